This is an optimization exercise on Yosys and OpenROAD, whose aim is small area, a short achievable clock period and few clock cycles, not a production implementation. Only simulation tests tie the RTL to the original design; equivalence was not proved. Order is by start time. A run may have started before the one above it ended, and the first run may already hold edits. Some runs may be left out. An edit can pass the tests and still lose a function that they never use.

**design/flow/design.v**
```verilog
`timescale 1ns / 1ps
module mult_param (
    input  [191:0] LANE,
    input  [107:0] ENC,
    output [8*324-1:0] PP
    );
    genvar s, t, i;
    for (s = 0; s < 8; s = s + 1) begin : g_slot
        for (t = 0; t < 9; t = t + 1) begin : g_tap
            wire [7:0] a = LANE[8*(6*(s/4 + t/3) + s%4 + t%3) +: 8];
            wire [8:0] x  = {a[7], a};
            wire [8:0] x2 = {a, 1'b0};
            for (i = 0; i < 4; i = i + 1) begin : g_row
                wire [8:0] p = (({9{ENC[12*t + i]}} & x) | ({9{ENC[12*t + 4 + i]}} & x2)) ^ {9{ENC[12*t + 8 + i]}};
                assign PP[324*s + 36*t + 9*i +: 9] = {~p[8], p[7:0]};
            end
        end
    end
endmodule
`timescale 1ns / 1ps
module subkernel_f (
    input  [323:0] pp,
    input  [21:0] nb,
    output [39:0] cout
    );
    wire f1;
    wire f2;
    wire f3;
    wire f4;
    wire f5;
    wire f6;
    wire f7;
    wire f8;
    wire f9;
    wire f10;
    wire f11;
    wire f12;
    wire f13;
    wire f14;
    wire f15;
    wire f16;
    wire f17;
    wire f18;
    wire f19;
    wire f20;
    wire f21;
    wire f22;
    wire f23;
    wire f24;
    wire f25;
    wire f26;
    wire f27;
    wire f28;
    wire f29;
    wire f30;
    wire f31;
    wire f32;
    wire f33;
    wire f34;
    wire f35;
    wire f36;
    wire f37;
    wire f38;
    wire f39;
    wire f40;
    wire f41;
    wire f42;
    wire f43;
    wire f44;
    wire f45;
    wire f46;
    wire f47;
    wire f48;
    wire f49;
    wire f50;
    wire f51;
    wire f52;
    wire f53;
    wire f54;
    wire f55;
    wire f56;
    wire f57;
    wire f58;
    wire f59;
    wire f60;
    wire f61;
    wire f62;
    wire f63;
    wire f64;
    wire f65;
    wire f66;
    wire f67;
    wire f68;
    wire f69;
    wire f70;
    wire f71;
    wire f72;
    wire f73;
    wire f74;
    wire f75;
    wire f76;
    wire f77;
    wire f78;
    wire f79;
    wire f80;
    wire f81;
    wire f82;
    wire f83;
    wire f84;
    wire f85;
    wire f86;
    wire f87;
    wire f88;
    wire f89;
    wire f90;
    wire f91;
    wire f92;
    wire f93;
    wire f94;
    wire f95;
    wire f96;
    wire f97;
    wire f98;
    wire f99;
    wire f100;
    wire f101;
    wire f102;
    wire f103;
    wire f104;
    wire f105;
    wire f106;
    wire f107;
    wire f108;
    wire f109;
    wire f110;
    wire f111;
    wire f112;
    wire f113;
    wire f114;
    wire f115;
    wire f116;
    wire f117;
    wire f118;
    wire f119;
    wire f120;
    wire f121;
    wire f122;
    wire f123;
    wire f124;
    wire f125;
    wire f126;
    wire f127;
    wire f128;
    wire f129;
    wire f130;
    wire f131;
    wire f132;
    wire f133;
    wire f134;
    wire f135;
    wire f136;
    wire f137;
    wire f138;
    wire f139;
    wire f140;
    wire f141;
    wire f142;
    wire f143;
    wire f144;
    wire f145;
    wire f146;
    wire f147;
    wire f148;
    wire f149;
    wire f150;
    wire f151;
    wire f152;
    wire f153;
    wire f154;
    wire f155;
    wire f156;
    wire f157;
    wire f158;
    wire f159;
    wire f160;
    wire f161;
    wire f162;
    wire f163;
    wire f164;
    wire f165;
    wire f166;
    wire f167;
    wire f168;
    wire f169;
    wire f170;
    wire f171;
    wire f172;
    wire f173;
    wire f174;
    wire f175;
    wire f176;
    wire f177;
    wire f178;
    wire f179;
    wire f180;
    wire f181;
    wire f182;
    wire f183;
    wire f184;
    wire f185;
    wire f186;
    wire f187;
    wire f188;
    wire f189;
    wire f190;
    wire f191;
    wire f192;
    wire f193;
    wire f194;
    wire f195;
    wire f196;
    wire f197;
    wire f198;
    wire f199;
    wire f200;
    wire f201;
    wire f202;
    wire f203;
    wire f204;
    wire f205;
    wire f206;
    wire f207;
    wire f208;
    wire f209;
    wire f210;
    wire f211;
    wire f212;
    wire f213;
    wire f214;
    wire f215;
    wire f216;
    wire f217;
    wire f218;
    wire f219;
    wire f220;
    wire f221;
    wire f222;
    wire f223;
    wire f224;
    wire f225;
    wire f226;
    wire f227;
    wire f228;
    wire f229;
    wire f230;
    wire f231;
    wire f232;
    wire f233;
    wire f234;
    wire f235;
    wire f236;
    wire f237;
    wire f238;
    wire f239;
    wire f240;
    wire f241;
    wire f242;
    wire f243;
    wire f244;
    wire f245;
    wire f246;
    wire f247;
    wire f248;
    wire f249;
    wire f250;
    wire f251;
    wire f252;
    wire f253;
    wire f254;
    wire f255;
    wire f256;
    wire f257;
    wire f258;
    wire f259;
    wire f260;
    wire f261;
    wire f262;
    wire f263;
    wire f264;
    wire f265;
    wire f266;
    wire f267;
    wire f268;
    wire f269;
    wire f270;
    wire f271;
    wire f272;
    wire f273;
    wire f274;
    wire f275;
    wire f276;
    wire f277;
    wire f278;
    wire f279;
    wire f280;
    wire f281;
    wire f282;
    wire f283;
    wire f284;
    wire f285;
    wire f286;
    wire f287;
    wire f288;
    wire f289;
    wire f290;
    wire f291;
    wire f292;
    wire f293;
    wire f294;
    wire f295;
    wire f296;
    wire f297;
    wire f298;
    wire f299;
    wire f300;
    wire f301;
    wire f302;
    wire f303;
    wire f304;
    wire f305;
    wire f306;
    wire f307;
    wire f308;
    wire f309;
    wire f310;
    wire f311;
    wire f312;
    wire f313;
    wire f314;
    wire f315;
    wire f316;
    wire f317;
    wire f318;
    wire f319;
    wire f320;
    wire f321;
    wire f322;
    wire f323;
    wire f324;
    wire f325;
    wire f326;
    wire f327;
    wire f328;
    wire f329;
    wire f330;
    wire f331;
    wire f332;
    wire f333;
    wire f334;
    wire f335;
    wire f336;
    wire f337;
    wire f338;
    wire f339;
    wire f340;
    wire f341;
    wire f342;
    wire f343;
    wire f344;
    wire f345;
    wire f346;
    wire f347;
    wire f348;
    wire f349;
    wire f350;
    wire f351;
    wire f352;
    wire f353;
    wire f354;
    wire f355;
    wire f356;
    wire f357;
    wire f358;
    wire f359;
    wire f360;
    wire f361;
    wire f362;
    wire f363;
    wire f364;
    wire f365;
    wire f366;
    wire f367;
    wire f368;
    wire f369;
    wire f370;
    wire f371;
    wire f372;
    wire f373;
    wire f374;
    wire f375;
    wire f376;
    wire f377;
    wire f378;
    wire f379;
    wire f380;
    wire f381;
    wire f382;
    wire f383;
    wire f384;
    wire f385;
    wire f386;
    wire f387;
    wire f388;
    wire f389;
    wire f390;
    wire f391;
    wire f392;
    wire f393;
    wire f394;
    wire f395;
    wire f396;
    wire f397;
    wire f398;
    wire f399;
    wire f400;
    wire f401;
    wire f402;
    wire f403;
    wire f404;
    wire f405;
    wire f406;
    wire f407;
    wire f408;
    wire f409;
    wire f410;
    wire f411;
    wire f412;
    wire f413;
    wire f414;
    wire f415;
    wire f416;
    wire f417;
    wire f418;
    wire f419;
    wire f420;
    wire f421;
    wire f422;
    wire f423;
    wire f424;
    wire f425;
    wire f426;
    wire f427;
    wire f428;
    wire f429;
    wire f430;
    wire f431;
    wire f432;
    wire f433;
    wire f434;
    wire f435;
    wire f436;
    wire f437;
    wire f438;
    wire f439;
    wire f440;
    wire f441;
    wire f442;
    wire f443;
    wire f444;
    wire f445;
    wire f446;
    wire f447;
    wire f448;
    wire f449;
    wire f450;
    wire f451;
    wire f452;
    wire f453;
    wire f454;
    wire f455;
    wire f456;
    wire f457;
    wire f458;
    wire f459;
    wire f460;
    wire f461;
    wire f462;
    wire f463;
    wire f464;
    wire f465;
    wire f466;
    wire f467;
    wire f468;
    wire f469;
    wire f470;
    wire f471;
    wire f472;
    wire f473;
    wire f474;
    wire f475;
    wire f476;
    wire f477;
    wire f478;
    wire f479;
    wire f480;
    wire f481;
    wire f482;
    wire f483;
    wire f484;
    wire f485;
    wire f486;
    wire f487;
    wire f488;
    wire f489;
    wire f490;
    wire f491;
    wire f492;
    wire f493;
    wire f494;
    wire f495;
    wire f496;
    wire f497;
    wire f498;
    wire f499;
    wire f500;
    wire f501;
    wire f502;
    wire f503;
    wire f504;
    wire f505;
    wire f506;
    wire f507;
    wire f508;
    wire f509;
    wire f510;
    wire f511;
    wire f512;
    wire f513;
    wire f514;
    wire f515;
    wire f516;
    wire f517;
    wire f518;
    wire f519;
    wire f520;
    wire f521;
    wire f522;
    wire f523;
    wire f524;
    wire f525;
    wire f526;
    wire f527;
    wire f528;
    wire f529;
    wire f530;
    wire f531;
    wire f532;
    wire f533;
    wire f534;
    wire f535;
    wire f536;
    wire f537;
    wire f538;
    wire f539;
    wire f540;
    wire f541;
    wire f542;
    wire f543;
    wire f544;
    wire f545;
    wire f546;
    wire f547;
    wire f548;
    wire f549;
    wire f550;
    wire f551;
    wire f552;
    wire f553;
    wire f554;
    wire f555;
    wire f556;
    wire f557;
    wire f558;
    wire f559;
    wire f560;
    wire f561;
    wire f562;
    wire f563;
    wire f564;
    wire f565;
    wire f566;
    wire f567;
    wire f568;
    fa uf1 (.a(pp[0]), .b(pp[36]), .c(pp[72]), .s(f1), .co(f2));
    fa uf3 (.a(pp[108]), .b(pp[144]), .c(pp[180]), .s(f3), .co(f4));
    fa uf5 (.a(pp[216]), .b(pp[252]), .c(pp[288]), .s(f5), .co(f6));
    fa uf7 (.a(f1), .b(f3), .c(f5), .s(f7), .co(f8));
    fa uf9 (.a(pp[1]), .b(pp[37]), .c(pp[73]), .s(f9), .co(f10));
    fa uf11 (.a(pp[109]), .b(pp[145]), .c(pp[181]), .s(f11), .co(f12));
    fa uf13 (.a(pp[217]), .b(pp[253]), .c(pp[289]), .s(f13), .co(f14));
    fa uf15 (.a(f2), .b(f4), .c(f6), .s(f15), .co(f16));
    fa uf17 (.a(f9), .b(f11), .c(f13), .s(f17), .co(f18));
    fa uf19 (.a(f8), .b(f15), .c(f17), .s(f19), .co(f20));
    fa uf21 (.a(pp[2]), .b(pp[9]), .c(pp[38]), .s(f21), .co(f22));
    fa uf23 (.a(pp[45]), .b(pp[74]), .c(pp[81]), .s(f23), .co(f24));
    fa uf25 (.a(pp[110]), .b(pp[117]), .c(pp[146]), .s(f25), .co(f26));
    fa uf27 (.a(pp[153]), .b(pp[182]), .c(pp[189]), .s(f27), .co(f28));
    fa uf29 (.a(pp[218]), .b(pp[225]), .c(pp[254]), .s(f29), .co(f30));
    fa uf31 (.a(pp[261]), .b(pp[290]), .c(pp[297]), .s(f31), .co(f32));
    fa uf33 (.a(f10), .b(f12), .c(f14), .s(f33), .co(f34));
    fa uf35 (.a(f21), .b(f23), .c(f25), .s(f35), .co(f36));
    fa uf37 (.a(f27), .b(f29), .c(f31), .s(f37), .co(f38));
    fa uf39 (.a(f16), .b(f18), .c(f33), .s(f39), .co(f40));
    fa uf41 (.a(f35), .b(f37), .c(f20), .s(f41), .co(f42));
    fa uf43 (.a(pp[3]), .b(pp[10]), .c(pp[39]), .s(f43), .co(f44));
    fa uf45 (.a(pp[46]), .b(pp[75]), .c(pp[82]), .s(f45), .co(f46));
    fa uf47 (.a(pp[111]), .b(pp[118]), .c(pp[147]), .s(f47), .co(f48));
    fa uf49 (.a(pp[154]), .b(pp[183]), .c(pp[190]), .s(f49), .co(f50));
    fa uf51 (.a(pp[219]), .b(pp[226]), .c(pp[255]), .s(f51), .co(f52));
    fa uf53 (.a(pp[262]), .b(pp[291]), .c(pp[298]), .s(f53), .co(f54));
    fa uf55 (.a(f22), .b(f24), .c(f26), .s(f55), .co(f56));
    fa uf57 (.a(f28), .b(f30), .c(f32), .s(f57), .co(f58));
    fa uf59 (.a(f43), .b(f45), .c(f47), .s(f59), .co(f60));
    fa uf61 (.a(f49), .b(f51), .c(f53), .s(f61), .co(f62));
    fa uf63 (.a(f34), .b(f36), .c(f38), .s(f63), .co(f64));
    fa uf65 (.a(f55), .b(f57), .c(f59), .s(f65), .co(f66));
    fa uf67 (.a(f61), .b(f40), .c(f63), .s(f67), .co(f68));
    fa uf69 (.a(f65), .b(f42), .c(f67), .s(f69), .co(f70));
    fa uf71 (.a(pp[4]), .b(pp[11]), .c(pp[18]), .s(f71), .co(f72));
    fa uf73 (.a(pp[40]), .b(pp[47]), .c(pp[54]), .s(f73), .co(f74));
    fa uf75 (.a(pp[76]), .b(pp[83]), .c(pp[90]), .s(f75), .co(f76));
    fa uf77 (.a(pp[112]), .b(pp[119]), .c(pp[126]), .s(f77), .co(f78));
    fa uf79 (.a(pp[148]), .b(pp[155]), .c(pp[162]), .s(f79), .co(f80));
    fa uf81 (.a(pp[184]), .b(pp[191]), .c(pp[198]), .s(f81), .co(f82));
    fa uf83 (.a(pp[220]), .b(pp[227]), .c(pp[234]), .s(f83), .co(f84));
    fa uf85 (.a(pp[256]), .b(pp[263]), .c(pp[270]), .s(f85), .co(f86));
    fa uf87 (.a(pp[292]), .b(pp[299]), .c(pp[306]), .s(f87), .co(f88));
    fa uf89 (.a(f44), .b(f46), .c(f48), .s(f89), .co(f90));
    fa uf91 (.a(f50), .b(f52), .c(f54), .s(f91), .co(f92));
    fa uf93 (.a(f71), .b(f73), .c(f75), .s(f93), .co(f94));
    fa uf95 (.a(f77), .b(f79), .c(f81), .s(f95), .co(f96));
    fa uf97 (.a(f83), .b(f85), .c(f87), .s(f97), .co(f98));
    fa uf99 (.a(f56), .b(f58), .c(f60), .s(f99), .co(f100));
    fa uf101 (.a(f62), .b(f89), .c(f91), .s(f101), .co(f102));
    fa uf103 (.a(f93), .b(f95), .c(f97), .s(f103), .co(f104));
    fa uf105 (.a(f64), .b(f66), .c(f99), .s(f105), .co(f106));
    fa uf107 (.a(f101), .b(f103), .c(f68), .s(f107), .co(f108));
    fa uf109 (.a(f105), .b(f70), .c(f107), .s(f109), .co(f110));
    fa uf111 (.a(pp[5]), .b(pp[12]), .c(pp[19]), .s(f111), .co(f112));
    fa uf113 (.a(pp[41]), .b(pp[48]), .c(pp[55]), .s(f113), .co(f114));
    fa uf115 (.a(pp[77]), .b(pp[84]), .c(pp[91]), .s(f115), .co(f116));
    fa uf117 (.a(pp[113]), .b(pp[120]), .c(pp[127]), .s(f117), .co(f118));
    fa uf119 (.a(pp[149]), .b(pp[156]), .c(pp[163]), .s(f119), .co(f120));
    fa uf121 (.a(pp[185]), .b(pp[192]), .c(pp[199]), .s(f121), .co(f122));
    fa uf123 (.a(pp[221]), .b(pp[228]), .c(pp[235]), .s(f123), .co(f124));
    fa uf125 (.a(pp[257]), .b(pp[264]), .c(pp[271]), .s(f125), .co(f126));
    fa uf127 (.a(pp[293]), .b(pp[300]), .c(pp[307]), .s(f127), .co(f128));
    fa uf129 (.a(f72), .b(f74), .c(f76), .s(f129), .co(f130));
    fa uf131 (.a(f78), .b(f80), .c(f82), .s(f131), .co(f132));
    fa uf133 (.a(f84), .b(f86), .c(f88), .s(f133), .co(f134));
    fa uf135 (.a(f111), .b(f113), .c(f115), .s(f135), .co(f136));
    fa uf137 (.a(f117), .b(f119), .c(f121), .s(f137), .co(f138));
    fa uf139 (.a(f123), .b(f125), .c(f127), .s(f139), .co(f140));
    fa uf141 (.a(f90), .b(f92), .c(f94), .s(f141), .co(f142));
    fa uf143 (.a(f96), .b(f98), .c(f129), .s(f143), .co(f144));
    fa uf145 (.a(f131), .b(f133), .c(f135), .s(f145), .co(f146));
    fa uf147 (.a(f137), .b(f139), .c(f100), .s(f147), .co(f148));
    fa uf149 (.a(f102), .b(f104), .c(f141), .s(f149), .co(f150));
    fa uf151 (.a(f143), .b(f145), .c(f147), .s(f151), .co(f152));
    fa uf153 (.a(f106), .b(f149), .c(f151), .s(f153), .co(f154));
    fa uf155 (.a(pp[6]), .b(pp[13]), .c(pp[20]), .s(f155), .co(f156));
    fa uf157 (.a(pp[27]), .b(pp[42]), .c(pp[49]), .s(f157), .co(f158));
    fa uf159 (.a(pp[56]), .b(pp[63]), .c(pp[78]), .s(f159), .co(f160));
    fa uf161 (.a(pp[85]), .b(pp[92]), .c(pp[99]), .s(f161), .co(f162));
    fa uf163 (.a(pp[114]), .b(pp[121]), .c(pp[128]), .s(f163), .co(f164));
    fa uf165 (.a(pp[135]), .b(pp[150]), .c(pp[157]), .s(f165), .co(f166));
    fa uf167 (.a(pp[164]), .b(pp[171]), .c(pp[186]), .s(f167), .co(f168));
    fa uf169 (.a(pp[193]), .b(pp[200]), .c(pp[207]), .s(f169), .co(f170));
    fa uf171 (.a(pp[222]), .b(pp[229]), .c(pp[236]), .s(f171), .co(f172));
    fa uf173 (.a(pp[243]), .b(pp[258]), .c(pp[265]), .s(f173), .co(f174));
    fa uf175 (.a(pp[272]), .b(pp[279]), .c(pp[294]), .s(f175), .co(f176));
    fa uf177 (.a(pp[301]), .b(pp[308]), .c(pp[315]), .s(f177), .co(f178));
    fa uf179 (.a(f112), .b(f114), .c(f116), .s(f179), .co(f180));
    fa uf181 (.a(f118), .b(f120), .c(f122), .s(f181), .co(f182));
    fa uf183 (.a(f124), .b(f126), .c(f128), .s(f183), .co(f184));
    fa uf185 (.a(f155), .b(f157), .c(f159), .s(f185), .co(f186));
    fa uf187 (.a(f161), .b(f163), .c(f165), .s(f187), .co(f188));
    fa uf189 (.a(f167), .b(f169), .c(f171), .s(f189), .co(f190));
    fa uf191 (.a(f173), .b(f175), .c(f177), .s(f191), .co(f192));
    fa uf193 (.a(f130), .b(f132), .c(f134), .s(f193), .co(f194));
    fa uf195 (.a(f136), .b(f138), .c(f140), .s(f195), .co(f196));
    fa uf197 (.a(f179), .b(f181), .c(f183), .s(f197), .co(f198));
    fa uf199 (.a(f185), .b(f187), .c(f189), .s(f199), .co(f200));
    fa uf201 (.a(f191), .b(f142), .c(f144), .s(f201), .co(f202));
    fa uf203 (.a(f146), .b(f193), .c(f195), .s(f203), .co(f204));
    fa uf205 (.a(f197), .b(f199), .c(f148), .s(f205), .co(f206));
    fa uf207 (.a(f150), .b(f201), .c(f203), .s(f207), .co(f208));
    fa uf209 (.a(f152), .b(f205), .c(f207), .s(f209), .co(f210));
    fa uf211 (.a(pp[7]), .b(pp[14]), .c(pp[21]), .s(f211), .co(f212));
    fa uf213 (.a(pp[28]), .b(pp[43]), .c(pp[50]), .s(f213), .co(f214));
    fa uf215 (.a(pp[57]), .b(pp[64]), .c(pp[79]), .s(f215), .co(f216));
    fa uf217 (.a(pp[86]), .b(pp[93]), .c(pp[100]), .s(f217), .co(f218));
    fa uf219 (.a(pp[115]), .b(pp[122]), .c(pp[129]), .s(f219), .co(f220));
    fa uf221 (.a(pp[136]), .b(pp[151]), .c(pp[158]), .s(f221), .co(f222));
    fa uf223 (.a(pp[165]), .b(pp[172]), .c(pp[187]), .s(f223), .co(f224));
    fa uf225 (.a(pp[194]), .b(pp[201]), .c(pp[208]), .s(f225), .co(f226));
    fa uf227 (.a(pp[223]), .b(pp[230]), .c(pp[237]), .s(f227), .co(f228));
    fa uf229 (.a(pp[244]), .b(pp[259]), .c(pp[266]), .s(f229), .co(f230));
    fa uf231 (.a(pp[273]), .b(pp[280]), .c(pp[295]), .s(f231), .co(f232));
    fa uf233 (.a(pp[302]), .b(pp[309]), .c(pp[316]), .s(f233), .co(f234));
    fa uf235 (.a(f156), .b(f158), .c(f160), .s(f235), .co(f236));
    fa uf237 (.a(f162), .b(f164), .c(f166), .s(f237), .co(f238));
    fa uf239 (.a(f168), .b(f170), .c(f172), .s(f239), .co(f240));
    fa uf241 (.a(f174), .b(f176), .c(f178), .s(f241), .co(f242));
    fa uf243 (.a(f211), .b(f213), .c(f215), .s(f243), .co(f244));
    fa uf245 (.a(f217), .b(f219), .c(f221), .s(f245), .co(f246));
    fa uf247 (.a(f223), .b(f225), .c(f227), .s(f247), .co(f248));
    fa uf249 (.a(f229), .b(f231), .c(f233), .s(f249), .co(f250));
    fa uf251 (.a(f180), .b(f182), .c(f184), .s(f251), .co(f252));
    fa uf253 (.a(f186), .b(f188), .c(f190), .s(f253), .co(f254));
    fa uf255 (.a(f192), .b(f235), .c(f237), .s(f255), .co(f256));
    fa uf257 (.a(f239), .b(f241), .c(f243), .s(f257), .co(f258));
    fa uf259 (.a(f245), .b(f247), .c(f249), .s(f259), .co(f260));
    fa uf261 (.a(f194), .b(f196), .c(f198), .s(f261), .co(f262));
    fa uf263 (.a(f200), .b(f251), .c(f253), .s(f263), .co(f264));
    fa uf265 (.a(f255), .b(f257), .c(f259), .s(f265), .co(f266));
    fa uf267 (.a(f202), .b(f204), .c(f261), .s(f267), .co(f268));
    fa uf269 (.a(f263), .b(f265), .c(f206), .s(f269), .co(f270));
    fa uf271 (.a(f208), .b(f267), .c(f269), .s(f271), .co(f272));
    fa uf273 (.a(pp[8]), .b(pp[15]), .c(pp[22]), .s(f273), .co(f274));
    fa uf275 (.a(pp[29]), .b(pp[44]), .c(pp[51]), .s(f275), .co(f276));
    fa uf277 (.a(pp[58]), .b(pp[65]), .c(pp[80]), .s(f277), .co(f278));
    fa uf279 (.a(pp[87]), .b(pp[94]), .c(pp[101]), .s(f279), .co(f280));
    fa uf281 (.a(pp[116]), .b(pp[123]), .c(pp[130]), .s(f281), .co(f282));
    fa uf283 (.a(pp[137]), .b(pp[152]), .c(pp[159]), .s(f283), .co(f284));
    fa uf285 (.a(pp[166]), .b(pp[173]), .c(pp[188]), .s(f285), .co(f286));
    fa uf287 (.a(pp[195]), .b(pp[202]), .c(pp[209]), .s(f287), .co(f288));
    fa uf289 (.a(pp[224]), .b(pp[231]), .c(pp[238]), .s(f289), .co(f290));
    fa uf291 (.a(pp[245]), .b(pp[260]), .c(pp[267]), .s(f291), .co(f292));
    fa uf293 (.a(pp[274]), .b(pp[281]), .c(pp[296]), .s(f293), .co(f294));
    fa uf295 (.a(pp[303]), .b(pp[310]), .c(pp[317]), .s(f295), .co(f296));
    fa uf297 (.a(f212), .b(f214), .c(f216), .s(f297), .co(f298));
    fa uf299 (.a(f218), .b(f220), .c(f222), .s(f299), .co(f300));
    fa uf301 (.a(f224), .b(f226), .c(f228), .s(f301), .co(f302));
    fa uf303 (.a(f230), .b(f232), .c(f234), .s(f303), .co(f304));
    fa uf305 (.a(f273), .b(f275), .c(f277), .s(f305), .co(f306));
    fa uf307 (.a(f279), .b(f281), .c(f283), .s(f307), .co(f308));
    fa uf309 (.a(f285), .b(f287), .c(f289), .s(f309), .co(f310));
    fa uf311 (.a(f291), .b(f293), .c(f295), .s(f311), .co(f312));
    fa uf313 (.a(f236), .b(f238), .c(f240), .s(f313), .co(f314));
    fa uf315 (.a(f242), .b(f244), .c(f246), .s(f315), .co(f316));
    fa uf317 (.a(f248), .b(f250), .c(f297), .s(f317), .co(f318));
    fa uf319 (.a(f299), .b(f301), .c(f303), .s(f319), .co(f320));
    fa uf321 (.a(f305), .b(f307), .c(f309), .s(f321), .co(f322));
    fa uf323 (.a(f311), .b(f252), .c(f254), .s(f323), .co(f324));
    fa uf325 (.a(f256), .b(f258), .c(f260), .s(f325), .co(f326));
    fa uf327 (.a(f313), .b(f315), .c(f317), .s(f327), .co(f328));
    fa uf329 (.a(f319), .b(f321), .c(f262), .s(f329), .co(f330));
    fa uf331 (.a(f264), .b(f266), .c(f323), .s(f331), .co(f332));
    fa uf333 (.a(f325), .b(f327), .c(f329), .s(f333), .co(f334));
    fa uf335 (.a(f268), .b(f331), .c(f270), .s(f335), .co(f336));
    fa uf337 (.a(pp[16]), .b(pp[23]), .c(pp[30]), .s(f337), .co(f338));
    fa uf339 (.a(pp[52]), .b(pp[59]), .c(pp[66]), .s(f339), .co(f340));
    fa uf341 (.a(pp[88]), .b(pp[95]), .c(pp[102]), .s(f341), .co(f342));
    fa uf343 (.a(pp[124]), .b(pp[131]), .c(pp[138]), .s(f343), .co(f344));
    fa uf345 (.a(pp[160]), .b(pp[167]), .c(pp[174]), .s(f345), .co(f346));
    fa uf347 (.a(pp[196]), .b(pp[203]), .c(pp[210]), .s(f347), .co(f348));
    fa uf349 (.a(pp[232]), .b(pp[239]), .c(pp[246]), .s(f349), .co(f350));
    fa uf351 (.a(pp[268]), .b(pp[275]), .c(pp[282]), .s(f351), .co(f352));
    fa uf353 (.a(pp[304]), .b(pp[311]), .c(pp[318]), .s(f353), .co(f354));
    fa uf355 (.a(f274), .b(f276), .c(f278), .s(f355), .co(f356));
    fa uf357 (.a(f280), .b(f282), .c(f284), .s(f357), .co(f358));
    fa uf359 (.a(f286), .b(f288), .c(f290), .s(f359), .co(f360));
    fa uf361 (.a(f292), .b(f294), .c(f296), .s(f361), .co(f362));
    fa uf363 (.a(f337), .b(f339), .c(f341), .s(f363), .co(f364));
    fa uf365 (.a(f343), .b(f345), .c(f347), .s(f365), .co(f366));
    fa uf367 (.a(f349), .b(f351), .c(f353), .s(f367), .co(f368));
    fa uf369 (.a(f298), .b(f300), .c(f302), .s(f369), .co(f370));
    fa uf371 (.a(f304), .b(f306), .c(f308), .s(f371), .co(f372));
    fa uf373 (.a(f310), .b(f312), .c(f355), .s(f373), .co(f374));
    fa uf375 (.a(f357), .b(f359), .c(f361), .s(f375), .co(f376));
    fa uf377 (.a(f363), .b(f365), .c(f367), .s(f377), .co(f378));
    fa uf379 (.a(f314), .b(f316), .c(f318), .s(f379), .co(f380));
    fa uf381 (.a(f320), .b(f322), .c(f369), .s(f381), .co(f382));
    fa uf383 (.a(f371), .b(f373), .c(f375), .s(f383), .co(f384));
    fa uf385 (.a(f377), .b(f324), .c(f326), .s(f385), .co(f386));
    fa uf387 (.a(f328), .b(f379), .c(f381), .s(f387), .co(f388));
    fa uf389 (.a(f383), .b(f330), .c(f332), .s(f389), .co(f390));
    fa uf391 (.a(f385), .b(f387), .c(f334), .s(f391), .co(f392));
    fa uf393 (.a(pp[17]), .b(pp[24]), .c(pp[31]), .s(f393), .co(f394));
    fa uf395 (.a(pp[53]), .b(pp[60]), .c(pp[67]), .s(f395), .co(f396));
    fa uf397 (.a(pp[89]), .b(pp[96]), .c(pp[103]), .s(f397), .co(f398));
    fa uf399 (.a(pp[125]), .b(pp[132]), .c(pp[139]), .s(f399), .co(f400));
    fa uf401 (.a(pp[161]), .b(pp[168]), .c(pp[175]), .s(f401), .co(f402));
    fa uf403 (.a(pp[197]), .b(pp[204]), .c(pp[211]), .s(f403), .co(f404));
    fa uf405 (.a(pp[233]), .b(pp[240]), .c(pp[247]), .s(f405), .co(f406));
    fa uf407 (.a(pp[269]), .b(pp[276]), .c(pp[283]), .s(f407), .co(f408));
    fa uf409 (.a(pp[305]), .b(pp[312]), .c(pp[319]), .s(f409), .co(f410));
    fa uf411 (.a(f338), .b(f340), .c(f342), .s(f411), .co(f412));
    fa uf413 (.a(f344), .b(f346), .c(f348), .s(f413), .co(f414));
    fa uf415 (.a(f350), .b(f352), .c(f354), .s(f415), .co(f416));
    fa uf417 (.a(f393), .b(f395), .c(f397), .s(f417), .co(f418));
    fa uf419 (.a(f399), .b(f401), .c(f403), .s(f419), .co(f420));
    fa uf421 (.a(f405), .b(f407), .c(f409), .s(f421), .co(f422));
    fa uf423 (.a(f356), .b(f358), .c(f360), .s(f423), .co(f424));
    fa uf425 (.a(f362), .b(f364), .c(f366), .s(f425), .co(f426));
    fa uf427 (.a(f368), .b(f411), .c(f413), .s(f427), .co(f428));
    fa uf429 (.a(f415), .b(f417), .c(f419), .s(f429), .co(f430));
    fa uf431 (.a(f421), .b(f370), .c(f372), .s(f431), .co(f432));
    fa uf433 (.a(f374), .b(f376), .c(f378), .s(f433), .co(f434));
    fa uf435 (.a(f423), .b(f425), .c(f427), .s(f435), .co(f436));
    fa uf437 (.a(f429), .b(f380), .c(f382), .s(f437), .co(f438));
    fa uf439 (.a(f384), .b(f431), .c(f433), .s(f439), .co(f440));
    fa uf441 (.a(f435), .b(f386), .c(f388), .s(f441), .co(f442));
    fa uf443 (.a(pp[25]), .b(pp[32]), .c(pp[61]), .s(f443), .co(f444));
    fa uf445 (.a(pp[68]), .b(pp[97]), .c(pp[104]), .s(f445), .co(f446));
    fa uf447 (.a(pp[133]), .b(pp[140]), .c(pp[169]), .s(f447), .co(f448));
    fa uf449 (.a(pp[176]), .b(pp[205]), .c(pp[212]), .s(f449), .co(f450));
    fa uf451 (.a(pp[241]), .b(pp[248]), .c(pp[277]), .s(f451), .co(f452));
    fa uf453 (.a(pp[284]), .b(pp[313]), .c(pp[320]), .s(f453), .co(f454));
    fa uf455 (.a(f394), .b(f396), .c(f398), .s(f455), .co(f456));
    fa uf457 (.a(f400), .b(f402), .c(f404), .s(f457), .co(f458));
    fa uf459 (.a(f406), .b(f408), .c(f410), .s(f459), .co(f460));
    fa uf461 (.a(f443), .b(f445), .c(f447), .s(f461), .co(f462));
    fa uf463 (.a(f449), .b(f451), .c(f453), .s(f463), .co(f464));
    fa uf465 (.a(f412), .b(f414), .c(f416), .s(f465), .co(f466));
    fa uf467 (.a(f418), .b(f420), .c(f422), .s(f467), .co(f468));
    fa uf469 (.a(f455), .b(f457), .c(f459), .s(f469), .co(f470));
    fa uf471 (.a(f461), .b(f463), .c(f424), .s(f471), .co(f472));
    fa uf473 (.a(f426), .b(f428), .c(f430), .s(f473), .co(f474));
    fa uf475 (.a(f465), .b(f467), .c(f469), .s(f475), .co(f476));
    fa uf477 (.a(f471), .b(f432), .c(f434), .s(f477), .co(f478));
    fa uf479 (.a(f436), .b(f473), .c(f475), .s(f479), .co(f480));
    fa uf481 (.a(f438), .b(f440), .c(f477), .s(f481), .co(f482));
    fa uf483 (.a(pp[26]), .b(pp[33]), .c(pp[62]), .s(f483), .co(f484));
    fa uf485 (.a(pp[69]), .b(pp[98]), .c(pp[105]), .s(f485), .co(f486));
    fa uf487 (.a(pp[134]), .b(pp[141]), .c(pp[170]), .s(f487), .co(f488));
    fa uf489 (.a(pp[177]), .b(pp[206]), .c(pp[213]), .s(f489), .co(f490));
    fa uf491 (.a(pp[242]), .b(pp[249]), .c(pp[278]), .s(f491), .co(f492));
    fa uf493 (.a(pp[285]), .b(pp[314]), .c(pp[321]), .s(f493), .co(f494));
    fa uf495 (.a(f444), .b(f446), .c(f448), .s(f495), .co(f496));
    fa uf497 (.a(f450), .b(f452), .c(f454), .s(f497), .co(f498));
    fa uf499 (.a(f483), .b(f485), .c(f487), .s(f499), .co(f500));
    fa uf501 (.a(f489), .b(f491), .c(f493), .s(f501), .co(f502));
    fa uf503 (.a(f456), .b(f458), .c(f460), .s(f503), .co(f504));
    fa uf505 (.a(f462), .b(f464), .c(f495), .s(f505), .co(f506));
    fa uf507 (.a(f497), .b(f499), .c(f501), .s(f507), .co(f508));
    fa uf509 (.a(f466), .b(f468), .c(f470), .s(f509), .co(f510));
    fa uf511 (.a(f503), .b(f505), .c(f507), .s(f511), .co(f512));
    fa uf513 (.a(f472), .b(f474), .c(f476), .s(f513), .co(f514));
    fa uf515 (.a(f509), .b(f511), .c(f478), .s(f515), .co(f516));
    fa uf517 (.a(pp[34]), .b(pp[70]), .c(pp[106]), .s(f517), .co(f518));
    fa uf519 (.a(pp[142]), .b(pp[178]), .c(pp[214]), .s(f519), .co(f520));
    fa uf521 (.a(pp[250]), .b(pp[286]), .c(pp[322]), .s(f521), .co(f522));
    fa uf523 (.a(f484), .b(f486), .c(f488), .s(f523), .co(f524));
    fa uf525 (.a(f490), .b(f492), .c(f494), .s(f525), .co(f526));
    fa uf527 (.a(f517), .b(f519), .c(f521), .s(f527), .co(f528));
    fa uf529 (.a(f496), .b(f498), .c(f500), .s(f529), .co(f530));
    fa uf531 (.a(f502), .b(f523), .c(f525), .s(f531), .co(f532));
    fa uf533 (.a(f527), .b(f504), .c(f506), .s(f533), .co(f534));
    fa uf535 (.a(f508), .b(f529), .c(f531), .s(f535), .co(f536));
    fa uf537 (.a(f510), .b(f512), .c(f533), .s(f537), .co(f538));
    fa uf539 (.a(f535), .b(f514), .c(f537), .s(f539), .co(f540));
    fa uf541 (.a(pp[35]), .b(pp[71]), .c(pp[107]), .s(f541), .co(f542));
    fa uf543 (.a(pp[143]), .b(pp[179]), .c(pp[215]), .s(f543), .co(f544));
    fa uf545 (.a(pp[251]), .b(pp[287]), .c(pp[323]), .s(f545), .co(f546));
    fa uf547 (.a(f518), .b(f520), .c(f522), .s(f547), .co(f548));
    fa uf549 (.a(f541), .b(f543), .c(f545), .s(f549), .co(f550));
    fa uf551 (.a(f524), .b(f526), .c(f528), .s(f551), .co(f552));
    fa uf553 (.a(f547), .b(f549), .c(f530), .s(f553), .co(f554));
    fa uf555 (.a(f532), .b(f551), .c(f553), .s(f555), .co(f556));
    fa uf557 (.a(f534), .b(f536), .c(f555), .s(f557), .co(f558));
    fa uf559 (.a(f542), .b(f544), .c(f546), .s(f559), .co(f560));
    fa uf561 (.a(f548), .b(f550), .c(f559), .s(f561), .co(f562));
    fa uf563 (.a(f552), .b(f561), .c(f554), .s(f563), .co(f564));
    fa uf565 (.a(f556), .b(f563), .c(f558), .s(f565), .co(f566));
    fa uf567 (.a(f560), .b(f562), .c(f564), .s(f567), .co(f568));
    assign cout[0] = f7;    
    assign cout[1] = f19;    
    assign cout[2] = f39;    
    assign cout[3] = f41;    
    assign cout[4] = f69;    
    assign cout[5] = f109;    
    assign cout[6] = f108;    
    assign cout[7] = f153;    
    assign cout[8] = f110;    
    assign cout[9] = f154;    
    assign cout[10] = f209;    
    assign cout[11] = f210;    
    assign cout[12] = f271;    
    assign cout[13] = f333;    
    assign cout[14] = f272;    
    assign cout[15] = f335;    
    assign cout[16] = f389;    
    assign cout[17] = f336;    
    assign cout[18] = f391;    
    assign cout[19] = f437;    
    assign cout[20] = f439;    
    assign cout[21] = f390;    
    assign cout[22] = f441;    
    assign cout[23] = f392;    
    assign cout[24] = f479;    
    assign cout[25] = f442;    
    assign cout[26] = f481;    
    assign cout[27] = f480;    
    assign cout[28] = f513;    
    assign cout[29] = f515;    
    assign cout[30] = f482;    
    assign cout[31] = f516;    
    assign cout[32] = f539;    
    assign cout[33] = f538;    
    assign cout[34] = f557;    
    assign cout[35] = f540;    
    assign cout[36] = f565;    
    assign cout[37] = f566;    
    assign cout[38] = f567;    
    assign cout[39] = f568;    
endmodule
module subkernel_b (
    input  [39:0] cin,
    input  [21:0] nb,
    output [21:0] result
    );
    wire b1;
    wire b2;
    wire b3;
    wire b4;
    wire b5;
    wire b6;
    wire b7;
    wire b8;
    wire b9;
    wire b10;
    wire b11;
    wire b12;
    wire b13;
    wire b14;
    wire b15;
    wire b16;
    wire b17;
    wire b18;
    wire b19;
    wire b20;
    wire b21;
    wire b22;
    wire b23;
    wire b24;
    wire b25;
    wire b26;
    wire b27;
    wire b28;
    wire b29;
    wire b30;
    wire b31;
    wire b32;
    wire b33;
    wire b34;
    wire b35;
    wire b36;
    wire b37;
    wire b38;
    wire b39;
    wire b40;
    wire b41;
    wire b42;
    wire b43;
    wire b44;
    wire b45;
    wire b46;
    wire b47;
    wire b48;
    wire b49;
    wire b50;
    wire b51;
    wire b52;
    wire b53;
    wire b54;
    wire b55;
    wire b56;
    wire b57;
    wire b58;
    assign b1 = cin[2] ^ cin[3];
    assign b2 = cin[2] & cin[3];
    assign b3 = cin[4] ^ nb[3];
    assign b4 = cin[4] & nb[3];
    assign b5 = cin[5] ^ nb[4];
    assign b6 = cin[5] & nb[4];
    fa ub7 (.a(cin[6]), .b(cin[7]), .c(cin[8]), .s(b7), .co(b8));
    assign b9 = nb[5] ^ b6;
    assign b10 = nb[5] & b6;
    fa ub11 (.a(cin[9]), .b(cin[10]), .c(nb[6]), .s(b11), .co(b12));
    assign b13 = b8 ^ b11;
    assign b14 = b8 & b11;
    fa ub15 (.a(cin[11]), .b(cin[12]), .c(nb[7]), .s(b15), .co(b16));
    assign b17 = b12 ^ b15;
    assign b18 = b12 & b15;
    fa ub19 (.a(cin[13]), .b(cin[14]), .c(cin[15]), .s(b19), .co(b20));
    fa ub21 (.a(nb[8]), .b(b16), .c(b19), .s(b21), .co(b22));
    fa ub23 (.a(cin[16]), .b(cin[17]), .c(cin[18]), .s(b23), .co(b24));
    fa ub25 (.a(nb[9]), .b(b20), .c(b23), .s(b25), .co(b26));
    fa ub27 (.a(cin[19]), .b(cin[20]), .c(cin[21]), .s(b27), .co(b28));
    fa ub29 (.a(cin[22]), .b(cin[23]), .c(nb[10]), .s(b29), .co(b30));
    fa ub31 (.a(b24), .b(b27), .c(b29), .s(b31), .co(b32));
    fa ub33 (.a(cin[24]), .b(cin[25]), .c(cin[26]), .s(b33), .co(b34));
    fa ub35 (.a(nb[11]), .b(b28), .c(b30), .s(b35), .co(b36));
    assign b37 = b33 ^ b32;
    assign b38 = b33 & b32;
    fa ub39 (.a(cin[27]), .b(cin[28]), .c(cin[29]), .s(b39), .co(b40));
    fa ub41 (.a(cin[30]), .b(nb[12]), .c(b34), .s(b41), .co(b42));
    fa ub43 (.a(b39), .b(b41), .c(b36), .s(b43), .co(b44));
    fa ub45 (.a(cin[31]), .b(cin[32]), .c(nb[13]), .s(b45), .co(b46));
    fa ub47 (.a(b40), .b(b45), .c(b42), .s(b47), .co(b48));
    fa ub49 (.a(cin[33]), .b(cin[34]), .c(cin[35]), .s(b49), .co(b50));
    fa ub51 (.a(nb[14]), .b(b46), .c(b49), .s(b51), .co(b52));
    fa ub53 (.a(cin[36]), .b(nb[15]), .c(b50), .s(b53), .co(b54));
    fa ub55 (.a(cin[37]), .b(cin[38]), .c(nb[16]), .s(b55), .co(b56));
    assign b57 = cin[39] ^ nb[17];
    assign b58 = cin[39] & nb[17];
    wire [21:0] ra = {nb[21], nb[20], nb[19], nb[18], b56, b54, b52, b48, b44, b38, b35, b26, b22, b18, b14, b10, b7, b4, b2, nb[2], cin[1], cin[0]};
    wire [21:0] rb = {1'b0, 1'b0, 1'b0, b58, b57, b55, b53, b51, b47, b43, b37, b31, b25, b21, b17, b13, b9, b5, b3, b1, nb[1], nb[0]};
    assign result = ra + rb;
endmodule
module fa (input a, b, c, output s, co);
    wire x = a ^ b;
    assign s = x ^ c;
    assign co = (a & b) | (x & c);
endmodule
`timescale 1ns / 1ps
module kernel#(parameter BIT_SIZE = 8,
               parameter INPUT_WIDTH=6,
               parameter INPUT_HEIGHT=6,
               parameter CHANNEL_SIZE=1,
               parameter SUBKERNEL_OUT_BIT = 20,
               parameter KERNEL_WIDTH = 3,
               parameter KERNEL_HEIGHT = 3,
               parameter STRIDE = 1,
               parameter OUTPUT_WIDTH = (INPUT_WIDTH - KERNEL_WIDTH) / STRIDE + 1,
               parameter OUTPUT_HEIGHT = (INPUT_HEIGHT - KERNEL_HEIGHT) / STRIDE + 1,
               parameter CHANNEL_EXTENSION_BIT = 2
               )(
    input [INPUT_WIDTH*INPUT_HEIGHT*CHANNEL_SIZE*BIT_SIZE-1:0] input_buffer,
    input [KERNEL_WIDTH*KERNEL_HEIGHT*CHANNEL_SIZE*BIT_SIZE-1:0] kernel_buffer,
    input signed [BIT_SIZE-1:0] bias,
    input clock,reset,enable,
    output  [(SUBKERNEL_OUT_BIT + CHANNEL_EXTENSION_BIT)*OUTPUT_WIDTH*OUTPUT_HEIGHT - 1 :0] conv_result,
    output reg done
    );
    localparam RW = 22;
    localparam NC = 40;
    localparam PPW = 324;
    wire [191:0] lane = reset ? input_buffer[0 +: 192] : input_buffer[96 +: 192];
    wire [107:0] enc;
    wire [21:0] nb;
    wire [8:0] negs [0:3];
    genvar t, i, r, c;
    for (t = 0; t < 9; t = t + 1) begin : g_w
        wire [7:0] w = kernel_buffer[8*t +: 8];
        wire [8:0] wx = {w, 1'b0};
        for (i = 0; i < 4; i = i + 1) begin : g_d
            wire b2 = wx[2*i+2], b1 = wx[2*i+1], b0 = wx[2*i];
            assign enc[12*t + i]     = b1 ^ b0;
            assign enc[12*t + 4 + i] = (b2 & ~b1 & ~b0) | (~b2 & b1 & b0);
            assign enc[12*t + 8 + i] = b2;
            assign negs[i][t] = b2;
        end
    end
    wire nbs1;
    wire nbs2;
    wire nbs3;
    wire nbs4;
    wire nbs5;
    wire nbs6;
    wire nbs7;
    wire nbs8;
    wire nbs9;
    wire nbs10;
    wire nbs11;
    wire nbs12;
    wire nbs13;
    wire nbs14;
    wire nbs15;
    wire nbs16;
    wire nbs17;
    wire nbs18;
    wire nbs19;
    wire nbs20;
    wire nbs21;
    wire nbs22;
    wire nbs23;
    wire nbs24;
    wire nbs25;
    wire nbs26;
    wire nbs27;
    wire nbs28;
    wire nbs29;
    wire nbs30;
    wire nbs31;
    wire nbs32;
    wire nbs33;
    wire nbs34;
    wire nbs35;
    wire nbs36;
    wire nbs37;
    wire nbs38;
    wire nbs39;
    wire nbs40;
    wire nbs41;
    wire nbs42;
    wire nbs43;
    wire nbs44;
    wire nbs45;
    wire nbs46;
    wire nbs47;
    wire nbs48;
    wire nbs49;
    wire nbs50;
    wire nbs51;
    wire nbs52;
    wire nbs53;
    wire nbs54;
    wire nbs55;
    wire nbs56;
    wire nbs57;
    wire nbs58;
    wire nbs59;
    wire nbs60;
    wire nbs61;
    wire nbs62;
    wire nbs63;
    wire nbs64;
    wire nbs65;
    wire nbs66;
    wire nbs67;
    wire nbs68;
    wire nbs69;
    wire nbs70;
    wire nbs71;
    wire nbs72;
    wire nbs73;
    wire nbs74;
    wire nbs75;
    wire nbs76;
    wire nbs77;
    wire nbs78;
    wire nbs79;
    wire nbs80;
    wire nbs81;
    wire nbs82;
    wire nbs83;
    wire nbs84;
    assign nbs3 = bias[0] ^ negs[0][0];
    assign nbs1 = nbs3 ^ negs[0][1];
    assign nbs2 = (bias[0] & negs[0][0]) | (nbs3 & negs[0][1]);
    assign nbs6 = negs[0][2] ^ negs[0][3];
    assign nbs4 = nbs6 ^ negs[0][4];
    assign nbs5 = (negs[0][2] & negs[0][3]) | (nbs6 & negs[0][4]);
    assign nbs9 = negs[0][5] ^ negs[0][6];
    assign nbs7 = nbs9 ^ negs[0][7];
    assign nbs8 = (negs[0][5] & negs[0][6]) | (nbs9 & negs[0][7]);
    assign nbs12 = negs[0][8] ^ nbs1;
    assign nbs10 = nbs12 ^ nbs4;
    assign nbs11 = (negs[0][8] & nbs1) | (nbs12 & nbs4);
    assign nbs15 = bias[1] ^ nbs2;
    assign nbs13 = nbs15 ^ nbs5;
    assign nbs14 = (bias[1] & nbs2) | (nbs15 & nbs5);
    assign nbs16 = nbs8 ^ nbs11;
    assign nbs17 = nbs8 & nbs11;
    assign nbs20 = bias[2] ^ negs[1][0];
    assign nbs18 = nbs20 ^ negs[1][1];
    assign nbs19 = (bias[2] & negs[1][0]) | (nbs20 & negs[1][1]);
    assign nbs23 = negs[1][2] ^ negs[1][3];
    assign nbs21 = nbs23 ^ negs[1][4];
    assign nbs22 = (negs[1][2] & negs[1][3]) | (nbs23 & negs[1][4]);
    assign nbs26 = negs[1][5] ^ negs[1][6];
    assign nbs24 = nbs26 ^ negs[1][7];
    assign nbs25 = (negs[1][5] & negs[1][6]) | (nbs26 & negs[1][7]);
    assign nbs29 = negs[1][8] ^ nbs18;
    assign nbs27 = nbs29 ^ nbs21;
    assign nbs28 = (negs[1][8] & nbs18) | (nbs29 & nbs21);
    assign nbs32 = nbs24 ^ nbs14;
    assign nbs30 = nbs32 ^ nbs27;
    assign nbs31 = (nbs24 & nbs14) | (nbs32 & nbs27);
    assign nbs35 = bias[3] ^ nbs19;
    assign nbs33 = nbs35 ^ nbs22;
    assign nbs34 = (bias[3] & nbs19) | (nbs35 & nbs22);
    assign nbs38 = nbs25 ^ nbs28;
    assign nbs36 = nbs38 ^ nbs33;
    assign nbs37 = (nbs25 & nbs28) | (nbs38 & nbs33);
    assign nbs41 = bias[4] ^ negs[2][0];
    assign nbs39 = nbs41 ^ negs[2][1];
    assign nbs40 = (bias[4] & negs[2][0]) | (nbs41 & negs[2][1]);
    assign nbs44 = negs[2][2] ^ negs[2][3];
    assign nbs42 = nbs44 ^ negs[2][4];
    assign nbs43 = (negs[2][2] & negs[2][3]) | (nbs44 & negs[2][4]);
    assign nbs47 = negs[2][5] ^ negs[2][6];
    assign nbs45 = nbs47 ^ negs[2][7];
    assign nbs46 = (negs[2][5] & negs[2][6]) | (nbs47 & negs[2][7]);
    assign nbs50 = negs[2][8] ^ nbs39;
    assign nbs48 = nbs50 ^ nbs42;
    assign nbs49 = (negs[2][8] & nbs39) | (nbs50 & nbs42);
    assign nbs53 = nbs45 ^ nbs34;
    assign nbs51 = nbs53 ^ nbs48;
    assign nbs52 = (nbs45 & nbs34) | (nbs53 & nbs48);
    assign nbs56 = bias[5] ^ nbs40;
    assign nbs54 = nbs56 ^ nbs43;
    assign nbs55 = (bias[5] & nbs40) | (nbs56 & nbs43);
    assign nbs59 = nbs46 ^ nbs49;
    assign nbs57 = nbs59 ^ nbs54;
    assign nbs58 = (nbs46 & nbs49) | (nbs59 & nbs54);
    assign nbs62 = bias[6] ^ negs[3][0];
    assign nbs60 = nbs62 ^ negs[3][1];
    assign nbs61 = (bias[6] & negs[3][0]) | (nbs62 & negs[3][1]);
    assign nbs65 = negs[3][2] ^ negs[3][3];
    assign nbs63 = nbs65 ^ negs[3][4];
    assign nbs64 = (negs[3][2] & negs[3][3]) | (nbs65 & negs[3][4]);
    assign nbs68 = negs[3][5] ^ negs[3][6];
    assign nbs66 = nbs68 ^ negs[3][7];
    assign nbs67 = (negs[3][5] & negs[3][6]) | (nbs68 & negs[3][7]);
    assign nbs71 = negs[3][8] ^ nbs60;
    assign nbs69 = nbs71 ^ nbs63;
    assign nbs70 = (negs[3][8] & nbs60) | (nbs71 & nbs63);
    assign nbs74 = nbs66 ^ nbs55;
    assign nbs72 = nbs74 ^ nbs69;
    assign nbs73 = (nbs66 & nbs55) | (nbs74 & nbs69);
    assign nbs77 = ~bias[7] ^ 1'b1;
    assign nbs75 = nbs77 ^ nbs61;
    assign nbs76 = (~bias[7] & 1'b1) | (nbs77 & nbs61);
    assign nbs80 = nbs64 ^ nbs67;
    assign nbs78 = nbs80 ^ nbs75;
    assign nbs79 = (nbs64 & nbs67) | (nbs80 & nbs75);
    assign nbs81 = nbs70 ^ nbs78;
    assign nbs82 = nbs70 & nbs78;
    assign nbs83 = nbs76 ^ nbs79;
    assign nbs84 = nbs76 & nbs79;
    assign nb = {1'b1, 1'b1, 1'b1, 1'b1, 1'b0, 1'b1, 1'b0, 1'b0, 1'b0, 1'b0, 1'b0, 1'b0, 1'b1, nbs82, nbs73, nbs58, nbs52, nbs37, nbs31, nbs17, nbs13, nbs7} + {1'b0, 1'b0, 1'b0, 1'b0, 1'b0, 1'b0, 1'b0, 1'b0, 1'b0, 1'b0, 1'b0, 1'b0, nbs84, nbs83, nbs81, nbs72, nbs57, nbs51, nbs36, nbs30, nbs16, nbs10};
    wire [8*PPW-1:0] pp;
    mult_param mp (.LANE(lane), .ENC(enc), .PP(pp));
    reg [8*NC-1:0] st;
    reg [21:0] nb_q;
    reg [8*RW-1:0] lo;
    wire [8*RW-1:0] fin;
    reg ph;
    for (r = 0; r < 2; r = r + 1) begin : g_r
        for (c = 0; c < 4; c = c + 1) begin : g_c
            wire [NC-1:0] f_out;
            subkernel_f skf (.pp(pp[PPW*(4*r+c) +: PPW]), .nb(nb), .cout(f_out));
            always @(posedge clock) st[NC*(4*r+c) +: NC] <= f_out;
            subkernel_b skb (.cin(st[NC*(4*r+c) +: NC]), .nb(nb_q), .result(fin[RW*(4*r+c) +: RW]));
        end
    end
    always @(posedge clock) begin
        nb_q <= nb;
        ph <= reset;
        if (ph) lo <= fin;
        done <= ~reset;
    end
    assign conv_result = {fin, lo};
endmodule
```
**design/flow/run.sh**
```bash
#!/bin/bash
# synth_recipe.tcl (not shown) runs the flow's synth.tcl, then flattens the netlist and writes it again
# the make line also repeats each setting of config.mk as NAME=value (left out here)
make -C /OpenROAD-flow-scripts/flow DESIGN_CONFIG=/design/flow/config.mk WORK_HOME=/design/flow/orfs CLKGATE_MAP_FILE= SYNTH_SCRIPT=/design/flow/synth_recipe.tcl finish
```
**design/flow/config.mk**
```make
export PLATFORM = sky130hd
export DESIGN_NAME = kernel
export DESIGN_NICKNAME = kernel
export VERILOG_FILES = /design/flow/design.v
export SDC_FILE = /design/flow/constraint.sdc
export NUM_CORES = 4
export LEC_CHECK = 0
export ABC_AREA = 0
export CAP_MARGIN = 40
export CORE_MARGIN = 2
export CORE_UTILIZATION = 50
export PLACE_DENSITY = 0.62
export SETUP_SLACK_MARGIN = 1.5
export SLEW_MARGIN = 40
export SYNTH_HIERARCHICAL = 1
export SYNTH_MINIMUM_KEEP_SIZE = 0
```
**design/flow/constraint.sdc**
```tcl
create_clock -name core_clock -period 7.0 [get_ports {clock}]
set_input_delay 1.4000 -clock core_clock [delete_from_list [all_inputs] [get_ports {clock}]]
set_output_delay 1.4000 -clock core_clock [all_outputs]
set_load 0.01 [all_outputs]
```
==> reports/results.txt, run 1 <==
# IOs -> 724
Yosys top cell area share -> 0.384
run status -> stopped before the end
Post-synth top flop -> dfxtp_1
syn_area_per_cell -> 11.4 sq um
Initial Utilization -> 0.503
Die H -> 512 um
Cells after Synth -> 11400
# clock sinks -> 509
CTS Buf Count -> 71
Area after DPL -> 140000 sq um
gr usage total -> 0.524
H-tree depth -> 3
row count -> 186
CTS Hold Bufs -> 0
Remaining Overflow, GRT -> 2
dpl hpwl -> 455 mm
warnings from Yosys -> 7
clock buffer depth -> 3
First Error -> [ERROR GRT-0232] Routing congestion too high. Check the congestion heatmap in the GUI.
failing step -> global routing (5_1_grt)
ys async rst share -> 0
dominant cell type by area after synthesis -> fa_1
Unique masters post-synth -> 51
top cells by area, synth -> fa_1, xnor2_1, a22oi_1, dfxtp_1, a22oi_2
sequential fraction of the synthesis area -> 0.0926
Seq cells post-synth -> 509
PortBufs -> 722
number of flops mapped to enable cells by yosys -> 176
Mapped Area -> 129000 sq um
GP Congestion -> 1.08
Clock Root Buffer -> clkbuf_16
Die Wd -> 512 um
Placed Cells incl. Taps -> 14700
pin count of the biggest net entering global routing -> 85
## per-stage QoR
step	hold slack [ps]	util	setup slack, ps
floorplan	583	-	1250
global placement	557	0.547	268
detailed placement	564	0.547	281
CTS	571	0.582	1350
## timing repair
| item | CTS |
|---|---|
| setup endpoints to repair | 299 |
| setup buffers | 305 |
| resized for setup | 831 |
| gates cloned | 53 |
| pin swaps | 289 |
## worst max-delay path by stage
stage | startpoint | end | slack, ps | cells past startpoint
4_1_cts | nb_q[10] | conv_result[347] | 1350 | 13
3_5_place_dp | kernel_buffer[26] | st[132] | 280 | 14
3_3_place_gp | reset | st[12] | 270 | 12
2_1_floorplan | reset | st[236] | 1250 | 15
## kinds of logic after synthesis
family	Yosys count	share of synthesized area
AO/OA/AOI/OAI	2826	0.175
XOR/XNOR	2769	0.188
adder cells (fa/ha/maj)	2704	0.406
buffers and inverters	1716	0.0987
AND/OR/NAND/NOR	637	0.0215
flip-flops	509	0.0926
multiplexers	201	0.0175
other	2	0.0000582
## layer usage
layer / GRT usage / GRT overflow
met1: 0.605 / 0
met2: 0.652 / 2
met3: 0.369 / 0
met4: 0.388 / 0
met5: 0.107 / 0
## modules after synthesis (local to each module, per instance)
module       cells inside  cell area [sq um]  flops+latches
fa                      1               20.0              0
kernel                956              16100            509
mult_param           6480              52900              0
subkernel_b           146               1090              0
subkernel_f            40                300              0
## cell usage after synthesis (192+ instances only)
library cell and number:
nand2_1 404, o21ai_0 192, mux2_2 192, ha_1 229, buf_4 701, a22oi_2 520
dfxtp_1 333, o21ai_1 238, xnor2_1 2389, a22oi_1 1496, buf_6 399, fa_1 2475
xor2_1 380, buf_2 498
Testbench counts, summed over its fixed seeds: cycles 192.
==> run 2: changes to the inputs <==
--- a/design/flow/design.v
+++ b/design/flow/design.v
@@ -21,7 +21,7 @@
 module subkernel_f (
     input  [323:0] pp,
     input  [21:0] nb,
-    output [39:0] cout
+    output [36:0] cout
     );
     wire f1;
     wire f2;
@@ -591,6 +591,12 @@
     wire f566;
     wire f567;
     wire f568;
+    wire f569;
+    wire f570;
+    wire f571;
+    wire f572;
+    wire f573;
+    wire f574;
     fa uf1 (.a(pp[0]), .b(pp[36]), .c(pp[72]), .s(f1), .co(f2));
     fa uf3 (.a(pp[108]), .b(pp[144]), .c(pp[180]), .s(f3), .co(f4));
     fa uf5 (.a(pp[216]), .b(pp[252]), .c(pp[288]), .s(f5), .co(f6));
@@ -668,256 +674,256 @@
     fa uf149 (.a(f102), .b(f104), .c(f141), .s(f149), .co(f150));
     fa uf151 (.a(f143), .b(f145), .c(f147), .s(f151), .co(f152));
     fa uf153 (.a(f106), .b(f149), .c(f151), .s(f153), .co(f154));
-    fa uf155 (.a(pp[6]), .b(pp[13]), .c(pp[20]), .s(f155), .co(f156));
-    fa uf157 (.a(pp[27]), .b(pp[42]), .c(pp[49]), .s(f157), .co(f158));
-    fa uf159 (.a(pp[56]), .b(pp[63]), .c(pp[78]), .s(f159), .co(f160));
-    fa uf161 (.a(pp[85]), .b(pp[92]), .c(pp[99]), .s(f161), .co(f162));
-    fa uf163 (.a(pp[114]), .b(pp[121]), .c(pp[128]), .s(f163), .co(f164));
-    fa uf165 (.a(pp[135]), .b(pp[150]), .c(pp[157]), .s(f165), .co(f166));
-    fa uf167 (.a(pp[164]), .b(pp[171]), .c(pp[186]), .s(f167), .co(f168));
-    fa uf169 (.a(pp[193]), .b(pp[200]), .c(pp[207]), .s(f169), .co(f170));
-    fa uf171 (.a(pp[222]), .b(pp[229]), .c(pp[236]), .s(f171), .co(f172));
-    fa uf173 (.a(pp[243]), .b(pp[258]), .c(pp[265]), .s(f173), .co(f174));
-    fa uf175 (.a(pp[272]), .b(pp[279]), .c(pp[294]), .s(f175), .co(f176));
-    fa uf177 (.a(pp[301]), .b(pp[308]), .c(pp[315]), .s(f177), .co(f178));
-    fa uf179 (.a(f112), .b(f114), .c(f116), .s(f179), .co(f180));
-    fa uf181 (.a(f118), .b(f120), .c(f122), .s(f181), .co(f182));
-    fa uf183 (.a(f124), .b(f126), .c(f128), .s(f183), .co(f184));
-    fa uf185 (.a(f155), .b(f157), .c(f159), .s(f185), .co(f186));
-    fa uf187 (.a(f161), .b(f163), .c(f165), .s(f187), .co(f188));
-    fa uf189 (.a(f167), .b(f169), .c(f171), .s(f189), .co(f190));
-    fa uf191 (.a(f173), .b(f175), .c(f177), .s(f191), .co(f192));
-    fa uf193 (.a(f130), .b(f132), .c(f134), .s(f193), .co(f194));
-    fa uf195 (.a(f136), .b(f138), .c(f140), .s(f195), .co(f196));
-    fa uf197 (.a(f179), .b(f181), .c(f183), .s(f197), .co(f198));
-    fa uf199 (.a(f185), .b(f187), .c(f189), .s(f199), .co(f200));
-    fa uf201 (.a(f191), .b(f142), .c(f144), .s(f201), .co(f202));
-    fa uf203 (.a(f146), .b(f193), .c(f195), .s(f203), .co(f204));
-    fa uf205 (.a(f197), .b(f199), .c(f148), .s(f205), .co(f206));
-    fa uf207 (.a(f150), .b(f201), .c(f203), .s(f207), .co(f208));
-    fa uf209 (.a(f152), .b(f205), .c(f207), .s(f209), .co(f210));
-    fa uf211 (.a(pp[7]), .b(pp[14]), .c(pp[21]), .s(f211), .co(f212));
-    fa uf213 (.a(pp[28]), .b(pp[43]), .c(pp[50]), .s(f213), .co(f214));
-    fa uf215 (.a(pp[57]), .b(pp[64]), .c(pp[79]), .s(f215), .co(f216));
-    fa uf217 (.a(pp[86]), .b(pp[93]), .c(pp[100]), .s(f217), .co(f218));
-    fa uf219 (.a(pp[115]), .b(pp[122]), .c(pp[129]), .s(f219), .co(f220));
-    fa uf221 (.a(pp[136]), .b(pp[151]), .c(pp[158]), .s(f221), .co(f222));
-    fa uf223 (.a(pp[165]), .b(pp[172]), .c(pp[187]), .s(f223), .co(f224));
-    fa uf225 (.a(pp[194]), .b(pp[201]), .c(pp[208]), .s(f225), .co(f226));
-    fa uf227 (.a(pp[223]), .b(pp[230]), .c(pp[237]), .s(f227), .co(f228));
-    fa uf229 (.a(pp[244]), .b(pp[259]), .c(pp[266]), .s(f229), .co(f230));
-    fa uf231 (.a(pp[273]), .b(pp[280]), .c(pp[295]), .s(f231), .co(f232));
-    fa uf233 (.a(pp[302]), .b(pp[309]), .c(pp[316]), .s(f233), .co(f234));
-    fa uf235 (.a(f156), .b(f158), .c(f160), .s(f235), .co(f236));
-    fa uf237 (.a(f162), .b(f164), .c(f166), .s(f237), .co(f238));
-    fa uf239 (.a(f168), .b(f170), .c(f172), .s(f239), .co(f240));
-    fa uf241 (.a(f174), .b(f176), .c(f178), .s(f241), .co(f242));
-    fa uf243 (.a(f211), .b(f213), .c(f215), .s(f243), .co(f244));
-    fa uf245 (.a(f217), .b(f219), .c(f221), .s(f245), .co(f246));
-    fa uf247 (.a(f223), .b(f225), .c(f227), .s(f247), .co(f248));
-    fa uf249 (.a(f229), .b(f231), .c(f233), .s(f249), .co(f250));
-    fa uf251 (.a(f180), .b(f182), .c(f184), .s(f251), .co(f252));
-    fa uf253 (.a(f186), .b(f188), .c(f190), .s(f253), .co(f254));
-    fa uf255 (.a(f192), .b(f235), .c(f237), .s(f255), .co(f256));
-    fa uf257 (.a(f239), .b(f241), .c(f243), .s(f257), .co(f258));
-    fa uf259 (.a(f245), .b(f247), .c(f249), .s(f259), .co(f260));
-    fa uf261 (.a(f194), .b(f196), .c(f198), .s(f261), .co(f262));
-    fa uf263 (.a(f200), .b(f251), .c(f253), .s(f263), .co(f264));
-    fa uf265 (.a(f255), .b(f257), .c(f259), .s(f265), .co(f266));
-    fa uf267 (.a(f202), .b(f204), .c(f261), .s(f267), .co(f268));
-    fa uf269 (.a(f263), .b(f265), .c(f206), .s(f269), .co(f270));
-    fa uf271 (.a(f208), .b(f267), .c(f269), .s(f271), .co(f272));
-    fa uf273 (.a(pp[8]), .b(pp[15]), .c(pp[22]), .s(f273), .co(f274));
-    fa uf275 (.a(pp[29]), .b(pp[44]), .c(pp[51]), .s(f275), .co(f276));
-    fa uf277 (.a(pp[58]), .b(pp[65]), .c(pp[80]), .s(f277), .co(f278));
-    fa uf279 (.a(pp[87]), .b(pp[94]), .c(pp[101]), .s(f279), .co(f280));
-    fa uf281 (.a(pp[116]), .b(pp[123]), .c(pp[130]), .s(f281), .co(f282));
-    fa uf283 (.a(pp[137]), .b(pp[152]), .c(pp[159]), .s(f283), .co(f284));
-    fa uf285 (.a(pp[166]), .b(pp[173]), .c(pp[188]), .s(f285), .co(f286));
-    fa uf287 (.a(pp[195]), .b(pp[202]), .c(pp[209]), .s(f287), .co(f288));
-    fa uf289 (.a(pp[224]), .b(pp[231]), .c(pp[238]), .s(f289), .co(f290));
-    fa uf291 (.a(pp[245]), .b(pp[260]), .c(pp[267]), .s(f291), .co(f292));
-    fa uf293 (.a(pp[274]), .b(pp[281]), .c(pp[296]), .s(f293), .co(f294));
-    fa uf295 (.a(pp[303]), .b(pp[310]), .c(pp[317]), .s(f295), .co(f296));
-    fa uf297 (.a(f212), .b(f214), .c(f216), .s(f297), .co(f298));
-    fa uf299 (.a(f218), .b(f220), .c(f222), .s(f299), .co(f300));
-    fa uf301 (.a(f224), .b(f226), .c(f228), .s(f301), .co(f302));
-    fa uf303 (.a(f230), .b(f232), .c(f234), .s(f303), .co(f304));
-    fa uf305 (.a(f273), .b(f275), .c(f277), .s(f305), .co(f306));
-    fa uf307 (.a(f279), .b(f281), .c(f283), .s(f307), .co(f308));
-    fa uf309 (.a(f285), .b(f287), .c(f289), .s(f309), .co(f310));
-    fa uf311 (.a(f291), .b(f293), .c(f295), .s(f311), .co(f312));
-    fa uf313 (.a(f236), .b(f238), .c(f240), .s(f313), .co(f314));
-    fa uf315 (.a(f242), .b(f244), .c(f246), .s(f315), .co(f316));
-    fa uf317 (.a(f248), .b(f250), .c(f297), .s(f317), .co(f318));
-    fa uf319 (.a(f299), .b(f301), .c(f303), .s(f319), .co(f320));
-    fa uf321 (.a(f305), .b(f307), .c(f309), .s(f321), .co(f322));
-    fa uf323 (.a(f311), .b(f252), .c(f254), .s(f323), .co(f324));
-    fa uf325 (.a(f256), .b(f258), .c(f260), .s(f325), .co(f326));
-    fa uf327 (.a(f313), .b(f315), .c(f317), .s(f327), .co(f328));
-    fa uf329 (.a(f319), .b(f321), .c(f262), .s(f329), .co(f330));
-    fa uf331 (.a(f264), .b(f266), .c(f323), .s(f331), .co(f332));
-    fa uf333 (.a(f325), .b(f327), .c(f329), .s(f333), .co(f334));
-    fa uf335 (.a(f268), .b(f331), .c(f270), .s(f335), .co(f336));
-    fa uf337 (.a(pp[16]), .b(pp[23]), .c(pp[30]), .s(f337), .co(f338));
-    fa uf339 (.a(pp[52]), .b(pp[59]), .c(pp[66]), .s(f339), .co(f340));
-    fa uf341 (.a(pp[88]), .b(pp[95]), .c(pp[102]), .s(f341), .co(f342));
-    fa uf343 (.a(pp[124]), .b(pp[131]), .c(pp[138]), .s(f343), .co(f344));
-    fa uf345 (.a(pp[160]), .b(pp[167]), .c(pp[174]), .s(f345), .co(f346));
-    fa uf347 (.a(pp[196]), .b(pp[203]), .c(pp[210]), .s(f347), .co(f348));
-    fa uf349 (.a(pp[232]), .b(pp[239]), .c(pp[246]), .s(f349), .co(f350));
-    fa uf351 (.a(pp[268]), .b(pp[275]), .c(pp[282]), .s(f351), .co(f352));
-    fa uf353 (.a(pp[304]), .b(pp[311]), .c(pp[318]), .s(f353), .co(f354));
-    fa uf355 (.a(f274), .b(f276), .c(f278), .s(f355), .co(f356));
-    fa uf357 (.a(f280), .b(f282), .c(f284), .s(f357), .co(f358));
-    fa uf359 (.a(f286), .b(f288), .c(f290), .s(f359), .co(f360));
-    fa uf361 (.a(f292), .b(f294), .c(f296), .s(f361), .co(f362));
-    fa uf363 (.a(f337), .b(f339), .c(f341), .s(f363), .co(f364));
-    fa uf365 (.a(f343), .b(f345), .c(f347), .s(f365), .co(f366));
-    fa uf367 (.a(f349), .b(f351), .c(f353), .s(f367), .co(f368));
-    fa uf369 (.a(f298), .b(f300), .c(f302), .s(f369), .co(f370));
-    fa uf371 (.a(f304), .b(f306), .c(f308), .s(f371), .co(f372));
-    fa uf373 (.a(f310), .b(f312), .c(f355), .s(f373), .co(f374));
-    fa uf375 (.a(f357), .b(f359), .c(f361), .s(f375), .co(f376));
-    fa uf377 (.a(f363), .b(f365), .c(f367), .s(f377), .co(f378));
-    fa uf379 (.a(f314), .b(f316), .c(f318), .s(f379), .co(f380));
-    fa uf381 (.a(f320), .b(f322), .c(f369), .s(f381), .co(f382));
-    fa uf383 (.a(f371), .b(f373), .c(f375), .s(f383), .co(f384));
-    fa uf385 (.a(f377), .b(f324), .c(f326), .s(f385), .co(f386));
-    fa uf387 (.a(f328), .b(f379), .c(f381), .s(f387), .co(f388));
-    fa uf389 (.a(f383), .b(f330), .c(f332), .s(f389), .co(f390));
-    fa uf391 (.a(f385), .b(f387), .c(f334), .s(f391), .co(f392));
-    fa uf393 (.a(pp[17]), .b(pp[24]), .c(pp[31]), .s(f393), .co(f394));
-    fa uf395 (.a(pp[53]), .b(pp[60]), .c(pp[67]), .s(f395), .co(f396));
-    fa uf397 (.a(pp[89]), .b(pp[96]), .c(pp[103]), .s(f397), .co(f398));
-    fa uf399 (.a(pp[125]), .b(pp[132]), .c(pp[139]), .s(f399), .co(f400));
-    fa uf401 (.a(pp[161]), .b(pp[168]), .c(pp[175]), .s(f401), .co(f402));
-    fa uf403 (.a(pp[197]), .b(pp[204]), .c(pp[211]), .s(f403), .co(f404));
-    fa uf405 (.a(pp[233]), .b(pp[240]), .c(pp[247]), .s(f405), .co(f406));
-    fa uf407 (.a(pp[269]), .b(pp[276]), .c(pp[283]), .s(f407), .co(f408));
-    fa uf409 (.a(pp[305]), .b(pp[312]), .c(pp[319]), .s(f409), .co(f410));
-    fa uf411 (.a(f338), .b(f340), .c(f342), .s(f411), .co(f412));
-    fa uf413 (.a(f344), .b(f346), .c(f348), .s(f413), .co(f414));
-    fa uf415 (.a(f350), .b(f352), .c(f354), .s(f415), .co(f416));
-    fa uf417 (.a(f393), .b(f395), .c(f397), .s(f417), .co(f418));
-    fa uf419 (.a(f399), .b(f401), .c(f403), .s(f419), .co(f420));
-    fa uf421 (.a(f405), .b(f407), .c(f409), .s(f421), .co(f422));
-    fa uf423 (.a(f356), .b(f358), .c(f360), .s(f423), .co(f424));
-    fa uf425 (.a(f362), .b(f364), .c(f366), .s(f425), .co(f426));
-    fa uf427 (.a(f368), .b(f411), .c(f413), .s(f427), .co(f428));
-    fa uf429 (.a(f415), .b(f417), .c(f419), .s(f429), .co(f430));
-    fa uf431 (.a(f421), .b(f370), .c(f372), .s(f431), .co(f432));
-    fa uf433 (.a(f374), .b(f376), .c(f378), .s(f433), .co(f434));
-    fa uf435 (.a(f423), .b(f425), .c(f427), .s(f435), .co(f436));
-    fa uf437 (.a(f429), .b(f380), .c(f382), .s(f437), .co(f438));
-    fa uf439 (.a(f384), .b(f431), .c(f433), .s(f439), .co(f440));
-    fa uf441 (.a(f435), .b(f386), .c(f388), .s(f441), .co(f442));
-    fa uf443 (.a(pp[25]), .b(pp[32]), .c(pp[61]), .s(f443), .co(f444));
-    fa uf445 (.a(pp[68]), .b(pp[97]), .c(pp[104]), .s(f445), .co(f446));
-    fa uf447 (.a(pp[133]), .b(pp[140]), .c(pp[169]), .s(f447), .co(f448));
-    fa uf449 (.a(pp[176]), .b(pp[205]), .c(pp[212]), .s(f449), .co(f450));
-    fa uf451 (.a(pp[241]), .b(pp[248]), .c(pp[277]), .s(f451), .co(f452));
-    fa uf453 (.a(pp[284]), .b(pp[313]), .c(pp[320]), .s(f453), .co(f454));
-    fa uf455 (.a(f394), .b(f396), .c(f398), .s(f455), .co(f456));
-    fa uf457 (.a(f400), .b(f402), .c(f404), .s(f457), .co(f458));
-    fa uf459 (.a(f406), .b(f408), .c(f410), .s(f459), .co(f460));
-    fa uf461 (.a(f443), .b(f445), .c(f447), .s(f461), .co(f462));
-    fa uf463 (.a(f449), .b(f451), .c(f453), .s(f463), .co(f464));
-    fa uf465 (.a(f412), .b(f414), .c(f416), .s(f465), .co(f466));
-    fa uf467 (.a(f418), .b(f420), .c(f422), .s(f467), .co(f468));
-    fa uf469 (.a(f455), .b(f457), .c(f459), .s(f469), .co(f470));
-    fa uf471 (.a(f461), .b(f463), .c(f424), .s(f471), .co(f472));
-    fa uf473 (.a(f426), .b(f428), .c(f430), .s(f473), .co(f474));
-    fa uf475 (.a(f465), .b(f467), .c(f469), .s(f475), .co(f476));
-    fa uf477 (.a(f471), .b(f432), .c(f434), .s(f477), .co(f478));
-    fa uf479 (.a(f436), .b(f473), .c(f475), .s(f479), .co(f480));
-    fa uf481 (.a(f438), .b(f440), .c(f477), .s(f481), .co(f482));
-    fa uf483 (.a(pp[26]), .b(pp[33]), .c(pp[62]), .s(f483), .co(f484));
-    fa uf485 (.a(pp[69]), .b(pp[98]), .c(pp[105]), .s(f485), .co(f486));
-    fa uf487 (.a(pp[134]), .b(pp[141]), .c(pp[170]), .s(f487), .co(f488));
-    fa uf489 (.a(pp[177]), .b(pp[206]), .c(pp[213]), .s(f489), .co(f490));
-    fa uf491 (.a(pp[242]), .b(pp[249]), .c(pp[278]), .s(f491), .co(f492));
-    fa uf493 (.a(pp[285]), .b(pp[314]), .c(pp[321]), .s(f493), .co(f494));
-    fa uf495 (.a(f444), .b(f446), .c(f448), .s(f495), .co(f496));
-    fa uf497 (.a(f450), .b(f452), .c(f454), .s(f497), .co(f498));
-    fa uf499 (.a(f483), .b(f485), .c(f487), .s(f499), .co(f500));
-    fa uf501 (.a(f489), .b(f491), .c(f493), .s(f501), .co(f502));
-    fa uf503 (.a(f456), .b(f458), .c(f460), .s(f503), .co(f504));
-    fa uf505 (.a(f462), .b(f464), .c(f495), .s(f505), .co(f506));
-    fa uf507 (.a(f497), .b(f499), .c(f501), .s(f507), .co(f508));
-    fa uf509 (.a(f466), .b(f468), .c(f470), .s(f509), .co(f510));
-    fa uf511 (.a(f503), .b(f505), .c(f507), .s(f511), .co(f512));
-    fa uf513 (.a(f472), .b(f474), .c(f476), .s(f513), .co(f514));
-    fa uf515 (.a(f509), .b(f511), .c(f478), .s(f515), .co(f516));
-    fa uf517 (.a(pp[34]), .b(pp[70]), .c(pp[106]), .s(f517), .co(f518));
-    fa uf519 (.a(pp[142]), .b(pp[178]), .c(pp[214]), .s(f519), .co(f520));
-    fa uf521 (.a(pp[250]), .b(pp[286]), .c(pp[322]), .s(f521), .co(f522));
-    fa uf523 (.a(f484), .b(f486), .c(f488), .s(f523), .co(f524));
-    fa uf525 (.a(f490), .b(f492), .c(f494), .s(f525), .co(f526));
-    fa uf527 (.a(f517), .b(f519), .c(f521), .s(f527), .co(f528));
-    fa uf529 (.a(f496), .b(f498), .c(f500), .s(f529), .co(f530));
-    fa uf531 (.a(f502), .b(f523), .c(f525), .s(f531), .co(f532));
-    fa uf533 (.a(f527), .b(f504), .c(f506), .s(f533), .co(f534));
-    fa uf535 (.a(f508), .b(f529), .c(f531), .s(f535), .co(f536));
-    fa uf537 (.a(f510), .b(f512), .c(f533), .s(f537), .co(f538));
-    fa uf539 (.a(f535), .b(f514), .c(f537), .s(f539), .co(f540));
-    fa uf541 (.a(pp[35]), .b(pp[71]), .c(pp[107]), .s(f541), .co(f542));
-    fa uf543 (.a(pp[143]), .b(pp[179]), .c(pp[215]), .s(f543), .co(f544));
-    fa uf545 (.a(pp[251]), .b(pp[287]), .c(pp[323]), .s(f545), .co(f546));
-    fa uf547 (.a(f518), .b(f520), .c(f522), .s(f547), .co(f548));
-    fa uf549 (.a(f541), .b(f543), .c(f545), .s(f549), .co(f550));
-    fa uf551 (.a(f524), .b(f526), .c(f528), .s(f551), .co(f552));
-    fa uf553 (.a(f547), .b(f549), .c(f530), .s(f553), .co(f554));
-    fa uf555 (.a(f532), .b(f551), .c(f553), .s(f555), .co(f556));
-    fa uf557 (.a(f534), .b(f536), .c(f555), .s(f557), .co(f558));
-    fa uf559 (.a(f542), .b(f544), .c(f546), .s(f559), .co(f560));
-    fa uf561 (.a(f548), .b(f550), .c(f559), .s(f561), .co(f562));
-    fa uf563 (.a(f552), .b(f561), .c(f554), .s(f563), .co(f564));
-    fa uf565 (.a(f556), .b(f563), .c(f558), .s(f565), .co(f566));
-    fa uf567 (.a(f560), .b(f562), .c(f564), .s(f567), .co(f568));
+    fa uf155 (.a(f108), .b(f153), .c(f110), .s(f155), .co(f156));
+    fa uf157 (.a(pp[6]), .b(pp[13]), .c(pp[20]), .s(f157), .co(f158));
+    fa uf159 (.a(pp[27]), .b(pp[42]), .c(pp[49]), .s(f159), .co(f160));
+    fa uf161 (.a(pp[56]), .b(pp[63]), .c(pp[78]), .s(f161), .co(f162));
+    fa uf163 (.a(pp[85]), .b(pp[92]), .c(pp[99]), .s(f163), .co(f164));
+    fa uf165 (.a(pp[114]), .b(pp[121]), .c(pp[128]), .s(f165), .co(f166));
+    fa uf167 (.a(pp[135]), .b(pp[150]), .c(pp[157]), .s(f167), .co(f168));
+    fa uf169 (.a(pp[164]), .b(pp[171]), .c(pp[186]), .s(f169), .co(f170));
+    fa uf171 (.a(pp[193]), .b(pp[200]), .c(pp[207]), .s(f171), .co(f172));
+    fa uf173 (.a(pp[222]), .b(pp[229]), .c(pp[236]), .s(f173), .co(f174));
+    fa uf175 (.a(pp[243]), .b(pp[258]), .c(pp[265]), .s(f175), .co(f176));
+    fa uf177 (.a(pp[272]), .b(pp[279]), .c(pp[294]), .s(f177), .co(f178));
+    fa uf179 (.a(pp[301]), .b(pp[308]), .c(pp[315]), .s(f179), .co(f180));
+    fa uf181 (.a(f112), .b(f114), .c(f116), .s(f181), .co(f182));
+    fa uf183 (.a(f118), .b(f120), .c(f122), .s(f183), .co(f184));
+    fa uf185 (.a(f124), .b(f126), .c(f128), .s(f185), .co(f186));
+    fa uf187 (.a(f157), .b(f159), .c(f161), .s(f187), .co(f188));
+    fa uf189 (.a(f163), .b(f165), .c(f167), .s(f189), .co(f190));
+    fa uf191 (.a(f169), .b(f171), .c(f173), .s(f191), .co(f192));
+    fa uf193 (.a(f175), .b(f177), .c(f179), .s(f193), .co(f194));
+    fa uf195 (.a(f130), .b(f132), .c(f134), .s(f195), .co(f196));
+    fa uf197 (.a(f136), .b(f138), .c(f140), .s(f197), .co(f198));
+    fa uf199 (.a(f181), .b(f183), .c(f185), .s(f199), .co(f200));
+    fa uf201 (.a(f187), .b(f189), .c(f191), .s(f201), .co(f202));
+    fa uf203 (.a(f193), .b(f142), .c(f144), .s(f203), .co(f204));
+    fa uf205 (.a(f146), .b(f195), .c(f197), .s(f205), .co(f206));
+    fa uf207 (.a(f199), .b(f201), .c(f148), .s(f207), .co(f208));
+    fa uf209 (.a(f150), .b(f203), .c(f205), .s(f209), .co(f210));
+    fa uf211 (.a(f152), .b(f207), .c(f209), .s(f211), .co(f212));
+    fa uf213 (.a(pp[7]), .b(pp[14]), .c(pp[21]), .s(f213), .co(f214));
+    fa uf215 (.a(pp[28]), .b(pp[43]), .c(pp[50]), .s(f215), .co(f216));
+    fa uf217 (.a(pp[57]), .b(pp[64]), .c(pp[79]), .s(f217), .co(f218));
+    fa uf219 (.a(pp[86]), .b(pp[93]), .c(pp[100]), .s(f219), .co(f220));
+    fa uf221 (.a(pp[115]), .b(pp[122]), .c(pp[129]), .s(f221), .co(f222));
+    fa uf223 (.a(pp[136]), .b(pp[151]), .c(pp[158]), .s(f223), .co(f224));
+    fa uf225 (.a(pp[165]), .b(pp[172]), .c(pp[187]), .s(f225), .co(f226));
+    fa uf227 (.a(pp[194]), .b(pp[201]), .c(pp[208]), .s(f227), .co(f228));
+    fa uf229 (.a(pp[223]), .b(pp[230]), .c(pp[237]), .s(f229), .co(f230));
+    fa uf231 (.a(pp[244]), .b(pp[259]), .c(pp[266]), .s(f231), .co(f232));
+    fa uf233 (.a(pp[273]), .b(pp[280]), .c(pp[295]), .s(f233), .co(f234));
+    fa uf235 (.a(pp[302]), .b(pp[309]), .c(pp[316]), .s(f235), .co(f236));
+    fa uf237 (.a(f158), .b(f160), .c(f162), .s(f237), .co(f238));
+    fa uf239 (.a(f164), .b(f166), .c(f168), .s(f239), .co(f240));
+    fa uf241 (.a(f170), .b(f172), .c(f174), .s(f241), .co(f242));
+    fa uf243 (.a(f176), .b(f178), .c(f180), .s(f243), .co(f244));
+    fa uf245 (.a(f213), .b(f215), .c(f217), .s(f245), .co(f246));
+    fa uf247 (.a(f219), .b(f221), .c(f223), .s(f247), .co(f248));
+    fa uf249 (.a(f225), .b(f227), .c(f229), .s(f249), .co(f250));
+    fa uf251 (.a(f231), .b(f233), .c(f235), .s(f251), .co(f252));
+    fa uf253 (.a(f182), .b(f184), .c(f186), .s(f253), .co(f254));
+    fa uf255 (.a(f188), .b(f190), .c(f192), .s(f255), .co(f256));
+    fa uf257 (.a(f194), .b(f237), .c(f239), .s(f257), .co(f258));
+    fa uf259 (.a(f241), .b(f243), .c(f245), .s(f259), .co(f260));
+    fa uf261 (.a(f247), .b(f249), .c(f251), .s(f261), .co(f262));
+    fa uf263 (.a(f196), .b(f198), .c(f200), .s(f263), .co(f264));
+    fa uf265 (.a(f202), .b(f253), .c(f255), .s(f265), .co(f266));
+    fa uf267 (.a(f257), .b(f259), .c(f261), .s(f267), .co(f268));
+    fa uf269 (.a(f204), .b(f206), .c(f263), .s(f269), .co(f270));
+    fa uf271 (.a(f265), .b(f267), .c(f208), .s(f271), .co(f272));
+    fa uf273 (.a(f210), .b(f269), .c(f271), .s(f273), .co(f274));
+    fa uf275 (.a(pp[8]), .b(pp[15]), .c(pp[22]), .s(f275), .co(f276));
+    fa uf277 (.a(pp[29]), .b(pp[44]), .c(pp[51]), .s(f277), .co(f278));
+    fa uf279 (.a(pp[58]), .b(pp[65]), .c(pp[80]), .s(f279), .co(f280));
+    fa uf281 (.a(pp[87]), .b(pp[94]), .c(pp[101]), .s(f281), .co(f282));
+    fa uf283 (.a(pp[116]), .b(pp[123]), .c(pp[130]), .s(f283), .co(f284));
+    fa uf285 (.a(pp[137]), .b(pp[152]), .c(pp[159]), .s(f285), .co(f286));
+    fa uf287 (.a(pp[166]), .b(pp[173]), .c(pp[188]), .s(f287), .co(f288));
+    fa uf289 (.a(pp[195]), .b(pp[202]), .c(pp[209]), .s(f289), .co(f290));
+    fa uf291 (.a(pp[224]), .b(pp[231]), .c(pp[238]), .s(f291), .co(f292));
+    fa uf293 (.a(pp[245]), .b(pp[260]), .c(pp[267]), .s(f293), .co(f294));
+    fa uf295 (.a(pp[274]), .b(pp[281]), .c(pp[296]), .s(f295), .co(f296));
+    fa uf297 (.a(pp[303]), .b(pp[310]), .c(pp[317]), .s(f297), .co(f298));
+    fa uf299 (.a(f214), .b(f216), .c(f218), .s(f299), .co(f300));
+    fa uf301 (.a(f220), .b(f222), .c(f224), .s(f301), .co(f302));
+    fa uf303 (.a(f226), .b(f228), .c(f230), .s(f303), .co(f304));
+    fa uf305 (.a(f232), .b(f234), .c(f236), .s(f305), .co(f306));
+    fa uf307 (.a(f275), .b(f277), .c(f279), .s(f307), .co(f308));
+    fa uf309 (.a(f281), .b(f283), .c(f285), .s(f309), .co(f310));
+    fa uf311 (.a(f287), .b(f289), .c(f291), .s(f311), .co(f312));
+    fa uf313 (.a(f293), .b(f295), .c(f297), .s(f313), .co(f314));
+    fa uf315 (.a(f238), .b(f240), .c(f242), .s(f315), .co(f316));
+    fa uf317 (.a(f244), .b(f246), .c(f248), .s(f317), .co(f318));
+    fa uf319 (.a(f250), .b(f252), .c(f299), .s(f319), .co(f320));
+    fa uf321 (.a(f301), .b(f303), .c(f305), .s(f321), .co(f322));
+    fa uf323 (.a(f307), .b(f309), .c(f311), .s(f323), .co(f324));
+    fa uf325 (.a(f313), .b(f254), .c(f256), .s(f325), .co(f326));
+    fa uf327 (.a(f258), .b(f260), .c(f262), .s(f327), .co(f328));
+    fa uf329 (.a(f315), .b(f317), .c(f319), .s(f329), .co(f330));
+    fa uf331 (.a(f321), .b(f323), .c(f264), .s(f331), .co(f332));
+    fa uf333 (.a(f266), .b(f268), .c(f325), .s(f333), .co(f334));
+    fa uf335 (.a(f327), .b(f329), .c(f331), .s(f335), .co(f336));
+    fa uf337 (.a(f270), .b(f333), .c(f272), .s(f337), .co(f338));
+    fa uf339 (.a(pp[16]), .b(pp[23]), .c(pp[30]), .s(f339), .co(f340));
+    fa uf341 (.a(pp[52]), .b(pp[59]), .c(pp[66]), .s(f341), .co(f342));
+    fa uf343 (.a(pp[88]), .b(pp[95]), .c(pp[102]), .s(f343), .co(f344));
+    fa uf345 (.a(pp[124]), .b(pp[131]), .c(pp[138]), .s(f345), .co(f346));
+    fa uf347 (.a(pp[160]), .b(pp[167]), .c(pp[174]), .s(f347), .co(f348));
+    fa uf349 (.a(pp[196]), .b(pp[203]), .c(pp[210]), .s(f349), .co(f350));
+    fa uf351 (.a(pp[232]), .b(pp[239]), .c(pp[246]), .s(f351), .co(f352));
+    fa uf353 (.a(pp[268]), .b(pp[275]), .c(pp[282]), .s(f353), .co(f354));
+    fa uf355 (.a(pp[304]), .b(pp[311]), .c(pp[318]), .s(f355), .co(f356));
+    fa uf357 (.a(f276), .b(f278), .c(f280), .s(f357), .co(f358));
+    fa uf359 (.a(f282), .b(f284), .c(f286), .s(f359), .co(f360));
+    fa uf361 (.a(f288), .b(f290), .c(f292), .s(f361), .co(f362));
+    fa uf363 (.a(f294), .b(f296), .c(f298), .s(f363), .co(f364));
+    fa uf365 (.a(f339), .b(f341), .c(f343), .s(f365), .co(f366));
+    fa uf367 (.a(f345), .b(f347), .c(f349), .s(f367), .co(f368));
+    fa uf369 (.a(f351), .b(f353), .c(f355), .s(f369), .co(f370));
+    fa uf371 (.a(f300), .b(f302), .c(f304), .s(f371), .co(f372));
+    fa uf373 (.a(f306), .b(f308), .c(f310), .s(f373), .co(f374));
+    fa uf375 (.a(f312), .b(f314), .c(f357), .s(f375), .co(f376));
+    fa uf377 (.a(f359), .b(f361), .c(f363), .s(f377), .co(f378));
+    fa uf379 (.a(f365), .b(f367), .c(f369), .s(f379), .co(f380));
+    fa uf381 (.a(f316), .b(f318), .c(f320), .s(f381), .co(f382));
+    fa uf383 (.a(f322), .b(f324), .c(f371), .s(f383), .co(f384));
+    fa uf385 (.a(f373), .b(f375), .c(f377), .s(f385), .co(f386));
+    fa uf387 (.a(f379), .b(f326), .c(f328), .s(f387), .co(f388));
+    fa uf389 (.a(f330), .b(f381), .c(f383), .s(f389), .co(f390));
+    fa uf391 (.a(f385), .b(f332), .c(f334), .s(f391), .co(f392));
+    fa uf393 (.a(f387), .b(f389), .c(f336), .s(f393), .co(f394));
+    fa uf395 (.a(pp[17]), .b(pp[24]), .c(pp[31]), .s(f395), .co(f396));
+    fa uf397 (.a(pp[53]), .b(pp[60]), .c(pp[67]), .s(f397), .co(f398));
+    fa uf399 (.a(pp[89]), .b(pp[96]), .c(pp[103]), .s(f399), .co(f400));
+    fa uf401 (.a(pp[125]), .b(pp[132]), .c(pp[139]), .s(f401), .co(f402));
+    fa uf403 (.a(pp[161]), .b(pp[168]), .c(pp[175]), .s(f403), .co(f404));
+    fa uf405 (.a(pp[197]), .b(pp[204]), .c(pp[211]), .s(f405), .co(f406));
+    fa uf407 (.a(pp[233]), .b(pp[240]), .c(pp[247]), .s(f407), .co(f408));
+    fa uf409 (.a(pp[269]), .b(pp[276]), .c(pp[283]), .s(f409), .co(f410));
+    fa uf411 (.a(pp[305]), .b(pp[312]), .c(pp[319]), .s(f411), .co(f412));
+    fa uf413 (.a(f340), .b(f342), .c(f344), .s(f413), .co(f414));
+    fa uf415 (.a(f346), .b(f348), .c(f350), .s(f415), .co(f416));
+    fa uf417 (.a(f352), .b(f354), .c(f356), .s(f417), .co(f418));
+    fa uf419 (.a(f395), .b(f397), .c(f399), .s(f419), .co(f420));
+    fa uf421 (.a(f401), .b(f403), .c(f405), .s(f421), .co(f422));
+    fa uf423 (.a(f407), .b(f409), .c(f411), .s(f423), .co(f424));
+    fa uf425 (.a(f358), .b(f360), .c(f362), .s(f425), .co(f426));
+    fa uf427 (.a(f364), .b(f366), .c(f368), .s(f427), .co(f428));
+    fa uf429 (.a(f370), .b(f413), .c(f415), .s(f429), .co(f430));
+    fa uf431 (.a(f417), .b(f419), .c(f421), .s(f431), .co(f432));
+    fa uf433 (.a(f423), .b(f372), .c(f374), .s(f433), .co(f434));
+    fa uf435 (.a(f376), .b(f378), .c(f380), .s(f435), .co(f436));
+    fa uf437 (.a(f425), .b(f427), .c(f429), .s(f437), .co(f438));
+    fa uf439 (.a(f431), .b(f382), .c(f384), .s(f439), .co(f440));
+    fa uf441 (.a(f386), .b(f433), .c(f435), .s(f441), .co(f442));
+    fa uf443 (.a(f437), .b(f388), .c(f390), .s(f443), .co(f444));
+    fa uf445 (.a(f439), .b(f441), .c(f392), .s(f445), .co(f446));
+    fa uf447 (.a(pp[25]), .b(pp[32]), .c(pp[61]), .s(f447), .co(f448));
+    fa uf449 (.a(pp[68]), .b(pp[97]), .c(pp[104]), .s(f449), .co(f450));
+    fa uf451 (.a(pp[133]), .b(pp[140]), .c(pp[169]), .s(f451), .co(f452));
+    fa uf453 (.a(pp[176]), .b(pp[205]), .c(pp[212]), .s(f453), .co(f454));
+    fa uf455 (.a(pp[241]), .b(pp[248]), .c(pp[277]), .s(f455), .co(f456));
+    fa uf457 (.a(pp[284]), .b(pp[313]), .c(pp[320]), .s(f457), .co(f458));
+    fa uf459 (.a(f396), .b(f398), .c(f400), .s(f459), .co(f460));
+    fa uf461 (.a(f402), .b(f404), .c(f406), .s(f461), .co(f462));
+    fa uf463 (.a(f408), .b(f410), .c(f412), .s(f463), .co(f464));
+    fa uf465 (.a(f447), .b(f449), .c(f451), .s(f465), .co(f466));
+    fa uf467 (.a(f453), .b(f455), .c(f457), .s(f467), .co(f468));
+    fa uf469 (.a(f414), .b(f416), .c(f418), .s(f469), .co(f470));
+    fa uf471 (.a(f420), .b(f422), .c(f424), .s(f471), .co(f472));
+    fa uf473 (.a(f459), .b(f461), .c(f463), .s(f473), .co(f474));
+    fa uf475 (.a(f465), .b(f467), .c(f426), .s(f475), .co(f476));
+    fa uf477 (.a(f428), .b(f430), .c(f432), .s(f477), .co(f478));
+    fa uf479 (.a(f469), .b(f471), .c(f473), .s(f479), .co(f480));
+    fa uf481 (.a(f475), .b(f434), .c(f436), .s(f481), .co(f482));
+    fa uf483 (.a(f438), .b(f477), .c(f479), .s(f483), .co(f484));
+    fa uf485 (.a(f440), .b(f442), .c(f481), .s(f485), .co(f486));
+    fa uf487 (.a(pp[26]), .b(pp[33]), .c(pp[62]), .s(f487), .co(f488));
+    fa uf489 (.a(pp[69]), .b(pp[98]), .c(pp[105]), .s(f489), .co(f490));
+    fa uf491 (.a(pp[134]), .b(pp[141]), .c(pp[170]), .s(f491), .co(f492));
+    fa uf493 (.a(pp[177]), .b(pp[206]), .c(pp[213]), .s(f493), .co(f494));
+    fa uf495 (.a(pp[242]), .b(pp[249]), .c(pp[278]), .s(f495), .co(f496));
+    fa uf497 (.a(pp[285]), .b(pp[314]), .c(pp[321]), .s(f497), .co(f498));
+    fa uf499 (.a(f448), .b(f450), .c(f452), .s(f499), .co(f500));
+    fa uf501 (.a(f454), .b(f456), .c(f458), .s(f501), .co(f502));
+    fa uf503 (.a(f487), .b(f489), .c(f491), .s(f503), .co(f504));
+    fa uf505 (.a(f493), .b(f495), .c(f497), .s(f505), .co(f506));
+    fa uf507 (.a(f460), .b(f462), .c(f464), .s(f507), .co(f508));
+    fa uf509 (.a(f466), .b(f468), .c(f499), .s(f509), .co(f510));
+    fa uf511 (.a(f501), .b(f503), .c(f505), .s(f511), .co(f512));
+    fa uf513 (.a(f470), .b(f472), .c(f474), .s(f513), .co(f514));
+    fa uf515 (.a(f507), .b(f509), .c(f511), .s(f515), .co(f516));
+    fa uf517 (.a(f476), .b(f478), .c(f480), .s(f517), .co(f518));
+    fa uf519 (.a(f513), .b(f515), .c(f482), .s(f519), .co(f520));
+    fa uf521 (.a(f484), .b(f517), .c(f519), .s(f521), .co(f522));
+    fa uf523 (.a(pp[34]), .b(pp[70]), .c(pp[106]), .s(f523), .co(f524));
+    fa uf525 (.a(pp[142]), .b(pp[178]), .c(pp[214]), .s(f525), .co(f526));
+    fa uf527 (.a(pp[250]), .b(pp[286]), .c(pp[322]), .s(f527), .co(f528));
+    fa uf529 (.a(f488), .b(f490), .c(f492), .s(f529), .co(f530));
+    fa uf531 (.a(f494), .b(f496), .c(f498), .s(f531), .co(f532));
+    fa uf533 (.a(f523), .b(f525), .c(f527), .s(f533), .co(f534));
+    fa uf535 (.a(f500), .b(f502), .c(f504), .s(f535), .co(f536));
+    fa uf537 (.a(f506), .b(f529), .c(f531), .s(f537), .co(f538));
+    fa uf539 (.a(f533), .b(f508), .c(f510), .s(f539), .co(f540));
+    fa uf541 (.a(f512), .b(f535), .c(f537), .s(f541), .co(f542));
+    fa uf543 (.a(f514), .b(f516), .c(f539), .s(f543), .co(f544));
+    fa uf545 (.a(f541), .b(f518), .c(f543), .s(f545), .co(f546));
+    fa uf547 (.a(pp[35]), .b(pp[71]), .c(pp[107]), .s(f547), .co(f548));
+    fa uf549 (.a(pp[143]), .b(pp[179]), .c(pp[215]), .s(f549), .co(f550));
+    fa uf551 (.a(pp[251]), .b(pp[287]), .c(pp[323]), .s(f551), .co(f552));
+    fa uf553 (.a(f524), .b(f526), .c(f528), .s(f553), .co(f554));
+    fa uf555 (.a(f547), .b(f549), .c(f551), .s(f555), .co(f556));
+    fa uf557 (.a(f530), .b(f532), .c(f534), .s(f557), .co(f558));
+    fa uf559 (.a(f553), .b(f555), .c(f536), .s(f559), .co(f560));
+    fa uf561 (.a(f538), .b(f557), .c(f559), .s(f561), .co(f562));
+    fa uf563 (.a(f540), .b(f542), .c(f561), .s(f563), .co(f564));
+    fa uf565 (.a(f548), .b(f550), .c(f552), .s(f565), .co(f566));
+    fa uf567 (.a(f554), .b(f556), .c(f565), .s(f567), .co(f568));
+    fa uf569 (.a(f558), .b(f567), .c(f560), .s(f569), .co(f570));
+    fa uf571 (.a(f562), .b(f569), .c(f564), .s(f571), .co(f572));
+    fa uf573 (.a(f566), .b(f568), .c(f570), .s(f573), .co(f574));
     assign cout[0] = f7;    
     assign cout[1] = f19;    
     assign cout[2] = f39;    
     assign cout[3] = f41;    
     assign cout[4] = f69;    
     assign cout[5] = f109;    
-    assign cout[6] = f108;    
-    assign cout[7] = f153;    
-    assign cout[8] = f110;    
-    assign cout[9] = f154;    
-    assign cout[10] = f209;    
-    assign cout[11] = f210;    
-    assign cout[12] = f271;    
-    assign cout[13] = f333;    
-    assign cout[14] = f272;    
-    assign cout[15] = f335;    
-    assign cout[16] = f389;    
-    assign cout[17] = f336;    
-    assign cout[18] = f391;    
-    assign cout[19] = f437;    
-    assign cout[20] = f439;    
-    assign cout[21] = f390;    
-    assign cout[22] = f441;    
-    assign cout[23] = f392;    
-    assign cout[24] = f479;    
-    assign cout[25] = f442;    
-    assign cout[26] = f481;    
-    assign cout[27] = f480;    
-    assign cout[28] = f513;    
-    assign cout[29] = f515;    
-    assign cout[30] = f482;    
-    assign cout[31] = f516;    
-    assign cout[32] = f539;    
-    assign cout[33] = f538;    
-    assign cout[34] = f557;    
-    assign cout[35] = f540;    
-    assign cout[36] = f565;    
-    assign cout[37] = f566;    
-    assign cout[38] = f567;    
-    assign cout[39] = f568;    
+    assign cout[6] = f155;    
+    assign cout[7] = f154;    
+    assign cout[8] = f211;    
+    assign cout[9] = f156;    
+    assign cout[10] = f212;    
+    assign cout[11] = f273;    
+    assign cout[12] = f335;    
+    assign cout[13] = f274;    
+    assign cout[14] = f337;    
+    assign cout[15] = f391;    
+    assign cout[16] = f338;    
+    assign cout[17] = f393;    
+    assign cout[18] = f443;    
+    assign cout[19] = f394;    
+    assign cout[20] = f445;    
+    assign cout[21] = f483;    
+    assign cout[22] = f444;    
+    assign cout[23] = f485;    
+    assign cout[24] = f446;    
+    assign cout[25] = f486;    
+    assign cout[26] = f521;    
+    assign cout[27] = f520;    
+    assign cout[28] = f545;    
+    assign cout[29] = f522;    
+    assign cout[30] = f544;    
+    assign cout[31] = f563;    
+    assign cout[32] = f546;    
+    assign cout[33] = f571;    
+    assign cout[34] = f572;    
+    assign cout[35] = f573;    
+    assign cout[36] = f574;    
 endmodule
 module subkernel_b (
-    input  [39:0] cin,
+    input  [36:0] cin,
     input  [21:0] nb,
     output [21:0] result
     );
@@ -973,51 +979,42 @@
     wire b50;
     wire b51;
     wire b52;
-    wire b53;
-    wire b54;
-    wire b55;
-    wire b56;
-    wire b57;
-    wire b58;
     assign b1 = cin[2] ^ cin[3];
     assign b2 = cin[2] & cin[3];
-    assign b3 = cin[4] ^ nb[3];
-    assign b4 = cin[4] & nb[3];
+    assign b3 = cin[4] ^ b2;
+    assign b4 = cin[4] & b2;
     assign b5 = cin[5] ^ nb[4];
     assign b6 = cin[5] & nb[4];
-    fa ub7 (.a(cin[6]), .b(cin[7]), .c(cin[8]), .s(b7), .co(b8));
-    assign b9 = nb[5] ^ b6;
-    assign b10 = nb[5] & b6;
-    fa ub11 (.a(cin[9]), .b(cin[10]), .c(nb[6]), .s(b11), .co(b12));
-    assign b13 = b8 ^ b11;
-    assign b14 = b8 & b11;
-    fa ub15 (.a(cin[11]), .b(cin[12]), .c(nb[7]), .s(b15), .co(b16));
-    assign b17 = b12 ^ b15;
-    assign b18 = b12 & b15;
-    fa ub19 (.a(cin[13]), .b(cin[14]), .c(cin[15]), .s(b19), .co(b20));
-    fa ub21 (.a(nb[8]), .b(b16), .c(b19), .s(b21), .co(b22));
-    fa ub23 (.a(cin[16]), .b(cin[17]), .c(cin[18]), .s(b23), .co(b24));
-    fa ub25 (.a(nb[9]), .b(b20), .c(b23), .s(b25), .co(b26));
-    fa ub27 (.a(cin[19]), .b(cin[20]), .c(cin[21]), .s(b27), .co(b28));
-    fa ub29 (.a(cin[22]), .b(cin[23]), .c(nb[10]), .s(b29), .co(b30));
-    fa ub31 (.a(b24), .b(b27), .c(b29), .s(b31), .co(b32));
-    fa ub33 (.a(cin[24]), .b(cin[25]), .c(cin[26]), .s(b33), .co(b34));
-    fa ub35 (.a(nb[11]), .b(b28), .c(b30), .s(b35), .co(b36));
-    assign b37 = b33 ^ b32;
-    assign b38 = b33 & b32;
+    assign b7 = cin[6] ^ nb[5];
+    assign b8 = cin[6] & nb[5];
+    fa ub9 (.a(cin[7]), .b(cin[8]), .c(cin[9]), .s(b9), .co(b10));
+    assign b11 = nb[6] ^ b9;
+    assign b12 = nb[6] & b9;
+    fa ub13 (.a(cin[10]), .b(cin[11]), .c(nb[7]), .s(b13), .co(b14));
+    assign b15 = b10 ^ b12;
+    assign b16 = b10 & b12;
+    fa ub17 (.a(cin[12]), .b(cin[13]), .c(cin[14]), .s(b17), .co(b18));
+    fa ub19 (.a(nb[8]), .b(b17), .c(b14), .s(b19), .co(b20));
+    fa ub21 (.a(cin[15]), .b(cin[16]), .c(cin[17]), .s(b21), .co(b22));
+    fa ub23 (.a(nb[9]), .b(b18), .c(b21), .s(b23), .co(b24));
+    fa ub25 (.a(cin[18]), .b(cin[19]), .c(cin[20]), .s(b25), .co(b26));
+    fa ub27 (.a(nb[10]), .b(b22), .c(b25), .s(b27), .co(b28));
+    fa ub29 (.a(cin[21]), .b(cin[22]), .c(cin[23]), .s(b29), .co(b30));
+    fa ub31 (.a(cin[24]), .b(nb[11]), .c(b26), .s(b31), .co(b32));
+    assign b33 = b29 ^ b28;
+    assign b34 = b29 & b28;
+    fa ub35 (.a(cin[25]), .b(cin[26]), .c(nb[12]), .s(b35), .co(b36));
+    fa ub37 (.a(b30), .b(b35), .c(b32), .s(b37), .co(b38));
     fa ub39 (.a(cin[27]), .b(cin[28]), .c(cin[29]), .s(b39), .co(b40));
-    fa ub41 (.a(cin[30]), .b(nb[12]), .c(b34), .s(b41), .co(b42));
-    fa ub43 (.a(b39), .b(b41), .c(b36), .s(b43), .co(b44));
-    fa ub45 (.a(cin[31]), .b(cin[32]), .c(nb[13]), .s(b45), .co(b46));
-    fa ub47 (.a(b40), .b(b45), .c(b42), .s(b47), .co(b48));
-    fa ub49 (.a(cin[33]), .b(cin[34]), .c(cin[35]), .s(b49), .co(b50));
-    fa ub51 (.a(nb[14]), .b(b46), .c(b49), .s(b51), .co(b52));
-    fa ub53 (.a(cin[36]), .b(nb[15]), .c(b50), .s(b53), .co(b54));
-    fa ub55 (.a(cin[37]), .b(cin[38]), .c(nb[16]), .s(b55), .co(b56));
-    assign b57 = cin[39] ^ nb[17];
-    assign b58 = cin[39] & nb[17];
-    wire [21:0] ra = {nb[21], nb[20], nb[19], nb[18], b56, b54, b52, b48, b44, b38, b35, b26, b22, b18, b14, b10, b7, b4, b2, nb[2], cin[1], cin[0]};
-    wire [21:0] rb = {1'b0, 1'b0, 1'b0, b58, b57, b55, b53, b51, b47, b43, b37, b31, b25, b21, b17, b13, b9, b5, b3, b1, nb[1], nb[0]};
+    fa ub41 (.a(nb[13]), .b(b39), .c(b36), .s(b41), .co(b42));
+    fa ub43 (.a(cin[30]), .b(cin[31]), .c(cin[32]), .s(b43), .co(b44));
+    fa ub45 (.a(nb[14]), .b(b40), .c(b43), .s(b45), .co(b46));
+    fa ub47 (.a(cin[33]), .b(nb[15]), .c(b44), .s(b47), .co(b48));
+    fa ub49 (.a(cin[34]), .b(cin[35]), .c(nb[16]), .s(b49), .co(b50));
+    assign b51 = cin[36] ^ nb[17];
+    assign b52 = cin[36] & nb[17];
+    wire [21:0] ra = {nb[21], nb[20], nb[19], nb[18], b50, b48, b46, b42, b38, b34, b31, b24, b20, b16, b13, b8, b6, b4, nb[3], nb[2], cin[1], cin[0]};
+    wire [21:0] rb = {1'b0, 1'b0, 1'b0, b52, b51, b49, b47, b45, b41, b37, b33, b27, b23, b19, b15, b11, b7, b5, b3, b1, nb[1], nb[0]};
     assign result = ra + rb;
 endmodule
 module fa (input a, b, c, output s, co);
@@ -1046,7 +1043,7 @@
     output reg done
     );
     localparam RW = 22;
-    localparam NC = 40;
+    localparam NC = 37;
     localparam PPW = 324;
     wire [191:0] lane = reset ? input_buffer[0 +: 192] : input_buffer[96 +: 192];
     wire [107:0] enc;
==> design/flow/flow/run.sh (new file) <==
#!/bin/bash
# The standard layout (standard.sh, unchanged synthesis and steps),
# with plain buffers (buf_2) as the port buffers instead of the default
# delay-cell buffers.  All tool output goes to the ORFS logs and to
# standard_sh.log in this folder.
set -euo pipefail
export BUFFER_PORTS_ARGS="-buffer_cell sky130_fd_sc_hd__buf_2"
bash standard.sh > standard_sh.log 2>&1
==> design/flow/standard.sh (new file) <==
#!/bin/bash
# synth_recipe.tcl (not shown) runs the flow's synth.tcl, then flattens the netlist and writes it again
# the make line also repeats each setting of config.mk as NAME=value (left out here)
make -C /OpenROAD-flow-scripts/flow DESIGN_CONFIG=/design/flow/config.mk WORK_HOME=/design/flow/orfs CLKGATE_MAP_FILE= SYNTH_SCRIPT=/design/flow/synth_recipe.tcl "${@:-finish}"
--- a/design/flow/config.mk
+++ b/design/flow/config.mk
@@ -8,9 +8,9 @@
 export ABC_AREA = 0
 export CAP_MARGIN = 40
 export CORE_MARGIN = 2
-export CORE_UTILIZATION = 50
-export PLACE_DENSITY = 0.62
-export SETUP_SLACK_MARGIN = 1.5
+export CORE_UTILIZATION = 40
+export PLACE_DENSITY = 0.55
+export SETUP_SLACK_MARGIN = 1.2
 export SLEW_MARGIN = 40
 export SYNTH_HIERARCHICAL = 1
 export SYNTH_MINIMUM_KEEP_SIZE = 0
removed: design/flow/run.sh
==> reports/results.txt, run 2 <==
final WL -> 644 mm
HP Class -> reg -> reg
startpoint types -> input pin
ANT nets after route -> 0
most common cell after layout, fill and taps aside -> xnor2_1
DRC Markers -> 0
slew margin rel. -> 0.332
First DRT Iteration DRCs -> 14500
CTS clock-pin slew for the worst setup and hold paths -> 60 ps
Die H -> 570 um
Die Wd -> 570 um
Post-synth top cells -> fa_1, xnor2_1, a22oi_1
max reg flops -> 296
Critical Path AT -> 6530 ps
area of the multi-input gates -> 107000 sq um
antenna violations before repair -> 59
Critical Path End Type -> register
pin count of the biggest net entering global routing -> 89
CTS Buf Count -> 61
RSZ-0062 raised after global routing -> true
Register Area -> 11500 sq um
Top Registers -> st: 296 flops, lo: 176 flops, nb_q: 11 flops
Mapped Area -> 128000 sq um
Clock Root Buffer -> clkbuf_16
Seq cells post-synth -> 485
CP max FO -> 48
max_cap viols -> 0
dpl hpwl -> 445 mm
PortBufs -> 722
final worst path period share -> 0.840
number of flops mapped to enable cells by yosys -> 176
syn_area_per_cell -> 11.4 sq um
total iterations of the first detailed-routing run -> 9
max-slew violations -> 0
run status -> timing/DRC/antenna clean
Initial Utilization -> 0.403
most numerous cell in the Yosys netlist -> fa_1
Worst-Margin Slew -> 1000 ps
FILL cells -> 29700
# setup viols final -> 0
Worst Skew -> 25.2 ps
first-pass GRT wire length -> 871 mm
clock buffer depth -> 3
Post-synth top flop -> dfxtp_1
post-layout min period -> 5880 ps
top cells by area, synth -> fa_1, xnor2_1, a22oi_1, a22oi_2, dfxtp_1
worst hold slack -> 562 ps
Unique masters post-synth -> 52
vias in the first global route -> 108000
CTS tree -> yes
Largest Register -> st
die area -> 325000 sq um
DR vias/cell -> 6.71
worst path required time -> 7650 ps
core area -> 319000 sq um
H-tree depth -> 2
Max Clock Freq -> 170 MHz
fraction of layout cells with a size suffix above 1 -> 0.232
# clock sinks -> 485
commonest cells after routing, fill and taps aside -> xnor2_1, fa_1, a22oi_1, buf_2, a22oi_2
row count -> 207
GP Congestion -> 1.01
gr usage total -> 0.385
Yosys top cell area share -> 0.386
via count -> 103000
synthesis-to-layout area growth -> 7.47%
clock latency (worst-skew pair) -> 790 ps
# nets final -> 14200
CP Class -> in -> reg
ys async rst share -> 0
Cells after Synth -> 11300
per-cell routed wire length -> 41.8 um
warnings from Yosys -> 7
# IOs -> 724
CTS Hold Bufs -> 0
Remaining Overflow, GRT -> 0
Fin. Hold Viols -> 0
dominant cell type by area after synthesis -> fa_1
sequential fraction of the synthesis area -> 0.0894
==> run 2: cell types whose count changed after synthesis, moves of 32 or more <==
cell     delta
nand3_1    +40
a21oi_1    +32
o21ai_1    +32
o21ai_0    -80
==> run 2: kinds of logic (layout without fill, tap and decap cells) <==
kind of cell,after synthesis,after routing,synth area share
other,2,162,0.0000585
XOR/XNOR,2769,2769,0.189
AO/OA/AOI/OAI,2754,2754,0.173
flip-flops,485,485,0.0894
buffers and inverters,1692,1474,0.0978
AND/OR/NAND/NOR,701,701,0.0252
multiplexers,193,199,0.0169
adder cells (fa/ha/maj),2704,2704,0.408
==> run 2: worst paths after layout <==
kind	slack [ps]	startpoint	cells after the start	to
min reg2reg	560	st[37]	1	lo[22]
min	560	st[37]	1	lo[22]
max reg2reg	3390	nb_q[5]	8	lo[36]
max	1120	reset	14	st[128]
==> run 2: modules after synthesis, one instance, submodules excluded <==
module	times used	cell area [sq um]	flip-flops and latches
mult_param	1	52900	0
kernel	1	15600	485
fa	2440	20.0	0
subkernel_b	8	1090	0
subkernel_f	8	278	0
==> run 2: metrics by stage <==
step | instances | area (sq um) | util | setup TNS [ps] | worst slack, ps
global placement | 15200 | 134000 | 0.421 | -4.65 | -3.13
global route | 15400 | 138000 | 0.433 | 0 | 1120
floorplan | 11400 | 130000 | - | 0 | 1070
finish | 15400 | 138000 | 0.433 | 0 | 1120
detailed placement | 15200 | 134000 | 0.422 | 0 | 34.1
CTS | 15400 | 137000 | 0.429 | 0 | 1160
==> run 2: metal layers <==
metal	track usage	vias to the layer above	routed length, um
met5	0.0156	-	1760
met4	0.244	50	51600
met3	0.169	2471	99800
met2	0.535	9673	257000
met1	0.484	53600	234000
li1	-	37700	-
==> run 2: what timing repair did <==
action                                  in CTS  in global routing
setup buffers                                9                 22
resized for setup                           41                101
pin swaps                                    2                 16
endpoints found under the setup margin     105                 81
cloned                                       3                 11
==> run 2: critical path: stages <==
cell	delay, ps
buf_16	200
buf_16	190
buf_4	140
mux2_2	360
buf_12	190
a22oi_2	370
xnor2_1	130
fa_2	420
fa_1	620
fa_1	460
fa_1	420
fa_1	480
fa_1	400
fa_1	430
==> run 2: layout make-up <==
class	instances	share of cell area
Clock buffer	90	0.0136
Inverter	63	0.00171
Timing Repair Buffer	1296	0.0824
Antenna cell	34	0.000617
Clock inverter	25	0.00112
Sequential cell	485	0.0835
Tap cell	4180	0.0379
Multi-Input combinational cell	9255	0.779
Testbench counts for the RTL of run 2, summed over its fixed seeds: cycles 192.
Power of run 2 is left out: the tool's default activity adds up to more than one toggle a clock period on the data nets, which glitch-free logic cannot reach.
==> run 3: changes to the inputs <==
--- a/design/flow/config.mk
+++ b/design/flow/config.mk
@@ -8,9 +8,9 @@
 export ABC_AREA = 0
 export CAP_MARGIN = 40
 export CORE_MARGIN = 2
-export CORE_UTILIZATION = 40
-export PLACE_DENSITY = 0.55
-export SETUP_SLACK_MARGIN = 1.2
+export CORE_UTILIZATION = 35
+export PLACE_DENSITY = 0.5
+export SETUP_SLACK_MARGIN = 1.0
 export SLEW_MARGIN = 40
 export SYNTH_HIERARCHICAL = 1
 export SYNTH_MINIMUM_KEEP_SIZE = 0
==> reports/results.txt, run 3 <==
Fin. Hold Viols -> 0
PortBufs -> 722
die area -> 372000 sq um
Worst-Margin Slew -> 1060 ps
FILL cells -> 35500
Cells after Synth -> 11300
Placed Cells incl. Taps -> 15900
Post-synth top cells -> fa_1, xnor2_1, a22oi_1
synthesis-to-layout area growth -> 8.09%
CTS Hold Bufs -> 0
Critical Path AT -> 6720 ps
max reg flops -> 296
cell mode on critical path -> fa_1
slowest CP cell -> mux2_2
dpl hpwl -> 467 mm
Yosys top cell area share -> 0.386
CP delay by family, top -> adder cells
antenna violations before repair -> 69
DRC Markers -> 0
gr usage total -> 0.351
sequential fraction of the synthesis area -> 0.0894
H-tree depth -> 3
vias in the first global route -> 108000
ys async rst share -> 0
# nets final -> 14300
syn_area_per_cell -> 11.4 sq um
clock latency (worst-skew pair) -> 820 ps
CTS tree -> yes
first-pass GRT wire length -> 902 mm
Post-synth top flop -> dfxtp_1
fraction of layout cells with a size suffix above 1 -> 0.206
most numerous cell in the Yosys netlist -> fa_1
commonest cells after routing, fill and taps aside -> fa_1, xnor2_1, a22oi_1, buf_2, a22oi_2
Unique masters post-synth -> 52
most common cell after layout, fill and taps aside -> fa_1
pin count of the biggest net entering global routing -> 89
Max Clock Freq -> 166 MHz
RSZ-0062 raised after global routing -> true
Clock Root Buffer -> clkbuf_16
Remaining Overflow, GRT -> 0
Seq cells post-synth -> 485
Critical Path End Type -> register
row count -> 222
Worst Skew -> 36.2 ps
top cells by area, synth -> fa_1, xnor2_1, a22oi_1, a22oi_2, dfxtp_1
max_cap viols -> 0
First DRT Iteration DRCs -> 15400
CP Class -> in -> reg
CTS Buf Count -> 74
Mapped Area -> 128000 sq um
# clock sinks -> 485
worst path required time -> 7690 ps
run status -> timing/DRC/antenna clean
DR vias/cell -> 6.40
HP Class -> reg -> reg
Initial Utilization -> 0.351
slew margin rel. -> 0.295
worst setup margin -> 972 ps
# IOs -> 724
per-cell routed wire length -> 41.4 um
CTS clock-pin slew for the worst setup and hold paths -> 50 ps
GP Congestion -> 0.986
Die H -> 610 um
warnings from Yosys -> 7
max-slew violations -> 0
CP max FO -> 12
max incr delay on CP -> 780 ps
final WL -> 667 mm
total iterations of the first detailed-routing run -> 7
final non-filler cell total -> 16100
pre-CTS WS -> 50.4 ps
Die Wd -> 610 um
number of flops mapped to enable cells by yosys -> 176
Top Registers -> st: 296 flops, lo: 176 flops, nb_q: 11 flops
core area -> 365000 sq um
dominant cell type by area after synthesis -> fa_1
clock buffer depth -> 4
final worst path period share -> 0.861
Buf+Inv Stages, Crit Path -> 3
post-layout min period -> 6030 ps
# setup viols final -> 0
via count -> 103000
Largest Register -> st
Final Core Density -> 0.380
startpoint types -> input pin
crit-path cells -> buf_16, buf_12, clkbuf_16, mux2_2, a22oi_1, xnor2_1, fa_1, fa_1, fa_1, fa_1, fa_1, fa_1, fa_1
ANT nets after route -> 0
run 3: changes by cell type in the layout (fill, tap and decap cells not counted), sizes merged:
| cell | delta |
|---|---|
| mux2 | -6 |
| clkinvlp | -1 |
| inv | -1 |
| buf | +44 |
| bufinv | +5 |
| clkinv | +2 |
| bufbuf | -2 |
| diode | +2 |
| clkbuf | +9 |
run 3: through the flow:
| stage | area, sq um | setup TNS [ps] | hold slack (ps) |
|---|---|---|---|
| 2_1_floorplan | 129000 | 0 | 583 |
| 3_3_place_gp | 135000 | -547 | 569 |
| 4_1_cts | 138000 | 0 | 584 |
| 6_report | 139000 | 0 | 573 |
| 3_5_place_dp | 136000 | 0 | 563 |
| 5_1_grt | 139000 | 0 | 601 |
run 3: path summary, 6_finish.rpt:
path	end	cells past startpoint	slack [ps]	start
max	st[26]	13	970	reset
max reg2reg	lo[82]	10	3500	nb_q[7]
min	lo[44]	1	570	st[74]
min reg2reg	lo[44]	1	570	st[74]
run 3: cells by family after synthesis:
group,share of synthesized area
AO/OA/AOI/OAI,0.173
flip-flops,0.0894
XOR/XNOR,0.189
buffers and inverters,0.0978
AND/OR/NAND/NOR,0.0252
multiplexers,0.0169
adder cells (fa/ha/maj),0.408
other,0.0000585
run 3: metal layers:
metal,vias to the layer above,track usage,wire length [um],share of wire
met5,-,0.00103,471,0.00071
met4,50,0.183,44200,0.066
met3,2076,0.154,102000,0.15
met2,9415,0.486,265000,0.40
met1,53800,0.456,254000,0.38
li1,37800,-,-,-
run 3: worst reg2reg max path, stage by stage (launching register included):
cell and delay [ps]:
dfxtp_4 540, buf_6 400, fa_1 340, fa_1 430, ha_1 380, o21ai_0 110, a32oi_1 170, o31a_1 260
a21o_1 240, a21oi_2 80, xnor2_1 320
run 3: cell type report:
| cell class | instances | area [sq um] | share of cell area |
|---|---|---|---|
| Clock inverter | 30 | 297 | 0.00214 |
| Clock buffer | 99 | 2100 | 0.0152 |
| Tap cell | 4816 | 6030 | 0.0434 |
| Sequential cell | 485 | 11500 | 0.0830 |
| Timing Repair Buffer | 1338 | 12600 | 0.0906 |
| Multi-Input combinational cell | 9249 | 106000 | 0.763 |
| Antenna cell | 36 | 90.1 | 0.000649 |
| Inverter | 63 | 236 | 0.00170 |
run 3: Yosys stat by module (local to each module, per instance):
module | copies in the design | cells | area [sq um] | flops+latches
subkernel_f | 8 | 37 | 278 | 0
subkernel_b | 8 | 144 | 1090 | 0
kernel | 1 | 932 | 15600 | 485
fa | 2440 | 1 | 20.0 | 0
mult_param | 1 | 6480 | 52900 | 0
run 3: what timing repair did:
item | CTS | global route
endpoints found under the hold margin | 0 | 0
setup endpoints to repair | 4 | 47
pin swaps | 0 | 5
gates cloned | 0 | 4
resized for setup | 3 | 52
setup buffers | 0 | 8
Power of run 3 is left out for the same reason.
==> run 4: changes to the inputs <==
--- a/design/flow/design.v
+++ b/design/flow/design.v
@@ -21,7 +21,7 @@
 module subkernel_f (
     input  [323:0] pp,
     input  [21:0] nb,
-    output [36:0] cout
+    output [43:0] cout
     );
     wire f1;
     wire f2;
@@ -583,20 +583,6 @@
     wire f558;
     wire f559;
     wire f560;
-    wire f561;
-    wire f562;
-    wire f563;
-    wire f564;
-    wire f565;
-    wire f566;
-    wire f567;
-    wire f568;
-    wire f569;
-    wire f570;
-    wire f571;
-    wire f572;
-    wire f573;
-    wire f574;
     fa uf1 (.a(pp[0]), .b(pp[36]), .c(pp[72]), .s(f1), .co(f2));
     fa uf3 (.a(pp[108]), .b(pp[144]), .c(pp[180]), .s(f3), .co(f4));
     fa uf5 (.a(pp[216]), .b(pp[252]), .c(pp[288]), .s(f5), .co(f6));
@@ -674,256 +660,256 @@
     fa uf149 (.a(f102), .b(f104), .c(f141), .s(f149), .co(f150));
     fa uf151 (.a(f143), .b(f145), .c(f147), .s(f151), .co(f152));
     fa uf153 (.a(f106), .b(f149), .c(f151), .s(f153), .co(f154));
-    fa uf155 (.a(f108), .b(f153), .c(f110), .s(f155), .co(f156));
-    fa uf157 (.a(pp[6]), .b(pp[13]), .c(pp[20]), .s(f157), .co(f158));
-    fa uf159 (.a(pp[27]), .b(pp[42]), .c(pp[49]), .s(f159), .co(f160));
-    fa uf161 (.a(pp[56]), .b(pp[63]), .c(pp[78]), .s(f161), .co(f162));
-    fa uf163 (.a(pp[85]), .b(pp[92]), .c(pp[99]), .s(f163), .co(f164));
-    fa uf165 (.a(pp[114]), .b(pp[121]), .c(pp[128]), .s(f165), .co(f166));
-    fa uf167 (.a(pp[135]), .b(pp[150]), .c(pp[157]), .s(f167), .co(f168));
-    fa uf169 (.a(pp[164]), .b(pp[171]), .c(pp[186]), .s(f169), .co(f170));
-    fa uf171 (.a(pp[193]), .b(pp[200]), .c(pp[207]), .s(f171), .co(f172));
-    fa uf173 (.a(pp[222]), .b(pp[229]), .c(pp[236]), .s(f173), .co(f174));
-    fa uf175 (.a(pp[243]), .b(pp[258]), .c(pp[265]), .s(f175), .co(f176));
-    fa uf177 (.a(pp[272]), .b(pp[279]), .c(pp[294]), .s(f177), .co(f178));
-    fa uf179 (.a(pp[301]), .b(pp[308]), .c(pp[315]), .s(f179), .co(f180));
-    fa uf181 (.a(f112), .b(f114), .c(f116), .s(f181), .co(f182));
-    fa uf183 (.a(f118), .b(f120), .c(f122), .s(f183), .co(f184));
-    fa uf185 (.a(f124), .b(f126), .c(f128), .s(f185), .co(f186));
-    fa uf187 (.a(f157), .b(f159), .c(f161), .s(f187), .co(f188));
-    fa uf189 (.a(f163), .b(f165), .c(f167), .s(f189), .co(f190));
-    fa uf191 (.a(f169), .b(f171), .c(f173), .s(f191), .co(f192));
-    fa uf193 (.a(f175), .b(f177), .c(f179), .s(f193), .co(f194));
-    fa uf195 (.a(f130), .b(f132), .c(f134), .s(f195), .co(f196));
-    fa uf197 (.a(f136), .b(f138), .c(f140), .s(f197), .co(f198));
-    fa uf199 (.a(f181), .b(f183), .c(f185), .s(f199), .co(f200));
-    fa uf201 (.a(f187), .b(f189), .c(f191), .s(f201), .co(f202));
-    fa uf203 (.a(f193), .b(f142), .c(f144), .s(f203), .co(f204));
-    fa uf205 (.a(f146), .b(f195), .c(f197), .s(f205), .co(f206));
-    fa uf207 (.a(f199), .b(f201), .c(f148), .s(f207), .co(f208));
-    fa uf209 (.a(f150), .b(f203), .c(f205), .s(f209), .co(f210));
-    fa uf211 (.a(f152), .b(f207), .c(f209), .s(f211), .co(f212));
-    fa uf213 (.a(pp[7]), .b(pp[14]), .c(pp[21]), .s(f213), .co(f214));
-    fa uf215 (.a(pp[28]), .b(pp[43]), .c(pp[50]), .s(f215), .co(f216));
-    fa uf217 (.a(pp[57]), .b(pp[64]), .c(pp[79]), .s(f217), .co(f218));
-    fa uf219 (.a(pp[86]), .b(pp[93]), .c(pp[100]), .s(f219), .co(f220));
-    fa uf221 (.a(pp[115]), .b(pp[122]), .c(pp[129]), .s(f221), .co(f222));
-    fa uf223 (.a(pp[136]), .b(pp[151]), .c(pp[158]), .s(f223), .co(f224));
-    fa uf225 (.a(pp[165]), .b(pp[172]), .c(pp[187]), .s(f225), .co(f226));
-    fa uf227 (.a(pp[194]), .b(pp[201]), .c(pp[208]), .s(f227), .co(f228));
-    fa uf229 (.a(pp[223]), .b(pp[230]), .c(pp[237]), .s(f229), .co(f230));
-    fa uf231 (.a(pp[244]), .b(pp[259]), .c(pp[266]), .s(f231), .co(f232));
-    fa uf233 (.a(pp[273]), .b(pp[280]), .c(pp[295]), .s(f233), .co(f234));
-    fa uf235 (.a(pp[302]), .b(pp[309]), .c(pp[316]), .s(f235), .co(f236));
-    fa uf237 (.a(f158), .b(f160), .c(f162), .s(f237), .co(f238));
-    fa uf239 (.a(f164), .b(f166), .c(f168), .s(f239), .co(f240));
-    fa uf241 (.a(f170), .b(f172), .c(f174), .s(f241), .co(f242));
-    fa uf243 (.a(f176), .b(f178), .c(f180), .s(f243), .co(f244));
-    fa uf245 (.a(f213), .b(f215), .c(f217), .s(f245), .co(f246));
-    fa uf247 (.a(f219), .b(f221), .c(f223), .s(f247), .co(f248));
-    fa uf249 (.a(f225), .b(f227), .c(f229), .s(f249), .co(f250));
-    fa uf251 (.a(f231), .b(f233), .c(f235), .s(f251), .co(f252));
-    fa uf253 (.a(f182), .b(f184), .c(f186), .s(f253), .co(f254));
-    fa uf255 (.a(f188), .b(f190), .c(f192), .s(f255), .co(f256));
-    fa uf257 (.a(f194), .b(f237), .c(f239), .s(f257), .co(f258));
-    fa uf259 (.a(f241), .b(f243), .c(f245), .s(f259), .co(f260));
-    fa uf261 (.a(f247), .b(f249), .c(f251), .s(f261), .co(f262));
-    fa uf263 (.a(f196), .b(f198), .c(f200), .s(f263), .co(f264));
-    fa uf265 (.a(f202), .b(f253), .c(f255), .s(f265), .co(f266));
-    fa uf267 (.a(f257), .b(f259), .c(f261), .s(f267), .co(f268));
-    fa uf269 (.a(f204), .b(f206), .c(f263), .s(f269), .co(f270));
-    fa uf271 (.a(f265), .b(f267), .c(f208), .s(f271), .co(f272));
-    fa uf273 (.a(f210), .b(f269), .c(f271), .s(f273), .co(f274));
-    fa uf275 (.a(pp[8]), .b(pp[15]), .c(pp[22]), .s(f275), .co(f276));
-    fa uf277 (.a(pp[29]), .b(pp[44]), .c(pp[51]), .s(f277), .co(f278));
-    fa uf279 (.a(pp[58]), .b(pp[65]), .c(pp[80]), .s(f279), .co(f280));
-    fa uf281 (.a(pp[87]), .b(pp[94]), .c(pp[101]), .s(f281), .co(f282));
-    fa uf283 (.a(pp[116]), .b(pp[123]), .c(pp[130]), .s(f283), .co(f284));
-    fa uf285 (.a(pp[137]), .b(pp[152]), .c(pp[159]), .s(f285), .co(f286));
-    fa uf287 (.a(pp[166]), .b(pp[173]), .c(pp[188]), .s(f287), .co(f288));
-    fa uf289 (.a(pp[195]), .b(pp[202]), .c(pp[209]), .s(f289), .co(f290));
-    fa uf291 (.a(pp[224]), .b(pp[231]), .c(pp[238]), .s(f291), .co(f292));
-    fa uf293 (.a(pp[245]), .b(pp[260]), .c(pp[267]), .s(f293), .co(f294));
-    fa uf295 (.a(pp[274]), .b(pp[281]), .c(pp[296]), .s(f295), .co(f296));
-    fa uf297 (.a(pp[303]), .b(pp[310]), .c(pp[317]), .s(f297), .co(f298));
-    fa uf299 (.a(f214), .b(f216), .c(f218), .s(f299), .co(f300));
-    fa uf301 (.a(f220), .b(f222), .c(f224), .s(f301), .co(f302));
-    fa uf303 (.a(f226), .b(f228), .c(f230), .s(f303), .co(f304));
-    fa uf305 (.a(f232), .b(f234), .c(f236), .s(f305), .co(f306));
-    fa uf307 (.a(f275), .b(f277), .c(f279), .s(f307), .co(f308));
-    fa uf309 (.a(f281), .b(f283), .c(f285), .s(f309), .co(f310));
-    fa uf311 (.a(f287), .b(f289), .c(f291), .s(f311), .co(f312));
-    fa uf313 (.a(f293), .b(f295), .c(f297), .s(f313), .co(f314));
-    fa uf315 (.a(f238), .b(f240), .c(f242), .s(f315), .co(f316));
-    fa uf317 (.a(f244), .b(f246), .c(f248), .s(f317), .co(f318));
-    fa uf319 (.a(f250), .b(f252), .c(f299), .s(f319), .co(f320));
-    fa uf321 (.a(f301), .b(f303), .c(f305), .s(f321), .co(f322));
-    fa uf323 (.a(f307), .b(f309), .c(f311), .s(f323), .co(f324));
-    fa uf325 (.a(f313), .b(f254), .c(f256), .s(f325), .co(f326));
-    fa uf327 (.a(f258), .b(f260), .c(f262), .s(f327), .co(f328));
-    fa uf329 (.a(f315), .b(f317), .c(f319), .s(f329), .co(f330));
-    fa uf331 (.a(f321), .b(f323), .c(f264), .s(f331), .co(f332));
-    fa uf333 (.a(f266), .b(f268), .c(f325), .s(f333), .co(f334));
-    fa uf335 (.a(f327), .b(f329), .c(f331), .s(f335), .co(f336));
-    fa uf337 (.a(f270), .b(f333), .c(f272), .s(f337), .co(f338));
-    fa uf339 (.a(pp[16]), .b(pp[23]), .c(pp[30]), .s(f339), .co(f340));
-    fa uf341 (.a(pp[52]), .b(pp[59]), .c(pp[66]), .s(f341), .co(f342));
-    fa uf343 (.a(pp[88]), .b(pp[95]), .c(pp[102]), .s(f343), .co(f344));
-    fa uf345 (.a(pp[124]), .b(pp[131]), .c(pp[138]), .s(f345), .co(f346));
-    fa uf347 (.a(pp[160]), .b(pp[167]), .c(pp[174]), .s(f347), .co(f348));
-    fa uf349 (.a(pp[196]), .b(pp[203]), .c(pp[210]), .s(f349), .co(f350));
-    fa uf351 (.a(pp[232]), .b(pp[239]), .c(pp[246]), .s(f351), .co(f352));
-    fa uf353 (.a(pp[268]), .b(pp[275]), .c(pp[282]), .s(f353), .co(f354));
-    fa uf355 (.a(pp[304]), .b(pp[311]), .c(pp[318]), .s(f355), .co(f356));
-    fa uf357 (.a(f276), .b(f278), .c(f280), .s(f357), .co(f358));
-    fa uf359 (.a(f282), .b(f284), .c(f286), .s(f359), .co(f360));
-    fa uf361 (.a(f288), .b(f290), .c(f292), .s(f361), .co(f362));
-    fa uf363 (.a(f294), .b(f296), .c(f298), .s(f363), .co(f364));
-    fa uf365 (.a(f339), .b(f341), .c(f343), .s(f365), .co(f366));
-    fa uf367 (.a(f345), .b(f347), .c(f349), .s(f367), .co(f368));
-    fa uf369 (.a(f351), .b(f353), .c(f355), .s(f369), .co(f370));
-    fa uf371 (.a(f300), .b(f302), .c(f304), .s(f371), .co(f372));
-    fa uf373 (.a(f306), .b(f308), .c(f310), .s(f373), .co(f374));
-    fa uf375 (.a(f312), .b(f314), .c(f357), .s(f375), .co(f376));
-    fa uf377 (.a(f359), .b(f361), .c(f363), .s(f377), .co(f378));
-    fa uf379 (.a(f365), .b(f367), .c(f369), .s(f379), .co(f380));
-    fa uf381 (.a(f316), .b(f318), .c(f320), .s(f381), .co(f382));
-    fa uf383 (.a(f322), .b(f324), .c(f371), .s(f383), .co(f384));
-    fa uf385 (.a(f373), .b(f375), .c(f377), .s(f385), .co(f386));
-    fa uf387 (.a(f379), .b(f326), .c(f328), .s(f387), .co(f388));
-    fa uf389 (.a(f330), .b(f381), .c(f383), .s(f389), .co(f390));
-    fa uf391 (.a(f385), .b(f332), .c(f334), .s(f391), .co(f392));
-    fa uf393 (.a(f387), .b(f389), .c(f336), .s(f393), .co(f394));
-    fa uf395 (.a(pp[17]), .b(pp[24]), .c(pp[31]), .s(f395), .co(f396));
-    fa uf397 (.a(pp[53]), .b(pp[60]), .c(pp[67]), .s(f397), .co(f398));
-    fa uf399 (.a(pp[89]), .b(pp[96]), .c(pp[103]), .s(f399), .co(f400));
-    fa uf401 (.a(pp[125]), .b(pp[132]), .c(pp[139]), .s(f401), .co(f402));
-    fa uf403 (.a(pp[161]), .b(pp[168]), .c(pp[175]), .s(f403), .co(f404));
-    fa uf405 (.a(pp[197]), .b(pp[204]), .c(pp[211]), .s(f405), .co(f406));
-    fa uf407 (.a(pp[233]), .b(pp[240]), .c(pp[247]), .s(f407), .co(f408));
-    fa uf409 (.a(pp[269]), .b(pp[276]), .c(pp[283]), .s(f409), .co(f410));
-    fa uf411 (.a(pp[305]), .b(pp[312]), .c(pp[319]), .s(f411), .co(f412));
-    fa uf413 (.a(f340), .b(f342), .c(f344), .s(f413), .co(f414));
-    fa uf415 (.a(f346), .b(f348), .c(f350), .s(f415), .co(f416));
+    fa uf155 (.a(pp[6]), .b(pp[13]), .c(pp[20]), .s(f155), .co(f156));
+    fa uf157 (.a(pp[27]), .b(pp[42]), .c(pp[49]), .s(f157), .co(f158));
+    fa uf159 (.a(pp[56]), .b(pp[63]), .c(pp[78]), .s(f159), .co(f160));
+    fa uf161 (.a(pp[85]), .b(pp[92]), .c(pp[99]), .s(f161), .co(f162));
+    fa uf163 (.a(pp[114]), .b(pp[121]), .c(pp[128]), .s(f163), .co(f164));
+    fa uf165 (.a(pp[135]), .b(pp[150]), .c(pp[157]), .s(f165), .co(f166));
+    fa uf167 (.a(pp[164]), .b(pp[171]), .c(pp[186]), .s(f167), .co(f168));
+    fa uf169 (.a(pp[193]), .b(pp[200]), .c(pp[207]), .s(f169), .co(f170));
+    fa uf171 (.a(pp[222]), .b(pp[229]), .c(pp[236]), .s(f171), .co(f172));
+    fa uf173 (.a(pp[243]), .b(pp[258]), .c(pp[265]), .s(f173), .co(f174));
+    fa uf175 (.a(pp[272]), .b(pp[279]), .c(pp[294]), .s(f175), .co(f176));
+    fa uf177 (.a(pp[301]), .b(pp[308]), .c(pp[315]), .s(f177), .co(f178));
+    fa uf179 (.a(f112), .b(f114), .c(f116), .s(f179), .co(f180));
+    fa uf181 (.a(f118), .b(f120), .c(f122), .s(f181), .co(f182));
+    fa uf183 (.a(f124), .b(f126), .c(f128), .s(f183), .co(f184));
+    fa uf185 (.a(f155), .b(f157), .c(f159), .s(f185), .co(f186));
+    fa uf187 (.a(f161), .b(f163), .c(f165), .s(f187), .co(f188));
+    fa uf189 (.a(f167), .b(f169), .c(f171), .s(f189), .co(f190));
+    fa uf191 (.a(f173), .b(f175), .c(f177), .s(f191), .co(f192));
+    fa uf193 (.a(f130), .b(f132), .c(f134), .s(f193), .co(f194));
+    fa uf195 (.a(f136), .b(f138), .c(f140), .s(f195), .co(f196));
+    fa uf197 (.a(f179), .b(f181), .c(f183), .s(f197), .co(f198));
+    fa uf199 (.a(f185), .b(f187), .c(f189), .s(f199), .co(f200));
+    fa uf201 (.a(f191), .b(f142), .c(f144), .s(f201), .co(f202));
+    fa uf203 (.a(f146), .b(f193), .c(f195), .s(f203), .co(f204));
+    fa uf205 (.a(f197), .b(f199), .c(f148), .s(f205), .co(f206));
+    fa uf207 (.a(f150), .b(f201), .c(f203), .s(f207), .co(f208));
+    fa uf209 (.a(f152), .b(f205), .c(f207), .s(f209), .co(f210));
+    fa uf211 (.a(pp[7]), .b(pp[14]), .c(pp[21]), .s(f211), .co(f212));
+    fa uf213 (.a(pp[28]), .b(pp[43]), .c(pp[50]), .s(f213), .co(f214));
+    fa uf215 (.a(pp[57]), .b(pp[64]), .c(pp[79]), .s(f215), .co(f216));
+    fa uf217 (.a(pp[86]), .b(pp[93]), .c(pp[100]), .s(f217), .co(f218));
+    fa uf219 (.a(pp[115]), .b(pp[122]), .c(pp[129]), .s(f219), .co(f220));
+    fa uf221 (.a(pp[136]), .b(pp[151]), .c(pp[158]), .s(f221), .co(f222));
+    fa uf223 (.a(pp[165]), .b(pp[172]), .c(pp[187]), .s(f223), .co(f224));
+    fa uf225 (.a(pp[194]), .b(pp[201]), .c(pp[208]), .s(f225), .co(f226));
+    fa uf227 (.a(pp[223]), .b(pp[230]), .c(pp[237]), .s(f227), .co(f228));
+    fa uf229 (.a(pp[244]), .b(pp[259]), .c(pp[266]), .s(f229), .co(f230));
+    fa uf231 (.a(pp[273]), .b(pp[280]), .c(pp[295]), .s(f231), .co(f232));
+    fa uf233 (.a(pp[302]), .b(pp[309]), .c(pp[316]), .s(f233), .co(f234));
+    fa uf235 (.a(f156), .b(f158), .c(f160), .s(f235), .co(f236));
+    fa uf237 (.a(f162), .b(f164), .c(f166), .s(f237), .co(f238));
+    fa uf239 (.a(f168), .b(f170), .c(f172), .s(f239), .co(f240));
+    fa uf241 (.a(f174), .b(f176), .c(f178), .s(f241), .co(f242));
+    fa uf243 (.a(f211), .b(f213), .c(f215), .s(f243), .co(f244));
+    fa uf245 (.a(f217), .b(f219), .c(f221), .s(f245), .co(f246));
+    fa uf247 (.a(f223), .b(f225), .c(f227), .s(f247), .co(f248));
+    fa uf249 (.a(f229), .b(f231), .c(f233), .s(f249), .co(f250));
+    fa uf251 (.a(f180), .b(f182), .c(f184), .s(f251), .co(f252));
+    fa uf253 (.a(f186), .b(f188), .c(f190), .s(f253), .co(f254));
+    fa uf255 (.a(f192), .b(f235), .c(f237), .s(f255), .co(f256));
+    fa uf257 (.a(f239), .b(f241), .c(f243), .s(f257), .co(f258));
+    fa uf259 (.a(f245), .b(f247), .c(f249), .s(f259), .co(f260));
+    fa uf261 (.a(f194), .b(f196), .c(f198), .s(f261), .co(f262));
+    fa uf263 (.a(f200), .b(f251), .c(f253), .s(f263), .co(f264));
+    fa uf265 (.a(f255), .b(f257), .c(f259), .s(f265), .co(f266));
+    fa uf267 (.a(f202), .b(f204), .c(f261), .s(f267), .co(f268));
+    fa uf269 (.a(f263), .b(f265), .c(f206), .s(f269), .co(f270));
+    fa uf271 (.a(pp[8]), .b(pp[15]), .c(pp[22]), .s(f271), .co(f272));
+    fa uf273 (.a(pp[29]), .b(pp[44]), .c(pp[51]), .s(f273), .co(f274));
+    fa uf275 (.a(pp[58]), .b(pp[65]), .c(pp[80]), .s(f275), .co(f276));
+    fa uf277 (.a(pp[87]), .b(pp[94]), .c(pp[101]), .s(f277), .co(f278));
+    fa uf279 (.a(pp[116]), .b(pp[123]), .c(pp[130]), .s(f279), .co(f280));
+    fa uf281 (.a(pp[137]), .b(pp[152]), .c(pp[159]), .s(f281), .co(f282));
+    fa uf283 (.a(pp[166]), .b(pp[173]), .c(pp[188]), .s(f283), .co(f284));
+    fa uf285 (.a(pp[195]), .b(pp[202]), .c(pp[209]), .s(f285), .co(f286));
+    fa uf287 (.a(pp[224]), .b(pp[231]), .c(pp[238]), .s(f287), .co(f288));
+    fa uf289 (.a(pp[245]), .b(pp[260]), .c(pp[267]), .s(f289), .co(f290));
+    fa uf291 (.a(pp[274]), .b(pp[281]), .c(pp[296]), .s(f291), .co(f292));
+    fa uf293 (.a(pp[303]), .b(pp[310]), .c(pp[317]), .s(f293), .co(f294));
+    fa uf295 (.a(f212), .b(f214), .c(f216), .s(f295), .co(f296));
+    fa uf297 (.a(f218), .b(f220), .c(f222), .s(f297), .co(f298));
+    fa uf299 (.a(f224), .b(f226), .c(f228), .s(f299), .co(f300));
+    fa uf301 (.a(f230), .b(f232), .c(f234), .s(f301), .co(f302));
+    fa uf303 (.a(f271), .b(f273), .c(f275), .s(f303), .co(f304));
+    fa uf305 (.a(f277), .b(f279), .c(f281), .s(f305), .co(f306));
+    fa uf307 (.a(f283), .b(f285), .c(f287), .s(f307), .co(f308));
+    fa uf309 (.a(f289), .b(f291), .c(f293), .s(f309), .co(f310));
+    fa uf311 (.a(f236), .b(f238), .c(f240), .s(f311), .co(f312));
+    fa uf313 (.a(f242), .b(f244), .c(f246), .s(f313), .co(f314));
+    fa uf315 (.a(f248), .b(f250), .c(f295), .s(f315), .co(f316));
+    fa uf317 (.a(f297), .b(f299), .c(f301), .s(f317), .co(f318));
+    fa uf319 (.a(f303), .b(f305), .c(f307), .s(f319), .co(f320));
+    fa uf321 (.a(f309), .b(f252), .c(f254), .s(f321), .co(f322));
+    fa uf323 (.a(f256), .b(f258), .c(f260), .s(f323), .co(f324));
+    fa uf325 (.a(f311), .b(f313), .c(f315), .s(f325), .co(f326));
+    fa uf327 (.a(f317), .b(f319), .c(f262), .s(f327), .co(f328));
+    fa uf329 (.a(f264), .b(f266), .c(f321), .s(f329), .co(f330));
+    fa uf331 (.a(f323), .b(f325), .c(f327), .s(f331), .co(f332));
+    fa uf333 (.a(pp[16]), .b(pp[23]), .c(pp[30]), .s(f333), .co(f334));
+    fa uf335 (.a(pp[52]), .b(pp[59]), .c(pp[66]), .s(f335), .co(f336));
+    fa uf337 (.a(pp[88]), .b(pp[95]), .c(pp[102]), .s(f337), .co(f338));
+    fa uf339 (.a(pp[124]), .b(pp[131]), .c(pp[138]), .s(f339), .co(f340));
+    fa uf341 (.a(pp[160]), .b(pp[167]), .c(pp[174]), .s(f341), .co(f342));
+    fa uf343 (.a(pp[196]), .b(pp[203]), .c(pp[210]), .s(f343), .co(f344));
+    fa uf345 (.a(pp[232]), .b(pp[239]), .c(pp[246]), .s(f345), .co(f346));
+    fa uf347 (.a(pp[268]), .b(pp[275]), .c(pp[282]), .s(f347), .co(f348));
+    fa uf349 (.a(pp[304]), .b(pp[311]), .c(pp[318]), .s(f349), .co(f350));
+    fa uf351 (.a(f272), .b(f274), .c(f276), .s(f351), .co(f352));
+    fa uf353 (.a(f278), .b(f280), .c(f282), .s(f353), .co(f354));
+    fa uf355 (.a(f284), .b(f286), .c(f288), .s(f355), .co(f356));
+    fa uf357 (.a(f290), .b(f292), .c(f294), .s(f357), .co(f358));
+    fa uf359 (.a(f333), .b(f335), .c(f337), .s(f359), .co(f360));
+    fa uf361 (.a(f339), .b(f341), .c(f343), .s(f361), .co(f362));
+    fa uf363 (.a(f345), .b(f347), .c(f349), .s(f363), .co(f364));
+    fa uf365 (.a(f296), .b(f298), .c(f300), .s(f365), .co(f366));
+    fa uf367 (.a(f302), .b(f304), .c(f306), .s(f367), .co(f368));
+    fa uf369 (.a(f308), .b(f310), .c(f351), .s(f369), .co(f370));
+    fa uf371 (.a(f353), .b(f355), .c(f357), .s(f371), .co(f372));
+    fa uf373 (.a(f359), .b(f361), .c(f363), .s(f373), .co(f374));
+    fa uf375 (.a(f312), .b(f314), .c(f316), .s(f375), .co(f376));
+    fa uf377 (.a(f318), .b(f320), .c(f365), .s(f377), .co(f378));
+    fa uf379 (.a(f367), .b(f369), .c(f371), .s(f379), .co(f380));
+    fa uf381 (.a(f373), .b(f322), .c(f324), .s(f381), .co(f382));
+    fa uf383 (.a(f326), .b(f375), .c(f377), .s(f383), .co(f384));
+    fa uf385 (.a(f379), .b(f328), .c(f330), .s(f385), .co(f386));
+    fa uf387 (.a(pp[17]), .b(pp[24]), .c(pp[31]), .s(f387), .co(f388));
+    fa uf389 (.a(pp[53]), .b(pp[60]), .c(pp[67]), .s(f389), .co(f390));
+    fa uf391 (.a(pp[89]), .b(pp[96]), .c(pp[103]), .s(f391), .co(f392));
+    fa uf393 (.a(pp[125]), .b(pp[132]), .c(pp[139]), .s(f393), .co(f394));
+    fa uf395 (.a(pp[161]), .b(pp[168]), .c(pp[175]), .s(f395), .co(f396));
+    fa uf397 (.a(pp[197]), .b(pp[204]), .c(pp[211]), .s(f397), .co(f398));
+    fa uf399 (.a(pp[233]), .b(pp[240]), .c(pp[247]), .s(f399), .co(f400));
+    fa uf401 (.a(pp[269]), .b(pp[276]), .c(pp[283]), .s(f401), .co(f402));
+    fa uf403 (.a(pp[305]), .b(pp[312]), .c(pp[319]), .s(f403), .co(f404));
+    fa uf405 (.a(f334), .b(f336), .c(f338), .s(f405), .co(f406));
+    fa uf407 (.a(f340), .b(f342), .c(f344), .s(f407), .co(f408));
+    fa uf409 (.a(f346), .b(f348), .c(f350), .s(f409), .co(f410));
+    fa uf411 (.a(f387), .b(f389), .c(f391), .s(f411), .co(f412));
+    fa uf413 (.a(f393), .b(f395), .c(f397), .s(f413), .co(f414));
+    fa uf415 (.a(f399), .b(f401), .c(f403), .s(f415), .co(f416));
     fa uf417 (.a(f352), .b(f354), .c(f356), .s(f417), .co(f418));
-    fa uf419 (.a(f395), .b(f397), .c(f399), .s(f419), .co(f420));
-    fa uf421 (.a(f401), .b(f403), .c(f405), .s(f421), .co(f422));
-    fa uf423 (.a(f407), .b(f409), .c(f411), .s(f423), .co(f424));
-    fa uf425 (.a(f358), .b(f360), .c(f362), .s(f425), .co(f426));
-    fa uf427 (.a(f364), .b(f366), .c(f368), .s(f427), .co(f428));
-    fa uf429 (.a(f370), .b(f413), .c(f415), .s(f429), .co(f430));
-    fa uf431 (.a(f417), .b(f419), .c(f421), .s(f431), .co(f432));
-    fa uf433 (.a(f423), .b(f372), .c(f374), .s(f433), .co(f434));
-    fa uf435 (.a(f376), .b(f378), .c(f380), .s(f435), .co(f436));
-    fa uf437 (.a(f425), .b(f427), .c(f429), .s(f437), .co(f438));
-    fa uf439 (.a(f431), .b(f382), .c(f384), .s(f439), .co(f440));
-    fa uf441 (.a(f386), .b(f433), .c(f435), .s(f441), .co(f442));
-    fa uf443 (.a(f437), .b(f388), .c(f390), .s(f443), .co(f444));
-    fa uf445 (.a(f439), .b(f441), .c(f392), .s(f445), .co(f446));
-    fa uf447 (.a(pp[25]), .b(pp[32]), .c(pp[61]), .s(f447), .co(f448));
-    fa uf449 (.a(pp[68]), .b(pp[97]), .c(pp[104]), .s(f449), .co(f450));
-    fa uf451 (.a(pp[133]), .b(pp[140]), .c(pp[169]), .s(f451), .co(f452));
-    fa uf453 (.a(pp[176]), .b(pp[205]), .c(pp[212]), .s(f453), .co(f454));
-    fa uf455 (.a(pp[241]), .b(pp[248]), .c(pp[277]), .s(f455), .co(f456));
-    fa uf457 (.a(pp[284]), .b(pp[313]), .c(pp[320]), .s(f457), .co(f458));
-    fa uf459 (.a(f396), .b(f398), .c(f400), .s(f459), .co(f460));
-    fa uf461 (.a(f402), .b(f404), .c(f406), .s(f461), .co(f462));
-    fa uf463 (.a(f408), .b(f410), .c(f412), .s(f463), .co(f464));
-    fa uf465 (.a(f447), .b(f449), .c(f451), .s(f465), .co(f466));
-    fa uf467 (.a(f453), .b(f455), .c(f457), .s(f467), .co(f468));
-    fa uf469 (.a(f414), .b(f416), .c(f418), .s(f469), .co(f470));
-    fa uf471 (.a(f420), .b(f422), .c(f424), .s(f471), .co(f472));
-    fa uf473 (.a(f459), .b(f461), .c(f463), .s(f473), .co(f474));
-    fa uf475 (.a(f465), .b(f467), .c(f426), .s(f475), .co(f476));
-    fa uf477 (.a(f428), .b(f430), .c(f432), .s(f477), .co(f478));
-    fa uf479 (.a(f469), .b(f471), .c(f473), .s(f479), .co(f480));
-    fa uf481 (.a(f475), .b(f434), .c(f436), .s(f481), .co(f482));
-    fa uf483 (.a(f438), .b(f477), .c(f479), .s(f483), .co(f484));
-    fa uf485 (.a(f440), .b(f442), .c(f481), .s(f485), .co(f486));
-    fa uf487 (.a(pp[26]), .b(pp[33]), .c(pp[62]), .s(f487), .co(f488));
-    fa uf489 (.a(pp[69]), .b(pp[98]), .c(pp[105]), .s(f489), .co(f490));
-    fa uf491 (.a(pp[134]), .b(pp[141]), .c(pp[170]), .s(f491), .co(f492));
-    fa uf493 (.a(pp[177]), .b(pp[206]), .c(pp[213]), .s(f493), .co(f494));
-    fa uf495 (.a(pp[242]), .b(pp[249]), .c(pp[278]), .s(f495), .co(f496));
-    fa uf497 (.a(pp[285]), .b(pp[314]), .c(pp[321]), .s(f497), .co(f498));
-    fa uf499 (.a(f448), .b(f450), .c(f452), .s(f499), .co(f500));
-    fa uf501 (.a(f454), .b(f456), .c(f458), .s(f501), .co(f502));
-    fa uf503 (.a(f487), .b(f489), .c(f491), .s(f503), .co(f504));
-    fa uf505 (.a(f493), .b(f495), .c(f497), .s(f505), .co(f506));
-    fa uf507 (.a(f460), .b(f462), .c(f464), .s(f507), .co(f508));
-    fa uf509 (.a(f466), .b(f468), .c(f499), .s(f509), .co(f510));
-    fa uf511 (.a(f501), .b(f503), .c(f505), .s(f511), .co(f512));
-    fa uf513 (.a(f470), .b(f472), .c(f474), .s(f513), .co(f514));
-    fa uf515 (.a(f507), .b(f509), .c(f511), .s(f515), .co(f516));
-    fa uf517 (.a(f476), .b(f478), .c(f480), .s(f517), .co(f518));
-    fa uf519 (.a(f513), .b(f515), .c(f482), .s(f519), .co(f520));
-    fa uf521 (.a(f484), .b(f517), .c(f519), .s(f521), .co(f522));
-    fa uf523 (.a(pp[34]), .b(pp[70]), .c(pp[106]), .s(f523), .co(f524));
-    fa uf525 (.a(pp[142]), .b(pp[178]), .c(pp[214]), .s(f525), .co(f526));
-    fa uf527 (.a(pp[250]), .b(pp[286]), .c(pp[322]), .s(f527), .co(f528));
-    fa uf529 (.a(f488), .b(f490), .c(f492), .s(f529), .co(f530));
-    fa uf531 (.a(f494), .b(f496), .c(f498), .s(f531), .co(f532));
-    fa uf533 (.a(f523), .b(f525), .c(f527), .s(f533), .co(f534));
-    fa uf535 (.a(f500), .b(f502), .c(f504), .s(f535), .co(f536));
-    fa uf537 (.a(f506), .b(f529), .c(f531), .s(f537), .co(f538));
-    fa uf539 (.a(f533), .b(f508), .c(f510), .s(f539), .co(f540));
-    fa uf541 (.a(f512), .b(f535), .c(f537), .s(f541), .co(f542));
-    fa uf543 (.a(f514), .b(f516), .c(f539), .s(f543), .co(f544));
-    fa uf545 (.a(f541), .b(f518), .c(f543), .s(f545), .co(f546));
-    fa uf547 (.a(pp[35]), .b(pp[71]), .c(pp[107]), .s(f547), .co(f548));
-    fa uf549 (.a(pp[143]), .b(pp[179]), .c(pp[215]), .s(f549), .co(f550));
-    fa uf551 (.a(pp[251]), .b(pp[287]), .c(pp[323]), .s(f551), .co(f552));
-    fa uf553 (.a(f524), .b(f526), .c(f528), .s(f553), .co(f554));
-    fa uf555 (.a(f547), .b(f549), .c(f551), .s(f555), .co(f556));
-    fa uf557 (.a(f530), .b(f532), .c(f534), .s(f557), .co(f558));
-    fa uf559 (.a(f553), .b(f555), .c(f536), .s(f559), .co(f560));
-    fa uf561 (.a(f538), .b(f557), .c(f559), .s(f561), .co(f562));
-    fa uf563 (.a(f540), .b(f542), .c(f561), .s(f563), .co(f564));
-    fa uf565 (.a(f548), .b(f550), .c(f552), .s(f565), .co(f566));
-    fa uf567 (.a(f554), .b(f556), .c(f565), .s(f567), .co(f568));
-    fa uf569 (.a(f558), .b(f567), .c(f560), .s(f569), .co(f570));
-    fa uf571 (.a(f562), .b(f569), .c(f564), .s(f571), .co(f572));
-    fa uf573 (.a(f566), .b(f568), .c(f570), .s(f573), .co(f574));
+    fa uf419 (.a(f358), .b(f360), .c(f362), .s(f419), .co(f420));
+    fa uf421 (.a(f364), .b(f405), .c(f407), .s(f421), .co(f422));
+    fa uf423 (.a(f409), .b(f411), .c(f413), .s(f423), .co(f424));
+    fa uf425 (.a(f415), .b(f366), .c(f368), .s(f425), .co(f426));
+    fa uf427 (.a(f370), .b(f372), .c(f374), .s(f427), .co(f428));
+    fa uf429 (.a(f417), .b(f419), .c(f421), .s(f429), .co(f430));
+    fa uf431 (.a(f423), .b(f376), .c(f378), .s(f431), .co(f432));
+    fa uf433 (.a(f380), .b(f425), .c(f427), .s(f433), .co(f434));
+    fa uf435 (.a(f429), .b(f382), .c(f384), .s(f435), .co(f436));
+    fa uf437 (.a(pp[25]), .b(pp[32]), .c(pp[61]), .s(f437), .co(f438));
+    fa uf439 (.a(pp[68]), .b(pp[97]), .c(pp[104]), .s(f439), .co(f440));
+    fa uf441 (.a(pp[133]), .b(pp[140]), .c(pp[169]), .s(f441), .co(f442));
+    fa uf443 (.a(pp[176]), .b(pp[205]), .c(pp[212]), .s(f443), .co(f444));
+    fa uf445 (.a(pp[241]), .b(pp[248]), .c(pp[277]), .s(f445), .co(f446));
+    fa uf447 (.a(pp[284]), .b(pp[313]), .c(pp[320]), .s(f447), .co(f448));
+    fa uf449 (.a(f388), .b(f390), .c(f392), .s(f449), .co(f450));
+    fa uf451 (.a(f394), .b(f396), .c(f398), .s(f451), .co(f452));
+    fa uf453 (.a(f400), .b(f402), .c(f404), .s(f453), .co(f454));
+    fa uf455 (.a(f437), .b(f439), .c(f441), .s(f455), .co(f456));
+    fa uf457 (.a(f443), .b(f445), .c(f447), .s(f457), .co(f458));
+    fa uf459 (.a(f406), .b(f408), .c(f410), .s(f459), .co(f460));
+    fa uf461 (.a(f412), .b(f414), .c(f416), .s(f461), .co(f462));
+    fa uf463 (.a(f449), .b(f451), .c(f453), .s(f463), .co(f464));
+    fa uf465 (.a(f455), .b(f457), .c(f418), .s(f465), .co(f466));
+    fa uf467 (.a(f420), .b(f422), .c(f424), .s(f467), .co(f468));
+    fa uf469 (.a(f459), .b(f461), .c(f463), .s(f469), .co(f470));
+    fa uf471 (.a(f465), .b(f426), .c(f428), .s(f471), .co(f472));
+    fa uf473 (.a(f430), .b(f467), .c(f469), .s(f473), .co(f474));
+    fa uf475 (.a(f432), .b(f434), .c(f471), .s(f475), .co(f476));
+    fa uf477 (.a(pp[26]), .b(pp[33]), .c(pp[62]), .s(f477), .co(f478));
+    fa uf479 (.a(pp[69]), .b(pp[98]), .c(pp[105]), .s(f479), .co(f480));
+    fa uf481 (.a(pp[134]), .b(pp[141]), .c(pp[170]), .s(f481), .co(f482));
+    fa uf483 (.a(pp[177]), .b(pp[206]), .c(pp[213]), .s(f483), .co(f484));
+    fa uf485 (.a(pp[242]), .b(pp[249]), .c(pp[278]), .s(f485), .co(f486));
+    fa uf487 (.a(pp[285]), .b(pp[314]), .c(pp[321]), .s(f487), .co(f488));
+    fa uf489 (.a(f438), .b(f440), .c(f442), .s(f489), .co(f490));
+    fa uf491 (.a(f444), .b(f446), .c(f448), .s(f491), .co(f492));
+    fa uf493 (.a(f477), .b(f479), .c(f481), .s(f493), .co(f494));
+    fa uf495 (.a(f483), .b(f485), .c(f487), .s(f495), .co(f496));
+    fa uf497 (.a(f450), .b(f452), .c(f454), .s(f497), .co(f498));
+    fa uf499 (.a(f456), .b(f458), .c(f489), .s(f499), .co(f500));
+    fa uf501 (.a(f491), .b(f493), .c(f495), .s(f501), .co(f502));
+    fa uf503 (.a(f460), .b(f462), .c(f464), .s(f503), .co(f504));
+    fa uf505 (.a(f497), .b(f499), .c(f501), .s(f505), .co(f506));
+    fa uf507 (.a(f466), .b(f468), .c(f470), .s(f507), .co(f508));
+    fa uf509 (.a(f503), .b(f505), .c(f472), .s(f509), .co(f510));
+    fa uf511 (.a(pp[34]), .b(pp[70]), .c(pp[106]), .s(f511), .co(f512));
+    fa uf513 (.a(pp[142]), .b(pp[178]), .c(pp[214]), .s(f513), .co(f514));
+    fa uf515 (.a(pp[250]), .b(pp[286]), .c(pp[322]), .s(f515), .co(f516));
+    fa uf517 (.a(f478), .b(f480), .c(f482), .s(f517), .co(f518));
+    fa uf519 (.a(f484), .b(f486), .c(f488), .s(f519), .co(f520));
+    fa uf521 (.a(f511), .b(f513), .c(f515), .s(f521), .co(f522));
+    fa uf523 (.a(f490), .b(f492), .c(f494), .s(f523), .co(f524));
+    fa uf525 (.a(f496), .b(f517), .c(f519), .s(f525), .co(f526));
+    fa uf527 (.a(f521), .b(f498), .c(f500), .s(f527), .co(f528));
+    fa uf529 (.a(f502), .b(f523), .c(f525), .s(f529), .co(f530));
+    fa uf531 (.a(f504), .b(f506), .c(f527), .s(f531), .co(f532));
+    fa uf533 (.a(f529), .b(f508), .c(f531), .s(f533), .co(f534));
+    fa uf535 (.a(pp[35]), .b(pp[71]), .c(pp[107]), .s(f535), .co(f536));
+    fa uf537 (.a(pp[143]), .b(pp[179]), .c(pp[215]), .s(f537), .co(f538));
+    fa uf539 (.a(pp[251]), .b(pp[287]), .c(pp[323]), .s(f539), .co(f540));
+    fa uf541 (.a(f512), .b(f514), .c(f516), .s(f541), .co(f542));
+    fa uf543 (.a(f535), .b(f537), .c(f539), .s(f543), .co(f544));
+    fa uf545 (.a(f518), .b(f520), .c(f522), .s(f545), .co(f546));
+    fa uf547 (.a(f541), .b(f543), .c(f524), .s(f547), .co(f548));
+    fa uf549 (.a(f526), .b(f545), .c(f547), .s(f549), .co(f550));
+    fa uf551 (.a(f528), .b(f530), .c(f549), .s(f551), .co(f552));
+    fa uf553 (.a(f536), .b(f538), .c(f540), .s(f553), .co(f554));
+    fa uf555 (.a(f542), .b(f544), .c(f553), .s(f555), .co(f556));
+    fa uf557 (.a(f546), .b(f555), .c(f548), .s(f557), .co(f558));
+    fa uf559 (.a(f554), .b(f556), .c(f558), .s(f559), .co(f560));
     assign cout[0] = f7;    
     assign cout[1] = f19;    
     assign cout[2] = f39;    
     assign cout[3] = f41;    
     assign cout[4] = f69;    
     assign cout[5] = f109;    
-    assign cout[6] = f155;    
-    assign cout[7] = f154;    
-    assign cout[8] = f211;    
-    assign cout[9] = f156;    
-    assign cout[10] = f212;    
-    assign cout[11] = f273;    
-    assign cout[12] = f335;    
-    assign cout[13] = f274;    
-    assign cout[14] = f337;    
-    assign cout[15] = f391;    
-    assign cout[16] = f338;    
-    assign cout[17] = f393;    
-    assign cout[18] = f443;    
-    assign cout[19] = f394;    
-    assign cout[20] = f445;    
-    assign cout[21] = f483;    
-    assign cout[22] = f444;    
-    assign cout[23] = f485;    
-    assign cout[24] = f446;    
-    assign cout[25] = f486;    
-    assign cout[26] = f521;    
-    assign cout[27] = f520;    
-    assign cout[28] = f545;    
-    assign cout[29] = f522;    
-    assign cout[30] = f544;    
-    assign cout[31] = f563;    
-    assign cout[32] = f546;    
-    assign cout[33] = f571;    
-    assign cout[34] = f572;    
-    assign cout[35] = f573;    
-    assign cout[36] = f574;    
+    assign cout[6] = f108;    
+    assign cout[7] = f153;    
+    assign cout[8] = f110;    
+    assign cout[9] = f154;    
+    assign cout[10] = f209;    
+    assign cout[11] = f208;    
+    assign cout[12] = f267;    
+    assign cout[13] = f269;    
+    assign cout[14] = f210;    
+    assign cout[15] = f268;    
+    assign cout[16] = f329;    
+    assign cout[17] = f270;    
+    assign cout[18] = f331;    
+    assign cout[19] = f381;    
+    assign cout[20] = f383;    
+    assign cout[21] = f332;    
+    assign cout[22] = f385;    
+    assign cout[23] = f431;    
+    assign cout[24] = f433;    
+    assign cout[25] = f386;    
+    assign cout[26] = f435;    
+    assign cout[27] = f473;    
+    assign cout[28] = f436;    
+    assign cout[29] = f475;    
+    assign cout[30] = f474;    
+    assign cout[31] = f507;    
+    assign cout[32] = f509;    
+    assign cout[33] = f476;    
+    assign cout[34] = f510;    
+    assign cout[35] = f533;    
+    assign cout[36] = f532;    
+    assign cout[37] = f551;    
+    assign cout[38] = f534;    
+    assign cout[39] = f550;    
+    assign cout[40] = f557;    
+    assign cout[41] = f552;    
+    assign cout[42] = f559;    
+    assign cout[43] = f560;    
 endmodule
 module subkernel_b (
-    input  [36:0] cin,
+    input  [43:0] cin,
     input  [21:0] nb,
     output [21:0] result
     );
@@ -979,42 +965,63 @@
     wire b50;
     wire b51;
     wire b52;
+    wire b53;
+    wire b54;
+    wire b55;
+    wire b56;
+    wire b57;
+    wire b58;
+    wire b59;
+    wire b60;
+    wire b61;
+    wire b62;
+    wire b63;
+    wire b64;
+    wire b65;
+    wire b66;
     assign b1 = cin[2] ^ cin[3];
     assign b2 = cin[2] & cin[3];
     assign b3 = cin[4] ^ b2;
     assign b4 = cin[4] & b2;
     assign b5 = cin[5] ^ nb[4];
     assign b6 = cin[5] & nb[4];
-    assign b7 = cin[6] ^ nb[5];
-    assign b8 = cin[6] & nb[5];
-    fa ub9 (.a(cin[7]), .b(cin[8]), .c(cin[9]), .s(b9), .co(b10));
-    assign b11 = nb[6] ^ b9;
-    assign b12 = nb[6] & b9;
-    fa ub13 (.a(cin[10]), .b(cin[11]), .c(nb[7]), .s(b13), .co(b14));
-    assign b15 = b10 ^ b12;
-    assign b16 = b10 & b12;
-    fa ub17 (.a(cin[12]), .b(cin[13]), .c(cin[14]), .s(b17), .co(b18));
-    fa ub19 (.a(nb[8]), .b(b17), .c(b14), .s(b19), .co(b20));
+    fa ub7 (.a(cin[6]), .b(cin[7]), .c(cin[8]), .s(b7), .co(b8));
+    assign b9 = nb[5] ^ b7;
+    assign b10 = nb[5] & b7;
+    fa ub11 (.a(cin[9]), .b(cin[10]), .c(nb[6]), .s(b11), .co(b12));
+    assign b13 = b8 ^ b10;
+    assign b14 = b8 & b10;
+    fa ub15 (.a(cin[11]), .b(cin[12]), .c(cin[13]), .s(b15), .co(b16));
+    fa ub17 (.a(cin[14]), .b(nb[7]), .c(b15), .s(b17), .co(b18));
+    assign b19 = b12 ^ b17;
+    assign b20 = b12 & b17;
     fa ub21 (.a(cin[15]), .b(cin[16]), .c(cin[17]), .s(b21), .co(b22));
-    fa ub23 (.a(nb[9]), .b(b18), .c(b21), .s(b23), .co(b24));
-    fa ub25 (.a(cin[18]), .b(cin[19]), .c(cin[20]), .s(b25), .co(b26));
-    fa ub27 (.a(nb[10]), .b(b22), .c(b25), .s(b27), .co(b28));
-    fa ub29 (.a(cin[21]), .b(cin[22]), .c(cin[23]), .s(b29), .co(b30));
-    fa ub31 (.a(cin[24]), .b(nb[11]), .c(b26), .s(b31), .co(b32));
-    assign b33 = b29 ^ b28;
-    assign b34 = b29 & b28;
-    fa ub35 (.a(cin[25]), .b(cin[26]), .c(nb[12]), .s(b35), .co(b36));
-    fa ub37 (.a(b30), .b(b35), .c(b32), .s(b37), .co(b38));
+    fa ub23 (.a(cin[18]), .b(nb[8]), .c(b16), .s(b23), .co(b24));
+    fa ub25 (.a(b21), .b(b18), .c(b23), .s(b25), .co(b26));
+    fa ub27 (.a(cin[19]), .b(cin[20]), .c(cin[21]), .s(b27), .co(b28));
+    fa ub29 (.a(cin[22]), .b(nb[9]), .c(b22), .s(b29), .co(b30));
+    fa ub31 (.a(b27), .b(b24), .c(b29), .s(b31), .co(b32));
+    fa ub33 (.a(cin[23]), .b(cin[24]), .c(cin[25]), .s(b33), .co(b34));
+    fa ub35 (.a(cin[26]), .b(nb[10]), .c(b28), .s(b35), .co(b36));
+    fa ub37 (.a(b33), .b(b30), .c(b35), .s(b37), .co(b38));
     fa ub39 (.a(cin[27]), .b(cin[28]), .c(cin[29]), .s(b39), .co(b40));
-    fa ub41 (.a(nb[13]), .b(b39), .c(b36), .s(b41), .co(b42));
-    fa ub43 (.a(cin[30]), .b(cin[31]), .c(cin[32]), .s(b43), .co(b44));
-    fa ub45 (.a(nb[14]), .b(b40), .c(b43), .s(b45), .co(b46));
-    fa ub47 (.a(cin[33]), .b(nb[15]), .c(b44), .s(b47), .co(b48));
-    fa ub49 (.a(cin[34]), .b(cin[35]), .c(nb[16]), .s(b49), .co(b50));
-    assign b51 = cin[36] ^ nb[17];
-    assign b52 = cin[36] & nb[17];
-    wire [21:0] ra = {nb[21], nb[20], nb[19], nb[18], b50, b48, b46, b42, b38, b34, b31, b24, b20, b16, b13, b8, b6, b4, nb[3], nb[2], cin[1], cin[0]};
-    wire [21:0] rb = {1'b0, 1'b0, 1'b0, b52, b51, b49, b47, b45, b41, b37, b33, b27, b23, b19, b15, b11, b7, b5, b3, b1, nb[1], nb[0]};
+    fa ub41 (.a(nb[11]), .b(b34), .c(b39), .s(b41), .co(b42));
+    assign b43 = b36 ^ b41;
+    assign b44 = b36 & b41;
+    fa ub45 (.a(cin[30]), .b(cin[31]), .c(cin[32]), .s(b45), .co(b46));
+    fa ub47 (.a(cin[33]), .b(nb[12]), .c(b40), .s(b47), .co(b48));
+    fa ub49 (.a(b45), .b(b42), .c(b47), .s(b49), .co(b50));
+    fa ub51 (.a(cin[34]), .b(cin[35]), .c(nb[13]), .s(b51), .co(b52));
+    fa ub53 (.a(b46), .b(b51), .c(b48), .s(b53), .co(b54));
+    fa ub55 (.a(cin[36]), .b(cin[37]), .c(cin[38]), .s(b55), .co(b56));
+    fa ub57 (.a(nb[14]), .b(b55), .c(b52), .s(b57), .co(b58));
+    fa ub59 (.a(cin[39]), .b(cin[40]), .c(cin[41]), .s(b59), .co(b60));
+    fa ub61 (.a(nb[15]), .b(b56), .c(b59), .s(b61), .co(b62));
+    fa ub63 (.a(cin[42]), .b(nb[16]), .c(b60), .s(b63), .co(b64));
+    assign b65 = cin[43] ^ nb[17];
+    assign b66 = cin[43] & nb[17];
+    wire [21:0] ra = {nb[21], nb[20], nb[19], nb[18], b64, b62, b58, b54, b50, b44, b38, b32, b26, b20, b14, b11, b6, b4, nb[3], nb[2], cin[1], cin[0]};
+    wire [21:0] rb = {1'b0, 1'b0, 1'b0, b66, b65, b63, b61, b57, b53, b49, b43, b37, b31, b25, b19, b13, b9, b5, b3, b1, nb[1], nb[0]};
     assign result = ra + rb;
 endmodule
 module fa (input a, b, c, output s, co);
@@ -1043,7 +1050,7 @@
     output reg done
     );
     localparam RW = 22;
-    localparam NC = 37;
+    localparam NC = 44;
     localparam PPW = 324;
     wire [191:0] lane = reset ? input_buffer[0 +: 192] : input_buffer[96 +: 192];
     wire [107:0] enc;
==> reports/results.txt, run 4 <==
# IOs -> 724
Post-synth top cells -> fa_1, xnor2_1, a22oi_1
CP max FO -> 32
number of flops mapped to enable cells by yosys -> 176
First DRT Iteration DRCs -> 16400
Unique masters post-synth -> 50
sequential fraction of the synthesis area -> 0.0970
gr usage total -> 0.346
Cells after Synth -> 11400
crit-path cells -> buf_8, buf_12, buf_4, mux2_2, buf_4, a22oi_1, xnor2_1, fa_1, fa_1, fa_1, fa_1, fa_1, fa_1
Placed Cells incl. Taps -> 16000
Post-synth top flop -> dfxtp_1
CTS tree -> yes
die area -> 376000 sq um
slowest CP cell -> fa_1
reg2reg setup slack -> 3420 ps
CTS clock-pin slew for the worst setup and hold paths -> 60 ps
per-cell routed wire length -> 40.8 um
commonest cells after routing, fill and taps aside -> fa_1, xnor2_1, a22oi_1, buf_2, a22oi_2
CTS Buf Count -> 81
clock buffer depth -> 4
ys async rst share -> 0
worst path required time -> 7680 ps
final setup TNS -> 0 ps
dominant cell type by area after synthesis -> fa_1
final WL -> 661 mm
slew margin rel. -> 0.297
GP Congestion -> 0.987
Buf+Inv Stages, Crit Path -> 4
via count -> 104000
CP delay by family, top -> adder cells
syn_area_per_cell -> 11.4 sq um
clock latency (worst-skew pair) -> 860 ps
DRC Markers -> 0
ANT nets after route -> 0
Clock Root Buffer -> clkbuf_16
Crit path depth -> 13
top cells by area, synth -> fa_1, xnor2_1, a22oi_1, dfxtp_1, a22oi_2
CP Class -> in -> reg
core area -> 369000 sq um
Max Clock Freq -> 166 MHz
hold_sp -> st[264]
Largest Register -> st
HP Class -> reg -> reg
Worst R2R Path Depth -> 10
Yosys top cell area share -> 0.382
Worst-Margin Slew -> 1050 ps
# setup viols final -> 0
final non-filler cell total -> 16200
Hold Path Depth -> 1
max-slew violations -> 0
WHS Endpoint -> lo[132]
FF-to-FF End -> lo[108]
RSZ-0062 raised after global routing -> false
Initial Utilization -> 0.352
first-pass GRT wire length -> 897 mm
Remaining Overflow, GRT -> 0
most numerous cell in the Yosys netlist -> fa_1
row count -> 223
run status -> timing/DRC/antenna clean
Mapped Area -> 130000 sq um
max reg flops -> 352
Top Registers -> st: 352 flops, lo: 176 flops, nb_q: 11 flops
Worst Skew -> 68.4 ps
most common cell after layout, fill and taps aside -> fa_1
Seq cells post-synth -> 541
post-layout min period -> 6040 ps
Critical Path AT -> 6720 ps
PortBufs -> 722
final worst path period share -> 0.863
synthesis-to-layout area growth -> 6.61%
worst hold slack -> 579 ps
Critical Path End Type -> register
# nets final -> 14200
antenna violations before repair -> 72
fraction of layout cells with a size suffix above 1 -> 0.196
H-tree depth -> 3
max_cap viols -> 0
pre-CTS WS -> 314 ps
vias in the first global route -> 109000
warnings from Yosys -> 7
Die Wd -> 613 um
cell mode on critical path -> fa_1
worst setup margin -> 958 ps
Die H -> 613 um
Fin. Hold Viols -> 0
DR vias/cell -> 6.40
dpl hpwl -> 449 mm
pin count of the biggest net entering global routing -> 89
max incr delay on CP -> 790 ps
# clock sinks -> 541
reg2reg start -> st[191]
startpoint types -> input pin
total iterations of the first detailed-routing run -> 9
[run 4: cell type report]
cell class | count | area [sq um]
sequential | 541 | 12600
antenna | 33 | 82.6
clock buffer | 104 | 2350
fill | 35900 | 231000
timing repair buffer | 1217 | 10800
multi-input combinational | 9265 | 106000
inverter | 55 | 206
tap | 4950 | 6190
clock inverter | 41 | 400
[run 4: how the worst max path moves through the flow]
stage | from | end | slack [ps]
after floorplan | reset | st[230] | 1110
after global placement | reset | st[211] | 290
after detailed placement | reset | st[165] | 310
after CTS | nb_q[9] | conv_result[280] | 1000
after global routing | reset | st[154] | 1010
final | reset | st[165] | 960
[run 4: per-layer routing]
layer,wire length (um),vias to the layer above,track usage,share of wire
li1,-,37800,-,-
met1,251000,53700,0.444,0.38
met2,259000,9903,0.469,0.39
met3,106000,2322,0.171,0.16
met4,43700,66,0.186,0.066
met5,550,-,0.00452,0.00083
[run 4: timing repair]
item / 4_1_cts / 5_1_grt
setup buffers: 0 / 5
hold buffers: 0 / 0
endpoints found under the setup margin: 24 / 21
gates cloned: 0 / 0
resized for setup: 7 / 5
[run 4: cell families after synthesis]
logic type	after synthesis	share of synthesized area
xor+xnor	2769	0.187
other cells	2	0.0000578
flops	541	0.0970
mux	193	0.0167
fa+ha+maj	2704	0.404
compound gates	2770	0.172
buf+inv	1740	0.0996
simple gates	701	0.0246
[run 4: modules after synthesis (local to each module, per instance)]
module	flops+latches	cells	area [sq um]
fa	0	1	20.0
kernel	541	988	16700
mult_param	0	6480	52900
subkernel_b	0	145	1090
subkernel_f	0	44	330
[run 4: per-stage QoR]
stage          area (sq um)   util
2_1_floorplan        130000      -
3_3_place_gp         135000  0.365
3_5_place_dp         135000  0.366
4_1_cts              138000  0.374
5_1_grt              138000  0.375
6_report             138000  0.375
Testbench counts for the RTL of run 4, summed over its fixed seeds: cycles 192.
Power of run 4 is left out for the same reason.
==> run 5: changes to the inputs <==
--- a/design/flow/config.mk
+++ b/design/flow/config.mk
@@ -10,7 +10,7 @@
 export CORE_MARGIN = 2
 export CORE_UTILIZATION = 35
 export PLACE_DENSITY = 0.5
-export SETUP_SLACK_MARGIN = 1.0
+export SETUP_SLACK_MARGIN = 1.5
 export SLEW_MARGIN = 40
 export SYNTH_HIERARCHICAL = 1
 export SYNTH_MINIMUM_KEEP_SIZE = 0
==> reports/results.txt, run 5 <==
Largest Register -> st
final worst path period share -> 0.805
RSZ-0062 raised after global routing -> true
slowest CP cell -> fa_2
most numerous cell in the Yosys netlist -> fa_1
Clock Root Buffer -> clkbuf_16
Remaining Overflow, GRT -> 0
Mapped Area -> 130000 sq um
final setup TNS -> 0 ps
simple-gate share of the synthesized area -> 0.0246
antenna violations before repair -> 63
# setup viols final -> 0
ys async rst share -> 0
startpoint types -> register
synthesis-to-layout area growth -> 10.3%
CTS clock-pin slew for the worst setup and hold paths -> 60 ps
Synth Area in XOR/XNOR -> 0.187
run status -> timing/DRC/antenna clean
Synth Area in Compound Gates -> 0.172
gr usage total -> 0.354
warnings from Yosys -> 7
Initial Utilization -> 0.352
top cells by area, synth -> fa_1, xnor2_1, a22oi_1, dfxtp_1, a22oi_2
Worst-Margin Slew -> 1080 ps
core area -> 369000 sq um
Critical Path End Type -> output pin
post-layout min period -> 5630 ps
H-tree depth -> 3
syn_area_per_cell -> 11.4 sq um
adder-cell share of the synthesized area -> 0.404
max incr delay on CP -> 540 ps
GP Congestion -> 0.994
DR vias/cell -> 6.38
Critical Path AT -> 4230 ps
max reg flops -> 352
Seq cells post-synth -> 541
vias in the first global route -> 109000
FILL cells -> 35700
Die Wd -> 613 um
Max Clock Freq -> 178 MHz
per-cell routed wire length -> 41.6 um
CTS Buf Count -> 81
first-pass GRT wire length -> 916 mm
CTS tree -> yes
dpl hpwl -> 467 mm
HP Class -> reg -> reg
Unique masters post-synth -> 50
# clock sinks -> 541
slew margin rel. -> 0.282
commonest cells after routing, fill and taps aside -> xnor2_1, fa_1, a22oi_1, buf_2, a22oi_2
# IOs -> 724
mux share of post-synthesis cell area -> 0.0167
Yosys top cell area share -> 0.382
Fin. Hold Viols -> 0
pin count of the biggest net entering global routing -> 79
clock buffer depth -> 4
worst path required time -> 5600 ps
main combinational cell family by area after synthesis -> adder cells
PortBufs -> 722
max_cap viols -> 0
Die H -> 613 um
Final Core Density -> 0.388
row count -> 223
CP delay by family, top -> adder cells
via count -> 104000
CTS Hold Bufs -> 0
dominant cell type by area after synthesis -> fa_1
ANT nets after route -> 0
CP Class -> reg -> out
max-slew violations -> 0
die area -> 376000 sq um
most common cell after layout, fill and taps aside -> xnor2_1
Worst Skew -> 38.0 ps
fraction of layout cells with a size suffix above 1 -> 0.265
total iterations of the first detailed-routing run -> 8
First DRT Iteration DRCs -> 15400
Top Registers -> st: 352 flops, lo: 176 flops, nb_q: 11 flops
crit-path cells -> fa_2, fa_2, fa_2, ha_4, o21ai_2, a32oi_1, o31a_1, nand2_1, o21ai_2, xor2_1, buf_2
DRC Markers -> 0
number of flops mapped to enable cells by yosys -> 176
Post-synth top flop -> dfxtp_1
final WL -> 680 mm
Cells after Synth -> 11400
CP max FO -> 4
# nets final -> 14400
clock latency (worst-skew pair) -> 850 ps
cell mode on critical path -> fa_2
sequential fraction of the synthesis area -> 0.0970
Buf+Inv Stages, Crit Path -> 1
Post-synth top cells -> fa_1, xnor2_1, a22oi_1
-- run 5: cell counts after synthesis --
No cell type changed its count.
-- run 5: modules after synthesis (local to each module, per instance) --
module | cells | flip-flops and latches | cell area (sq um) | copies in the design
mult_param | 6480 | 0 | 52900 | 1
kernel | 988 | 541 | 16700 | 1
fa | 1 | 0 | 20.0 | 2440
subkernel_b | 145 | 0 | 1090 | 8
subkernel_f | 44 | 0 | 330 | 8
-- run 5: per-layer routing --
| metal | up-vias | share of wire | global-route usage |
|---|---|---|---|
| met2 | 9430 | 0.40 | 0.490 |
| li1 | 38100 | - | - |
| met3 | 2504 | 0.15 | 0.155 |
| met5 | - | 0.00081 | 0.000646 |
| met4 | 64 | 0.078 | 0.218 |
| met1 | 54200 | 0.37 | 0.450 |
-- run 5: final timing paths --
path	start	endpoint	slack, ps	cells after the start
worst max register to register	st[321]	lo[172]	3530	11
worst min-delay path	st[220]	lo[110]	570	1
worst min register to register	st[220]	lo[110]	570	1
worst max-delay path	st[321]	conv_result[344]	1370	11
-- run 5: per-stage QoR --
stage / instance area [sq um] / hold WS [ps] / setup slack (ps) / std cells
2_1_floorplan: 132000 / 583 / 1440 / 11500
3_3_place_gp: 136000 / 575 / 261 / 16000
3_5_place_dp: 137000 / 575 / 346 / 16100
4_1_cts: 141000 / 595 / 1310 / 16300
5_1_grt: 143000 / 607 / 1320 / 16300
6_report: 143000 / 573 / 1370 / 16300
-- run 5: layout make-up --
type / instances / area [sq um] / area share
antenna: 19 / 47.5 / 0.000332
clock buffer: 104 / 2380 / 0.0166
clock inverter: 41 / 424 / 0.00296
inverter: 55 / 206 / 0.00144
multi-input combinational: 9267 / 109000 / 0.762
sequential: 541 / 12700 / 0.0884
tap: 4950 / 6190 / 0.0432
timing repair buffer: 1370 / 12200 / 0.0852
-- run 5: logic make-up (layout without fill, tap and decap cells) --
family | count (synthesis) | count (layout)
xor+xnor | 2769 | 2769
buf+inv | 1740 | 1570
fa+ha+maj | 2704 | 2704
flops | 541 | 541
compound gates | 2770 | 2770
simple gates | 701 | 701
other cells | 2 | 147
mux | 193 | 195
-- run 5: timing repair --
action | 4_1_cts | 5_1_grt
gates cloned | 3 | 4
resized for setup | 232 | 301
buffers inserted | 51 | 53
pin swaps | 110 | 148
endpoints found under the setup margin | 186 | 184
Power of run 5 is left out for the same reason.
==> run 6: changes to the inputs <==
--- a/design/flow/config.mk
+++ b/design/flow/config.mk
@@ -8,8 +8,8 @@
 export ABC_AREA = 0
 export CAP_MARGIN = 40
 export CORE_MARGIN = 2
-export CORE_UTILIZATION = 35
-export PLACE_DENSITY = 0.5
+export CORE_UTILIZATION = 40
+export PLACE_DENSITY = 0.55
 export SETUP_SLACK_MARGIN = 1.5
 export SLEW_MARGIN = 40
 export SYNTH_HIERARCHICAL = 1
==> reports/results.txt, run 6 <==
RSZ-0062 raised after global routing -> true
final setup TNS -> 0 ps
Clock Root Buffer -> clkbuf_16
DRC Markers -> 0
worst setup path end -> conv_result[192]
warnings from Yosys -> 7
reg2reg setup slack -> 3520 ps
Top Usage Layer GRT -> met2
commonest cells after routing, fill and taps aside -> xnor2_1, fa_1, a22oi_1, buf_2, a22oi_2
max reg flops -> 352
Area after DPL -> 136000 sq um
most common cell after layout, fill and taps aside -> xnor2_1
Initial Utilization -> 0.401
max-slew violations -> 0
clock buffer depth -> 4
Post-synth top flop -> dfxtp_1
number of flops mapped to enable cells by yosys -> 176
post-layout min period -> 5660 ps
dominant cell type by area after synthesis -> fa_1
worst path required time -> 5600 ps
final instance area -> 143000 sq um
Die H -> 574 um
CTS tree -> yes
Critical Path End Type -> output pin
# clock sinks -> 541
PortBufs -> 722
gr usage total -> 0.383
Mapped Area -> 130000 sq um
M3 GR Usage -> 0.207
Critical Path AT -> 4260 ps
dpl hpwl -> 447 mm
via count -> 106000
vias in the first global route -> 110000
Post-synth top cells -> fa_1, xnor2_1, a22oi_1
DR vias/cell -> 6.70
Yosys top cell area share -> 0.382
ys async rst share -> 0
die area -> 329000 sq um
H-tree depth -> 3
ANT nets after route -> 0
syn_area_per_cell -> 11.4 sq um
GP Congestion -> 1.04
clock latency (worst-skew pair) -> 870 ps
HP Class -> reg -> reg
row count -> 209
CP Launch Point -> st[17]
run status -> timing/DRC/antenna clean
core area -> 323000 sq um
Max Clock Freq -> 177 MHz
worst hold slack -> 564 ps
met2 Use GR -> 0.506
CTS Hold Bufs -> 0
Worst Skew -> 64.5 ps
final worst path period share -> 0.809
antenna violations before repair -> 55
FF-to-FF End -> lo[130]
Unique masters post-synth -> 50
CP max FO -> 3
Remaining Overflow, GRT -> 0
Die Wd -> 574 um
grt met1 use -> 0.484
final WL -> 649 mm
First DRT Iteration DRCs -> 17900
Top Registers -> st: 352 flops, lo: 176 flops, nb_q: 11 flops
total iterations of the first detailed-routing run -> 7
per-cell routed wire length -> 41.2 um
# nets final -> 14400
Cells after Synth -> 11400
CTS Buf Count -> 82
top cells by area, synth -> fa_1, xnor2_1, a22oi_1, dfxtp_1, a22oi_2
slew margin rel. -> 0.239
most numerous cell in the Yosys netlist -> fa_1
fraction of layout cells with a size suffix above 1 -> 0.263
Largest Register -> st
pin count of the biggest net entering global routing -> 79
Seq cells post-synth -> 541
first-pass GRT wire length -> 880 mm
startpoint types -> register
CTS clock-pin slew for the worst setup and hold paths -> 60 ps
Fin. Hold Viols -> 0
synthesis-to-layout area growth -> 9.90%
# IOs -> 724
Worst-Margin Slew -> 1140 ps
CP Class -> reg -> out
reg2reg start -> st[233]
sequential fraction of the synthesis area -> 0.0970
Worst R2R Path Depth -> 11
max_cap viols -> 0
# setup viols final -> 0
## run 6: final cells by class
| type | instances | area, sq um |
|---|---|---|
| Antenna cell | 39 | 97.6 |
| Clock buffer | 108 | 2410 |
| Clock inverter | 36 | 407 |
| Fill cell | 29800 | 181000 |
| Inverter | 55 | 206 |
| Multi-Input combinational cell | 9268 | 109000 |
| Sequential cell | 541 | 12700 |
| Tap cell | 4325 | 5410 |
| Timing Repair Buffer | 1379 | 12300 |
## run 6: cells by family after synthesis
family / Yosys count / synth area share
AO/OA/AOI/OAI: 2770 / 0.172
AND/OR/NAND/NOR: 701 / 0.0246
XOR/XNOR: 2769 / 0.187
adder cells (fa/ha/maj): 2704 / 0.404
multiplexers: 193 / 0.0167
other: 2 / 0.0000578
flip-flops: 541 / 0.0970
buffers and inverters: 1740 / 0.0996
## run 6: how the worst min path moves through the flow
stage,start,end,slack [ps],depth (start not counted)
after floorplan,st[0],lo[0],580,1
after global placement,st[88],lo[44],550,1
after detailed placement,st[88],lo[44],550,1
after CTS,st[88],lo[44],560,1
after global routing,st[88],lo[44],590,1
final,st[88],lo[44],560,1
## run 6: through the flow
step,worst slack (ps),std cells,utilization
2_1_floorplan,1440,11500,-
3_3_place_gp,308,15400,0.418
3_5_place_dp,250,15400,0.420
4_1_cts,1320,15600,0.434
5_1_grt,1240,15700,0.441
6_report,1340,15800,0.441
## run 6: what timing repair did
action,CTS,global route
endpoints found under the hold margin,0,0
resized for setup,233,308
setup endpoints to repair,237,167
buffers inserted,52,60
pin swaps,91,138
cloned,3,5
## run 6: metal layers
layer  wire (um)  part of all wire
met1      236000              0.36
met2      248000              0.38
met3      113000              0.17
met4       51000             0.079
met5        1460            0.0023
## run 6: worst max-delay path, stage by stage, from the launching register on
cell and delay, ps:
dfxtp_2 320, fa_2 480, fa_1 490, fa_2 590
ha_4 220, a21oi_4 120, nand2_1 70, o31a_1 310
a21o_1 230, a21oi_2 200, xnor2_2 160, buf_2 180
## run 6: Yosys stat by module, one instance, submodules excluded
module / cells / times used / cell area (sq um) / flops+latches
fa: 1 / 2440 / 20.0 / 0
kernel: 988 / 1 / 16700 / 541
mult_param: 6480 / 1 / 52900 / 0
subkernel_b: 145 / 8 / 1090 / 0
subkernel_f: 44 / 8 / 330 / 0
Power of run 6 is left out for the same reason.
==> run 7: changes to the inputs <==
--- a/design/flow/config.mk
+++ b/design/flow/config.mk
@@ -8,8 +8,8 @@
 export ABC_AREA = 0
 export CAP_MARGIN = 40
 export CORE_MARGIN = 2
-export CORE_UTILIZATION = 40
-export PLACE_DENSITY = 0.55
+export CORE_UTILIZATION = 35
+export PLACE_DENSITY = 0.6
 export SETUP_SLACK_MARGIN = 1.5
 export SLEW_MARGIN = 40
 export SYNTH_HIERARCHICAL = 1
==> reports/results.txt, run 7 <==
run status -> timing/DRC/antenna clean
Synth Area in Compound Gates -> 0.172
main combinational cell family by area after synthesis -> adder cells
Worst-Margin Slew -> 1050 ps
first-pass GRT wire length -> 838 mm
antenna violations before repair -> 76
FILL cells -> 35800
adder-cell share of the synthesized area -> 0.404
Fin. Hold Viols -> 0
core area -> 369000 sq um
H-tree depth -> 3
# nets final -> 14300
vias in the first global route -> 106000
reg2reg setup slack -> 3480 ps
row count -> 223
CTS tree -> yes
Synth Area in XOR/XNOR -> 0.187
number of flops mapped to enable cells by yosys -> 176
RSZ-0062 raised after global routing -> true
Worst Skew -> 92.5 ps
Unique masters post-synth -> 50
# setup viols final -> 0
hold_sp -> st[88]
via count -> 104000
worst path required time -> 5600 ps
slew margin rel. -> 0.303
top cells by area, synth -> fa_1, xnor2_1, a22oi_1, dfxtp_1, a22oi_2
post-layout min period -> 5630 ps
reg2reg start -> st[57]
Critical Path End Type -> output pin
crit-path cells -> fa_2, fa_1, fa_1, ha_4, buf_6, nand2_4, o21a_1, o31a_1, o21ai_2, a21oi_2, xnor2_2, buf_2
per-cell routed wire length -> 37.4 um
fraction of layout cells with a size suffix above 1 -> 0.259
First DRT Iteration DRCs -> 17100
sequential fraction of the synthesis area -> 0.0970
max reg flops -> 352
DR vias/cell -> 6.38
Die H -> 613 um
commonest cells after routing, fill and taps aside -> xnor2_1, fa_1, a22oi_1, buf_2, a22oi_2
GP Congestion -> 1.01
Top Registers -> st: 352 flops, lo: 176 flops, nb_q: 11 flops
max_cap viols -> 0
# clock sinks -> 541
final worst path period share -> 0.804
Remaining Overflow, GRT -> 0
CTS Hold Bufs -> 0
CTS clock-pin slew for the worst setup and hold paths -> 60 ps
mux share of post-synthesis cell area -> 0.0167
CP Launch Point -> st[57]
cell mode on critical path -> fa_1
ys async rst share -> 0
clock buffer depth -> 4
most common cell after layout, fill and taps aside -> xnor2_1
Largest Register -> st
Cells after Synth -> 11400
total iterations of the first detailed-routing run -> 13
die area -> 376000 sq um
Seq cells post-synth -> 541
CTS Buf Count -> 83
gr usage total -> 0.319
Critical Path AT -> 4230 ps
Post-synth top cells -> fa_1, xnor2_1, a22oi_1
warnings from Yosys -> 7
most numerous cell in the Yosys netlist -> fa_1
Die Wd -> 613 um
clock latency (worst-skew pair) -> 910 ps
synthesis-to-layout area growth -> 9.45%
Initial Utilization -> 0.352
dpl hpwl -> 417 mm
syn_area_per_cell -> 11.4 sq um
HP Class -> reg -> reg
Post-synth top flop -> dfxtp_1
startpoint types -> register
# IOs -> 724
final WL -> 611 mm
Max Clock Freq -> 178 MHz
simple-gate share of the synthesized area -> 0.0246
max-slew violations -> 0
ANT nets after route -> 0
CP Class -> reg -> out
PortBufs -> 722
slowest CP cell -> fa_1
max incr delay on CP -> 540 ps
dominant cell type by area after synthesis -> fa_1
CP max FO -> 3
DRC Markers -> 0
Clock Root Buffer -> clkbuf_16
pin count of the biggest net entering global routing -> 91
Mapped Area -> 130000 sq um
Yosys top cell area share -> 0.382
final setup TNS -> 0 ps
-- run 7: cell types whose count changed in the layout (fill, tap and decap cells not counted), sizes merged --
cell	previous run	this run
clkbuf	112	109
diode	39	51
clkinv	16	20
mux2	195	193
bufinv	6	3
bufbuf	2	0
inv	65	69
buf	1373	1306
-- run 7: final timing paths --
kind / endpoint / cells after the start
max: conv_result[211] / 12
min: lo[44] / 1
max reg2reg: lo[39] / 12
min reg2reg: lo[44] / 1
-- run 7: layer usage --
metal | GRT usage | vias up | wire (um)
met5 | 0.0132 | - | 1450
met4 | 0.211 | 77 | 52500
met3 | 0.164 | 2767 | 105000
met1 | 0.398 | 52700 | 220000
li1 | - | 38000 | -
met2 | 0.422 | 10600 | 232000
-- run 7: stage by stage --
stage | setup slack, ps | hold slack [ps] | util | area (sq um) | std cells
after floorplan | 1440 | 583 | - | 132000 | 11500
after global placement | 426 | 619 | 0.366 | 135000 | 16000
after detailed placement | 377 | 611 | 0.367 | 135000 | 16000
after CTS | 1350 | 634 | 0.380 | 140000 | 16200
after global routing | 1300 | 647 | 0.385 | 142000 | 16300
final | 1370 | 615 | 0.385 | 142000 | 16300
-- run 7: area by class of cell --
| type | count | area, sq um | share of cell area |
|---|---|---|---|
| repair buffers | 1309 | 11300 | 0.0796 |
| inverters | 55 | 206 | 0.00145 |
| clock inverters | 41 | 353 | 0.00248 |
| diodes | 51 | 128 | 0.000898 |
| clock buffers | 106 | 2310 | 0.0163 |
| multi-input cells | 9266 | 109000 | 0.767 |
| well taps | 4950 | 6190 | 0.0436 |
| flip-flops and latches | 541 | 12600 | 0.0890 |
-- run 7: critical path, delay by kind of cell (launching register included) --
family,cells,cell delay (ps)
AOI/OAI and AO/OA,4,630
xor gates and xnor gates,1,290
adders and majority gates,4,1700
buffers and inverters,2,300
DFF,1,320
and+or+nand+nor,1,50
-- run 7: cell families after synthesis --
logic type | Yosys count
AOI/OAI and AO/OA | 2770
xor gates and xnor gates | 2769
adders and majority gates | 2704
buffers and inverters | 1740
DFF | 541
muxes | 193
other | 2
and+or+nand+nor | 701
-- run 7: timing repair --
action | 4_1_cts | 5_1_grt
gates cloned | 1 | 4
resized for setup | 270 | 239
pin swaps | 97 | 129
endpoints found under the setup margin | 217 | 195
setup buffers | 70 | 57
-- run 7: Yosys stat by module (local to each module, per instance) --
module	times used	flip-flops and latches	cell area (sq um)
fa	2440	0	20.0
mult_param	1	0	52900
subkernel_f	8	0	330
kernel	1	541	16700
subkernel_b	8	0	1090
Power of run 7 is left out for the same reason.
==> run 8: changes to the inputs <==
--- a/design/flow/config.mk
+++ b/design/flow/config.mk
@@ -6,11 +6,11 @@
 export NUM_CORES = 4
 export LEC_CHECK = 0
 export ABC_AREA = 0
-export CAP_MARGIN = 40
+export CAP_MARGIN = 20
 export CORE_MARGIN = 2
 export CORE_UTILIZATION = 35
-export PLACE_DENSITY = 0.6
+export PLACE_DENSITY = 0.5
 export SETUP_SLACK_MARGIN = 1.5
-export SLEW_MARGIN = 40
+export SLEW_MARGIN = 20
 export SYNTH_HIERARCHICAL = 1
 export SYNTH_MINIMUM_KEEP_SIZE = 0
==> reports/results.txt, run 8 <==
run status -> timing/DRC/antenna clean
final setup TNS -> 0 ps
max_cap viols -> 0
PortBufs -> 722
Worst-Margin Slew -> 1240 ps
clock latency (worst-skew pair) -> 860 ps
Max Clock Freq -> 179 MHz
H-tree depth -> 3
Critical Path End Type -> output pin
Remaining Overflow, GRT -> 0
# IOs -> 724
max reg flops -> 352
warnings from Yosys -> 7
WHS Endpoint -> lo[132]
Largest Register -> st
DRC Markers -> 0
Cells after Synth -> 11400
Die H -> 613 um
Mapped Area -> 130000 sq um
synthesis-to-layout area growth -> 10.1%
dpl hpwl -> 460 mm
hold_sp -> st[264]
# nets final -> 14400
CTS clock-pin slew for the worst setup and hold paths -> 60 ps
Critical Path AT -> 4200 ps
CTS Buf Count -> 82
dominant cell type by area after synthesis -> fa_1
Final Core Density -> 0.387
Clock Root Buffer -> clkbuf_16
pin count of the biggest net entering global routing -> 79
Die Wd -> 613 um
Area after DPL -> 136000 sq um
per-cell routed wire length -> 41.4 um
Unique masters post-synth -> 50
sequential fraction of the synthesis area -> 0.0970
Top Registers -> st: 352 flops, lo: 176 flops, nb_q: 11 flops
reg2reg start -> st[203]
final non-filler cell total -> 16400
GP Congestion -> 0.994
most common cell after layout, fill and taps aside -> xnor2_1
total iterations of the first detailed-routing run -> 8
startpoint types -> register
max-slew violations -> 0
vias in the first global route -> 108000
Seq cells post-synth -> 541
Post-synth top flop -> dfxtp_1
met2 Use GR -> 0.491
most numerous cell in the Yosys netlist -> fa_1
top cells by area, synth -> fa_1, xnor2_1, a22oi_1, dfxtp_1, a22oi_2
first-pass GRT wire length -> 915 mm
# clock sinks -> 541
Post-synth top cells -> fa_1, xnor2_1, a22oi_1
ANT nets after route -> 0
syn_area_per_cell -> 11.4 sq um
M3 GR Usage -> 0.157
clock buffer depth -> 4
fraction of layout cells with a size suffix above 1 -> 0.262
final WL -> 678 mm
DR vias/cell -> 6.38
antenna violations before repair -> 61
reg2reg setup slack -> 3580 ps
via count -> 104000
FF-to-FF End -> lo[108]
commonest cells after routing, fill and taps aside -> xnor2_1, fa_1, a22oi_1, buf_2, a22oi_2
CP Class -> reg -> out
grt met1 use -> 0.451
Fin. Hold Viols -> 0
post-layout min period -> 5600 ps
ys async rst share -> 0
CTS tree -> yes
die area -> 376000 sq um
Top Usage Layer GRT -> met2
worst path required time -> 5600 ps
# setup viols final -> 0
slew margin rel. -> 0.172
Worst R2R Path Depth -> 11
final worst path period share -> 0.800
Yosys top cell area share -> 0.382
RSZ-0062 raised after global routing -> true
Worst Skew -> 47.7 ps
number of flops mapped to enable cells by yosys -> 176
final instance area -> 143000 sq um
Initial Utilization -> 0.352
gr usage total -> 0.354
Placed Cells incl. Taps -> 16000
row count -> 223
Hold Path Depth -> 1
First DRT Iteration DRCs -> 16100
core area -> 369000 sq um
CP max FO -> 4
HP Class -> reg -> reg
## run 8: cell counts after synthesis
No cell type changed its count.
## run 8: per-layer routing
layer / wire, um / share of wire / up-vias
met3: 104000 / 0.15 / 2409
met4: 50600 / 0.075 / 48
met1: 253000 / 0.37 / 54100
li1: - / - / 38100
met5: 523 / 0.00077 / -
met2: 271000 / 0.40 / 9717
## run 8: how the worst max path moves through the flow
stage	endpoint	slack, ps	from	depth (start not counted)
global route	conv_result[278]	1300	st[189]	12
global placement	st[313]	260	reset	12
detailed placement	st[337]	230	reset	12
floorplan	st[142]	1440	reset	14
finish	conv_result[346]	1400	st[323]	11
CTS	conv_result[214]	1310	st[59]	12
## run 8: through the flow
stage / hold slack [ps] / worst slack, ps
after CTS: 595 / 1310
after floorplan: 583 / 1440
after detailed placement: 569 / 234
after global routing: 605 / 1300
final: 583 / 1400
after global placement: 575 / 261
## run 8: logic make-up (layout without fill, tap and decap cells)
group	after synthesis	count (layout)	synth area share
mux	193	194	0.0167
buf+inv	1740	1570	0.0996
compound gates	2770	2770	0.172
other cells	2	159	0.0000578
flops	541	541	0.0970
simple gates	701	701	0.0246
fa+ha+maj	2704	2704	0.404
xor+xnor	2769	2769	0.187
## run 8: what timing repair did
item,in CTS,in global routing
pin swaps,112,118
endpoints found under the setup margin,254,201
buffers inserted,78,48
hold buffers,0,0
gates resized for setup,269,261
gates cloned,4,2
## run 8: final cells by class
class | count | area, sq um
diodes | 31 | 77.6
clock buffers | 113 | 2400
clock inverters | 34 | 322
fillers | 35700 | 226000
inverters | 55 | 206
multi-input cells | 9266 | 109000
flip-flops and latches | 541 | 12700
well taps | 4950 | 6190
repair buffers | 1368 | 12000
## run 8: critical path, cell delays in order, from the launching register on
cell and delay [ps]:
dfxtp_2 330, fa_2 410, fa_1 480, fa_2 640, ha_4 240, a21oi_2 160, nand2_1 70, o31a_1 270
a21o_1 240, a21oi_2 190, xnor2_2 150, buf_2 170
## run 8: modules after synthesis (local to each module, per instance)
| module | cell area [sq um] | flip-flops and latches | cells | copies in the design |
|---|---|---|---|---|
| subkernel_b | 1090 | 0 | 145 | 8 |
| kernel | 16700 | 541 | 988 | 1 |
| subkernel_f | 330 | 0 | 44 | 8 |
| fa | 20.0 | 0 | 1 | 2440 |
| mult_param | 52900 | 0 | 6480 | 1 |
Power of run 8 is left out for the same reason.

## static timing again, ports no longer ideal
Ports are ideal in the flow. The routed layouts listed here were re-timed in OpenROAD.
Step 1 (the two cells are an assumption about what drives the block):
set clk [get_ports {clock}]
set_driving_cell -lib_cell sky130_fd_sc_hd__clkbuf_16 $clk
set_driving_cell -lib_cell sky130_fd_sc_hd__buf_2 [delete_from_list [all_inputs] $clk]
Step 2 times the ports against the registers' clock, not the clock port: input delays grow and output delays shrink by t, the midpoint of the rising clock arrivals with the driver on.
Three values: no drivers, after step 1, after step 2; two values: the first two.
run	t (ns)	setup slack, ns	hold slack, ns	slew at the worst register clock pin (ns)	cell pins on the clock port's net
run 2	0.893	1.121 / 0.844 / -0.049	0.562 / 0.562 / 0.562	0.07 / 0.07	1
run 3	0.916	0.972 / 1.010 / 0.094	0.573 / 0.573 / 0.573	0.06 / 0.06	1
run 4	0.945	0.958 / 1.015 / 0.070	0.579 / 0.579 / 0.579	0.07 / 0.07	1
run 5	0.948	1.367 / 1.247 / 0.466	0.573 / 0.573 / 0.573	0.09 / 0.09	1
run 6	0.960	1.340 / 1.153 / 0.194	0.564 / 0.564 / 0.564	0.07 / 0.07	1
run 7	0.968	1.371 / 1.136 / 0.168	0.615 / 0.615 / 0.615	0.07 / 0.07	1
run 8	0.957	1.401 / 1.213 / 0.256	0.583 / 0.583 / 0.583	0.08 / 0.08	1
Met with ideal ports but missed after step 2: setup timing in run 2. The setup slack of run 7, which loses most, moves by -0.235 ns with the drivers and by -1.203 ns with both steps.
